This design comes from an exercise in tuning for small area and a short achievable clock period on the open sky130 flow, not from production work. Where RTL was checked, it was by simulation tests only, not by an equivalence proof against the original. Order is by start time. A run may have started before the one above it ended, and the first run may already hold edits. The series may have gaps, and a smaller design here may also do less where the tests do not look. For runs 1 to 3, only the layout was checked, not whether the RTL still works. No activity file was given, so power comes from the tool's default toggle rates.

--- design/flow/design.v ---
module ALU( op_i, funct_i, shamt_i, imm_i, rs_i, rt_i, result_o, cond_o );
input  [5:0]  op_i;
input  [5:0]  funct_i;
input  [4:0]  shamt_i;
input  [15:0] imm_i;
input  [31:0] rs_i;
input  [31:0] rt_i;
output [31:0] result_o;
output        cond_o;
wire r    = op_i == 6'b000000;
wire addi = op_i == 6'b001000;
wire lw   = op_i == 6'b100011;
wire sw   = op_i == 6'b101011;
wire beq  = op_i == 6'b000100;
wire bne  = op_i == 6'b000101;
wire blt  = op_i == 6'b000110;
wire bgez = op_i == 6'b000001;
wire jr   = r & (funct_i == 6'b001000);
wire rr   = r & ~jr;
reg [3:0] aop;
always @(*) begin
  if (addi | lw | sw) aop = 4'b0010;
  else if (beq)       aop = 4'b0110;
  else if (bne)       aop = 4'b0111;
  else if (rr) begin
    case (funct_i)
      6'b100000: aop = 4'b0010;
      6'b100010: aop = 4'b0110;
      6'b100100: aop = 4'b0000;
      6'b100101: aop = 4'b0001;
      6'b100111: aop = 4'b1100;
      6'b101010: aop = 4'b0111;
      6'b000000: aop = 4'b0001;
      6'b000010: aop = 4'b0000;
      6'b000100: aop = 4'b0011;
      6'b000110: aop = 4'b0010;
      default:   aop = 4'b0000;
    endcase
  end
  else aop = 4'b0000;
end
wire [31:0] se = {{16{imm_i[15]}}, imm_i};
wire [31:0] b  = (addi | lw | sw) ? se : bgez ? 32'd0 : rt_i;
wire [31:0] x = rs_i ^ {32{aop[3]}};
wire [31:0] y = b ^ {32{aop[2]}};
wire [31:0] sum = x + y + {31'd0, aop[2]};
reg  [31:0] alu;
always @(*) begin
  case (aop[1:0])
    2'b00: alu = x & y;
    2'b01: alu = x | y;
    2'b10: alu = sum;
    default: alu = {31'd0, sum[31]};
  endcase
end
wire zero = alu == 32'd0;
wire shift = rr & (funct_i == 6'b000000 || funct_i == 6'b000010);
wire [31:0] shl = rt_i << shamt_i;
wire [31:0] shr = rt_i >> shamt_i;
wire lui = ~(rr | addi | lw | sw | beq | bne | blt | bgez);    
assign result_o = lui ? {imm_i, 16'd0} : shift ? (funct_i[1] ? shr : shl) : alu;
assign cond_o = bne ? ~zero : blt ? alu[0] : bgez ? ~alu[0] : zero;
endmodule
module Reg_File( clk_i, rst_n, RSaddr_i, RTaddr_i, Wrtaddr_i, Wrtdata_i, RegWrite_i, RSdata_o, RTdata_o );
input           clk_i;
input           rst_n;
input           RegWrite_i;
input  [5-1:0]  RSaddr_i;
input  [5-1:0]  RTaddr_i;
input  [5-1:0]  Wrtaddr_i;
input  [32-1:0] Wrtdata_i;
output reg [32-1:0] RSdata_o;
output reg [32-1:0] RTdata_o;
reg [31:0] r [0:31];
wire [31:0] wd = rst_n ? Wrtdata_i : 32'd0;
genvar g;
generate
  for (g = 0; g < 32; g = g + 1) begin : regs
    wire we = ~rst_n | (RegWrite_i & (Wrtaddr_i == g));
    wire [31:0] d = (g == 29) ? {wd[31:8], wd[7] | ~rst_n, wd[6:0]} : wd;
    always @(posedge clk_i)
      if (we) r[g] <= d;
  end
endgenerate
integer i;
always @(*) begin
  RSdata_o = 32'd0;
  RTdata_o = 32'd0;
  for (i = 0; i < 32; i = i + 1) begin
    RSdata_o = RSdata_o | (r[i] & {32{RSaddr_i == i}});
    RTdata_o = RTdata_o | (r[i] & {32{RTaddr_i == i}});
  end
end
endmodule
module Pipeline_CPU( clk_i, rst_n, imem_addr_o, imem_data_i,
                     dmem_addr_o, dmem_wdata_o, dmem_we_o, dmem_re_o, dmem_rdata_i );
input         clk_i;
input         rst_n;
output [31:0] imem_addr_o;
input  [31:0] imem_data_i;
output [31:0] dmem_addr_o;
output [31:0] dmem_wdata_o;
output        dmem_we_o;
output        dmem_re_o;
input  [31:0] dmem_rdata_i;
reg  [31:2] pc;
reg  [31:2] mem_target;
wire        pcsrc;
wire [31:2] pc4 = pc + 30'd1;
always @(posedge clk_i or negedge rst_n)
  if (!rst_n) pc <= 30'd0;
  else        pc <= pcsrc ? mem_target : pc4;
assign imem_addr_o = {pc, 2'b00};
reg [31:0] id_intr;
reg [31:2] id_pc4;
always @(posedge clk_i)
  if (!rst_n) begin
    id_intr <= 32'd0;
    id_pc4  <= 30'd0;
  end else begin
    id_intr <= imem_data_i;
    id_pc4  <= pc4;
  end
reg [31:26] ex_op;
reg [25:0]  ex_f;
reg [31:2]  ex_pc4;
always @(posedge clk_i) begin
  if (!rst_n) ex_op <= 6'b000010;
  else        ex_op <= id_intr[31:26];
  ex_f   <= id_intr[25:0];
  ex_pc4 <= id_pc4;
end
wire [4:0] ex_rs_a = ex_f[25:21];
wire [4:0] ex_rt_a = ex_f[20:16];
wire [4:0] ex_rd_a = ex_f[15:11];
wire [15:0] ex_imm = ex_f[15:0];
wire e_r    = ex_op == 6'b000000;
wire e_lw   = ex_op == 6'b100011;
wire e_sw   = ex_op == 6'b101011;
wire e_beq  = ex_op == 6'b000100;
wire e_bne  = ex_op == 6'b000101;
wire e_j    = ex_op == 6'b000010;
wire e_jal  = ex_op == 6'b000011;
wire e_blt  = ex_op == 6'b000110;
wire e_bgez = ex_op == 6'b000001;
wire e_jr   = e_r & (ex_f[5:0] == 6'b001000);
wire e_branch = e_beq | e_bne | e_blt | e_bgez;
wire e_regwrite = ~(e_sw | e_beq | e_bne | e_j | e_jr | e_blt | e_bgez);
wire [4:0] e_wr = e_r ? ex_rd_a : e_jal ? 5'd31 : ex_rt_a;
wire [31:0] rs_val, rt_val;
reg         wb_regwrite;
reg  [4:0]  wb_wr;
reg  [31:0] wb_data;
Reg_File RF(
  .clk_i(clk_i), .rst_n(rst_n),
  .RSaddr_i(ex_rs_a), .RTaddr_i(ex_rt_a),
  .Wrtaddr_i(wb_wr), .Wrtdata_i(wb_data), .RegWrite_i(wb_regwrite),
  .RSdata_o(rs_val), .RTdata_o(rt_val)
);
wire [31:0] e_result;
wire        e_cond;
ALU ALU1(
  .op_i(ex_op), .funct_i(ex_f[5:0]), .shamt_i(ex_f[10:6]), .imm_i(ex_imm),
  .rs_i(rs_val), .rt_i(rt_val), .result_o(e_result), .cond_o(e_cond)
);
wire [31:2] e_target = ex_pc4 + {{14{ex_imm[15]}}, ex_imm};
reg        mem_re, mem_we, mem_regwrite, mem_cond;
reg [4:0]  mem_wr;
reg [31:0] mem_result, mem_rt;
always @(posedge clk_i) begin
  if (!rst_n) begin
    mem_re <= 1'b0;
    mem_we <= 1'b0;
    mem_regwrite <= 1'b0;
  end else begin
    mem_re <= e_lw;
    mem_we <= e_sw;
    mem_regwrite <= e_regwrite;
  end
  mem_cond   <= e_cond;
  mem_wr     <= e_wr;
  mem_result <= e_result;
  mem_rt     <= rt_val;
  mem_target <= e_target;
end
assign pcsrc = e_branch & mem_cond;
assign dmem_addr_o  = mem_result;
assign dmem_wdata_o = mem_rt;
assign dmem_re_o    = mem_re;
assign dmem_we_o    = mem_we;
always @(posedge clk_i) begin
  if (!rst_n) wb_regwrite <= 1'b0;
  else        wb_regwrite <= mem_regwrite;
  wb_wr   <= mem_wr;
  wb_data <= mem_re ? dmem_rdata_i : mem_result;
end
endmodule
--- design/flow/config.mk ---
export PLATFORM = sky130hd
export DESIGN_NAME = Pipeline_CPU
export DESIGN_NICKNAME = Pipeline_CPU
export VERILOG_FILES = /design/flow/design.v
export SDC_FILE = /design/flow/constraint.sdc
export NUM_CORES = 8
export LEC_CHECK = 0
export CAP_MARGIN = 20
export CORE_MARGIN = 2
export CORE_UTILIZATION = 30
export SLEW_MARGIN = 20
--- design/flow/run.sh ---
#!/bin/bash
# synth_recipe.tcl (not shown) runs the flow's synth.tcl, then flattens the netlist and writes it again
# the make line also repeats each setting of config.mk as NAME=value (left out here)
make -C /OpenROAD-flow-scripts/flow DESIGN_CONFIG=/design/flow/config.mk WORK_HOME=/design/flow/orfs CLKGATE_MAP_FILE= SYNTH_SCRIPT=/design/flow/synth_recipe.tcl finish
--- design/flow/constraint.sdc ---
create_clock -name core_clock -period 20.0 [get_ports {clk_i}]
set_input_delay 4.0000 -clock core_clock [delete_from_list [all_inputs] [get_ports {clk_i}]]
set_output_delay 4.0000 -clock core_clock [all_outputs]
set_load 0.01 [all_outputs]
==> results of run 1 <==
[layout make-up]
cell class,count,area share
Antenna cell,10,0.000357
Clock buffer,170,0.0529
Clock inverter,75,0.0114
Inverter,104,0.00557
Multi-Input combinational cell,3153,0.318
Sequential cell,1319,0.525
Tap cell,2640,0.0471
Timing Repair Buffer,312,0.0395
[cells by family after synthesis]
group	synth area share
other	0.0000627
AOI/OAI and AO/OA	0.181
xor gates and xnor gates	0.0180
muxes	0.0315
adders and majority gates	0.0203
buffers and inverters	0.0283
and+or+nand+nor	0.105
DFF	0.615
[per-layer routing]
| metal | up-vias | GRT usage |
|---|---|---|
| li1 | 19600 | - |
| met1 | 24700 | 0.342 |
| met2 | 5095 | 0.393 |
| met3 | 1555 | 0.140 |
| met4 | 20 | 0.161 |
| met5 | - | 0.0185 |
[metrics by stage]
stage           util  instances  area [µm²]
2_1_floorplan      -       4909       59800
3_3_place_gp   0.331       7525       65500
3_5_place_dp   0.331       7525       65500
4_1_cts        0.354       7770       70000
5_1_grt        0.354       7774       70100
6_report       0.354       7783       70100
[placed cells by master (no fill, tap or decap), types with 135 or more instances in the layout]
cell type	netlist	routed
nand3_1	216	215
nand2_1	311	311
nor2_1	210	153
edfxtp_1	1024	1024
a21oi_1	137	135
a22oi_1	815	815
clkbuf_16	0	139
buf_4	8	149
clkdlybuf4s50_1	0	160
dfxtp_1	265	259
[where the power goes]
group	total, W	switching (W)	internal, W
registers	0.00349	0.000215	0.00327
clock network	0.00262	0.00116	0.00146
logic	0.00123	0.000817	0.000415
[sequential cells by signal, summed over array words and instances, names as in the netlist, 5 cells and up]
signal,count
ex_op,6
mem_target,30
ex_pc4,30
pc,30
mem_result,32
mem_rt,32
id_intr,32
wb_wr,5
wb_data,32
RF.r,1024
ex_f,26
mem_wr,5
id_pc4,30
[how the worst min path moves through the flow]
stage,cells past startpoint,start,to
after floorplan,0,id_intr[0],ex_f[0]
after global placement,0,id_pc4[24],ex_pc4[24]
after detailed placement,0,id_intr[24],ex_f[24]
after CTS,0,id_intr[14],ex_f[14]
after global routing,0,id_pc4[16],ex_pc4[16]
final,0,id_pc4[16],ex_pc4[16]
==> summary.txt, run 1 <==
worst slew pin tran=~1300 ps; DR vias=~51,000; post-detail-place hpwl=171 mm; synth unique cells=roughly 90; max incr delay on CP=1000 ps; IO Pins=approximately 160; Setup Fix Bufs, Post-CTS=0; WL met1=roughly 100 mm; WS Path Type=register to register; Req. time, crit path=roughly 21,000 ps; Die Width=~450 µm; initial core utilization=0.302; Lkg Pwr=around 25 nW; R2R cell count=26; Yosys top cell area share=0.514; Async SR Flop Fraction=0.0227; Primary FF master, synth=edfxtp_1; Worst setup SP type=register; largest area contributor in the netlist=edfxtp_1; vias per cell=6.55; crit path buf inv count=1; final hold violations=0; first-pass GRT wire length=around 400 mm; Avg Synthesized Cell Area=approximately 12 µm²; fillcell total=~19,000; Design Power=0.00734 W; post-CTS sizing=0; CP top delay family=simple AND/OR/NAND/NOR gates; most frequent CP cell=nor4_1; post-route ant nets=0; fraction of the yosys area taken by sequential cells=0.615; drt first-iter violations=~9,900; Final GP Congestion=around 1.0; critical path's slowest cell=nor4_1; clk slew on worst S/H paths=~70 ps; TNS Setup=0 ps; met2 WL=between 100 and 150 mm; Cells after Synth=approximately 4,900; Pre-Repair DR Iteration Count=10; most frequent cell after synthesis=edfxtp_1; VDD IR max=approximately 92 µV; DR WL/cell=37.8 µm; Post-synth top cells=edfxtp_1 (1,024), a22oi_1 (815), nand2_1 (311); Hold/Removal Path Class=register to register; DRC violations left=0; WP depth=26; largest net degree at the start of global routing=about 70; synthesized cell area=59,800 µm²; Core Box Area=just under 200,000 µm²; share of cells above drive strength 1=0.110; Max-cap violations=0; vias in the first global route=between 40,000 and 50,000; multi-input logic area=approximately 22,000 µm²; met3 wire len=between 50 and 60 mm; Max Fclk=~0.11 GHz; DIE AREA=between 200,000 and 250,000 µm²; row cnt=163; worst setup path start=ex_f[16]; Slew headroom=0.106; Tot GR Track Use=0.280; Longest Clk Path Bufs=3; cts hold-fix bufs=0; Synth Register Bits=1,319; Final period util=0.476; Hold WS=319 ps; Slew Viols, Final=0; Clk Latency, worst-skew pair=830 ps; number of flops mapped to enable cells by yosys=1,024; CTS Root Cell=clkbuf_16; Min Clock Period, post-route=around 9500 ps; Storage cell area=roughly 37,000 µm²; P&R area growth vs syn=17.1%; crit path max fanout=18; port buffer count=between 150 and 200; critical path data arrival time=approximately 10,000 ps; Reg2Reg Launch Point=ex_f[16]; YS warnings=4; highest metal used=met5; Worst Clk Skew=between 60 and 70 ps; pre-CTS setup slack=11,010 ps; Worst R2R End=mem_cond; Final setup viols=0; CP Capture Type=register; initial antenna violation count=19; clock sink count=about 1,300; PD cells=between 100 and 150 nW/µm²; worst setup margin=between 10,000 and 15,000 ps; TritonCTS Buffers=between 100 and 150; chip height=between 400 and 500 µm; Max H-tree Level=4; gr ovfl total=0; reg-to-reg slack, setup=~10,000 ps; nets@finish=about 5,200; top post-synthesis cells by area=edfxtp_1 (51%), a22oi_1 (10%), dfxtp_1 (8.9%); Critical Path Sink=mem_cond; unrepaired setup endpoints after global routing=false; TritonCTS clock tree=done; status=timing/DRC/antenna clean; DRT Wirelength=294 mm
==> inputs of run 2 (changes only) <==
--- a/design/flow/design.v
+++ b/design/flow/design.v
@@ -39,58 +39,75 @@
   end
   else aop = 4'b0000;
 end
-wire [31:0] se = {{16{imm_i[15]}}, imm_i};
-wire [31:0] b  = (addi | lw | sw) ? se : bgez ? 32'd0 : rt_i;
-wire [31:0] x = rs_i ^ {32{aop[3]}};
-wire [31:0] y = b ^ {32{aop[2]}};
-wire [31:0] sum = x + y + {31'd0, aop[2]};
+wire imm_src = addi | lw | sw;
+wire [31:0] b = imm_src ? {{16{imm_i[15]}}, imm_i} : bgez ? 32'd0 : rt_i;
+wire [31:0] y   = b ^ {32{aop[2]}};
+wire [31:0] sum = rs_i + y + {31'd0, aop[2]};
+wire [31:0] orv = rs_i | b;
 reg  [31:0] alu;
 always @(*) begin
   case (aop[1:0])
-    2'b00: alu = x & y;
-    2'b01: alu = x | y;
+    2'b00: alu = aop[3] ? ~orv : (rs_i & b);
+    2'b01: alu = orv;
     2'b10: alu = sum;
     default: alu = {31'd0, sum[31]};
   endcase
 end
-wire zero = alu == 32'd0;
+wire zero = ~|alu;
 wire shift = rr & (funct_i == 6'b000000 || funct_i == 6'b000010);
-wire [31:0] shl = rt_i << shamt_i;
-wire [31:0] shr = rt_i >> shamt_i;
+wire left  = ~funct_i[1];
+wire [31:0] rt_rev, sh_rev, sh;
+genvar i;
+generate
+  for (i = 0; i < 32; i = i + 1) begin : rev
+    assign rt_rev[i] = rt_i[31-i];
+    assign sh_rev[i] = sh[31-i];
+  end
+endgenerate
+assign sh = (left ? rt_rev : rt_i) >> shamt_i;
 wire lui = ~(rr | addi | lw | sw | beq | bne | blt | bgez);    
-assign result_o = lui ? {imm_i, 16'd0} : shift ? (funct_i[1] ? shr : shl) : alu;
+assign result_o = lui ? {imm_i, 16'd0} : shift ? (left ? sh_rev : sh) : alu;
 assign cond_o = bne ? ~zero : blt ? alu[0] : bgez ? ~alu[0] : zero;
 endmodule
-module Reg_File( clk_i, rst_n, RSaddr_i, RTaddr_i, Wrtaddr_i, Wrtdata_i, RegWrite_i, RSdata_o, RTdata_o );
-input           clk_i;
-input           rst_n;
-input           RegWrite_i;
-input  [5-1:0]  RSaddr_i;
-input  [5-1:0]  RTaddr_i;
-input  [5-1:0]  Wrtaddr_i;
-input  [32-1:0] Wrtdata_i;
-output reg [32-1:0] RSdata_o;
-output reg [32-1:0] RTdata_o;
-reg [31:0] r [0:31];
-wire [31:0] wd = rst_n ? Wrtdata_i : 32'd0;
-genvar g;
-generate
-  for (g = 0; g < 32; g = g + 1) begin : regs
-    wire we = ~rst_n | (RegWrite_i & (Wrtaddr_i == g));
-    wire [31:0] d = (g == 29) ? {wd[31:8], wd[7] | ~rst_n, wd[6:0]} : wd;
-    always @(posedge clk_i)
-      if (we) r[g] <= d;
-  end
-endgenerate
-integer i;
-always @(*) begin
-  RSdata_o = 32'd0;
-  RTdata_o = 32'd0;
-  for (i = 0; i < 32; i = i + 1) begin
-    RSdata_o = RSdata_o | (r[i] & {32{RSaddr_i == i}});
-    RTdata_o = RTdata_o | (r[i] & {32{RTaddr_i == i}});
-  end
-end
+module aoi222( a, b, c, d, e, f, y );
+input  a, b, c, d, e, f;
+output y;
+assign y = ~((a & b) | (c & d) | (e & f));
+endmodule
+module aoi22( a, b, c, d, y );
+input  a, b, c, d;
+output y;
+assign y = ~((a & b) | (c & d));
+endmodule
+module rfmux32( d, s, y );
+input  [31:0] d;
+input  [31:0] s;
+output        y;
+wire   [10:0] n;
+genvar i;
+generate
+  for (i = 0; i < 10; i = i + 1) begin : g
+    aoi222 u( .a(d[3*i]), .b(s[3*i]), .c(d[3*i+1]), .d(s[3*i+1]), .e(d[3*i+2]), .f(s[3*i+2]), .y(n[i]) );
+  end
+endgenerate
+aoi22 u10( .a(d[30]), .b(s[30]), .c(d[31]), .d(s[31]), .y(n[10]) );
+assign y = ~(&n);
+endmodule
+module Reg_File( q, addr, data );
+input  [1023:0] q;
+input  [4:0]    addr;
+output [31:0]   data;
+wire   [31:0]   sel = 32'd1 << addr;
+genvar b, i;
+generate
+  for (b = 0; b < 32; b = b + 1) begin : bits
+    wire [31:0] d;
+    for (i = 0; i < 32; i = i + 1) begin : regs
+      assign d[i] = q[32*i+b];
+    end
+    rfmux32 m( .d(d), .s(sel), .y(data[b]) );
+  end
+endgenerate
 endmodule
 module Pipeline_CPU( clk_i, rst_n, imem_addr_o, imem_data_i,
                      dmem_addr_o, dmem_wdata_o, dmem_we_o, dmem_re_o, dmem_rdata_i );
@@ -130,10 +147,27 @@
   ex_f   <= id_intr[25:0];
   ex_pc4 <= id_pc4;
 end
-wire [4:0] ex_rs_a = ex_f[25:21];
-wire [4:0] ex_rt_a = ex_f[20:16];
-wire [4:0] ex_rd_a = ex_f[15:11];
-wire [15:0] ex_imm = ex_f[15:0];
+reg         wb_regwrite;
+reg  [4:0]  wb_wr;
+reg  [31:0] wb_data;
+reg         rf_rst;
+always @(posedge clk_i) rf_rst <= ~rst_n;
+wire [31:0]   rf_wd = rf_rst ? 32'd0 : wb_data;
+wire [1023:0] rf_q;
+genvar g;
+generate
+  for (g = 0; g < 32; g = g + 1) begin : rf
+    reg [31:0] r;
+    wire we = rf_rst | (wb_regwrite & (wb_wr == g));
+    always @(posedge clk_i)
+      if (we) r <= (g == 29) ? {rf_wd[31:8], rf_wd[7] | rf_rst, rf_wd[6:0]} : rf_wd;
+    assign rf_q[32*g+31:32*g] = r;
+  end
+endgenerate
+wire [4:0]  ex_rs_a = ex_f[25:21];
+wire [4:0]  ex_rt_a = ex_f[20:16];
+wire [4:0]  ex_rd_a = ex_f[15:11];
+wire [15:0] ex_imm  = ex_f[15:0];
 wire e_r    = ex_op == 6'b000000;
 wire e_lw   = ex_op == 6'b100011;
 wire e_sw   = ex_op == 6'b101011;
@@ -148,15 +182,8 @@
 wire e_regwrite = ~(e_sw | e_beq | e_bne | e_j | e_jr | e_blt | e_bgez);
 wire [4:0] e_wr = e_r ? ex_rd_a : e_jal ? 5'd31 : ex_rt_a;
 wire [31:0] rs_val, rt_val;
-reg         wb_regwrite;
-reg  [4:0]  wb_wr;
-reg  [31:0] wb_data;
-Reg_File RF(
-  .clk_i(clk_i), .rst_n(rst_n),
-  .RSaddr_i(ex_rs_a), .RTaddr_i(ex_rt_a),
-  .Wrtaddr_i(wb_wr), .Wrtdata_i(wb_data), .RegWrite_i(wb_regwrite),
-  .RSdata_o(rs_val), .RTdata_o(rt_val)
-);
+Reg_File RS( .q(rf_q), .addr(ex_rs_a), .data(rs_val) );
+Reg_File RT( .q(rf_q), .addr(ex_rt_a), .data(rt_val) );
 wire [31:0] e_result;
 wire        e_cond;
 ALU ALU1(
==> design/flow/flow/run.sh (new file) <==
#!/bin/bash
# Layout flow: the standard flow (standard.sh, ORFS) with two changes:
#  - ports are buffered with buf_2 instead of the delay cell buffer_ports picks
#  - repair_timing aims for a larger setup margin, so the resizer works on the
#    paths that set the achieved clock period
# ORFS writes each step's full log under orfs/logs/; make's own output goes to
# flow_make.log.
set -euo pipefail
bash standard.sh \
  "BUFFER_PORTS_ARGS=-buffer_cell sky130_fd_sc_hd__buf_2" \
  SETUP_SLACK_MARGIN=14.5 \
  finish > flow_make.log 2>&1
==> design/flow/standard.sh (new file) <==
#!/bin/bash
# synth_recipe.tcl (not shown) runs the flow's synth.tcl, then flattens the netlist and writes it again
# the make line also repeats each setting of config.mk as NAME=value (left out here)
make -C /OpenROAD-flow-scripts/flow DESIGN_CONFIG=/design/flow/config.mk WORK_HOME=/design/flow/orfs CLKGATE_MAP_FILE= SYNTH_SCRIPT=/design/flow/synth_recipe.tcl "${@:-finish}"
--- a/design/flow/config.mk
+++ b/design/flow/config.mk
@@ -7,5 +7,9 @@
 export LEC_CHECK = 0
 export CAP_MARGIN = 20
 export CORE_MARGIN = 2
-export CORE_UTILIZATION = 30
+export CORE_UTILIZATION = 55
+export CTS_BUF_LIST = sky130_fd_sc_hd__clkbuf_16
+export CTS_CLUSTER_DIAMETER = 80
+export CTS_CLUSTER_SIZE = 20
 export SLEW_MARGIN = 20
+export SYNTH_HIERARCHICAL = 1
removed: design/flow/run.sh
==> summary.txt, run 2 <==
status=timing/DRC/antenna clean; VDD IR max=78.7 µV (-14%); chip height=326 µm (-28%); port buffer count=161 (unchanged); Worst Clk Skew=46.1 ps (-18.3 ps); DR vias=44,900 (-12%); share of cells above drive strength 1=0.205 (+0.0944); Pint=0.00447 W (-13%); top post-synthesis cells by area=edfxtp_1 (54%), a222oi_1 (11%), dfxtp_1 (9.3%); number of flops mapped to enable cells by yosys=1,024 (unchanged); Async SR Flop Fraction=0.0227 (about the same); synth unique cells=93 (+1.1%); Clk pwr share=0.260 (-0.097); DRC violations left=0 (unchanged); DIE AREA=106,000 µm² (-48%); Slew Viols, Final=0 (unchanged); Synth Area in Compound Gates=0.186 (+0.00494); synthesized cell area=57,100 µm² (-4.6%); largest family of logic cells by synthesized area=compound AO/OA/AOI/OAI gates; worst setup margin=14,070 ps (+3580 ps); Sw Pwr=0.00195 W (-11%); final hold violations=0 (unchanged); crit-path cells=or2_4 -> nor2_4 -> buf_12 -> a222oi_1 -> nand4_1 -> or3_4 -> and3_1 -> a21oi_2 -> xnor2_1 -> ha_1 -> a21oi_1 -> o21ai_0 -> a21oi_2 -> o21ai_2 -> xor2_1 -> a221o_1 -> or4_1 -> nor4_2 -> nand3_1 -> a21oi_1; crit path max fanout=32 (+14); Tot GR Track Use=0.408 (+0.128); most frequent cell after synthesis=edfxtp_1; WS Path Type=register to register; Final GP Congestion=0.995 (-0.11%); Final period util=0.297 (-0.179); CP Capture Type=register; Post-Synth XOR/XNOR Area=0.0146 (-0.00343); Cells after Synth=4,113 (-16%); placed instance area=61,000 µm² (-6.8%); max incr delay on CP=640 ps (-360 ps); Pre-Repair DR Iteration Count=14 (+4); max reg flops=1,024 (unchanged); Yosys top cell area share=0.539 (+0.0249); initial core utilization=0.553 (+0.251); clk slew on worst S/H paths=90 ps (+20 ps); Storage cell area=36,900 µm² (about the same); TNS Setup=0 ps (unchanged); post-synthesis mux area share=0.0286 (-0.00293); Lkg Pwr=23.2 nW (-7.3%); fraction of the yosys area taken by sequential cells=0.645 (+0.0301); Max-cap violations=0 (unchanged); TritonCTS clock tree=done; Final setup viols=0 (unchanged); unrepaired setup endpoints after global routing=true; Clk Latency, worst-skew pair=700 ps (-130 ps); largest net degree at the start of global routing=60 (-15%); sw frac=0.303 (+0.00490); first-pass GRT wire length=309 mm (-22%); CTS Root Cell=clkbuf_16; YS warnings=8 (+4); Design Power=0.00642 W (-13%); initial antenna violation count=7 (-12); multi-input logic area=21,100 µm² (-5.4%); pre-CTS setup slack=13,190 ps (+2170 ps); crit path buf inv count=1 (unchanged); clock sink count=1,320 (+0.076%); combinational group share of total power=0.197 (+0.029); Max Fclk=0.169 GHz (+60%); PD cells=98.8 nW/µm² (-5.7%); DRT Wirelength=224 mm (-24%); Core Box Area=103,000 µm² (-48%); row cnt=118 (-28%); critical path's slowest cell=a222oi_1; most common cell after layout, fill and taps aside=edfxtp_1; Synth Area in Simple Gates=0.0980 (-0.00715); Hold WS=324 ps (+5.00 ps); nets@finish=4,580 (-12%); DR WL/cell=38.1 µm (+0.71%); worst slew pin tran=1120 ps (-208 ps); Max H-tree Level=3 (-1); Min Clock Period, post-route=5930 ps (-3580 ps); Largest Register=rf.r; gr ovfl total=0 (unchanged); sequential fraction of design power=0.543 (+0.068); most frequent cells in the layout=edfxtp_1 (1,024), a222oi_1 (640), dfxtp_1 (258), nor2_1 (248), buf_4 (189); Req. time, crit path=20,620 ps (-90 ps); cts hold-fix bufs=0 (unchanged); vias per cell=7.64 (+17%); TritonCTS Buffers=78 (-43%); IO Pins=164 (unchanged); fin area=65,000 µm² (-7.3%); critical path data arrival time=6550 ps (-3670 ps); drt first-iter violations=9,998 (+0.58%); Slew headroom=0.250 (+0.144); Die Width=326 µm (-28%); fillcell total=7,861 (-59%); P&R area growth vs syn=13.9%; Primary FF master, synth=edfxtp_1; largest area contributor in the netlist=edfxtp_1; Avg Synthesized Cell Area=13.9 µm² (+14%); post-detail-place hpwl=137 mm (-20%); Worst setup SP type=register; vias in the first global route=41,900 (-13%); post-route ant nets=0 (unchanged); Hold/Removal Path Class=register to register; adder-cell area share of the yosys netlist=0.0154 (-0.00494); Synth Register Bits=1,320 (+0.076%); Longest Clk Path Bufs=3 (unchanged); Post-synth top cells=edfxtp_1 (1,024), a222oi_1 (640), nor2_1 (314); CP top delay family=simple AND/OR/NAND/NOR gates
[run 2: final cells by class]
cell class	instances	share of cell area
well taps	1380	0.0266
repair buffers	392	0.0446
diodes	1	0.0000385
clock inverters	54	0.00460
inverters	26	0.00150
flip-flops and latches	1320	0.567
clock buffers	81	0.0312
multi-input cells	2627	0.324
[run 2: worst register-to-register path: stages, from the launching register on]
cell	delay, ps
dfxtp_4	400
or2_4	230
nor2_4	70
buf_12	200
a222oi_1	650
nand4_1	470
or3_4	550
and3_1	180
a21oi_2	180
xnor2_1	180
ha_1	290
a21oi_1	270
o21ai_0	140
a21oi_2	270
o21ai_2	160
xor2_1	160
a221o_1	340
or4_1	590
nor4_2	270
nand3_1	110
a21oi_1	140
[run 2: metrics by stage]
stage	std cells	util
after global placement	5665	0.591
after CTS	5835	0.622
final	5881	0.630
after floorplan	4114	-
after global routing	5880	0.630
after detailed placement	5666	0.591
[run 2: cells by family (layout without fill, tap and decap cells)]
| kind of cell | after synthesis | in the layout |
|---|---|---|
| compound gates | 1244 | 1244 |
| xor+xnor | 95 | 95 |
| flops | 1320 | 1320 |
| buf+inv | 167 | 553 |
| mux | 118 | 118 |
| simple gates | 1099 | 1099 |
| other cells | 1 | 3 |
| fa+ha+maj | 69 | 69 |
[run 2: repair_timing]
action | in CTS | in global routing
gates cloned | 3 | 2
endpoints found under the setup margin | 30 | 19
gates resized for setup | 120 | 91
pin swaps | 43 | 65
setup buffers | 31 | 42
[run 2: worst paths after layout]
kind | startpoint | endpoint | slack (ps) | depth (start not counted)
hold reg to reg | id_pc4[29] | ex_pc4[29] | 320 | 0
setup / recovery | ex_f[20] | mem_cond | 14070 | 20
setup reg to reg | ex_f[20] | mem_cond | 14070 | 20
max in group asynchronous | rst_n | pc[3] | 15840 | 3
min in group asynchronous | rst_n | pc[11] | 3310 | 2
hold / removal | id_pc4[29] | ex_pc4[29] | 320 | 0
[run 2: layer usage]
metal / routed length, µm / up-vias / track usage
li1: - / 18400 / -
met2: 94500 / 3834 / 0.584
met4: 15000 / 8 / 0.237
met5: 144 / - / 0.00665
met1: 81800 / 22100 / 0.565
met3: 32700 / 601 / 0.105
[run 2: per-module statistics from Yosys (local to each module, per instance)]
module,area [µm²],flip-flops and latches
Pipeline_CPU,40700,1320
aoi222,10.0,0
Reg_File,214,0
ALU,7250,0
rfmux32,23.8,0
aoi22,12.5,0
[run 2: power by group through the flow]
stage | registers [W] | clock network [W] | logic (W)
finish | 0.00349 | 0.00167 | 0.00127
detailed placement | 0.00354 | 0 | 0.00114
CTS | 0.00348 | 0.00168 | 0.00117
global route | 0.00352 | 0.00177 | 0.00132
floorplan | 0.00350 | 0 | 0.000648
global placement | 0.00353 | 0 | 0.00114
==> inputs of run 3 (changes only) <==
--- a/design/flow/design.v
+++ b/design/flow/design.v
@@ -1,4 +1,4 @@
-module ALU( op_i, funct_i, shamt_i, imm_i, rs_i, rt_i, result_o, cond_o );
+module ALU( op_i, funct_i, shamt_i, imm_i, rs_i, rt_i, result_o, rt_o, use_rt_o );
 input  [5:0]  op_i;
 input  [5:0]  funct_i;
 input  [4:0]  shamt_i;
@@ -6,7 +6,8 @@
 input  [31:0] rs_i;
 input  [31:0] rt_i;
 output [31:0] result_o;
-output        cond_o;
+output [31:0] rt_o;
+output        use_rt_o;
 wire r    = op_i == 6'b000000;
 wire addi = op_i == 6'b001000;
 wire lw   = op_i == 6'b100011;
@@ -43,17 +44,14 @@
 wire [31:0] b = imm_src ? {{16{imm_i[15]}}, imm_i} : bgez ? 32'd0 : rt_i;
 wire [31:0] y   = b ^ {32{aop[2]}};
 wire [31:0] sum = rs_i + y + {31'd0, aop[2]};
+wire sel_and = aop[1:0] == 2'b00 & ~aop[3];
+wire sel_nor = aop[1:0] == 2'b00 &  aop[3];
+wire sel_or  = aop[1:0] == 2'b01;
+wire sel_sum = aop[1:0] == 2'b10;
+wire sel_lt  = aop[1:0] == 2'b11;
 wire [31:0] orv = rs_i | b;
-reg  [31:0] alu;
-always @(*) begin
-  case (aop[1:0])
-    2'b00: alu = aop[3] ? ~orv : (rs_i & b);
-    2'b01: alu = orv;
-    2'b10: alu = sum;
-    default: alu = {31'd0, sum[31]};
-  endcase
-end
-wire zero = ~|alu;
+wire [31:0] logic_v = ({32{sel_and}} & rs_i & b) | ({32{sel_or}} & orv) | ({32{sel_nor}} & ~orv);
+assign result_o = logic_v | ({32{sel_sum}} & sum) | {31'd0, sel_lt & sum[31]};
 wire shift = rr & (funct_i == 6'b000000 || funct_i == 6'b000010);
 wire left  = ~funct_i[1];
 wire [31:0] rt_rev, sh_rev, sh;
@@ -66,8 +64,48 @@
 endgenerate
 assign sh = (left ? rt_rev : rt_i) >> shamt_i;
 wire lui = ~(rr | addi | lw | sw | beq | bne | blt | bgez);    
-assign result_o = lui ? {imm_i, 16'd0} : shift ? (left ? sh_rev : sh) : alu;
-assign cond_o = bne ? ~zero : blt ? alu[0] : bgez ? ~alu[0] : zero;
+assign rt_o = lui ? {imm_i, 16'd0} : shift ? (left ? sh_rev : sh) : rt_i;
+assign use_rt_o = lui | shift;
+endmodule
+module Adder( a, b, c, s );
+parameter W = 32;
+input  [W-1:0] a;
+input  [W-1:0] b;
+input          c;
+output [W-1:0] s;
+localparam L = $clog2(W);
+wire [W-1:0] g0 = a & b;
+wire [W-1:0] p0 = a ^ b;
+wire [W-1:0] G [0:2*L-1];
+wire [W-1:0] P [0:2*L-1];
+assign G[0] = {g0[W-1:1], g0[0] | (p0[0] & c)};
+assign P[0] = p0;
+genvar l, i;
+generate
+  for (l = 0; l < L; l = l + 1) begin : up
+    for (i = 0; i < W; i = i + 1) begin : bt
+      if ((i % (1 << (l+1))) == (1 << (l+1)) - 1) begin : op
+        assign G[l+1][i] = G[l][i] | (P[l][i] & G[l][i - (1<<l)]);
+        assign P[l+1][i] = P[l][i] & P[l][i - (1<<l)];
+      end else begin : pass
+        assign G[l+1][i] = G[l][i];
+        assign P[l+1][i] = P[l][i];
+      end
+    end
+  end
+  for (l = L-1; l > 0; l = l - 1) begin : dn
+    for (i = 0; i < W; i = i + 1) begin : bt
+      if ((i % (1 << l)) == (1 << (l-1)) - 1 && i >= (1 << l)) begin : op
+        assign G[2*L-l][i] = G[2*L-1-l][i] | (P[2*L-1-l][i] & G[2*L-1-l][i - (1<<(l-1))]);
+        assign P[2*L-l][i] = P[2*L-1-l][i] & P[2*L-1-l][i - (1<<(l-1))];
+      end else begin : pass
+        assign G[2*L-l][i] = G[2*L-1-l][i];
+        assign P[2*L-l][i] = P[2*L-1-l][i];
+      end
+    end
+  end
+endgenerate
+assign s = p0 ^ {G[2*L-1][W-2:0], c};
 endmodule
 module aoi222( a, b, c, d, e, f, y );
 input  a, b, c, d, e, f;
@@ -184,14 +222,17 @@
 wire [31:0] rs_val, rt_val;
 Reg_File RS( .q(rf_q), .addr(ex_rs_a), .data(rs_val) );
 Reg_File RT( .q(rf_q), .addr(ex_rt_a), .data(rt_val) );
-wire [31:0] e_result;
-wire        e_cond;
+wire [31:0] e_result, e_rt;
+wire        e_use_rt;
 ALU ALU1(
   .op_i(ex_op), .funct_i(ex_f[5:0]), .shamt_i(ex_f[10:6]), .imm_i(ex_imm),
-  .rs_i(rs_val), .rt_i(rt_val), .result_o(e_result), .cond_o(e_cond)
+  .rs_i(rs_val), .rt_i(rt_val), .result_o(e_result), .rt_o(e_rt), .use_rt_o(e_use_rt)
 );
-wire [31:2] e_target = ex_pc4 + {{14{ex_imm[15]}}, ex_imm};
-reg        mem_re, mem_we, mem_regwrite, mem_cond;
+wire [1:0] e_bt = e_bne ? 2'd1 : e_blt ? 2'd2 : e_bgez ? 2'd3 : 2'd0;
+wire [31:2] e_target;
+Adder #(.W(30)) BA( .a(ex_pc4), .b({{14{ex_imm[15]}}, ex_imm}), .c(1'b0), .s(e_target) );
+reg        mem_re, mem_we, mem_regwrite, mem_ld, mem_use_rt;
+reg [1:0]  mem_bt;
 reg [4:0]  mem_wr;
 reg [31:0] mem_result, mem_rt;
 always @(posedge clk_i) begin
@@ -204,11 +245,23 @@
     mem_we <= e_sw;
     mem_regwrite <= e_regwrite;
   end
-  mem_cond   <= e_cond;
+  mem_ld     <= e_lw;
+  mem_use_rt <= e_use_rt;
+  mem_bt     <= e_bt;
   mem_wr     <= e_wr;
   mem_result <= e_result;
-  mem_rt     <= rt_val;
+  mem_rt     <= e_rt;
   mem_target <= e_target;
+end
+wire mem_zero = ~|mem_result;
+reg  mem_cond;
+always @(*) begin
+  case (mem_bt)
+    2'd0: mem_cond = mem_zero;
+    2'd1: mem_cond = ~mem_zero;
+    2'd2: mem_cond = mem_result[0];
+    default: mem_cond = ~mem_result[0];
+  endcase
 end
 assign pcsrc = e_branch & mem_cond;
 assign dmem_addr_o  = mem_result;
@@ -219,6 +272,6 @@
   if (!rst_n) wb_regwrite <= 1'b0;
   else        wb_regwrite <= mem_regwrite;
   wb_wr   <= mem_wr;
-  wb_data <= mem_re ? dmem_rdata_i : mem_result;
-end
-endmodule
+  wb_data <= mem_ld ? dmem_rdata_i : mem_use_rt ? mem_rt : mem_result;
+end
+endmodule
==> summary.txt, run 3 <==
most common cell after layout, fill and taps aside=edfxtp_1; Core Box Area=102,000 µm² (-1.3%); status=timing/DRC/antenna clean; PD cells=100 nW/µm² (+1.4%); Min Clock Period, post-route=5460 ps (-477 ps); VDD IR max=93.0 µV (+18%); top post-synthesis cells by area=edfxtp_1 (54%), a222oi_1 (11%), dfxtp_1 (9.5%); number of flops mapped to enable cells by yosys=1,024 (unchanged); IO Pins=164 (unchanged); Die Width=325 µm (-0.43%); Slew headroom=0.226 (-0.0239); clk slew on worst S/H paths=90 ps (about the same); vias in the first global route=41,000 (-2.2%); synth unique cells=93 (unchanged); Final period util=0.273 (-0.0238); Yosys top cell area share=0.543 (+0.00468); post-detail-place hpwl=136 mm (-0.91%); TritonCTS clock tree=done; CP Capture Type=register; largest net degree at the start of global routing=65 (+8.3%); Max-cap violations=0 (unchanged); Slew Viols, Final=0 (unchanged); R2R cell count=17 (-15%); initial antenna violation count=21 (+14); Final setup viols=0 (unchanged); YS warnings=9 (+1); Post-synth top cells=edfxtp_1 (1,024), a222oi_1 (640), dfxtp_1 (269); port buffer count=161 (unchanged); Max H-tree Level=3 (unchanged); nets@finish=4,339 (-5.3%); TritonCTS Buffers=77 (-1.3%); Avg Synthesized Cell Area=14.5 µm² (+4.2%); Longest Clk Path Bufs=3 (unchanged); drt first-iter violations=10,700 (+7.2%); Tot GR Track Use=0.396 (-0.0120); Cells after Synth=3,914 (-4.8%); TNS Setup=0 ps (unchanged); synthesized cell area=56,600 µm² (-0.86%); DRC violations left=0 (unchanged); initial core utilization=0.555 (+0.00230); crit path max fanout=32 (unchanged); Clk Latency, worst-skew pair=700 ps (about the same); Reg2Reg Launch Point=ex_f[16]; vias per cell=7.72 (+0.95%); clock sink count=1,323 (+0.23%); worst hold stages=0 (unchanged); Lkg Pwr=22.8 nW (-1.5%); Primary FF master, synth=edfxtp_1; most frequent cell after synthesis=edfxtp_1; Hold Path End=ex_f[1]; Worst R2R End=mem_result[29]; Final GP Congestion=1.06 (+6.8%); DR vias=43,400 (-3.4%); max reg flops=1,024 (unchanged); Hold Crit Start=id_intr[1]; share of cells above drive strength 1=0.183 (-0.0215); Pre-Repair DR Iteration Count=19 (+5); Synth Register Bits=1,323 (+0.23%); most frequent cells in the layout=edfxtp_1 (1,024), a222oi_1 (640), dfxtp_1 (254), buf_2 (160), o21ai_0 (152); critical path data arrival time=5980 ps (-570 ps); WS Path Type=register to register; P&R area growth vs syn=11.6%; worst slew pin tran=1160 ps (+39.8 ps); largest area contributor in the netlist=edfxtp_1; post-route ant nets=0 (unchanged); row cnt=117 (-0.85%); placed instance area=60,300 µm² (-1.2%); Async SR Flop Fraction=0.0227 (-0.0000515); DIE AREA=105,000 µm² (-0.85%); chip height=325 µm (-0.43%); gr ovfl total=0 (unchanged); DRT Wirelength=215 mm (-4.2%); first-pass GRT wire length=301 mm (-2.6%); Worst setup SP type=register; Largest Register=rf.r; fin area=63,200 µm² (-2.8%); fraction of the yosys area taken by sequential cells=0.652 (+0.00667); Worst Clk Skew=33.6 ps (-12.5 ps); CTS Root Cell=clkbuf_16; Hold/Removal Path Class=register to register; Max Fclk=0.183 GHz (+8.7%); reg-to-reg slack, setup=14,540 ps (+480 ps); unrepaired setup endpoints after global routing=false; final hold violations=0 (unchanged); DR WL/cell=38.2 µm (+0.12%); Req. time, crit path=20,530 ps (-90 ps)
run 3: cell count changes after synthesis, sizes merged, moves of 20 or more:
| cell | change |
|---|---|
| and2 | +30 |
| o21ai | +51 |
| nand2 | -50 |
| mux2i | +28 |
| inv | +25 |
| a22oi | +26 |
| xnor2 | +22 |
| a21oi | -55 |
| nor2 | -114 |
| a211oi | -20 |
run 3: worst max path at each step:
| stage | start | to | cells past startpoint |
|---|---|---|---|
| final | ex_f[16] | mem_result[29] | 17 |
| after CTS | ex_f[18] | mem_result[31] | 18 |
| after detailed placement | ex_f[20] | mem_result[28] | 18 |
| after floorplan | ex_f[21] | mem_result[31] | 15 |
| after global placement | ex_f[18] | mem_result[28] | 18 |
| after global routing | ex_f[17] | mem_result[31] | 18 |
run 3: final cells by class:
| type | instances | area, µm² |
|---|---|---|
| Clock buffer | 78 | 1950 |
| Timing Repair Buffer | 314 | 2120 |
| Fill cell | 7705 | 38700 |
| Tap cell | 1368 | 1710 |
| Inverter | 53 | 199 |
| Sequential cell | 1323 | 36900 |
| Clock inverter | 62 | 398 |
| Antenna cell | 6 | 15.0 |
| Multi-Input combinational cell | 2423 | 19900 |
run 3: metrics by stage:
stage / instances / power, W / setup slack (ps) / hold slack [ps] / util
3_3_place_gp: 5463 / 0.00462 / 14230 / 311 / 0.591
6_report: 5627 / 0.00633 / 14540 / 320 / 0.620
4_1_cts: 5609 / 0.00628 / 14520 / 329 / 0.616
5_1_grt: 5621 / 0.00652 / 14480 / 330 / 0.620
2_1_floorplan: 3916 / 0.00413 / 14580 / 310 / -
3_5_place_dp: 5467 / 0.00465 / 14090 / 313 / 0.591
run 3: what timing repair did:
item / CTS / global route
hold buffers: 0 / 0
endpoints found under the setup margin: 16 / 11
setup buffers: 2 / 11
gates resized for setup: 33 / 71
pin swaps: 6 / 38
run 3: modules after synthesis, one instance, submodules excluded, excerpt:
module	flops+latches	cells inside	area [µm²]	times used
Pipeline_CPU	1323	1776	39900	1
aoi22	0	1	12.5	64
ALU	0	940	6290	1
rfmux32	0	4	23.8	64
Reg_File	0	47	214	2
aoi222	0	1	10.0	640
run 3: logic make-up after synthesis:
logic type	share of synthesized area
AOI/OAI and AO/OA	0.180
xor gates and xnor gates	0.0159
adders and majority gates	0.0202
buffers and inverters	0.0120
DFF	0.652
muxes	0.0360
other	0.0000663
and+or+nand+nor	0.0836
run 3: worst max-delay path, stage by stage, from the launching register on:
cell      delay [ps]
dfxtp_2          380
or3b_4           290
nor2_2            60
buf_12           180
a222oi_1         660
nand4_1          460
or3_1            730
a21oi_1          400
xnor2_1          170
ha_1             200
a21o_1           170
a21oi_1           80
nor2b_1          160
nor4_1            70
o41ai_1          590
a31oi_1          110
xor2_1           160
o21ai_0          370
run 3: power by group:
group	switching [W]	leakage [nW]	total (W)	internal, W
sequential	0.000211	13.2	0.00354	0.00333
combinational	0.000748	8.30	0.00112	0.000370
clock	0.000901	1.34	0.00167	0.000770
total	0.00186	22.8	0.00633	0.00447
run 3: routing by layer:
metal	wire length, µm	global-route usage	up-vias
met5	104	0	-
met2	94900	0.601	3884
met1	74400	0.531	21300
met4	14800	0.222	16
li1	-	-	17500
met3	30600	0.0873	667
==> inputs of run 4 (changes only) <==
--- a/design/flow/design.v
+++ b/design/flow/design.v
@@ -1,13 +1,16 @@
-module ALU( op_i, funct_i, shamt_i, imm_i, rs_i, rt_i, result_o, rt_o, use_rt_o );
+module ALU( op_i, funct_i, shamt_i, imm_i, rs_n_i, rt_n_i, result_o, slt_o, rt_o, use_rt_o );
 input  [5:0]  op_i;
 input  [5:0]  funct_i;
 input  [4:0]  shamt_i;
 input  [15:0] imm_i;
-input  [31:0] rs_i;
-input  [31:0] rt_i;
+input  [31:0] rs_n_i;      
+input  [31:0] rt_n_i;      
 output [31:0] result_o;
+output        slt_o;
 output [31:0] rt_o;
 output        use_rt_o;
+wire [31:0] rs_i = ~rs_n_i;
+wire [31:0] rt_i = ~rt_n_i;
 wire r    = op_i == 6'b000000;
 wire addi = op_i == 6'b001000;
 wire lw   = op_i == 6'b100011;
@@ -51,7 +54,8 @@
 wire sel_lt  = aop[1:0] == 2'b11;
 wire [31:0] orv = rs_i | b;
 wire [31:0] logic_v = ({32{sel_and}} & rs_i & b) | ({32{sel_or}} & orv) | ({32{sel_nor}} & ~orv);
-assign result_o = logic_v | ({32{sel_sum}} & sum) | {31'd0, sel_lt & sum[31]};
+assign result_o = logic_v | ({32{sel_sum | sel_lt}} & sum);
+assign slt_o = sel_lt;
 wire shift = rr & (funct_i == 6'b000000 || funct_i == 6'b000010);
 wire left  = ~funct_i[1];
 wire [31:0] rt_rev, sh_rev, sh;
@@ -68,12 +72,12 @@
 assign use_rt_o = lui | shift;
 endmodule
 module Adder( a, b, c, s );
-parameter W = 32;
+parameter W = 16;
+parameter L = 4;        
 input  [W-1:0] a;
 input  [W-1:0] b;
 input          c;
 output [W-1:0] s;
-localparam L = $clog2(W);
 wire [W-1:0] g0 = a & b;
 wire [W-1:0] p0 = a ^ b;
 wire [W-1:0] G [0:2*L-1];
@@ -117,10 +121,10 @@
 output y;
 assign y = ~((a & b) | (c & d));
 endmodule
-module rfmux32( d, s, y );
+module rfmux32( d, s, yn );
 input  [31:0] d;
 input  [31:0] s;
-output        y;
+output        yn;
 wire   [10:0] n;
 genvar i;
 generate
@@ -129,13 +133,12 @@
   end
 endgenerate
 aoi22 u10( .a(d[30]), .b(s[30]), .c(d[31]), .d(s[31]), .y(n[10]) );
-assign y = ~(&n);
-endmodule
-module Reg_File( q, addr, data );
+assign yn = &n;
+endmodule
+module Reg_File( q, sel, data_n );
 input  [1023:0] q;
-input  [4:0]    addr;
-output [31:0]   data;
-wire   [31:0]   sel = 32'd1 << addr;
+input  [31:0]   sel;
+output [31:0]   data_n;
 genvar b, i;
 generate
   for (b = 0; b < 32; b = b + 1) begin : bits
@@ -143,7 +146,7 @@
     for (i = 0; i < 32; i = i + 1) begin : regs
       assign d[i] = q[32*i+b];
     end
-    rfmux32 m( .d(d), .s(sel), .y(data[b]) );
+    rfmux32 m( .d(d), .s(sel), .yn(data_n[b]) );
   end
 endgenerate
 endmodule
@@ -162,7 +165,7 @@
 reg  [31:2] mem_target;
 wire        pcsrc;
 wire [31:2] pc4 = pc + 30'd1;
-always @(posedge clk_i or negedge rst_n)
+always @(posedge clk_i)
   if (!rst_n) pc <= 30'd0;
   else        pc <= pcsrc ? mem_target : pc4;
 assign imem_addr_o = {pc, 2'b00};
@@ -176,14 +179,22 @@
     id_intr <= imem_data_i;
     id_pc4  <= pc4;
   end
+wire d_r   = id_intr[31:26] == 6'b000000;
+wire d_jal = id_intr[31:26] == 6'b000011;
+wire [4:0] d_wr = d_r ? id_intr[15:11] : d_jal ? 5'd31 : id_intr[20:16];
 reg [31:26] ex_op;
-reg [25:0]  ex_f;
+reg [15:0]  ex_f;
+reg [31:0]  ex_rs_sel, ex_rt_sel;
+reg [4:0]   ex_wr;
 reg [31:2]  ex_pc4;
 always @(posedge clk_i) begin
   if (!rst_n) ex_op <= 6'b000010;
   else        ex_op <= id_intr[31:26];
-  ex_f   <= id_intr[25:0];
-  ex_pc4 <= id_pc4;
+  ex_f      <= id_intr[15:0];
+  ex_rs_sel <= 32'd1 << id_intr[25:21];
+  ex_rt_sel <= 32'd1 << id_intr[20:16];
+  ex_wr     <= d_wr;
+  ex_pc4    <= id_pc4;
 end
 reg         wb_regwrite;
 reg  [4:0]  wb_wr;
@@ -202,9 +213,6 @@
     assign rf_q[32*g+31:32*g] = r;
   end
 endgenerate
-wire [4:0]  ex_rs_a = ex_f[25:21];
-wire [4:0]  ex_rt_a = ex_f[20:16];
-wire [4:0]  ex_rd_a = ex_f[15:11];
 wire [15:0] ex_imm  = ex_f[15:0];
 wire e_r    = ex_op == 6'b000000;
 wire e_lw   = ex_op == 6'b100011;
@@ -212,26 +220,37 @@
 wire e_beq  = ex_op == 6'b000100;
 wire e_bne  = ex_op == 6'b000101;
 wire e_j    = ex_op == 6'b000010;
-wire e_jal  = ex_op == 6'b000011;
 wire e_blt  = ex_op == 6'b000110;
 wire e_bgez = ex_op == 6'b000001;
 wire e_jr   = e_r & (ex_f[5:0] == 6'b001000);
 wire e_branch = e_beq | e_bne | e_blt | e_bgez;
 wire e_regwrite = ~(e_sw | e_beq | e_bne | e_j | e_jr | e_blt | e_bgez);
-wire [4:0] e_wr = e_r ? ex_rd_a : e_jal ? 5'd31 : ex_rt_a;
-wire [31:0] rs_val, rt_val;
-Reg_File RS( .q(rf_q), .addr(ex_rs_a), .data(rs_val) );
-Reg_File RT( .q(rf_q), .addr(ex_rt_a), .data(rt_val) );
+wire [31:0] rs_n, rt_n;
+Reg_File RS( .q(rf_q), .sel(ex_rs_sel), .data_n(rs_n) );
+Reg_File RT( .q(rf_q), .sel(ex_rt_sel), .data_n(rt_n) );
 wire [31:0] e_result, e_rt;
-wire        e_use_rt;
+wire        e_use_rt, e_slt;
 ALU ALU1(
   .op_i(ex_op), .funct_i(ex_f[5:0]), .shamt_i(ex_f[10:6]), .imm_i(ex_imm),
-  .rs_i(rs_val), .rt_i(rt_val), .result_o(e_result), .rt_o(e_rt), .use_rt_o(e_use_rt)
+  .rs_n_i(rs_n), .rt_n_i(rt_n), .result_o(e_result), .slt_o(e_slt), .rt_o(e_rt), .use_rt_o(e_use_rt)
 );
 wire [1:0] e_bt = e_bne ? 2'd1 : e_blt ? 2'd2 : e_bgez ? 2'd3 : 2'd0;
-wire [31:2] e_target;
-Adder #(.W(30)) BA( .a(ex_pc4), .b({{14{ex_imm[15]}}, ex_imm}), .c(1'b0), .s(e_target) );
-reg        mem_re, mem_we, mem_regwrite, mem_ld, mem_use_rt;
+wire [17:2] t_lo;
+wire        t_c;
+Adder #(.W(16), .L(4)) BA( .a(ex_pc4[17:2]), .b(ex_imm), .c(1'b0), .s(t_lo) );
+assign t_c = (ex_pc4[17] & ex_imm[15]) | ((ex_pc4[17] | ex_imm[15]) & ~t_lo[17]);
+wire        t_en = t_c ^ ex_imm[15];
+wire [31:18] t_q = ex_pc4[31:18] ^ {14{ex_imm[15]}};
+wire [31:18] t_run;                        
+assign t_run[18] = 1'b1;
+genvar ti;
+generate
+  for (ti = 19; ti < 32; ti = ti + 1) begin : tr
+    assign t_run[ti] = t_run[ti-1] & t_q[ti-1];
+  end
+endgenerate
+wire [31:2] e_target = {ex_pc4[31:18] ^ ({14{t_en}} & t_run), t_lo};
+reg        mem_re, mem_we, mem_regwrite, mem_ld, mem_use_rt, mem_slt;
 reg [1:0]  mem_bt;
 reg [4:0]  mem_wr;
 reg [31:0] mem_result, mem_rt;
@@ -247,20 +266,22 @@
   end
   mem_ld     <= e_lw;
   mem_use_rt <= e_use_rt;
+  mem_slt    <= e_slt;
   mem_bt     <= e_bt;
-  mem_wr     <= e_wr;
+  mem_wr     <= ex_wr;
   mem_result <= e_result;
   mem_rt     <= e_rt;
   mem_target <= e_target;
 end
-wire mem_zero = ~|mem_result;
+wire [31:0] mem_alu  = mem_slt ? {31'd0, mem_result[31]} : mem_result;
+wire        mem_zero = ~|mem_alu;
 reg  mem_cond;
 always @(*) begin
   case (mem_bt)
     2'd0: mem_cond = mem_zero;
     2'd1: mem_cond = ~mem_zero;
-    2'd2: mem_cond = mem_result[0];
-    default: mem_cond = ~mem_result[0];
+    2'd2: mem_cond = mem_alu[0];
+    default: mem_cond = ~mem_alu[0];
   endcase
 end
 assign pcsrc = e_branch & mem_cond;
@@ -272,6 +293,6 @@
   if (!rst_n) wb_regwrite <= 1'b0;
   else        wb_regwrite <= mem_regwrite;
   wb_wr   <= mem_wr;
-  wb_data <= mem_ld ? dmem_rdata_i : mem_use_rt ? mem_rt : mem_result;
-end
-endmodule
+  wb_data <= mem_ld ? dmem_rdata_i : mem_use_rt ? mem_rt : mem_alu;
+end
+endmodule
--- a/design/flow/flow/run.sh
+++ b/design/flow/flow/run.sh
@@ -8,5 +8,5 @@
 set -euo pipefail
 bash standard.sh \
   "BUFFER_PORTS_ARGS=-buffer_cell sky130_fd_sc_hd__buf_2" \
-  SETUP_SLACK_MARGIN=14.5 \
+  SETUP_SLACK_MARGIN=14.8 \
   finish > flow_make.log 2>&1
==> summary.txt, run 4 <==
status=timing/DRC/antenna clean; number of flops mapped to enable cells by yosys=1,024 (unchanged); critical path data arrival time=1200 ps (-4780 ps); Hold/Removal Path Class=register to register; max incr delay on CP=400 ps (-330 ps); Primary FF master, synth=edfxtp_1; Max Fclk=0.192 GHz (+4.9%); gr ovfl total=0 (unchanged); adder-cell area share of the yosys netlist=0.0128 (-0.00740); Cells after Synth=4,084 (+4.3%); TritonCTS clock tree=done; largest net degree at the start of global routing=71 (+9.2%); Longest Clk Path Bufs=3 (unchanged); vias in the first global route=41,900 (+2.2%); Worst Clk Skew=31.4 ps (-2.17 ps); chip height=328 µm (+1.1%); TNS Setup=0 ps (unchanged); VDD IR max=91.6 µV (-1.4%); unrepaired setup endpoints after global routing=true; DRT Wirelength=216 mm (+0.59%); Final GP Congestion=0.969 (-8.8%); cts hold-fix bufs=0 (unchanged); reg-to-reg slack, setup=14,930 ps (+390 ps); port buffer count=161 (unchanged); Synth Register Bits=1,383 (+4.5%); Avg Synthesized Cell Area=14.2 µm² (-2.1%); CP top delay family=flip-flops; DR WL/cell=36.9 µm (-3.4%); Storage cell area=38,200 µm² (+3.5%); fraction of the yosys area taken by sequential cells=0.656 (+0.00432); final hold violations=0 (unchanged); largest area contributor in the netlist=edfxtp_1; DRC violations left=0 (unchanged); Synth Area in Simple Gates=0.0950 (+0.0114); Die Width=328 µm (+1.1%); top post-synthesis cells by area=edfxtp_1 (53%), dfxtp_1 (12%), a222oi_1 (11%); initial core utilization=0.556 (+0.000858); Yosys top cell area share=0.532 (-0.0116); YS warnings=9 (unchanged); most frequent cells in the layout=edfxtp_1 (1,024), a222oi_1 (640), dfxtp_1 (250), buf_4 (225), nor2_1 (196); Min Clock Period, post-route=5200 ps (-254 ps); DR vias=44,100 (+1.6%); crit-path cells=buf_6; fillcell total=8,016 (+4.0%); PD cells=96.6 nW/µm² (-3.6%); Final period util=0.260 (-0.0127); most common cell after layout, fill and taps aside=edfxtp_1; post-detail-place hpwl=129 mm (-5.0%); worst setup path start=mem_result[31]; Tot GR Track Use=0.391 (-0.00494); fin util=0.625 (+0.00544); Final setup viols=0 (unchanged); critical path's slowest cell=dfxtp_4; post-route ant nets=0 (unchanged); clock sink count=1,383 (+4.5%); post-synthesis mux area share=0.0218 (-0.0142); initial antenna violation count=8 (-62%); largest family of logic cells by synthesized area=compound AO/OA/AOI/OAI gates; IO Pins=164 (unchanged); Core Box Area=104,000 µm² (+2.0%); Clk Latency, worst-skew pair=700 ps (about the same); Largest Register=rf.r; first-pass GRT wire length=298 mm (-0.79%); worst slew pin tran=1180 ps (+21.7 ps); Lkg Pwr=23.0 nW (+0.83%); WS Path Type=register to output pin; Reg2Reg Launch Point=ex_rt_sel[3]; max reg flops=1,024 (unchanged); synth unique cells=89 (-4.3%); Pre-Repair DR Iteration Count=13 (-6); TritonCTS Buffers=80 (+3.9%); clk slew on worst S/H paths=90 ps (about the same); row cnt=118 (+0.85%); Max H-tree Level=3 (unchanged); vias per cell=7.53 (-2.4%); synthesized cell area=57,800 µm² (+2.2%); Async SR Flop Fraction=0 (-0.0227); Post-Synth XOR/XNOR Area=0.0161 (+0.000116); CTS Root Cell=clkbuf_16; multi-input logic area=19,500 µm² (-1.7%); crit path buf inv count=1 (unchanged); CP Capture Type=output pin; share of cells above drive strength 1=0.199 (+0.0151); Slew headroom=0.212 (-0.0145); most frequent cell after synthesis=edfxtp_1; Worst setup SP type=register; Synth Area in Compound Gates=0.184 (+0.00366); drt first-iter violations=9,830 (-8.3%); P&R area growth vs syn=12.4%; Post-synth top cells=edfxtp_1 (1,024), a222oi_1 (640), dfxtp_1 (359); Max-cap violations=0 (unchanged); Req. time, crit path=16,000 ps (-4530 ps); Hold Crit Start=id_intr[1]; nets@finish=4,540 (+4.6%); Hold WS=327 ps (+7.85 ps); DIE AREA=108,000 µm² (+2.1%); Slew Viols, Final=0 (unchanged); crit path max fanout=2 (-94%)
run 4: cell count changes after synthesis, moves of 29 or more:
| cell | before | now |
|---|---|---|
| o21ai_0 | 153 | 203 |
| or3_1 | 70 | 26 |
| nor3_2 | 0 | 80 |
| mux2_2 | 59 | 11 |
| nand2_1 | 129 | 179 |
| dfxtp_1 | 269 | 359 |
| dfrtp_1 | 30 | 0 |
| nor3_1 | 27 | 56 |
run 4: routing by layer:
layer  vias to the layer above  share of wire  global-route usage
met5                         -        0.00012                   0
met4                         4          0.065               0.219
met3                       609           0.14               0.108
met2                      3507           0.43               0.572
met1                     21700           0.36               0.530
li1                      18200              -                   -
run 4: per-module statistics from Yosys, one instance, submodules excluded, excerpt:
module        cells  area [µm²]  flip-flops and latches  copies in the design
Pipeline_CPU   2062       41800                    1383                     1
aoi222            1        10.0                       0                   640
ALU             997        6420                       0                     1
rfmux32           4        27.5                       0                    64
aoi22             1        12.5                       0                    64
run 4: what timing repair did:
action / 4_1_cts / 5_1_grt
gates resized for setup: 184 / 52
buffers inserted: 57 / 13
pin swaps: 0 / 11
setup endpoints to repair: 105 / 75
run 4: final timing paths:
check                                  endpoint  depth (start not counted)
worst max-delay path            dmem_addr_o[31]                          1
worst min-delay path                    ex_f[1]                          0
worst max register to register   mem_result[29]                         15
worst min register to register          ex_f[1]                          0
run 4: logic make-up after synthesis:
group | count (synthesis)
adder cells (fa/ha/maj) | 53
AND/OR/NAND/NOR | 995
AO/OA/AOI/OAI | 1254
XOR/XNOR | 106
buffers and inverters | 206
other | 1
multiplexers | 86
flip-flops | 1383
run 4: layout make-up:
type / instances / share of cell area
Antenna cell: 5 / 0.000192
Clock buffer: 80 / 0.0308
Clock inverter: 54 / 0.00483
Inverter: 70 / 0.00404
Multi-Input combinational cell: 2497 / 0.300
Sequential cell: 1383 / 0.588
Tap cell: 1380 / 0.0266
Timing Repair Buffer: 389 / 0.0457
run 4: stage by stage:
step	cells	total power, W	instance area [µm²]	worst slack (ps)
CTS	5840	0.00623	64600	14770
global route	5853	0.00645	65000	14710
floorplan	4086	0.00408	57800	15080
detailed placement	5649	0.00454	61400	13980
finish	5858	0.00628	65000	14800
global placement	5648	0.00452	61300	13990
run 4: power breakdown:
part           internal [W]  switching, W
clock              0.000760      0.000939
sequential          0.00339      0.000164
combinational      0.000332      0.000696
total               0.00448       0.00180
run 4: worst register-to-register path, stage by stage (launching register included):
cell,delay (ps)
dfxtp_1,470
buf_6,310
a222oi_1,380
nand4_1,380
nor3_2,500
o21ai_0,150
o21ai_0,230
xor2_1,140
ha_1,420
nand4_1,140
a211oi_2,570
o211ai_2,310
nor4_2,270
a31oi_1,90
or4b_1,470
nand3_1,150
==> inputs of run 5 (changes only) <==
--- a/design/flow/design.v
+++ b/design/flow/design.v
@@ -116,11 +116,6 @@
 output y;
 assign y = ~((a & b) | (c & d) | (e & f));
 endmodule
-module aoi22( a, b, c, d, y );
-input  a, b, c, d;
-output y;
-assign y = ~((a & b) | (c & d));
-endmodule
 module rfmux32( d, s, yn );
 input  [31:0] d;
 input  [31:0] s;
@@ -132,7 +127,7 @@
     aoi222 u( .a(d[3*i]), .b(s[3*i]), .c(d[3*i+1]), .d(s[3*i+1]), .e(d[3*i+2]), .f(s[3*i+2]), .y(n[i]) );
   end
 endgenerate
-aoi22 u10( .a(d[30]), .b(s[30]), .c(d[31]), .d(s[31]), .y(n[10]) );
+assign n[10] = ~((d[30] & s[30]) | (d[31] & s[31]));
 assign yn = &n;
 endmodule
 module Reg_File( q, sel, data_n );
@@ -201,7 +196,7 @@
 reg  [31:0] wb_data;
 reg         rf_rst;
 always @(posedge clk_i) rf_rst <= ~rst_n;
-wire [31:0]   rf_wd = rf_rst ? 32'd0 : wb_data;
+wire [31:0]   rf_wd = wb_data;
 wire [1023:0] rf_q;
 genvar g;
 generate
@@ -293,6 +288,7 @@
   if (!rst_n) wb_regwrite <= 1'b0;
   else        wb_regwrite <= mem_regwrite;
   wb_wr   <= mem_wr;
-  wb_data <= mem_ld ? dmem_rdata_i : mem_use_rt ? mem_rt : mem_alu;
-end
-endmodule
+  if (!rst_n) wb_data <= 32'd0;
+  else        wb_data <= mem_ld ? dmem_rdata_i : mem_use_rt ? mem_rt : mem_alu;
+end
+endmodule
--- a/design/flow/config.mk
+++ b/design/flow/config.mk
@@ -7,7 +7,7 @@
 export LEC_CHECK = 0
 export CAP_MARGIN = 20
 export CORE_MARGIN = 2
-export CORE_UTILIZATION = 55
+export CORE_UTILIZATION = 72
 export CTS_BUF_LIST = sky130_fd_sc_hd__clkbuf_16
 export CTS_CLUSTER_DIAMETER = 80
 export CTS_CLUSTER_SIZE = 20
==> summary.txt, run 5 <==
number of flops mapped to enable cells by yosys=1,024 (unchanged); Lkg Pwr=23.2 nW (+0.70%); post-detail-place hpwl=120 mm (-7.0%); Pre-Repair DR Iteration Count=22 (+9); DR vias=45,700 (+3.6%); synthesized cell area=57,500 µm² (-0.52%); chip height=287 µm (-13%); Final period util=0.260 (about the same); unrepaired setup endpoints after global routing=true; Final GP Congestion=1.06 (+9.5%); combinational group share of total power=0.159 (-0.005); drt first-iter violations=12,000 (+22%); CP top delay family=flip-flops; synth unique cells=91 (+2.2%); Pint=0.00445 W (-0.62%); Hold/Removal Path Class=register to register; row cnt=103 (-13%); adder-cell area share of the yosys netlist=0.0128 (+0.0000670); Die Width=287 µm (-13%); final hold violations=0 (unchanged); post-synthesis mux area share=0.0213 (-0.000495); Sw Pwr=0.00177 W (-1.6%); Min Clock Period, post-route=5200 ps (+2.40 ps); Tot GR Track Use=0.484 (+0.0924); largest net degree at the start of global routing=72 (+1.4%); Synth Area in Compound Gates=0.182 (-0.00217); clock sink count=1,383 (unchanged); worst slew pin tran=1290 ps (+112 ps); Largest Register=rf.r; Core Box Area=79,000 µm² (-24%); Clk Latency, worst-skew pair=710 ps (about the same); fillcell total=4,406 (-45%); most frequent cells in the layout=edfxtp_1 (1,024), a222oi_1 (640), dfxtp_1 (276), nor2_1 (266), buf_4 (225); Max Fclk=0.192 GHz (about the same); TritonCTS clock tree=done; VDD IR max=94.7 µV (+3.3%); fraction of the yosys area taken by sequential cells=0.660 (+0.00344); initial antenna violation count=6 (-2); nets@finish=4,546 (+0.13%); DRT Wirelength=204 mm (-5.5%); Max-cap violations=0 (unchanged); Slew Viols, Final=0 (unchanged); DIE AREA=82,100 µm² (-24%); gr ovfl total=0 (unchanged); Cells after Synth=4,091 (+0.17%); Post-Synth XOR/XNOR Area=0.0161 (+0.0000842); crit path max fanout=2 (unchanged); Avg Synthesized Cell Area=14.1 µm² (-0.69%); CP Capture Type=output pin; critical path's slowest cell=dfxtp_1; port buffer count=161 (unchanged); cts hold-fix bufs=0 (unchanged); WS Path Type=register to output pin; initial core utilization=0.728 (+0.172); sequential fraction of design power=0.570 (+0.004); crit-path cells=buf_2; vias per cell=8.30 (+10%); YS warnings=9 (unchanged); Slew headroom=0.130 (-0.0820); Yosys top cell area share=0.535 (+0.00279); Worst Clk Skew=44.6 ps (+13.2 ps); crit path buf inv count=1 (unchanged); TNS Setup=0 ps (unchanged); top post-synthesis cells by area=edfxtp_1 (53%), dfxtp_1 (12%), a222oi_1 (11%); TritonCTS Buffers=81 (+1.3%); largest family of logic cells by synthesized area=compound AO/OA/AOI/OAI gates; Clk pwr share=0.271 (about the same); Primary FF master, synth=edfxtp_1; Worst setup SP type=register; Final setup viols=0 (unchanged); max incr delay on CP=370 ps (-30 ps); IO Pins=164 (unchanged); Longest Clk Path Bufs=3 (unchanged); Max H-tree Level=3 (unchanged); vias in the first global route=43,100 (+2.7%); largest area contributor in the netlist=edfxtp_1; max reg flops=1,024 (unchanged); DRC violations left=0 (unchanged); share of cells above drive strength 1=0.168 (-0.0308); PD cells=97.4 nW/µm² (+0.80%); DR WL/cell=37.1 µm (+0.56%); status=timing/DRC/antenna clean; clk slew on worst S/H paths=80 ps (about the same); Synth Register Bits=1,383 (unchanged); P&R area growth vs syn=11.1%; first-pass GRT wire length=284 mm (-4.8%); sw frac=0.284 (-0.00208); Req. time, crit path=16,000 ps (about the same); most common cell after layout, fill and taps aside=edfxtp_1; reg-to-reg slack, setup=14,810 ps (-120 ps); post-route ant nets=0 (unchanged); Post-synth top cells=edfxtp_1 (1,024), a222oi_1 (640), dfxtp_1 (359); CTS Root Cell=clkbuf_16; most frequent cell after synthesis=edfxtp_1; critical path data arrival time=1200 ps (about the same); Design Power=0.00622 W (-0.91%); Synth Area in Simple Gates=0.0937 (-0.00133); Async SR Flop Fraction=0 (unchanged)
## run 5: path summary, 6_finish.rpt
path	from	end	depth (start not counted)
setup reg to reg	ex_rs_sel[27]	mem_result[24]	14
setup / recovery	mem_rt[3]	dmem_wdata_o[3]	1
hold / removal	id_intr[3]	ex_f[3]	0
hold reg to reg	id_intr[3]	ex_f[3]	0
## run 5: final cells by class
| class | count | area [µm²] | area share |
|---|---|---|---|
| Clock inverter | 27 | 246 | 0.00386 |
| Antenna cell | 2 | 5.00 | 0.0000783 |
| Tap cell | 1050 | 1310 | 0.0206 |
| Sequential cell | 1383 | 38100 | 0.597 |
| Clock buffer | 82 | 2050 | 0.0321 |
| Inverter | 71 | 267 | 0.00417 |
| Timing Repair Buffer | 389 | 2730 | 0.0428 |
| Multi-Input combinational cell | 2501 | 19200 | 0.300 |
## run 5: modules after synthesis, one instance, submodules excluded, excerpt
module	cell area [µm²]	copies in the design	flip-flops and latches
ALU	6420	1	0
Pipeline_CPU	41700	1	1383
rfmux32	37.5	64	0
aoi222	10.0	640	0
## run 5: per-layer routing
metal,global-route usage,part of all wire
met1,0.613,0.31
met2,0.679,0.41
met3,0.221,0.20
met4,0.300,0.083
met5,0.00872,0.00079
## run 5: what timing repair did
item	in CTS	in global routing
endpoints found under the setup margin	73	67
setup buffers	29	35
pin swaps	0	20
resized for setup	109	59
## run 5: through the flow
step / instances / cell area [µm²] / util / hold slack, ps / setup slack, ps
floorplan: 4093 / 57500 / - / 310 / 14990
global placement: 5327 / 60500 / 0.766 / 310 / 14320
detailed placement: 5327 / 60500 / 0.766 / 312 / 14290
CTS: 5465 / 63300 / 0.801 / 329 / 14780
global route: 5503 / 63900 / 0.809 / 334 / 14740
finish: 5505 / 63900 / 0.809 / 328 / 14800
## run 5: power by group through the flow
stage | Clock [W] | Combinational, W | Sequential, W
finish | 0.00168 | 0.000991 | 0.00355
global route | 0.00177 | 0.00102 | 0.00357
CTS | 0.00167 | 0.000902 | 0.00353
detailed placement | 0 | 0.000881 | 0.00360
global placement | 0 | 0.000870 | 0.00358
floorplan | 0 | 0.000485 | 0.00359
## run 5: cell families (layout without fill, tap and decap cells)
family                     count (synthesis)  in the layout
AOI/OAI and AO/OA                       1263           1263
xor gates and xnor gates                 106            106
adders and majority gates                 53             53
buffers and inverters                    209            569
DFF                                     1383           1383
muxes                                     83             83
other                                      1              5
and+or+nand+nor                          993            993
==> inputs of run 6 (changes only) <==
--- a/design/flow/design.v
+++ b/design/flow/design.v
@@ -46,7 +46,28 @@
 wire imm_src = addi | lw | sw;
 wire [31:0] b = imm_src ? {{16{imm_i[15]}}, imm_i} : bgez ? 32'd0 : rt_i;
 wire [31:0] y   = b ^ {32{aop[2]}};
-wire [31:0] sum = rs_i + y + {31'd0, aop[2]};
+wire [31:0] sum;
+wire [31:0] pg_g0 = rs_i & y;
+wire [31:0] pg_p0 = rs_i ^ y;
+wire [31:0] pg_G [0:5];
+wire [31:0] pg_P [0:5];
+assign pg_G[0] = {pg_g0[31:1], pg_g0[0] | (pg_p0[0] & aop[2])};
+assign pg_P[0] = pg_p0;
+genvar pl, pi;
+generate
+  for (pl = 0; pl < 5; pl = pl + 1) begin : skl
+    for (pi = 0; pi < 32; pi = pi + 1) begin : bt
+      if (((pi >> pl) & 1) == 1) begin : op
+        assign pg_G[pl+1][pi] = pg_G[pl][pi] | (pg_P[pl][pi] & pg_G[pl][((pi >> pl) << pl) - 1]);
+        assign pg_P[pl+1][pi] = pg_P[pl][pi] & pg_P[pl][((pi >> pl) << pl) - 1];
+      end else begin : pass
+        assign pg_G[pl+1][pi] = pg_G[pl][pi];
+        assign pg_P[pl+1][pi] = pg_P[pl][pi];
+      end
+    end
+  end
+endgenerate
+assign sum = pg_p0 ^ {pg_G[5][30:0], aop[2]};
 wire sel_and = aop[1:0] == 2'b00 & ~aop[3];
 wire sel_nor = aop[1:0] == 2'b00 &  aop[3];
 wire sel_or  = aop[1:0] == 2'b01;
@@ -116,6 +137,11 @@
 output y;
 assign y = ~((a & b) | (c & d) | (e & f));
 endmodule
+module rfbit( we, we_n, wd, q, d );
+input  we, we_n, wd, q;
+output d;
+assign d = (we & wd) | (we_n & q);
+endmodule
 module rfmux32( d, s, yn );
 input  [31:0] d;
 input  [31:0] s;
@@ -179,15 +205,15 @@
 wire [4:0] d_wr = d_r ? id_intr[15:11] : d_jal ? 5'd31 : id_intr[20:16];
 reg [31:26] ex_op;
 reg [15:0]  ex_f;
-reg [31:0]  ex_rs_sel, ex_rt_sel;
+reg [4:0]   ex_rs_a, ex_rt_a;
 reg [4:0]   ex_wr;
 reg [31:2]  ex_pc4;
 always @(posedge clk_i) begin
   if (!rst_n) ex_op <= 6'b000010;
   else        ex_op <= id_intr[31:26];
   ex_f      <= id_intr[15:0];
-  ex_rs_sel <= 32'd1 << id_intr[25:21];
-  ex_rt_sel <= 32'd1 << id_intr[20:16];
+  ex_rs_a   <= id_intr[25:21];
+  ex_rt_a   <= id_intr[20:16];
   ex_wr     <= d_wr;
   ex_pc4    <= id_pc4;
 end
@@ -198,13 +224,18 @@
 always @(posedge clk_i) rf_rst <= ~rst_n;
 wire [31:0]   rf_wd = wb_data;
 wire [1023:0] rf_q;
-genvar g;
+genvar g, gb;
 generate
   for (g = 0; g < 32; g = g + 1) begin : rf
-    reg [31:0] r;
-    wire we = rf_rst | (wb_regwrite & (wb_wr == g));
-    always @(posedge clk_i)
-      if (we) r <= (g == 29) ? {rf_wd[31:8], rf_wd[7] | rf_rst, rf_wd[6:0]} : rf_wd;
+    reg  [31:0] r;
+    wire [31:0] d;
+    wire we   = rf_rst | (wb_regwrite & (wb_wr == g));
+    wire we_n = ~we;
+    wire [31:0] wd = (g == 29) ? {rf_wd[31:8], rf_wd[7] | rf_rst, rf_wd[6:0]} : rf_wd;
+    for (gb = 0; gb < 32; gb = gb + 1) begin : bits
+      rfbit u( .we(we), .we_n(we_n), .wd(wd[gb]), .q(r[gb]), .d(d[gb]) );
+    end
+    always @(posedge clk_i) r <= d;
     assign rf_q[32*g+31:32*g] = r;
   end
 endgenerate
@@ -221,6 +252,8 @@
 wire e_branch = e_beq | e_bne | e_blt | e_bgez;
 wire e_regwrite = ~(e_sw | e_beq | e_bne | e_j | e_jr | e_blt | e_bgez);
 wire [31:0] rs_n, rt_n;
+wire [31:0] ex_rs_sel = 32'd1 << ex_rs_a;
+wire [31:0] ex_rt_sel = 32'd1 << ex_rt_a;
 Reg_File RS( .q(rf_q), .sel(ex_rs_sel), .data_n(rs_n) );
 Reg_File RT( .q(rf_q), .sel(ex_rt_sel), .data_n(rt_n) );
 wire [31:0] e_result, e_rt;
--- a/design/flow/config.mk
+++ b/design/flow/config.mk
@@ -7,7 +7,7 @@
 export LEC_CHECK = 0
 export CAP_MARGIN = 20
 export CORE_MARGIN = 2
-export CORE_UTILIZATION = 72
+export CORE_UTILIZATION = 65
 export CTS_BUF_LIST = sky130_fd_sc_hd__clkbuf_16
 export CTS_CLUSTER_DIAMETER = 80
 export CTS_CLUSTER_SIZE = 20
==> summary.txt, run 6 <==
crit path max fanout=32 (+30); P&R area growth vs syn=11.9%; Final period util=0.263 (+0.00316); reg-to-reg slack, setup=14,730 ps (-80 ps); YS warnings=9 (unchanged); DR WL/cell=36.2 µm (-2.3%); TritonCTS clock tree=done; port buffer count=161 (unchanged); post-detail-place hpwl=140 mm (+16%); Hold/Removal Path Class=register to register; critical path data arrival time=5830 ps (+4630 ps); Worst R2R End=mem_result[29]; Primary FF master, synth=dfxtp_1; IO Pins=164 (unchanged); Die Width=295 µm (+2.8%); Req. time, crit path=20,560 ps (+4560 ps); TNS Setup=0 ps (unchanged); Slew Viols, Final=0 (unchanged); PD cells=83.2 nW/µm² (-15%); Clk Latency, worst-skew pair=690 ps (-20 ps); gr ovfl total=0 (unchanged); Pre-Repair DR Iteration Count=23 (+4.5%); nets@finish=5,365 (+18%); Slew headroom=0.215 (+0.0856); Worst Clk Skew=43.6 ps (-1.02 ps); Lkg Pwr=23.9 nW (+3.2%); most frequent cell after synthesis=dfxtp_1; R2R cell count=20 (+6); drt first-iter violations=12,900 (+7.2%); worst slew pin tran=1180 ps (-118 ps); top post-synthesis cells by area=dfxtp_1 (48%), a22o_1 (17%), a222oi_1 (12%); max reg flops=1,024 (unchanged); synthesized cell area=54,900 µm² (-4.5%); Avg Synthesized Cell Area=11.3 µm² (-20%); largest area contributor in the netlist=dfxtp_1; Max-cap violations=0 (unchanged); largest net degree at the start of global routing=76 (+5.6%); unrepaired setup endpoints after global routing=true; Final GP Congestion=1.04 (-1.9%); CP Capture Type=register; initial core utilization=0.656 (-0.0718); DRC violations left=0 (unchanged); Reg2Reg Launch Point=ex_rt_a[1]; initial antenna violation count=9 (+3); Core Box Area=83,700 µm² (+5.9%); Design Power=0.00511 W (-18%); Async SR Flop Fraction=0 (unchanged); DIE AREA=86,800 µm² (+5.7%); DR vias=53,300 (+17%); Final setup viols=0 (unchanged); DRT Wirelength=232 mm (+13%); most frequent cells in the layout=dfxtp_1 (1,251), a22o_1 (1,088), a222oi_1 (640), buf_4 (232), nand2_1 (170); number of flops mapped to enable cells by yosys=0 (-100%); most common cell after layout, fill and taps aside=dfxtp_1; CTS Root Cell=clkbuf_16; status=timing/DRC/antenna clean; fraction of the yosys area taken by sequential cells=0.485 (-0.175); clock sink count=1,329 (-3.9%); post-route ant nets=0 (unchanged); Worst setup SP type=register; vias per cell=8.34 (+0.46%); Yosys top cell area share=0.485 (-0.0502); Max Fclk=0.190 GHz (-1.2%); first-pass GRT wire length=329 mm (+16%); clk slew on worst S/H paths=80 ps (about the same); Tot GR Track Use=0.507 (+0.0232); Min Clock Period, post-route=5270 ps (+63.2 ps); VDD IR max=83.3 µV (-12%); Cells after Synth=4,876 (+19%); synth unique cells=83 (-8.8%); WS Path Type=register to register; Hold Crit Start=id_intr[7]; row cnt=106 (+2.9%); Longest Clk Path Bufs=3 (unchanged); Max H-tree Level=3 (unchanged); chip height=295 µm (+2.8%); worst hold stages=0 (unchanged); Hold Path End=ex_f[7]; Largest Register=rf.r; TritonCTS Buffers=76 (-6.2%); Synth Register Bits=1,329 (-3.9%); share of cells above drive strength 1=0.161 (-0.00654); final hold violations=0 (unchanged); Post-synth top cells=dfxtp_1 (1,329), a22o_1 (1,088), a222oi_1 (640); vias in the first global route=49,400 (+15%)
-- run 6: changes by cell type in the layout (fill, tap and decap cells not counted), moves of 27 or more --
| cell | previous run | this run |
|---|---|---|
| o21ai_0 | 151 | 85 |
| nand2_1 | 217 | 170 |
| nor3_1 | 63 | 28 |
| nor2_1 | 266 | 160 |
| a21oi_1 | 158 | 88 |
| nor2_2 | 2 | 61 |
| mux2_4 | 1 | 28 |
| a21o_1 | 17 | 44 |
| dfxtp_1 | 276 | 1251 |
| edfxtp_1 | 1024 | 0 |
| a22o_1 | 64 | 1088 |
-- run 6: Yosys stat by module, one instance, submodules excluded, a selection --
module	flip-flops and latches	cells	copies in the design	cell area, µm²
rfmux32	0	5	64	37.5
ALU	0	825	1	5960
Pipeline_CPU	1329	2002	1	30600
rfbit	0	1	1024	8.76
aoi222	0	1	640	10.0
-- run 6: layout make-up --
type,instances,area [µm²]
clock inverter,11,124
antenna,5,12.5
tap,1134,1420
timing repair buffer,405,2760
sequential,1329,26800
fill,5942,22300
clock buffer,78,1950
multi-input combinational,3339,28000
inverter,92,345
-- run 6: cell families after synthesis --
family          share of synthesized area
xor+xnor                           0.0162
fa+ha+maj                          0.0147
buf+inv                            0.0160
mux                                0.0353
other cells                     0.0000683
simple gates                       0.0885
compound gates                      0.345
flops                               0.485
-- run 6: metal layers --
layer	global-route usage	wire (µm)
met4	0.400	23200
met2	0.688	89400
met3	0.219	40500
met5	0.0278	354
met1	0.622	78000
-- run 6: worst max path at each step --
stage / startpoint / to / slack (ps) / depth (start not counted)
floorplan: ex_rt_a[2] / mem_result[30] / 14970 / 17
global placement: ex_rt_a[1] / mem_result[31] / 14040 / 18
CTS: mem_result[14] / dmem_addr_o[14] / 14790 / 1
global route: ex_rt_a[0] / mem_result[29] / 14710 / 21
finish: ex_rt_a[1] / mem_result[29] / 14730 / 20
detailed placement: ex_rt_a[1] / mem_result[30] / 13860 / 18
-- run 6: what timing repair did --
| action | in CTS | in global routing |
|---|---|---|
| endpoints found under the setup margin | 78 | 61 |
| cloned | 0 | 0 |
| setup buffers | 27 | 38 |
| hold buffers | 0 | 0 |
| pin swaps | 22 | 60 |
| resized for setup | 129 | 82 |
-- run 6: critical path, cell delays in order, from the launching register on --
cell and delay (ps):
dfxtp_2 410, nand2b_4 230, buf_4 140, nor2_2 30, buf_4 320, a222oi_1 510
nand4_1 460, nor4_4 740, o21a_1 300, xnor2_1 80, ha_1 230, a21o_1 220
o21bai_1 180, a21bo_2 200, a21oi_1 170, o21ai_2 80, buf_4 170, buf_4 130
a31o_2 240, a211oi_2 200, o21ai_1 90
-- run 6: power by group --
group	total, W	switching [W]	internal, W
logic	0.000604	0.000398	0.000206
registers	0.00290	0.000125	0.00278
clock network	0.00160	0.000897	0.000705
total	0.00511	0.00142	0.00369
-- run 6: through the flow --
step           cell area, µm²  hold WS, ps  setup slack, ps   util  std cells
2_1_floorplan           54900          310            14970      -       4878
3_3_place_gp            58200          310            14040  0.695       6234
3_5_place_dp            58200          312            13860  0.695       6234
4_1_cts                 60900          325            14790  0.727       6350
5_1_grt                 61400          332            14710  0.734       6389
6_report                61400          323            14730  0.734       6393
==> inputs of run 7 (changes only) <==
--- a/design/flow/design.v
+++ b/design/flow/design.v
@@ -1,16 +1,14 @@
-module ALU( op_i, funct_i, shamt_i, imm_i, rs_n_i, rt_n_i, result_o, slt_o, rt_o, use_rt_o );
+module ALU( op_i, funct_i, shamt_i, imm_i, rs_i, rt_i, result_o, slt_o, rt_o, use_rt_o );
 input  [5:0]  op_i;
 input  [5:0]  funct_i;
 input  [4:0]  shamt_i;
 input  [15:0] imm_i;
-input  [31:0] rs_n_i;      
-input  [31:0] rt_n_i;      
+input  [31:0] rs_i;
+input  [31:0] rt_i;
 output [31:0] result_o;
 output        slt_o;
 output [31:0] rt_o;
 output        use_rt_o;
-wire [31:0] rs_i = ~rs_n_i;
-wire [31:0] rt_i = ~rt_n_i;
 wire r    = op_i == 6'b000000;
 wire addi = op_i == 6'b001000;
 wire lw   = op_i == 6'b100011;
@@ -87,7 +85,18 @@
     assign sh_rev[i] = sh[31-i];
   end
 endgenerate
-assign sh = (left ? rt_rev : rt_i) >> shamt_i;
+wire [31:0] sh_a = left ? rt_rev : rt_i;
+wire [34:0] sh_ax = {3'b0, sh_a};
+wire [31:0] sh_b, sh_c;
+wire [43:0] sh_bx = {12'b0, sh_b};
+wire [47:0] sh_cx = {16'b0, sh_c};
+generate
+  for (i = 0; i < 32; i = i + 1) begin : shs
+    assign sh_b[i] = shamt_i[1:0] == 2'd0 ? sh_ax[i] : shamt_i[1:0] == 2'd1 ? sh_ax[i+1] : shamt_i[1:0] == 2'd2 ? sh_ax[i+2] : sh_ax[i+3];
+    assign sh_c[i] = shamt_i[3:2] == 2'd0 ? sh_bx[i] : shamt_i[3:2] == 2'd1 ? sh_bx[i+4] : shamt_i[3:2] == 2'd2 ? sh_bx[i+8] : sh_bx[i+12];
+    assign sh[i]   = shamt_i[4] ? sh_cx[i+16] : sh_cx[i];
+  end
+endgenerate
 wire lui = ~(rr | addi | lw | sw | beq | bne | blt | bgez);    
 assign rt_o = lui ? {imm_i, 16'd0} : shift ? (left ? sh_rev : sh) : rt_i;
 assign use_rt_o = lui | shift;
@@ -137,16 +146,37 @@
 output y;
 assign y = ~((a & b) | (c & d) | (e & f));
 endmodule
+module nand4m( a, b, c, d, y );
+input  a, b, c, d;
+output y;
+assign y = ~(a & b & c & d);
+endmodule
+module nand2m( a, b, y );
+input  a, b;
+output y;
+assign y = ~(a & b);
+endmodule
+module nor2m( a, b, y );
+input  a, b;
+output y;
+assign y = ~(a | b);
+endmodule
+module and3m( a, b, c, y );
+input  a, b, c;
+output y;
+assign y = a & b & c;
+endmodule
 module rfbit( we, we_n, wd, q, d );
 input  we, we_n, wd, q;
 output d;
 assign d = (we & wd) | (we_n & q);
 endmodule
-module rfmux32( d, s, yn );
+module rfmux32( d, s, y );
 input  [31:0] d;
 input  [31:0] s;
-output        yn;
-wire   [10:0] n;
+output        y;
+wire   [10:0] n;       
+wire          p0, p1, a2, q0;
 genvar i;
 generate
   for (i = 0; i < 10; i = i + 1) begin : g
@@ -154,12 +184,16 @@
   end
 endgenerate
 assign n[10] = ~((d[30] & s[30]) | (d[31] & s[31]));
-assign yn = &n;
+nand4m r0( .a(n[0]), .b(n[1]), .c(n[2]), .d(n[3]), .y(p0) );
+nand4m r1( .a(n[4]), .b(n[5]), .c(n[6]), .d(n[7]), .y(p1) );
+and3m  r2( .a(n[8]), .b(n[9]), .c(n[10]), .y(a2) );
+nor2m  r3( .a(p0), .b(p1), .y(q0) );
+nand2m r4( .a(q0), .b(a2), .y(y) );
 endmodule
-module Reg_File( q, sel, data_n );
+module Reg_File( q, sel, data );
 input  [1023:0] q;
 input  [31:0]   sel;
-output [31:0]   data_n;
+output [31:0]   data;
 genvar b, i;
 generate
   for (b = 0; b < 32; b = b + 1) begin : bits
@@ -167,7 +201,7 @@
     for (i = 0; i < 32; i = i + 1) begin : regs
       assign d[i] = q[32*i+b];
     end
-    rfmux32 m( .d(d), .s(sel), .yn(data_n[b]) );
+    rfmux32 m( .d(d), .s(sel), .y(data[b]) );
   end
 endgenerate
 endmodule
@@ -251,16 +285,16 @@
 wire e_jr   = e_r & (ex_f[5:0] == 6'b001000);
 wire e_branch = e_beq | e_bne | e_blt | e_bgez;
 wire e_regwrite = ~(e_sw | e_beq | e_bne | e_j | e_jr | e_blt | e_bgez);
-wire [31:0] rs_n, rt_n;
+wire [31:0] rs_val, rt_val;
 wire [31:0] ex_rs_sel = 32'd1 << ex_rs_a;
 wire [31:0] ex_rt_sel = 32'd1 << ex_rt_a;
-Reg_File RS( .q(rf_q), .sel(ex_rs_sel), .data_n(rs_n) );
-Reg_File RT( .q(rf_q), .sel(ex_rt_sel), .data_n(rt_n) );
+Reg_File RS( .q(rf_q), .sel(ex_rs_sel), .data(rs_val) );
+Reg_File RT( .q(rf_q), .sel(ex_rt_sel), .data(rt_val) );
 wire [31:0] e_result, e_rt;
 wire        e_use_rt, e_slt;
 ALU ALU1(
   .op_i(ex_op), .funct_i(ex_f[5:0]), .shamt_i(ex_f[10:6]), .imm_i(ex_imm),
-  .rs_n_i(rs_n), .rt_n_i(rt_n), .result_o(e_result), .slt_o(e_slt), .rt_o(e_rt), .use_rt_o(e_use_rt)
+  .rs_i(rs_val), .rt_i(rt_val), .result_o(e_result), .slt_o(e_slt), .rt_o(e_rt), .use_rt_o(e_use_rt)
 );
 wire [1:0] e_bt = e_bne ? 2'd1 : e_blt ? 2'd2 : e_bgez ? 2'd3 : 2'd0;
 wire [17:2] t_lo;
==> summary.txt, run 7 <==
Core Box Area=83,400 µm² (-0.32%); dpl cells=6,192 (-0.67%); Hold Crit Start=id_intr[7]; synthesized cell area=54,600 µm² (-0.49%); fraction of the yosys area taken by sequential cells=0.487 (+0.00240); share of cells above drive strength 1=0.167 (+0.00542); CP Capture Type=register; WP depth=14 (-30%); PD cells=83.9 nW/µm² (+0.92%); CTS Root Cell=clkbuf_16; R2R cell count=14 (-30%); most frequent cell after synthesis=dfxtp_1; Non-Filler Instances=6,330 (-0.99%); unrepaired setup endpoints after global routing=true; critical path's slowest cell=nor2_1; worst slew pin tran=1260 ps (+80.3 ps); WS Path Type=register to register; DRT Wirelength=236 mm (+2.1%); Cells after Synth=4,881 (+0.10%); initial core utilization=0.655 (-0.00115); Worst setup SP type=register; Lkg Pwr=23.3 nW (-2.6%); number of flops mapped to enable cells by yosys=0 (unchanged); drt first-iter violations=13,100 (+2.1%); Longest Clk Path Bufs=3 (unchanged); Req. time, crit path=20,460 ps (-100 ps); Max H-tree Level=3 (unchanged); YS warnings=9 (unchanged); crit-path cells=or2_4 -> nor2_2 -> buf_6 -> a222oi_1 -> nand4_1 -> nor2_1 -> nand2_1 -> mux4_2 -> mux2i_1 -> nor2_1 -> a21oi_1 -> mux2i_1 -> a21oi_1 -> o21ai_0; crit path buf inv count=1 (-3); Pre-Repair DR Iteration Count=17 (-26%); Worst Clk Skew=37.5 ps (-6.11 ps); Hold/Removal Path Class=register to register; row cnt=106 (unchanged); Reg2Reg Launch Point=ex_rt_a[1]; clock sink count=1,329 (unchanged); fin area=61,200 µm² (-0.45%); met2 WL=90.4 mm (+1.2%); TNS Setup=0 ps (unchanged); final hold violations=0 (unchanged); TritonCTS clock tree=done; Largest Register=rf.r; max reg flops=1,024 (unchanged); Final GP Congestion=1.04 (+0.26%); Final setup viols=0 (unchanged); Synth Register Bits=1,329 (unchanged); Max Fclk=0.180 GHz (-5.0%); gr ovfl total=0 (unchanged); most frequent cells in the layout=dfxtp_1 (1,233), a22o_1 (1,038), a222oi_1 (642), buf_4 (216), nor2_1 (213); Die Width=294 µm (-0.24%); crit path max fanout=32 (unchanged); Design Power=0.00513 W (+0.46%); DR WL/cell=37.3 µm (+3.1%); DR vias=53,500 (+0.37%); CP top delay family=simple AND/OR/NAND/NOR gates; VDD IR max=84.9 µV (+1.9%); Max-cap violations=0 (unchanged); first-pass GRT wire length=335 mm (+1.8%); DIE AREA=86,400 µm² (-0.48%); chip height=294 µm (-0.24%); Tot GR Track Use=0.520 (+0.0138); worst hold stages=0 (unchanged); max incr delay on CP=650 ps (-90 ps); critical path data arrival time=6000 ps (+170 ps); Final period util=0.277 (+0.0138); post-route ant nets=0 (unchanged); vias in the first global route=48,700 (-1.4%); Yosys top cell area share=0.487 (+0.00240); initial antenna violation count=15 (+6); clk slew on worst S/H paths=90 ps (about the same); largest net degree at the start of global routing=75 (-1.3%); highest metal used=met5; Primary FF master, synth=dfxtp_1; P&R area growth vs syn=11.9% (about the same); Clk Latency, worst-skew pair=690 ps (about the same); placed instance area=58,000 µm² (-0.34%); Post-synth top cells=dfxtp_1 (1,329), a22o_1 (1,038), a222oi_1 (642); Avg Synthesized Cell Area=11.2 µm² (-0.59%); nets@finish=5,358 (-0.13%); synth unique cells=90 (+8.4%); status=timing/DRC/antenna clean; fillcell total=5,976 (+0.57%); largest area contributor in the netlist=dfxtp_1; Min Clock Period, post-route=5540 ps (+275 ps); post-detail-place hpwl=137 mm (-1.9%); WL met1=81.9 mm (+5.0%); port buffer count=161 (unchanged); Slew headroom=0.160 (-0.0555); IO Pins=164 (unchanged); most common cell after layout, fill and taps aside=dfxtp_1; top post-synthesis cells by area=dfxtp_1 (49%), a22o_1 (17%), a222oi_1 (12%); vias per cell=8.45 (+1.4%); DRC violations left=0 (unchanged); Async SR Flop Fraction=0 (unchanged); worst setup path start=ex_rt_a[1]; Slew Viols, Final=0 (unchanged); fin util=0.733 (-0.000996); TritonCTS Buffers=77 (+1.3%); met3 wire len=44.4 mm (+9.6%)
-- run 7: worst reg2reg max path, delay by kind of cell (launching register included) --
family / cells / cell delay, ps
AND/OR/NAND/NOR: 6 / 2010
multiplexers: 3 / 1170
flip-flops: 1 / 450
buffers and inverters: 1 / 220
AO/OA/AOI/OAI: 4 / 1470
-- run 7: layout make-up --
type	count	area, µm²	share of cell area
Antenna cell	5	12.5	0.000205
Clock buffer	79	1980	0.0323
Clock inverter	9	91.3	0.00149
Inverter	68	258	0.00421
Multi-Input combinational cell	3373	27800	0.455
Sequential cell	1329	26900	0.439
Tap cell	1080	1350	0.0221
Timing Repair Buffer	387	2750	0.0450
-- run 7: timing repair --
item	CTS	global route
setup buffers	33	11
endpoints found under the setup margin	117	77
gates cloned	1	0
hold buffers	0	0
pin swaps	4	32
endpoints found under the hold margin	0	0
resized for setup	199	84
-- run 7: logic make-up (layout without fill, tap and decap cells) --
kind of cell / count (synthesis) / in the layout / share of synthesized area
flip-flops: 1329 / 1329 / 0.487
AND/OR/NAND/NOR: 902 / 903 / 0.0825
buffers and inverters: 182 / 543 / 0.0140
adder cells (fa/ha/maj): 56 / 56 / 0.0147
AO/OA/AOI/OAI: 2190 / 2190 / 0.353
XOR/XNOR: 104 / 104 / 0.0169
multiplexers: 117 / 117 / 0.0316
other: 1 / 8 / 0.0000686
-- run 7: worst paths after layout --
check                           slack, ps    endpoint
worst max-delay path                14460  mem_rt[29]
worst min-delay path                  330     ex_f[7]
worst max register to register      14460  mem_rt[29]
worst min register to register        330     ex_f[7]
-- run 7: where the power goes --
group | switching (W) | total, W | internal, W
Clock | 0.000898 | 0.00161 | 0.000713
Sequential | 0.000123 | 0.00290 | 0.00278
Combinational | 0.000424 | 0.000622 | 0.000198
Total | 0.00145 | 0.00513 | 0.00369
-- run 7: stage by stage --
step,worst slack (ps),hold slack [ps]
floorplan,14860,310
global placement,14110,311
detailed placement,14080,312
CTS,14750,329
global route,14760,336
finish,14460,330
-- run 7: per-layer routing --
layer / track usage / vias to the layer above
met5: 0 / -
met4: 0.325 / 24
met3: 0.261 / 1117
met2: 0.693 / 5124
met1: 0.663 / 25700
li1: - / 21500
-- run 7: per-module statistics from Yosys, one instance, submodules excluded, excerpt --
module | flops+latches | cell area (µm²) | times used | cells
nand2m | 0 | 3.75 | 64 | 1
nor2m | 0 | 3.75 | 64 | 1
Pipeline_CPU | 1329 | 30600 | 1 | 1999
rfmux32 | 0 | 12.5 | 64 | 1
rfbit | 0 | 8.76 | 1024 | 1
nand4m | 0 | 6.26 | 128 | 1
and3m | 0 | 6.26 | 64 | 1
aoi222 | 0 | 10.0 | 640 | 1
ALU | 0 | 5630 | 1 | 769
==> inputs of run 8 (changes only) <==
--- a/design/flow/design.v
+++ b/design/flow/design.v
@@ -1,14 +1,16 @@
-module ALU( op_i, funct_i, shamt_i, imm_i, rs_i, rt_i, result_o, slt_o, rt_o, use_rt_o );
+module ALU( op_i, funct_i, shamt_i, imm_i, rs_n_i, rt_n_i, result_o, slt_o, rt_o, use_rt_o );
 input  [5:0]  op_i;
 input  [5:0]  funct_i;
 input  [4:0]  shamt_i;
 input  [15:0] imm_i;
-input  [31:0] rs_i;
-input  [31:0] rt_i;
+input  [31:0] rs_n_i;      
+input  [31:0] rt_n_i;      
 output [31:0] result_o;
 output        slt_o;
 output [31:0] rt_o;
 output        use_rt_o;
+wire [31:0] rs_i = ~rs_n_i;
+wire [31:0] rt_i = ~rt_n_i;
 wire r    = op_i == 6'b000000;
 wire addi = op_i == 6'b001000;
 wire lw   = op_i == 6'b100011;
@@ -85,18 +87,7 @@
     assign sh_rev[i] = sh[31-i];
   end
 endgenerate
-wire [31:0] sh_a = left ? rt_rev : rt_i;
-wire [34:0] sh_ax = {3'b0, sh_a};
-wire [31:0] sh_b, sh_c;
-wire [43:0] sh_bx = {12'b0, sh_b};
-wire [47:0] sh_cx = {16'b0, sh_c};
-generate
-  for (i = 0; i < 32; i = i + 1) begin : shs
-    assign sh_b[i] = shamt_i[1:0] == 2'd0 ? sh_ax[i] : shamt_i[1:0] == 2'd1 ? sh_ax[i+1] : shamt_i[1:0] == 2'd2 ? sh_ax[i+2] : sh_ax[i+3];
-    assign sh_c[i] = shamt_i[3:2] == 2'd0 ? sh_bx[i] : shamt_i[3:2] == 2'd1 ? sh_bx[i+4] : shamt_i[3:2] == 2'd2 ? sh_bx[i+8] : sh_bx[i+12];
-    assign sh[i]   = shamt_i[4] ? sh_cx[i+16] : sh_cx[i];
-  end
-endgenerate
+assign sh = (left ? rt_rev : rt_i) >> shamt_i;
 wire lui = ~(rr | addi | lw | sw | beq | bne | blt | bgez);    
 assign rt_o = lui ? {imm_i, 16'd0} : shift ? (left ? sh_rev : sh) : rt_i;
 assign use_rt_o = lui | shift;
@@ -146,37 +137,16 @@
 output y;
 assign y = ~((a & b) | (c & d) | (e & f));
 endmodule
-module nand4m( a, b, c, d, y );
-input  a, b, c, d;
-output y;
-assign y = ~(a & b & c & d);
-endmodule
-module nand2m( a, b, y );
-input  a, b;
-output y;
-assign y = ~(a & b);
-endmodule
-module nor2m( a, b, y );
-input  a, b;
-output y;
-assign y = ~(a | b);
-endmodule
-module and3m( a, b, c, y );
-input  a, b, c;
-output y;
-assign y = a & b & c;
-endmodule
 module rfbit( we, we_n, wd, q, d );
 input  we, we_n, wd, q;
 output d;
 assign d = (we & wd) | (we_n & q);
 endmodule
-module rfmux32( d, s, y );
+module rfmux32( d, s, yn );
 input  [31:0] d;
 input  [31:0] s;
-output        y;
-wire   [10:0] n;       
-wire          p0, p1, a2, q0;
+output        yn;
+wire   [10:0] n;
 genvar i;
 generate
   for (i = 0; i < 10; i = i + 1) begin : g
@@ -184,16 +154,12 @@
   end
 endgenerate
 assign n[10] = ~((d[30] & s[30]) | (d[31] & s[31]));
-nand4m r0( .a(n[0]), .b(n[1]), .c(n[2]), .d(n[3]), .y(p0) );
-nand4m r1( .a(n[4]), .b(n[5]), .c(n[6]), .d(n[7]), .y(p1) );
-and3m  r2( .a(n[8]), .b(n[9]), .c(n[10]), .y(a2) );
-nor2m  r3( .a(p0), .b(p1), .y(q0) );
-nand2m r4( .a(q0), .b(a2), .y(y) );
+assign yn = &n;
 endmodule
-module Reg_File( q, sel, data );
+module Reg_File( q, sel, data_n );
 input  [1023:0] q;
 input  [31:0]   sel;
-output [31:0]   data;
+output [31:0]   data_n;
 genvar b, i;
 generate
   for (b = 0; b < 32; b = b + 1) begin : bits
@@ -201,7 +167,7 @@
     for (i = 0; i < 32; i = i + 1) begin : regs
       assign d[i] = q[32*i+b];
     end
-    rfmux32 m( .d(d), .s(sel), .y(data[b]) );
+    rfmux32 m( .d(d), .s(sel), .yn(data_n[b]) );
   end
 endgenerate
 endmodule
@@ -239,15 +205,15 @@
 wire [4:0] d_wr = d_r ? id_intr[15:11] : d_jal ? 5'd31 : id_intr[20:16];
 reg [31:26] ex_op;
 reg [15:0]  ex_f;
-reg [4:0]   ex_rs_a, ex_rt_a;
+reg [31:0]  ex_rs_sel, ex_rt_sel;    
 reg [4:0]   ex_wr;
 reg [31:2]  ex_pc4;
 always @(posedge clk_i) begin
   if (!rst_n) ex_op <= 6'b000010;
   else        ex_op <= id_intr[31:26];
   ex_f      <= id_intr[15:0];
-  ex_rs_a   <= id_intr[25:21];
-  ex_rt_a   <= id_intr[20:16];
+  ex_rs_sel <= 32'd1 << id_intr[25:21];
+  ex_rt_sel <= 32'd1 << id_intr[20:16];
   ex_wr     <= d_wr;
   ex_pc4    <= id_pc4;
 end
@@ -285,16 +251,14 @@
 wire e_jr   = e_r & (ex_f[5:0] == 6'b001000);
 wire e_branch = e_beq | e_bne | e_blt | e_bgez;
 wire e_regwrite = ~(e_sw | e_beq | e_bne | e_j | e_jr | e_blt | e_bgez);
-wire [31:0] rs_val, rt_val;
-wire [31:0] ex_rs_sel = 32'd1 << ex_rs_a;
-wire [31:0] ex_rt_sel = 32'd1 << ex_rt_a;
-Reg_File RS( .q(rf_q), .sel(ex_rs_sel), .data(rs_val) );
-Reg_File RT( .q(rf_q), .sel(ex_rt_sel), .data(rt_val) );
+wire [31:0] rs_n, rt_n;
+Reg_File RS( .q(rf_q), .sel(ex_rs_sel), .data_n(rs_n) );
+Reg_File RT( .q(rf_q), .sel(ex_rt_sel), .data_n(rt_n) );
 wire [31:0] e_result, e_rt;
 wire        e_use_rt, e_slt;
 ALU ALU1(
   .op_i(ex_op), .funct_i(ex_f[5:0]), .shamt_i(ex_f[10:6]), .imm_i(ex_imm),
-  .rs_i(rs_val), .rt_i(rt_val), .result_o(e_result), .slt_o(e_slt), .rt_o(e_rt), .use_rt_o(e_use_rt)
+  .rs_n_i(rs_n), .rt_n_i(rt_n), .result_o(e_result), .slt_o(e_slt), .rt_o(e_rt), .use_rt_o(e_use_rt)
 );
 wire [1:0] e_bt = e_bne ? 2'd1 : e_blt ? 2'd2 : e_bgez ? 2'd3 : 2'd0;
 wire [17:2] t_lo;
==> summary.txt, run 8 <==
status=timing/DRC/antenna clean; Final GP Congestion=1.04 (-0.53%); Worst setup SP type=register; row cnt=107 (+0.94%); Hold/Removal Path Class=register to register; YS warnings=9 (unchanged); TNS Setup=0 ps (unchanged); Lkg Pwr=24.1 nW (+3.4%); Clk pwr share=0.314 (about the same); Req. time, crit path=20,440 ps (-20 ps); clk slew on worst S/H paths=80 ps (about the same); max incr delay on CP=1050 ps (+400 ps); Hold Crit Start=id_intr[1]; fin area=62,300 µm² (+1.9%); Cells after Synth=4,967 (+1.8%); number of flops mapped to enable cells by yosys=0 (unchanged); top post-synthesis cells by area=dfxtp_1 (50%), a22o_1 (17%), a222oi_1 (11%); Core Box Area=85,100 µm² (+2.1%); initial antenna violation count=1 (-14); final hold violations=0 (unchanged); reg-to-reg slack, setup=14,780 ps (+320 ps); most frequent CP cell=mux4_2; largest area contributor in the netlist=dfxtp_1; clock sink count=1,383 (+4.1%); synthesized cell area=55,900 µm² (+2.3%); DRT Wirelength=234 mm (-0.95%); Hold WS=326 ps (-4.10 ps); post-detail-place hpwl=143 mm (+4.6%); Hold Path End=ex_f[1]; fillcell total=6,133 (+2.6%); DRC violations left=0 (unchanged); drt first-iter violations=12,700 (-3.0%); DIE AREA=88,300 µm² (+2.2%); crit-path cells=buf_4 -> a222oi_1 -> nand4_1 -> nor4_2 -> mux4_2 -> or2_2 -> mux4_2 -> nor2_1 -> a21oi_1 -> o22ai_1 -> nand2_1 -> o311ai_1; most common cell after layout, fill and taps aside=dfxtp_1; critical path's slowest cell=nor4_2; most frequent cells in the layout=dfxtp_1 (1,283), a22o_1 (1,088), a222oi_1 (640), buf_4 (247), nor2_1 (209); Sw Pwr=0.00145 W (+0.51%); DR WL/cell=36.1 µm (-3.3%); Worst R2R End=mem_rt[29]; Worst Clk Skew=35.9 ps (-1.58 ps); combinational group share of total power=0.115 (-0.006); sw frac=0.274 (-0.00721); crit path max fanout=32 (unchanged); DR vias=54,000 (+0.90%); placed instance area=59,000 µm² (+1.8%); gr ovfl total=0 (unchanged); fraction of the yosys area taken by sequential cells=0.496 (+0.00861); Max-cap violations=0 (unchanged); Synth Register Bits=1,383 (+4.1%); worst slew pin tran=1230 ps (-28.4 ps); Clk Latency, worst-skew pair=700 ps (about the same); critical path data arrival time=5660 ps (-340 ps); Slew Viols, Final=0 (unchanged); Slew headroom=0.174 (+0.0141); vias in the first global route=50,400 (+3.4%); Min Clock Period, post-route=5220 ps (-324 ps); CTS Root Cell=clkbuf_16; initial core utilization=0.656 (+0.00121); TritonCTS Buffers=79 (+2.6%); post-route ant nets=0 (unchanged); Largest Register=rf.r; pre-CTS setup slack=14,060 ps (-21.4 ps); Non-Filler Instances=6,486 (+2.5%); Max H-tree Level=3 (unchanged); Final period util=0.261 (-0.0162); sequential fraction of design power=0.571 (+0.006); nets@finish=5,455 (+1.8%); first-pass GRT wire length=337 mm (+0.56%); Yosys top cell area share=0.496 (+0.00861); PD cells=85.0 nW/µm² (+1.3%); worst hold stages=0 (unchanged); Tot GR Track Use=0.504 (-0.0167); max reg flops=1,024 (unchanged); Primary FF master, synth=dfxtp_1; Pint=0.00384 W (+4.2%); Pre-Repair DR Iteration Count=15 (-2); WS Path Type=register to register; CP Capture Type=register; largest net degree at the start of global routing=71 (-5.3%); P&R area growth vs syn=11.5%; share of cells above drive strength 1=0.143 (-0.0232); chip height=297 µm (+1.1%); Storage cell area=27,900 µm² (+3.9%); vias per cell=8.32 (-1.5%); R2R cell count=12 (-2); dpl cells=6,336 (+2.3%); Longest Clk Path Bufs=3 (unchanged); Reg2Reg Launch Point=ex_rt_sel[21]; synth unique cells=84 (-6.7%); multi-input logic area=27,500 µm² (-1.2%); worst setup margin=14,780 ps (+324 ps); TritonCTS clock tree=done; Async SR Flop Fraction=0 (unchanged); most frequent cell after synthesis=dfxtp_1; Final setup viols=0 (unchanged); IO Pins=164 (unchanged); Max Fclk=0.192 GHz (+6.2%); VDD IR max=88.3 µV (+4.0%); port buffer count=161 (unchanged); unrepaired setup endpoints after global routing=true; Avg Synthesized Cell Area=11.2 µm² (+0.49%); Die Width=297 µm (+1.1%); Post-synth top cells=dfxtp_1 (1,383), a22o_1 (1,088), a222oi_1 (640)
[run 8: cell types whose count changed after synthesis, sizes merged, moves of 50 or more]
cell / delta
nor2: -101
dfxtp: +54
and3: -67
a22oi: -95
a22o: +50
nor4: +66
[run 8: logic make-up after synthesis]
| logic type | Yosys count | share of synthesized area |
|---|---|---|
| adders and majority gates | 56 | 0.0144 |
| AOI/OAI and AO/OA | 2213 | 0.342 |
| other | 1 | 0.0000671 |
| buffers and inverters | 218 | 0.0161 |
| xor gates and xnor gates | 104 | 0.0163 |
| muxes | 107 | 0.0272 |
| DFF | 1383 | 0.496 |
| and+or+nand+nor | 885 | 0.0884 |
[run 8: Yosys stat by module (local to each module, per instance), excerpt]
| module | area, µm² | times used | cells | flops+latches |
|---|---|---|---|---|
| aoi222 | 10.0 | 640 | 1 | 0 |
| rfbit | 8.76 | 1024 | 1 | 0 |
| ALU | 5940 | 1 | 826 | 0 |
| Pipeline_CPU | 31600 | 1 | 2092 | 1383 |
| rfmux32 | 37.5 | 64 | 5 | 0 |
[run 8: layer usage]
metal	vias to the layer above	track usage	part of all wire
met5	-	0.0119	0.00061
met4	2	0.371	0.096
met3	1327	0.199	0.17
met2	5214	0.704	0.40
met1	25600	0.626	0.34
li1	21900	-	-
[run 8: how the worst max path moves through the flow]
stage	from	slack (ps)	cells past startpoint	endpoint
3_3_place_gp	rst_n	14110	7	pc[8]
3_5_place_dp	rst_n	14060	7	pc[6]
6_report	ex_rt_sel[21]	14780	12	mem_rt[29]
4_1_cts	pc[23]	14780	1	imem_addr_o[23]
5_1_grt	pc[23]	14780	1	imem_addr_o[23]
2_1_floorplan	rst_n	15150	4	pc[29]
[run 8: cell type report]
class                      count  share of cell area
clock buffer                  81              0.0325
tap                         1144              0.0230
inverter                      91             0.00548
sequential                  1383               0.448
clock inverter                 8             0.00161
antenna                        1           0.0000402
timing repair buffer         410              0.0474
multi-input combinational   3368               0.442
[run 8: power by group through the flow]
stage	sequential, W	combinational, W	clock, W
global route	0.00304	0.000622	0.00174
floorplan	0.00306	0.000317	0
detailed placement	0.00308	0.000550	0
finish	0.00302	0.000608	0.00166
global placement	0.00308	0.000538	0
CTS	0.00301	0.000568	0.00165
[run 8: worst max-delay path: cells and delay by family, from the launching register on]
family                 cells  cell delay (ps)
AOI/OAI and AO/OA          4             1390
buffers and inverters      1              270
DFF                        1              310
muxes                      2              830
and+or+nand+nor            5             2100
[run 8: stage by stage]
| stage | util | power (W) |
|---|---|---|
| after floorplan | - | 0.00338 |
| after global placement | 0.693 | 0.00361 |
| after detailed placement | 0.693 | 0.00363 |
| after CTS | 0.729 | 0.00523 |
| after global routing | 0.732 | 0.00540 |
| final | 0.732 | 0.00529 |
[run 8: repair_timing]
action	CTS	global route
endpoints found under the setup margin	97	61
setup buffers	45	15
pin swaps	2	21
hold buffers	0	0
hold endpoints to repair	0	0
gates resized for setup	177	38
==> inputs of run 9 (changes only) <==
--- a/design/flow/design.v
+++ b/design/flow/design.v
@@ -205,15 +205,15 @@
 wire [4:0] d_wr = d_r ? id_intr[15:11] : d_jal ? 5'd31 : id_intr[20:16];
 reg [31:26] ex_op;
 reg [15:0]  ex_f;
-reg [31:0]  ex_rs_sel, ex_rt_sel;    
+reg [4:0]   ex_rs_a, ex_rt_a;
 reg [4:0]   ex_wr;
 reg [31:2]  ex_pc4;
 always @(posedge clk_i) begin
   if (!rst_n) ex_op <= 6'b000010;
   else        ex_op <= id_intr[31:26];
   ex_f      <= id_intr[15:0];
-  ex_rs_sel <= 32'd1 << id_intr[25:21];
-  ex_rt_sel <= 32'd1 << id_intr[20:16];
+  ex_rs_a   <= id_intr[25:21];
+  ex_rt_a   <= id_intr[20:16];
   ex_wr     <= d_wr;
   ex_pc4    <= id_pc4;
 end
@@ -252,6 +252,8 @@
 wire e_branch = e_beq | e_bne | e_blt | e_bgez;
 wire e_regwrite = ~(e_sw | e_beq | e_bne | e_j | e_jr | e_blt | e_bgez);
 wire [31:0] rs_n, rt_n;
+wire [31:0] ex_rs_sel = 32'd1 << ex_rs_a;
+wire [31:0] ex_rt_sel = 32'd1 << ex_rt_a;
 Reg_File RS( .q(rf_q), .sel(ex_rs_sel), .data_n(rs_n) );
 Reg_File RT( .q(rf_q), .sel(ex_rt_sel), .data_n(rt_n) );
 wire [31:0] e_result, e_rt;
--- a/design/flow/flow/run.sh
+++ b/design/flow/flow/run.sh
@@ -8,5 +8,5 @@
 set -euo pipefail
 bash standard.sh \
   "BUFFER_PORTS_ARGS=-buffer_cell sky130_fd_sc_hd__buf_2" \
-  SETUP_SLACK_MARGIN=14.8 \
+  SETUP_SLACK_MARGIN=14.9 \
   finish > flow_make.log 2>&1
==> summary.txt, run 9 <==
post-route ant nets=0 (unchanged); crit-path cells=buf_6; Max H-tree Level=3 (unchanged); nets@finish=5,437 (-0.33%); port buffer count=161 (unchanged); vias per cell=8.35 (+0.35%); WS Path Type=register to output pin; YS warnings=9 (unchanged); Tot GR Track Use=0.516 (+0.0120); critical path data arrival time=1220 ps (-4440 ps); max incr delay on CP=420 ps (-630 ps); Post-synth top cells=dfxtp_1 (1,329), a22o_1 (1,088), a222oi_1 (640); fillcell total=5,726 (-6.6%); Async SR Flop Fraction=0 (unchanged); initial antenna violation count=11 (+10); Max Fclk=0.191 GHz (about the same); gr ovfl total=0 (unchanged); number of flops mapped to enable cells by yosys=0 (unchanged); synth unique cells=83 (-1.2%); TritonCTS Buffers=76 (-3.8%); Slew headroom=0.0627 (-0.111); Core Box Area=83,700 µm² (-1.7%); DRT Wirelength=236 mm (+0.73%); P&R area growth vs syn=14.1%; worst slew pin tran=1390 ps (+165 ps); Primary FF master, synth=dfxtp_1; DR vias=54,000 (+0.043%); largest net degree at the start of global routing=76 (+7.0%); crit path max fanout=2 (-94%); Clk Latency, worst-skew pair=690 ps (about the same); PD cells=82.1 nW/µm² (-3.4%); final hold violations=0 (unchanged); Die Width=295 µm (-0.85%); VDD IR max=84.5 µV (-4.2%); CP Capture Type=output pin; TritonCTS clock tree=done; largest area contributor in the netlist=dfxtp_1; Lkg Pwr=24.4 nW (+1.3%); Longest Clk Path Bufs=3 (unchanged); dpl cells=6,234 (-1.6%); Largest Register=rf.r; Final GP Congestion=1.04 (+0.27%); status=timing/DRC/antenna clean; Max-cap violations=0 (unchanged); CTS Root Cell=clkbuf_16; top post-synthesis cells by area=dfxtp_1 (48%), a22o_1 (17%), a222oi_1 (12%); Slew Viols, Final=0 (unchanged); Cells after Synth=4,876 (-1.8%); DR WL/cell=36.5 µm (+1.0%); vias in the first global route=50,400 (+0.11%); Final period util=0.261 (about the same); Hold/Removal Path Class=register to register; Final setup viols=0 (unchanged); post-detail-place hpwl=140 mm (-2.5%); share of cells above drive strength 1=0.180 (+0.0370); Design Power=0.00514 W (-2.9%); clk slew on worst S/H paths=90 ps (about the same); initial core utilization=0.656 (about the same); CP top delay family=flip-flops; most common cell after layout, fill and taps aside=dfxtp_1; TNS Setup=0 ps (unchanged); first-pass GRT wire length=335 mm (-0.61%); drt first-iter violations=12,900 (+1.5%); chip height=295 µm (-0.85%); fin area=62,700 µm² (+0.57%); Req. time, crit path=16,000 ps (-4440 ps); Worst Clk Skew=42.4 ps (+6.47 ps); DRC violations left=0 (unchanged); cts hold-fix bufs=0 (unchanged); Non-Filler Instances=6,466 (-0.31%); Min Clock Period, post-route=5220 ps (+3.70 ps); crit path buf inv count=1 (unchanged); critical path's slowest cell=dfxtp_4; Avg Synthesized Cell Area=11.3 µm² (+0.11%); Synth Register Bits=1,329 (-3.9%); Yosys top cell area share=0.485 (-0.0110); most frequent cell after synthesis=dfxtp_1; fin util=0.749 (+0.0170); synthesized cell area=54,900 µm² (-1.7%); max reg flops=1,024 (unchanged); DIE AREA=86,800 µm² (-1.7%); Pre-Repair DR Iteration Count=23 (+8); unrepaired setup endpoints after global routing=true; IO Pins=164 (unchanged); placed instance area=58,200 µm² (-1.5%); most frequent cells in the layout=dfxtp_1 (1,212), a22o_1 (1,088), a222oi_1 (640), buf_4 (293), nand2_1 (169); fraction of the yosys area taken by sequential cells=0.485 (-0.0110); clock sink count=1,329 (-3.9%); Worst setup SP type=register; row cnt=106 (-0.93%)
## run 9: cell types whose count changed in the layout (fill, tap and decap cells not counted), moves of 19 or more
cell,delta
buf_6,+69
a21oi_1,-25
dfxtp_1,-71
nor2_1,-50
xnor2_1,-20
nor3_1,-31
buf_2,-53
mux2_4,+28
buf_4,+46
nor2_2,+61
o21ai_0,-19
dfxtp_2,+27
## run 9: per-module statistics from Yosys, one instance, submodules excluded, excerpt
module,copies in the design,area [µm²],flops+latches,cells
Pipeline_CPU,1,30600,1329,2002
aoi222,640,10.0,0,1
rfbit,1024,8.76,0,1
ALU,1,5960,0,825
rfmux32,64,37.5,0,5
## run 9: path summary, 6_finish.rpt
kind | from | to | slack [ps] | depth (start not counted)
worst max register to register | ex_rt_a[0] | mem_result[29] | 14820 | 20
worst min register to register | id_intr[21] | ex_rs_a[0] | 320 | 0
worst min-delay path | id_intr[21] | ex_rs_a[0] | 320 | 0
worst max-delay path | mem_result[14] | dmem_addr_o[14] | 14780 | 1
## run 9: area by class of cell
cell class	count	area (µm²)	area share
multi-input combinational	3339	28100	0.448
clock buffer	78	1950	0.0312
clock inverter	11	124	0.00198
inverter	92	345	0.00551
timing repair buffer	477	3890	0.0621
sequential	1329	26800	0.428
tap	1134	1420	0.0226
antenna	6	15.0	0.000240
## run 9: kinds of logic after synthesis
group | synth area share
adder cells (fa/ha/maj) | 0.0147
XOR/XNOR | 0.0162
AO/OA/AOI/OAI | 0.345
flip-flops | 0.485
other | 0.0000683
multiplexers | 0.0353
buffers and inverters | 0.0160
AND/OR/NAND/NOR | 0.0885
## run 9: through the flow
step	setup slack [ps]	hold WS [ps]
after floorplan	14970	310
after global placement	14040	310
final	14780	320
after CTS	14790	325
after global routing	14780	332
after detailed placement	13860	312
## run 9: timing repair
| item | CTS | global route |
|---|---|---|
| pin swaps | 33 | 70 |
| resized for setup | 289 | 82 |
| endpoints found under the hold margin | 0 | 0 |
| endpoints found under the setup margin | 123 | 143 |
| setup buffers | 94 | 43 |
## run 9: power breakdown
part	leakage (nW)	internal, W	total, W	switching [W]
sequential	10.9	0.00278	0.00290	0.000127
combinational	12.5	0.000222	0.000627	0.000405
clock	1.03	0.000706	0.00161	0.000906
total	24.4	0.00371	0.00514	0.00144
## run 9: metal layers
metal,routed length [µm],vias up,global-route usage
met1,79200,25600,0.626
li1,-,21700,-
met5,418,-,0.0369
met3,41000,1404,0.227
met2,92300,5249,0.707
met4,22900,10,0.401
==> inputs of run 10 (changes only) <==
--- a/design/flow/flow/run.sh
+++ b/design/flow/flow/run.sh
@@ -8,5 +8,5 @@
 set -euo pipefail
 bash standard.sh \
   "BUFFER_PORTS_ARGS=-buffer_cell sky130_fd_sc_hd__buf_2" \
-  SETUP_SLACK_MARGIN=14.9 \
+  SETUP_SLACK_MARGIN=14.8 \
   finish > flow_make.log 2>&1
--- a/design/flow/config.mk
+++ b/design/flow/config.mk
@@ -7,7 +7,7 @@
 export LEC_CHECK = 0
 export CAP_MARGIN = 20
 export CORE_MARGIN = 2
-export CORE_UTILIZATION = 65
+export CORE_UTILIZATION = 55
 export CTS_BUF_LIST = sky130_fd_sc_hd__clkbuf_16
 export CTS_CLUSTER_DIAMETER = 80
 export CTS_CLUSTER_SIZE = 20
==> summary.txt, run 10 <==
CP Capture Type=register; dpl cells=6,400 (+2.7%); Lkg Pwr=24.3 nW (-0.25%); top post-synthesis cells by area=dfxtp_1 (48%), a22o_1 (17%), a222oi_1 (12%); worst slew pin tran=1230 ps (-168 ps); R2R cell count=18 (-10%); vias in the first global route=48,200 (-4.4%); worst setup path start=ex_rs_a[3]; CP top delay family=compound AO/OA/AOI/OAI gates; Die Width=320 µm (+8.6%); Worst R2R End=mem_result[30]; crit path max fanout=32 (+30); Async SR Flop Fraction=0 (unchanged); reg-to-reg slack, setup=14,640 ps (-180 ps); Longest Clk Path Bufs=3 (unchanged); DR vias=52,500 (-2.7%); synth unique cells=83 (unchanged); Clk Latency, worst-skew pair=720 ps (+30 ps); max incr delay on CP=630 ps (+210 ps); clock sink count=1,329 (unchanged); Slew headroom=0.175 (+0.113); Avg Synthesized Cell Area=11.3 µm² (unchanged); Final period util=0.268 (+0.00690); WS Path Type=register to register; placed instance area=58,500 µm² (+0.66%); most frequent cells in the layout=dfxtp_1 (1,231), a22o_1 (1,088), a222oi_1 (640), buf_4 (283), nand2_1 (169); TritonCTS Buffers=77 (+1.3%); critical path data arrival time=5890 ps (+4670 ps); DIE AREA=102,000 µm² (+18%); Max-cap violations=0 (unchanged); fillcell total=7,935 (+39%); crit-path cells=or3_1 -> nor2_2 -> buf_4 -> a222oi_1 -> nand4_1 -> nor4_4 -> inv_1 -> ha_1 -> o21a_1 -> o211ai_1 -> a311oi_4 -> o211ai_1 -> buf_4 -> o21ai_2 -> buf_6 -> a311oi_4 -> xor2_1 -> o221ai_1; Slew Viols, Final=0 (unchanged); gr ovfl total=0 (unchanged); worst hold stages=0 (unchanged); PD cells=82.0 nW/µm² (about the same); Worst setup SP type=register; drt first-iter violations=12,300 (-5.0%); critical path's slowest cell=nand4_1; synthesized cell area=54,900 µm² (unchanged); Design Power=0.00514 W (about the same); first-pass GRT wire length=341 mm (+1.8%); Hold/Removal Path Class=register to register; YS warnings=9 (unchanged); DRC violations left=0 (unchanged); Core Box Area=98,700 µm² (+18%); CTS Root Cell=clkbuf_16; max reg flops=1,024 (unchanged); largest area contributor in the netlist=dfxtp_1; Non-Filler Instances=6,610 (+2.2%); clk slew on worst S/H paths=80 ps (about the same); status=timing/DRC/antenna clean; Hold Path End=ex_f[9]; Final GP Congestion=1.02 (-2.2%); initial antenna violation count=9 (-2); post-detail-place hpwl=147 mm (+5.4%); Worst Clk Skew=49.3 ps (+6.90 ps); share of cells above drive strength 1=0.177 (-0.00346); Max H-tree Level=3 (unchanged); Final setup viols=0 (unchanged); DRT Wirelength=240 mm (+1.8%); fraction of the yosys area taken by sequential cells=0.485 (unchanged); Tot GR Track Use=0.446 (-0.0698); final hold violations=0 (unchanged); DR WL/cell=36.3 µm (-0.40%); P&R area growth vs syn=14.2% (about the same); number of flops mapped to enable cells by yosys=0 (unchanged); TNS Setup=0 ps (unchanged); Synth Register Bits=1,329 (unchanged); crit path buf inv count=4 (+3); Cells after Synth=4,876 (unchanged); fin area=62,700 µm² (about the same); Yosys top cell area share=0.485 (unchanged); row cnt=115 (+8.5%); Reg2Reg Launch Point=ex_rs_a[3]; Largest Register=rf.r; TritonCTS clock tree=done; Primary FF master, synth=dfxtp_1; port buffer count=161 (unchanged); post-route ant nets=0 (unchanged); largest net degree at the start of global routing=76 (unchanged); most common cell after layout, fill and taps aside=dfxtp_1; Pre-Repair DR Iteration Count=20 (-13%); vias per cell=7.95 (-4.9%); unrepaired setup endpoints after global routing=true; Hold Crit Start=id_intr[9]; Req. time, crit path=20,530 ps (+4530 ps); Max Fclk=0.187 GHz (-2.6%); Min Clock Period, post-route=5360 ps (+138 ps); IO Pins=164 (unchanged); chip height=320 µm (+8.6%); initial core utilization=0.556 (-0.0998); Post-synth top cells=dfxtp_1 (1,329), a22o_1 (1,088), a222oi_1 (640); most frequent cell after synthesis=dfxtp_1; VDD IR max=64.5 µV (-24%); nets@finish=5,426 (-0.20%)
-- run 10: timing repair --
| action | CTS | global route |
|---|---|---|
| pin swaps | 24 | 62 |
| resized for setup | 207 | 105 |
| endpoints found under the setup margin | 108 | 65 |
| gates cloned | 0 | 3 |
| setup buffers | 75 | 34 |
| hold buffers | 0 | 0 |
-- run 10: worst reg2reg max path, stage by stage (launching register included) --
cell	delay, ps
dfxtp_1	520
or3_1	360
nor2_2	70
buf_4	290
a222oi_1	490
nand4_1	640
nor4_4	550
inv_1	90
ha_1	330
o21a_1	180
o211ai_1	330
a311oi_4	100
o211ai_1	220
buf_4	170
o21ai_2	60
buf_6	130
a311oi_4	330
xor2_1	190
o221ai_1	130
-- run 10: per-stage QoR --
stage | hold slack (ps) | util | setup WS (ps)
floorplan | 310 | - | 14970
global placement | 310 | 0.593 | 14020
detailed placement | 312 | 0.593 | 13850
CTS | 328 | 0.627 | 14760
global route | 333 | 0.635 | 14600
finish | 327 | 0.635 | 14640
-- run 10: cells by family after synthesis --
| family | after synthesis | synth area share |
|---|---|---|
| multiplexers | 135 | 0.0353 |
| AND/OR/NAND/NOR | 866 | 0.0885 |
| flip-flops | 1329 | 0.485 |
| XOR/XNOR | 101 | 0.0162 |
| adder cells (fa/ha/maj) | 56 | 0.0147 |
| AO/OA/AOI/OAI | 2178 | 0.345 |
| buffers and inverters | 210 | 0.0160 |
| other | 1 | 0.0000683 |
-- run 10: cell type report --
class                      instances  area [µm²]  area share
sequential                      1329       26800       0.428
multi-input combinational       3339       28200       0.450
antenna                            6        15.0    0.000239
tap                             1287        1610      0.0257
timing repair buffer             465        3580      0.0571
clock inverter                    14         151     0.00241
inverter                          92         345     0.00551
clock buffer                      78        1950      0.0311
-- run 10: metal layers --
layer  vias to the layer above  wire length, µm  GRT usage
met4                         8            19600      0.300
met2                      4497            98000      0.635
li1                      21700                -          -
met1                     25300            88000      0.575
met3                       995            34500      0.145
met5                         -               92    0.00378
-- run 10: per-module statistics from Yosys, one instance, submodules excluded, a selection --
module,times used,cells inside,flip-flops and latches
aoi222,640,1,0
Pipeline_CPU,1,2002,1329
rfmux32,64,5,0
ALU,1,825,0
rfbit,1024,1,0
-- run 10: report_power, final --
group	internal (W)	leakage, nW	switching [W]	total, W
clock network	0.000709	1.04	0.000914	0.00162
logic	0.000216	12.4	0.000410	0.000625
registers	0.00278	10.9	0.000118	0.00290
total	0.00370	24.3	0.00144	0.00514
-- run 10: worst max-delay path by stage --
stage	end	slack [ps]	cells after the start
3_5_place_dp	mem_result[30]	13850	18
3_3_place_gp	mem_result[31]	14020	18
2_1_floorplan	mem_result[30]	14970	17
5_1_grt	mem_result[30]	14600	21
6_report	mem_result[30]	14640	18
4_1_cts	mem_result[30]	14760	21
==> inputs of run 11 (changes only) <==
==> design/flow/flow/run.sh (replaced) <==
#!/bin/bash
# Layout flow: the standard flow (standard.sh, ORFS) with these changes:
#  - ports are buffered with buf_2 instead of the delay cell buffer_ports picks
#  - repair_timing aims for a larger setup margin, so the resizer works on the
#    paths that set the achieved clock period
#  - the timing repair after global routing estimates wire parasitics 20%
#    higher (flow/pessimistic_rc.tcl), closer to the extracted ones
# ORFS writes each step's full log under orfs/logs/; make's own output goes to
# flow_make.log.
set -euo pipefail
here=$(cd "$(dirname "$0")" && pwd)
bash standard.sh \
  "BUFFER_PORTS_ARGS=-buffer_cell sky130_fd_sc_hd__buf_2" \
  SETUP_SLACK_MARGIN=14.8 \
  "PRE_GLOBAL_ROUTE_TCL=$here/pessimistic_rc.tcl" \
  finish > flow_make.log 2>&1
==> design/flow/flow/pessimistic_rc.tcl (new file) <==
# Sourced before global routing (PRE_GLOBAL_ROUTE_TCL). The parasitics that
# the post-global-route repair estimates from the global routes come out
# lower than the ones extracted from the finished layout; raising the wire
# capacitance and resistance estimates by 20% makes that repair aim at the
# extracted values instead.
set rc_scale 1.2
foreach {layer c r} {
  li1  1.499e-04   7.176e-02
  met1 1.72375E-04 8.929e-04
  met2 1.36233E-04 8.929e-04
  met3 2.14962E-04 1.567e-04
  met4 1.48128E-04 1.567e-04
  met5 1.54087E-04 1.781e-05
} {
  set_layer_rc -layer $layer -capacitance [expr {$c * $rc_scale}] -resistance [expr {$r * $rc_scale}]
}
set_wire_rc -signal -layer met1
set_wire_rc -clock -layer met3
puts "pessimistic_rc: layer RC scaled by $rc_scale for the global-route repair"
--- a/design/flow/config.mk
+++ b/design/flow/config.mk
@@ -7,7 +7,7 @@
 export LEC_CHECK = 0
 export CAP_MARGIN = 20
 export CORE_MARGIN = 2
-export CORE_UTILIZATION = 55
+export CORE_UTILIZATION = 65
 export CTS_BUF_LIST = sky130_fd_sc_hd__clkbuf_16
 export CTS_CLUSTER_DIAMETER = 80
 export CTS_CLUSTER_SIZE = 20
==> summary.txt, run 11 <==
WS Path Type=register to register; Largest Register=rf.r; PD cells=81.8 nW/µm² (-0.34%); Final period util=0.264 (-0.00445); Max Fclk=0.190 GHz (+1.7%); nets@finish=5,451 (+0.46%); R2R cell count=19 (+1); crit path max fanout=6 (-81%); number of flops mapped to enable cells by yosys=0 (unchanged); top post-synthesis cells by area=dfxtp_1 (48%), a22o_1 (17%), a222oi_1 (12%); post-detail-place hpwl=140 mm (-5.1%); share of cells above drive strength 1=0.184 (+0.00710); first-pass GRT wire length=329 mm (-3.5%); Primary FF master, synth=dfxtp_1; synth unique cells=83 (unchanged); Final GP Congestion=1.04 (+2.2%); max reg flops=1,024 (unchanged); vias per cell=8.33 (+4.9%); Worst setup SP type=register; Longest Clk Path Bufs=3 (unchanged); Final setup viols=0 (unchanged); chip height=295 µm (-7.9%); TritonCTS Buffers=76 (-1.3%); critical path data arrival time=5760 ps (-130 ps); vias in the first global route=49,400 (+2.5%); Pre-Repair DR Iteration Count=22 (+10%); Core Box Area=83,700 µm² (-15%); most common cell after layout, fill and taps aside=dfxtp_1; port buffer count=161 (unchanged); Worst Clk Skew=52.6 ps (+3.36 ps); worst slew pin tran=1070 ps (-155 ps); final hold violations=0 (unchanged); CP Capture Type=register; Synth Register Bits=1,329 (unchanged); largest area contributor in the netlist=dfxtp_1; Clk Latency, worst-skew pair=700 ps (-20 ps); Req. time, crit path=20,490 ps (-40 ps); Max-cap violations=0 (unchanged); crit-path cells=nand3b_1 -> buf_4 -> nor2_4 -> buf_12 -> buf_6 -> a222oi_1 -> nand4_1 -> nor4_4 -> o21ai_1 -> o21ai_2 -> xnor2_2 -> ha_4 -> a21o_1 -> a21oi_2 -> nand2_1 -> a21o_1 -> a21oi_1 -> fa_1 -> o211ai_1; Post-synth top cells=dfxtp_1 (1,329), a22o_1 (1,088), a222oi_1 (640); DR vias=54,000 (+2.8%); Slew headroom=0.285 (+0.110); Avg Synthesized Cell Area=11.3 µm² (unchanged); post-route ant nets=0 (unchanged); VDD IR max=82.6 µV (+28%); Max H-tree Level=3 (unchanged); Async SR Flop Fraction=0 (unchanged); Min Clock Period, post-route=5270 ps (-89.0 ps); clock sink count=1,329 (unchanged); unrepaired setup endpoints after global routing=true; Hold/Removal Path Class=register to register; row cnt=106 (-7.8%); drt first-iter violations=13,100 (+6.4%); YS warnings=9 (unchanged); largest net degree at the start of global routing=76 (unchanged); initial antenna violation count=7 (-2); P&R area growth vs syn=14.4%; DIE AREA=86,800 µm² (-15%); crit path buf inv count=3 (-1); Tot GR Track Use=0.507 (+0.0608); TNS Setup=0 ps (unchanged); max incr delay on CP=580 ps (-50 ps); TritonCTS clock tree=done; Design Power=0.00514 W (-0.14%); most frequent cell after synthesis=dfxtp_1; DR WL/cell=36.5 µm (+0.37%); Die Width=295 µm (-7.9%); worst hold stages=0 (unchanged); initial core utilization=0.656 (+0.0998); fraction of the yosys area taken by sequential cells=0.485 (unchanged); status=timing/DRC/antenna clean; gr ovfl total=0 (unchanged); DRC violations left=0 (unchanged); IO Pins=164 (unchanged); synthesized cell area=54,900 µm² (unchanged); WP depth=19 (+1); clk slew on worst S/H paths=90 ps (about the same); Cells after Synth=4,876 (unchanged); most frequent CP cell=a21o_1; CTS Root Cell=clkbuf_16; CP top delay family=compound AO/OA/AOI/OAI gates; Lkg Pwr=24.5 nW (+0.82%); Slew Viols, Final=0 (unchanged); Yosys top cell area share=0.485 (unchanged); DRT Wirelength=236 mm (-1.6%); critical path's slowest cell=nand4_1; most frequent cells in the layout=dfxtp_1 (1,221), a22o_1 (1,088), a222oi_1 (640), buf_4 (305), nand2_1 (169)
run 11: cell counts after synthesis:
Identical to the previous run, type by type.
run 11: report_power, final:
| part | switching, W | leakage [nW] | total, W | internal [W] |
|---|---|---|---|---|
| Sequential | 0.000127 | 10.9 | 0.00290 | 0.00278 |
| Combinational | 0.000406 | 12.6 | 0.000629 | 0.000222 |
| Clock | 0.000899 | 1.03 | 0.00160 | 0.000705 |
| Total | 0.00143 | 24.5 | 0.00514 | 0.00370 |
run 11: cell families after synthesis:
| group | share of synthesized area |
|---|---|
| flops | 0.485 |
| fa+ha+maj | 0.0147 |
| xor+xnor | 0.0162 |
| simple gates | 0.0885 |
| compound gates | 0.345 |
| other cells | 0.0000683 |
| buf+inv | 0.0160 |
| mux | 0.0353 |
run 11: path summary, 6_finish.rpt:
kind | from | to | slack [ps]
setup / recovery | ex_rt_a[3] | mem_result[8] | 14730
hold / removal | id_intr[7] | ex_f[7] | 320
setup reg to reg | ex_rt_a[3] | mem_result[8] | 14730
hold reg to reg | id_intr[7] | ex_f[7] | 320
run 11: routing by layer:
metal	track usage	up-vias	part of all wire	wire length (µm)
met1	0.622	25500	0.33	78600
met5	0.0278	-	0.0017	399
met4	0.400	10	0.10	23600
li1	-	21800	-	-
met2	0.688	5289	0.39	91900
met3	0.219	1471	0.18	41800
run 11: repair_timing:
action | CTS | global route
hold buffers | 0 | 0
gates cloned | 0 | 2
buffers inserted | 27 | 122
pin swaps | 22 | 98
resized for setup | 129 | 265
setup endpoints to repair | 78 | 137
run 11: per-stage QoR:
stage | setup WS, ps | hold WS (ps) | utilization | std cells | area, µm²
finish | 14730 | 316 | 0.751 | 6479 | 62800
global route | 14530 | 328 | 0.750 | 6475 | 62800
CTS | 14790 | 325 | 0.727 | 6350 | 60900
detailed placement | 13860 | 312 | 0.695 | 6234 | 58200
global placement | 14040 | 310 | 0.695 | 6234 | 58200
floorplan | 14970 | 310 | - | 4878 | 54900
run 11: cell type report:
type	instances	area (µm²)
Multi-Input combinational cell	3339	28300
Clock inverter	11	124
Inverter	92	345
Fill cell	5720	20900
Tap cell	1134	1420
Antenna cell	5	12.5
Clock buffer	78	1950
Sequential cell	1329	26900
Timing Repair Buffer	491	3790
run 11: modules after synthesis, one instance, submodules excluded, a selection:
module,area [µm²],times used
Pipeline_CPU,30600,1
ALU,5960,1
rfmux32,37.5,64
aoi222,10.0,640
rfbit,8.76,1024
==> inputs of run 12 (changes only) <==
--- a/design/flow/design.v
+++ b/design/flow/design.v
@@ -142,9 +142,11 @@
 output d;
 assign d = (we & wd) | (we_n & q);
 endmodule
-module rfmux32( d, s, yn );
+module rfmux32( d, s, dw, bw, yn );
 input  [31:0] d;
 input  [31:0] s;
+input         dw;
+input         bw;
 output        yn;
 wire   [10:0] n;
 genvar i;
@@ -153,12 +155,14 @@
     aoi222 u( .a(d[3*i]), .b(s[3*i]), .c(d[3*i+1]), .d(s[3*i+1]), .e(d[3*i+2]), .f(s[3*i+2]), .y(n[i]) );
   end
 endgenerate
-assign n[10] = ~((d[30] & s[30]) | (d[31] & s[31]));
+aoi222 u10( .a(d[30]), .b(s[30]), .c(d[31]), .d(s[31]), .e(dw), .f(bw), .y(n[10]) );
 assign yn = &n;
 endmodule
-module Reg_File( q, sel, data_n );
+module Reg_File( q, sel, wd, byp, data_n );
 input  [1023:0] q;
 input  [31:0]   sel;
+input  [31:0]   wd;
+input           byp;
 output [31:0]   data_n;
 genvar b, i;
 generate
@@ -167,7 +171,7 @@
     for (i = 0; i < 32; i = i + 1) begin : regs
       assign d[i] = q[32*i+b];
     end
-    rfmux32 m( .d(d), .s(sel), .yn(data_n[b]) );
+    rfmux32 m( .d(d), .s(sel), .dw(wd[b]), .bw(byp), .yn(data_n[b]) );
   end
 endgenerate
 endmodule
@@ -203,27 +207,36 @@
 wire d_r   = id_intr[31:26] == 6'b000000;
 wire d_jal = id_intr[31:26] == 6'b000011;
 wire [4:0] d_wr = d_r ? id_intr[15:11] : d_jal ? 5'd31 : id_intr[20:16];
+reg         wb_regwrite;
+reg  [4:0]  wb_wr;
+reg  [31:0] wb_data;
+wire [1023:0] rf_q;
+wire [4:0]  d_rs_a = id_intr[25:21];
+wire [4:0]  d_rt_a = id_intr[20:16];
+wire        d_rs_byp = wb_regwrite & (wb_wr == d_rs_a);
+wire        d_rt_byp = wb_regwrite & (wb_wr == d_rt_a);
+wire [31:0] d_rs_sel = d_rs_byp ? 32'd0 : 32'd1 << d_rs_a;
+wire [31:0] d_rt_sel = d_rt_byp ? 32'd0 : 32'd1 << d_rt_a;
+wire [31:0] d_rs_n, d_rt_n;
+Reg_File RS( .q(rf_q), .sel(d_rs_sel), .wd(wb_data), .byp(d_rs_byp), .data_n(d_rs_n) );
+Reg_File RT( .q(rf_q), .sel(d_rt_sel), .wd(wb_data), .byp(d_rt_byp), .data_n(d_rt_n) );
 reg [31:26] ex_op;
 reg [15:0]  ex_f;
-reg [4:0]   ex_rs_a, ex_rt_a;
+reg [31:0]  ex_rs_n, ex_rt_n;       
 reg [4:0]   ex_wr;
 reg [31:2]  ex_pc4;
 always @(posedge clk_i) begin
   if (!rst_n) ex_op <= 6'b000010;
   else        ex_op <= id_intr[31:26];
   ex_f      <= id_intr[15:0];
-  ex_rs_a   <= id_intr[25:21];
-  ex_rt_a   <= id_intr[20:16];
+  ex_rs_n   <= d_rs_n;
+  ex_rt_n   <= d_rt_n;
   ex_wr     <= d_wr;
   ex_pc4    <= id_pc4;
 end
-reg         wb_regwrite;
-reg  [4:0]  wb_wr;
-reg  [31:0] wb_data;
 reg         rf_rst;
 always @(posedge clk_i) rf_rst <= ~rst_n;
 wire [31:0]   rf_wd = wb_data;
-wire [1023:0] rf_q;
 genvar g, gb;
 generate
   for (g = 0; g < 32; g = g + 1) begin : rf
@@ -251,16 +264,11 @@
 wire e_jr   = e_r & (ex_f[5:0] == 6'b001000);
 wire e_branch = e_beq | e_bne | e_blt | e_bgez;
 wire e_regwrite = ~(e_sw | e_beq | e_bne | e_j | e_jr | e_blt | e_bgez);
-wire [31:0] rs_n, rt_n;
-wire [31:0] ex_rs_sel = 32'd1 << ex_rs_a;
-wire [31:0] ex_rt_sel = 32'd1 << ex_rt_a;
-Reg_File RS( .q(rf_q), .sel(ex_rs_sel), .data_n(rs_n) );
-Reg_File RT( .q(rf_q), .sel(ex_rt_sel), .data_n(rt_n) );
 wire [31:0] e_result, e_rt;
 wire        e_use_rt, e_slt;
 ALU ALU1(
   .op_i(ex_op), .funct_i(ex_f[5:0]), .shamt_i(ex_f[10:6]), .imm_i(ex_imm),
-  .rs_n_i(rs_n), .rt_n_i(rt_n), .result_o(e_result), .slt_o(e_slt), .rt_o(e_rt), .use_rt_o(e_use_rt)
+  .rs_n_i(ex_rs_n), .rt_n_i(ex_rt_n), .result_o(e_result), .slt_o(e_slt), .rt_o(e_rt), .use_rt_o(e_use_rt)
 );
 wire [1:0] e_bt = e_bne ? 2'd1 : e_blt ? 2'd2 : e_bgez ? 2'd3 : 2'd0;
 wire [17:2] t_lo;
==> design/flow/flow/run.sh (replaced) <==
#!/bin/bash
# Layout flow: the standard flow (standard.sh, ORFS) with two changes:
#  - ports are buffered with buf_2 instead of the delay cell buffer_ports picks
#  - repair_timing aims for a larger setup margin, so the resizer works on the
#    paths that set the achieved clock period
# ORFS writes each step's full log under orfs/logs/; make's own output goes to
# flow_make.log.
set -euo pipefail
bash standard.sh \
  "BUFFER_PORTS_ARGS=-buffer_cell sky130_fd_sc_hd__buf_2" \
  SETUP_SLACK_MARGIN=14.8 \
  finish > flow_make.log 2>&1
removed: design/flow/flow/pessimistic_rc.tcl
==> summary.txt, run 12 <==
status=timing/DRC/antenna clean; nets@finish=5,438 (-0.24%); post-route ant nets=0 (unchanged); most frequent cells in the layout=dfxtp_1 (1,293), a22o_1 (1,024), a222oi_1 (704), buf_4 (231), nor2_1 (159); DR WL/cell=36.2 µm (-0.74%); max reg flops=1,024 (unchanged); P&R area growth vs syn=11.2%; Post-synth top cells=dfxtp_1 (1,383), a22o_1 (1,024), a222oi_1 (704); Non-Filler Instances=6,470 (-0.14%); Avg Synthesized Cell Area=11.3 µm² (+0.50%); PD cells=85.1 nW/µm² (+4.1%); Hold/Removal Path Class=register to register; Yosys top cell area share=0.493 (+0.00870); CP Capture Type=output pin; Primary FF master, synth=dfxtp_1; Max Fclk=0.192 GHz (+0.96%); WS Path Type=register to output pin; fillcell total=6,221 (+8.8%); IO Pins=164 (unchanged); Pre-Repair DR Iteration Count=17 (-23%); Slew Viols, Final=0 (unchanged); DRC violations left=0 (unchanged); YS warnings=9 (unchanged); chip height=298 µm (+1.1%); largest area contributor in the netlist=dfxtp_1; fin util=0.731 (-0.0196); Final GP Congestion=1.06 (+1.6%); Lkg Pwr=24.0 nW (-2.3%); Slew headroom=0.120 (-0.166); max incr delay on CP=410 ps (-170 ps); DR vias=53,900 (-0.18%); Longest Clk Path Bufs=3 (unchanged); TNS Setup=0 ps (unchanged); gr ovfl total=0 (unchanged); final hold violations=0 (unchanged); fraction of the yosys area taken by sequential cells=0.493 (+0.00870); initial antenna violation count=3 (-4); synthesized cell area=56,100 µm² (+2.2%); Largest Register=rf.r; worst hold stages=0 (unchanged); DIE AREA=88,700 µm² (+2.2%); Hold Crit Start=id_intr[5]; Final period util=0.261 (-0.00251); share of cells above drive strength 1=0.153 (-0.0306); critical path's slowest cell=dfxtp_4; Async SR Flop Fraction=0 (unchanged); Die Width=298 µm (+1.1%); CP top delay family=flip-flops; post-detail-place hpwl=138 mm (-0.90%); port buffer count=161 (unchanged); clk slew on worst S/H paths=90 ps (about the same); Req. time, crit path=16,000 ps (-4490 ps); row cnt=107 (+0.94%); clock sink count=1,383 (+4.1%); Worst R2R End=mem_result[30]; Core Box Area=85,400 µm² (+2.1%); number of flops mapped to enable cells by yosys=0 (unchanged); most common cell after layout, fill and taps aside=dfxtp_1; Clk Latency, worst-skew pair=700 ps (about the same); TritonCTS Buffers=79 (+3.9%); Synth Register Bits=1,383 (+4.1%); top post-synthesis cells by area=dfxtp_1 (49%), a22o_1 (16%), a222oi_1 (13%); crit path buf inv count=1 (-2); drt first-iter violations=13,500 (+3.4%); synth unique cells=82 (-1.2%); Min Clock Period, post-route=5220 ps (-50.3 ps); Final setup viols=0 (unchanged); Worst setup SP type=register; worst slew pin tran=1320 ps (+245 ps); VDD IR max=74.4 µV (-10%); crit-path cells=buf_6; Tot GR Track Use=0.498 (-0.00846); vias in the first global route=49,800 (+0.80%); critical path data arrival time=1220 ps (-4540 ps); most frequent cell after synthesis=dfxtp_1; initial core utilization=0.657 (+0.00106); first-pass GRT wire length=333 mm (+1.2%); vias per cell=8.33 (about the same); dpl cells=6,323 (+1.4%); crit path max fanout=2 (-4); R2R cell count=16 (-3); Hold Path End=ex_f[5]; largest net degree at the start of global routing=76 (unchanged); unrepaired setup endpoints after global routing=true; CTS Root Cell=clkbuf_16; Cells after Synth=4,960 (+1.7%); Worst Clk Skew=44.7 ps (-7.92 ps); TritonCTS clock tree=done; Max-cap violations=0 (unchanged); DRT Wirelength=234 mm (-0.88%); Max H-tree Level=3 (unchanged); Reg2Reg Launch Point=ex_op[28]; reg-to-reg slack, setup=14,990 ps (+260 ps)
==> run 12: cell types whose count changed after synthesis, sizes merged, moves of 8 or more <==
cell | before | now
a222oi | 640 | 704
a22o | 1088 | 1024
dfxtp | 1329 | 1383
nand2 | 171 | 117
nand3 | 39 | 104
nor3 | 30 | 96
nor4 | 80 | 21
xnor2 | 50 | 58
==> run 12: per-layer routing <==
metal  GRT usage  vias up  wire length [µm]
li1            -    21900                 -
met1       0.623    25600             79700
met2       0.705     5181             93700
met3       0.201     1211             40000
met4       0.334        4             20700
met5           0        -                22
==> run 12: worst max-delay path by stage <==
stage,from,to,slack [ps],cells after the start
finish,mem_result[2],dmem_addr_o[2],14780,1
global route,ex_op[28],mem_result[30],14760,16
CTS,mem_result[5],dmem_addr_o[5],14740,1
detailed placement,rst_n,pc[20],14210,6
global placement,rst_n,pc[6],14260,6
floorplan,rst_n,id_intr[10],15130,4
==> run 12: cell type report <==
type / count / area [µm²] / area share
antenna: 2 / 5.00 / 0.0000802
clock buffer: 80 / 2000 / 0.0321
sequential: 1383 / 27900 / 0.447
inverter: 95 / 357 / 0.00571
timing repair buffer: 393 / 2740 / 0.0439
multi-input combinational: 3364 / 27800 / 0.446
clock inverter: 9 / 183 / 0.00293
tap: 1144 / 1430 / 0.0229
==> run 12: cell families after synthesis <==
kind of cell / count (synthesis) / synth area share
AO/OA/AOI/OAI: 2181 / 0.339
flip-flops: 1383 / 0.493
AND/OR/NAND/NOR: 877 / 0.0857
buffers and inverters: 215 / 0.0160
multiplexers: 135 / 0.0344
XOR/XNOR: 112 / 0.0176
adder cells (fa/ha/maj): 56 / 0.0144
other: 1 / 0.0000668
==> run 12: where the power goes <==
group	switching, W	leakage, nW	internal, W
Sequential	0.000132	11.3	0.00289
Clock	0.000941	1.06	0.000741
Combinational	0.000406	11.6	0.000201
==> run 12: Yosys stat by module (local to each module, per instance), excerpt <==
module / flip-flops and latches / cells / area (µm²) / copies in the design
rfmux32: 0 / 4 / 27.5 / 64
Pipeline_CPU: 1383 / 2082 / 31800 / 1
aoi222: 0 / 1 / 10.0 / 704
rfbit: 0 / 1 / 8.76 / 1024
ALU: 0 / 825 / 5960 / 1
==> run 12: what timing repair did <==
| action | CTS | global route |
|---|---|---|
| gates cloned | 0 | 0 |
| endpoints found under the setup margin | 84 | 52 |
| hold buffers | 0 | 0 |
| pin swaps | 0 | 1 |
| buffers inserted | 35 | 18 |
| gates resized for setup | 124 | 31 |
==> run 12: stage by stage <==
stage	instance area [µm²]	power [W]	setup WS (ps)	hold slack, ps
detailed placement	59400	0.00363	14210	312
finish	62400	0.00531	14780	327
CTS	62100	0.00524	14740	321
floorplan	56100	0.00338	15130	310
global placement	59400	0.00362	14260	310
global route	62400	0.00541	14760	335
==> inputs of run 13 (changes only) <==
--- a/design/flow/flow/run.sh
+++ b/design/flow/flow/run.sh
@@ -8,5 +8,5 @@
 set -euo pipefail
 bash standard.sh \
   "BUFFER_PORTS_ARGS=-buffer_cell sky130_fd_sc_hd__buf_2" \
-  SETUP_SLACK_MARGIN=14.8 \
+  SETUP_SLACK_MARGIN=14.75 \
   finish > flow_make.log 2>&1
==> summary.txt, run 13 <==
status=timing/DRC/antenna clean; most frequent cell after synthesis=dfxtp_1; CTS Root Cell=clkbuf_16; Final setup viols=0 (unchanged); Post-Synth XOR/XNOR Area=0.0176 (unchanged); pre-CTS setup slack=14,210 ps (unchanged); Tot GR Track Use=0.495 (-0.00282); Longest Clk Path Bufs=3 (unchanged); IO Pins=164 (unchanged); largest family of logic cells by synthesized area=compound AO/OA/AOI/OAI gates; drt first-iter violations=13,700 (+1.2%); Largest Register=rf.r; synthesized cell area=56,100 µm² (unchanged); TritonCTS Buffers=79 (unchanged); worst setup margin=14,750 ps (-30.4 ps); Req. time, crit path=16,000 ps (about the same); clk slew on worst S/H paths=90 ps (about the same); Yosys top cell area share=0.493 (unchanged); Async SR Flop Fraction=0 (unchanged); WS Path Type=register to output pin; crit path max fanout=3 (+1); Avg Synthesized Cell Area=11.3 µm² (unchanged); Pre-Repair DR Iteration Count=17 (unchanged); Reg2Reg Launch Point=ex_op[28]; CP top delay family=flip-flops; largest area contributor in the netlist=dfxtp_1; DRT Wirelength=232 mm (-0.80%); DR vias=53,400 (-0.82%); most common cell after layout, fill and taps aside=dfxtp_1; largest net degree at the start of global routing=76 (unchanged); fillcell total=6,318 (+1.6%); gr ovfl total=0 (unchanged); post-detail-place hpwl=138 mm (unchanged); Slew Viols, Final=0 (unchanged); final hold violations=0 (unchanged); chip height=298 µm (unchanged); Primary FF master, synth=dfxtp_1; Worst setup SP type=register; CP Capture Type=output pin; Lkg Pwr=23.7 nW (-1.3%); DR WL/cell=36.2 µm (about the same); adder-cell area share of the yosys netlist=0.0144 (unchanged); PD cells=85.8 nW/µm² (+0.81%); most frequent cells in the layout=dfxtp_1 (1,316), a22o_1 (1,024), a222oi_1 (704), buf_4 (177), buf_2 (161); max incr delay on CP=410 ps (about the same); Min Clock Period, post-route=5250 ps (+30.4 ps); initial core utilization=0.657 (unchanged); Synth Area in Compound Gates=0.339 (unchanged); row cnt=107 (unchanged); WP depth=1 (unchanged); top post-synthesis cells by area=dfxtp_1 (49%), a22o_1 (16%), a222oi_1 (13%); Hold/Removal Path Class=register to register; reg-to-reg slack, setup=15,030 ps (+40 ps); vias in the first global route=49,500 (-0.61%); Hold Crit Start=id_intr[7]; Hold WS=330 ps (+3.00 ps); Slew headroom=0.0944 (-0.0254); DRC violations left=0 (unchanged); crit path buf inv count=1 (unchanged); max reg flops=1,024 (unchanged); TNS Setup=0 ps (unchanged); number of flops mapped to enable cells by yosys=0 (unchanged); Clk Latency, worst-skew pair=700 ps (about the same); Final period util=0.263 (+0.00152); cts hold-fix bufs=0 (unchanged); Worst R2R End=mem_result[30]; Cells after Synth=4,960 (unchanged); Final GP Congestion=1.06 (unchanged); Max-cap violations=0 (unchanged); YS warnings=9 (unchanged); nets@finish=5,388 (-0.92%); post-route ant nets=0 (unchanged); Synth Area in Simple Gates=0.0857 (unchanged); Hold Path End=ex_f[7]; worst slew pin tran=1360 ps (+38.0 ps); vias per cell=8.33 (about the same); Worst Clk Skew=48.4 ps (+3.71 ps); TritonCTS clock tree=done; Die Width=298 µm (unchanged); synth unique cells=82 (unchanged); crit-path cells=buf_2; share of cells above drive strength 1=0.141 (-0.0124); Post-synth top cells=dfxtp_1 (1,383), a22o_1 (1,024), a222oi_1 (704); critical path's slowest cell=dfxtp_4; Synth Register Bits=1,383 (unchanged); worst hold stages=0 (unchanged); Core Box Area=85,400 µm² (unchanged); DIE AREA=88,700 µm² (unchanged); unrepaired setup endpoints after global routing=true; clock sink count=1,383 (unchanged); VDD IR max=74.8 µV (+0.56%); Max Fclk=0.190 GHz (-0.58%); P&R area growth vs syn=10.1%; Max H-tree Level=3 (unchanged); port buffer count=161 (unchanged); critical path data arrival time=1250 ps (+30 ps); first-pass GRT wire length=331 mm (-0.54%); fraction of the yosys area taken by sequential cells=0.493 (unchanged); post-synthesis mux area share=0.0344 (unchanged); initial antenna violation count=4 (+1); R2R cell count=15 (-1)
## run 13: cell counts after synthesis
No cell type changed its count.
## run 13: routing by layer
metal / GRT usage / wire length, µm / vias up
met1: 0.622 / 78900 / 25500
met4: 0.321 / 20200 / 6
li1: - / - / 21800
met2: 0.704 / 93100 / 5039
met3: 0.199 / 40000 / 1130
met5: 0 / 32 / -
## run 13: final cells by class
cell class	count	area (µm²)	share of cell area
timing repair buffer	343	2230	0.0360
inverter	95	357	0.00577
sequential	1383	27800	0.450
tap	1144	1430	0.0232
antenna	1	2.50	0.0000405
clock inverter	9	183	0.00295
multi-input combinational	3364	27800	0.450
clock buffer	80	2000	0.0324
## run 13: logic make-up after synthesis
group                      after synthesis
buffers and inverters                  215
and+or+nand+nor                        877
AOI/OAI and AO/OA                     2181
muxes                                  135
other                                    1
xor gates and xnor gates               112
DFF                                   1383
adders and majority gates               56
## run 13: worst register-to-register path, delay by kind of cell, from the launching register on
kind / cells / cell delay (ps)
buffers and inverters: 1 / 370
and+or+nand+nor: 4 / 1460
adders and majority gates: 1 / 450
AOI/OAI and AO/OA: 7 / 1810
xor gates and xnor gates: 2 / 370
DFF: 1 / 430
## run 13: power breakdown
group / total [W] / internal, W / switching (W)
Sequential: 0.00303 / 0.00289 / 0.000135
Clock: 0.00168 / 0.000741 / 0.000941
Combinational: 0.000593 / 0.000194 / 0.000398
## run 13: through the flow
| stage | total power (W) | cell area, µm² | utilization | std cells |
|---|---|---|---|---|
| floorplan | 0.00338 | 56100 | - | 4962 |
| global placement | 0.00362 | 59400 | 0.695 | 6323 |
| detailed placement | 0.00363 | 59400 | 0.695 | 6323 |
| CTS | 0.00524 | 61700 | 0.722 | 6413 |
| global route | 0.00541 | 61800 | 0.724 | 6418 |
| finish | 0.00530 | 61800 | 0.724 | 6419 |
## run 13: worst max-delay path by stage
| stage | startpoint | end | slack (ps) |
|---|---|---|---|
| 3_5_place_dp | rst_n | pc[20] | 14210 |
| 4_1_cts | mem_result[5] | dmem_addr_o[5] | 14680 |
| 2_1_floorplan | rst_n | id_intr[10] | 15130 |
| 5_1_grt | ex_op[28] | mem_result[30] | 14730 |
| 6_report | mem_result[2] | dmem_addr_o[2] | 14750 |
| 3_3_place_gp | rst_n | pc[6] | 14260 |
## run 13: timing repair
action,in CTS,in global routing
endpoints found under the setup margin,50,28
resized for setup,56,24
buffers inserted,1,1
## run 13: modules after synthesis (local to each module, per instance), excerpt
| module | times used | cells |
|---|---|---|
| ALU | 1 | 825 |
| rfbit | 1024 | 1 |
| aoi222 | 704 | 1 |
| Pipeline_CPU | 1 | 2082 |
| rfmux32 | 64 | 4 |
==> inputs of run 14 (changes only) <==
--- a/design/flow/flow/run.sh
+++ b/design/flow/flow/run.sh
@@ -8,5 +8,5 @@
 set -euo pipefail
 bash standard.sh \
   "BUFFER_PORTS_ARGS=-buffer_cell sky130_fd_sc_hd__buf_2" \
-  SETUP_SLACK_MARGIN=14.75 \
+  SETUP_SLACK_MARGIN=14.7 \
   finish > flow_make.log 2>&1
==> summary.txt, run 14 <==
VDD IR max=75.4 µV (+0.87%); DR vias=53,400 (-0.082%); IO Pins=164 (unchanged); largest net degree at the start of global routing=76 (unchanged); critical path's slowest cell=dfxtp_1; Largest Register=rf.r; Worst R2R End=mem_result[30]; gr ovfl total=0 (unchanged); crit-path cells=buf_2; Min Clock Period, post-route=5290 ps (+39.3 ps); Primary FF master, synth=dfxtp_1; clk slew on worst S/H paths=80 ps (about the same); Tot GR Track Use=0.496 (about the same); post-route ant nets=0 (unchanged); crit path buf inv count=1 (unchanged); status=timing/DRC/antenna clean; Die Width=298 µm (unchanged); max incr delay on CP=430 ps (+20 ps); Slew headroom=0.0911 (-0.00328); DRC violations left=0 (unchanged); largest area contributor in the netlist=dfxtp_1; synthesized cell area=56,100 µm² (unchanged); Max H-tree Level=3 (unchanged); PD cells=85.9 nW/µm² (+0.12%); Pre-Repair DR Iteration Count=17 (unchanged); most common cell after layout, fill and taps aside=dfxtp_1; Max Fclk=0.189 GHz (-0.74%); row cnt=107 (unchanged); DR WL/cell=36.2 µm (about the same); Cells after Synth=4,960 (unchanged); Worst setup SP type=register; final hold violations=0 (unchanged); vias per cell=8.32 (about the same); TritonCTS clock tree=done; max reg flops=1,024 (unchanged); fraction of the yosys area taken by sequential cells=0.493 (unchanged); combinational group share of total power=0.112 (about the same); most frequent cell after synthesis=dfxtp_1; CP top delay family=flip-flops; unrepaired setup endpoints after global routing=true; Clk Latency, worst-skew pair=700 ps (about the same); Max-cap violations=0 (unchanged); Critical Path Sink=dmem_addr_o[14]; Core Box Area=85,400 µm² (unchanged); Synth Register Bits=1,383 (unchanged); DIE AREA=88,700 µm² (unchanged); Sw Pwr=0.00147 W (about the same); TNS Setup=0 ps (unchanged); CTS Root Cell=clkbuf_16; reg-to-reg slack, setup=14,920 ps (-110 ps); vias in the first global route=49,500 (-0.010%); share of cells above drive strength 1=0.134 (-0.00702); Async SR Flop Fraction=0 (unchanged); nets@finish=5,388 (unchanged); Slew Viols, Final=0 (unchanged); chip height=298 µm (unchanged); R2R cell count=16 (+1); Avg Synthesized Cell Area=11.3 µm² (unchanged); WP depth=1 (unchanged); Reg2Reg Launch Point=ex_op[28]; TritonCTS Buffers=79 (unchanged); Post-synth top cells=dfxtp_1 (1,383), a22o_1 (1,024), a222oi_1 (704); critical path data arrival time=1290 ps (+40 ps); most frequent cells in the layout=dfxtp_1 (1,351), a22o_1 (1,024), a222oi_1 (704), buf_4 (177), buf_2 (161); P&R area growth vs syn=10.0%; Yosys top cell area share=0.493 (unchanged); CP Capture Type=output pin; synth unique cells=82 (unchanged); post-detail-place hpwl=138 mm (unchanged); Final GP Congestion=1.06 (unchanged); Hold WS=330 ps (-0.0680 ps); initial antenna violation count=5 (+1); first-pass GRT wire length=331 mm (about the same); Final period util=0.265 (+0.00196); drt first-iter violations=13,000 (-4.7%); sw frac=0.278 (about the same); worst slew pin tran=1360 ps (+4.90 ps); Non-Filler Instances=6,419 (unchanged); dpl cells=6,323 (unchanged); clock sink count=1,383 (unchanged); Worst Clk Skew=49.4 ps (+0.987 ps); YS warnings=9 (unchanged); WS Path Type=register to output pin; worst setup path start=mem_result[14]; port buffer count=161 (unchanged); Req. time, crit path=16,000 ps (about the same); Longest Clk Path Bufs=3 (unchanged); number of flops mapped to enable cells by yosys=0 (unchanged); Hold/Removal Path Class=register to register; top post-synthesis cells by area=dfxtp_1 (49%), a22o_1 (16%), a222oi_1 (13%); Clk pwr share=0.317 (about the same); Lkg Pwr=23.6 nW (about the same); Final setup viols=0 (unchanged); crit path max fanout=3 (unchanged); DRT Wirelength=232 mm (about the same); sequential fraction of design power=0.571 (about the same); initial core utilization=0.657 (unchanged); Pint=0.00383 W (about the same)
run 14: cell counts after synthesis:
Identical to the previous run, type by type.
run 14: repair_timing:
item / CTS / global route
buffers inserted: 0 / 2
hold buffers: 0 / 0
pin swaps: 0 / 1
setup endpoints to repair: 20 / 21
cloned: 0 / 0
gates resized for setup: 19 / 15
run 14: layout make-up:
class                           count  area (µm²)
Tap cell                         1144        1430
Antenna cell                        1        2.50
Inverter                           95         357
Multi-Input combinational cell   3364       27800
Clock buffer                       80        2000
Fill cell                        6346       23700
Timing Repair Buffer              343        2230
Clock inverter                      9         183
Sequential cell                  1383       27700
run 14: per-stage QoR:
stage,area [µm²],total power [W],utilization,setup WS (ps)
after global routing,61700,0.00541,0.723,14630
after global placement,59400,0.00362,0.695,14260
after detailed placement,59400,0.00363,0.695,14210
after floorplan,56100,0.00338,-,15130
after CTS,61600,0.00524,0.721,14680
final,61700,0.00530,0.723,14710
run 14: per-layer routing:
metal	wire [µm]	global-route usage	share of wire	up-vias
met1	79200	0.623	0.34	25300
met3	40000	0.200	0.17	1129
met4	20000	0.324	0.086	8
met2	93100	0.701	0.40	5147
li1	-	-	-	21800
met5	40	0	0.00017	-
run 14: power groups by stage:
stage / combinational (W) / clock, W / sequential [W]
after floorplan: 0.000323 / 0 / 0.00306
after global placement: 0.000541 / 0 / 0.00308
after detailed placement: 0.000552 / 0 / 0.00308
after CTS: 0.000555 / 0.00167 / 0.00302
after global routing: 0.000604 / 0.00176 / 0.00304
final: 0.000595 / 0.00168 / 0.00303
run 14: cell families after synthesis:
logic type,Yosys count,synth area share
simple gates,877,0.0857
compound gates,2181,0.339
other cells,1,0.0000668
fa+ha+maj,56,0.0144
xor+xnor,112,0.0176
flops,1383,0.493
buf+inv,215,0.0160
mux,135,0.0344
run 14: worst min-delay path by stage:
| stage | startpoint | endpoint | cells after the start |
|---|---|---|---|
| finish | id_intr[7] | ex_f[7] | 0 |
| global route | mem_wr[1] | wb_wr[1] | 0 |
| CTS | id_pc4[21] | ex_pc4[21] | 0 |
| floorplan | id_intr[0] | ex_f[0] | 0 |
| detailed placement | id_pc4[7] | ex_pc4[7] | 0 |
| global placement | id_pc4[21] | ex_pc4[21] | 0 |
run 14: Yosys stat by module, one instance, submodules excluded, excerpt:
module,flops+latches,times used,cell area (µm²)
ALU,0,1,5960
Pipeline_CPU,1383,1,31800
aoi222,0,704,10.0
rfbit,0,1024,8.76
rfmux32,0,64,27.5
==> inputs of run 15 (changes only) <==
--- a/design/flow/flow/run.sh
+++ b/design/flow/flow/run.sh
@@ -8,5 +8,5 @@
 set -euo pipefail
 bash standard.sh \
   "BUFFER_PORTS_ARGS=-buffer_cell sky130_fd_sc_hd__buf_2" \
-  SETUP_SLACK_MARGIN=14.7 \
+  SETUP_SLACK_MARGIN=14.6 \
   finish > flow_make.log 2>&1
==> summary.txt, run 15 <==
Synth Register Bits=1,383 (unchanged); Tot GR Track Use=0.495 (about the same); crit-path cells=buf_2; first-pass GRT wire length=331 mm (-0.11%); most frequent cell after synthesis=dfxtp_1; most common cell after layout, fill and taps aside=dfxtp_1; nets@finish=5,388 (unchanged); Clk Latency, worst-skew pair=700 ps (about the same); share of cells above drive strength 1=0.129 (-0.00493); YS warnings=9 (unchanged); Final period util=0.271 (+0.00634); synth unique cells=82 (unchanged); largest net degree at the start of global routing=76 (unchanged); unrepaired setup endpoints after global routing=false; Avg Synthesized Cell Area=11.3 µm² (unchanged); VDD IR max=75.3 µV (-0.16%); Slew headroom=0.114 (+0.0227); reg-to-reg slack, setup=14,870 ps (-50 ps); CP top delay family=flip-flops; post-route ant nets=0 (unchanged); Post-synth top cells=dfxtp_1 (1,383), a22o_1 (1,024), a222oi_1 (704); Async SR Flop Fraction=0 (unchanged); DIE AREA=88,700 µm² (unchanged); Req. time, crit path=16,000 ps (about the same); Pre-Repair DR Iteration Count=17 (unchanged); Lkg Pwr=23.6 nW (about the same); Core Box Area=85,400 µm² (unchanged); Max Fclk=0.185 GHz (-2.3%); port buffer count=161 (unchanged); Worst setup SP type=register; CP Capture Type=output pin; gr ovfl total=0 (unchanged); synthesized cell area=56,100 µm² (unchanged); max reg flops=1,024 (unchanged); Hold Path End=ex_f[5]; Min Clock Period, post-route=5420 ps (+127 ps); Longest Clk Path Bufs=3 (unchanged); Storage cell area=27,700 µm² (-0.14%); Worst R2R End=mem_result[30]; Reg2Reg Launch Point=ex_op[28]; max incr delay on CP=520 ps (+90 ps); DR vias=53,400 (+0.094%); Hold/Removal Path Class=register to register; R2R cell count=16 (unchanged); crit path max fanout=3 (unchanged); worst slew pin tran=1330 ps (-34.0 ps); initial antenna violation count=5 (unchanged); vias per cell=8.33 (about the same); Slew Viols, Final=0 (unchanged); multi-input logic area=27,800 µm² (unchanged); worst hold stages=0 (unchanged); clock sink count=1,383 (unchanged); final hold violations=0 (unchanged); top post-synthesis cells by area=dfxtp_1 (49%), a22o_1 (16%), a222oi_1 (13%); DRT Wirelength=232 mm (about the same); Worst Clk Skew=46.6 ps (-2.80 ps); initial core utilization=0.657 (unchanged); P&R area growth vs syn=9.93% (about the same); Max-cap violations=0 (unchanged); TritonCTS Buffers=79 (unchanged); most frequent cells in the layout=dfxtp_1 (1,377), a22o_1 (1,024), a222oi_1 (704), buf_4 (177), buf_2 (161); Primary FF master, synth=dfxtp_1; clk slew on worst S/H paths=90 ps (about the same); Cells after Synth=4,960 (unchanged); PD cells=85.9 nW/µm² (about the same); IO Pins=164 (unchanged); fraction of the yosys area taken by sequential cells=0.493 (unchanged); CTS Root Cell=clkbuf_16; Die Width=298 µm (unchanged); Largest Register=rf.r; Hold Crit Start=id_intr[5]; Yosys top cell area share=0.493 (unchanged); worst setup path start=mem_result[2]; Design Power=0.00530 W (about the same); critical path data arrival time=1420 ps (+130 ps); status=timing/DRC/antenna clean; Max H-tree Level=3 (unchanged); fillcell total=6,349 (+0.047%); drt first-iter violations=13,100 (+0.59%); cts hold-fix bufs=0 (unchanged); crit path buf inv count=1 (unchanged); WS Path Type=register to output pin; number of flops mapped to enable cells by yosys=0 (unchanged); Final setup viols=0 (unchanged); post-detail-place hpwl=138 mm (unchanged); critical path's slowest cell=dfxtp_1; row cnt=107 (unchanged); TNS Setup=0 ps (unchanged); DR WL/cell=36.2 µm (about the same); DRC violations left=0 (unchanged); Final GP Congestion=1.06 (unchanged); chip height=298 µm (unchanged); vias in the first global route=49,500 (+0.028%); largest area contributor in the netlist=dfxtp_1; TritonCTS clock tree=done
run 15: cells by family after synthesis:
family	share of synthesized area
fa+ha+maj	0.0144
flops	0.493
xor+xnor	0.0176
other cells	0.0000668
simple gates	0.0857
compound gates	0.339
buf+inv	0.0160
mux	0.0344
run 15: area by class of cell:
cell class | instances | share of cell area
Inverter | 95 | 0.00578
Antenna cell | 1 | 0.0000406
Timing Repair Buffer | 343 | 0.0361
Sequential cell | 1383 | 0.449
Tap cell | 1144 | 0.0232
Multi-Input combinational cell | 3364 | 0.451
Clock buffer | 80 | 0.0324
Clock inverter | 9 | 0.00296
run 15: where the power goes:
part           internal, W  switching, W
registers          0.00289      0.000135
clock network     0.000741      0.000940
logic             0.000194      0.000399
total              0.00383       0.00147
run 15: metal layers:
metal  up-vias  track usage  wire (µm)
met5         -            0         40
met4         8        0.324      19900
met3      1123        0.199      39900
met2      5108        0.700      92900
met1     25400        0.623      79500
li1      21800            -          -
run 15: timing repair:
action | in CTS | in global routing
buffers inserted | 0 | 2
hold endpoints to repair | 0 | 0
pin swaps | 0 | 1
endpoints found under the setup margin | 2 | 8
resized for setup | 2 | 3
run 15: per-module statistics from Yosys (local to each module, per instance), excerpt:
module | cells | flops+latches
rfbit | 1 | 0
Pipeline_CPU | 2082 | 1383
ALU | 825 | 0
rfmux32 | 4 | 0
aoi222 | 1 | 0
run 15: through the flow:
step	instances	utilization	cell area, µm²	setup slack [ps]	hold slack (ps)
finish	6419	0.722	61700	14580	330
global route	6418	0.722	61700	14600	335
CTS	6412	0.721	61600	14600	321
detailed placement	6323	0.695	59400	14210	312
global placement	6323	0.695	59400	14260	310
floorplan	4962	-	56100	15130	310
run 15: worst max-delay path by stage:
stage                                end  slack (ps)  depth (start not counted)
final                     dmem_addr_o[2]       14580                          1
after global routing      dmem_addr_o[2]       14600                          1
after CTS                 mem_result[30]       14600                         15
after detailed placement          pc[20]       14210                          6
after global placement             pc[6]       14260                          6
after floorplan              id_intr[10]       15130                          4

static timing again, ports no longer ideal:
How much do the figures lean on ideal ports? The routed layouts below were timed once more, with nothing changed but the port constraints.
Step 1 sets driving cells, clkbuf_16 on the clock port and buf_2 on the other inputs (assumed; they add their load-dependent delay and slew).
Step 2, shift: input delay + t, output delay - t, t = (earliest + latest rising clock arrival at the registers) / 2. This alone moves slack from input paths to output paths.
Slacks: ideal / step 1 / step 2; pairs: ideal / step 1.
| run | t (ns) | slack for setup (ns) | worst setup path at the end | slew at the worst register clock pin (ns) |
|---|---|---|---|---|
| run 1 | 0.891 | 10.488 / 10.488 / 10.488 | register to register | 0.08 / 0.08 |
| run 2 | 0.760 | 14.067 / 14.067 / 14.067 | register to register | 0.10 / 0.10 |
| run 3 | 0.758 | 14.544 / 14.514 / 14.470 | input to register | 0.09 / 0.09 |
| run 4 | 0.760 | 14.797 / 14.723 / 14.225 | input to register | 0.10 / 0.10 |
| run 5 | 0.756 | 14.795 / 14.722 / 14.195 | input to register | 0.09 / 0.09 |
| run 6 | 0.740 | 14.732 / 14.718 / 14.198 | input to register | 0.09 / 0.09 |
| run 7 | 0.743 | 14.456 / 14.456 / 14.170 | input to register | 0.09 / 0.09 |
| run 8 | 0.763 | 14.781 / 14.709 / 14.239 | input to register | 0.09 / 0.09 |
| run 9 | 0.744 | 14.777 / 14.704 / 14.367 | input to register | 0.09 / 0.09 |
| run 10 | 0.776 | 14.639 / 14.639 / 14.215 | input to register | 0.09 / 0.09 |
| run 11 | 0.742 | 14.728 / 14.709 / 14.266 | input to register | 0.09 / 0.09 |
| run 12 | 0.750 | 14.778 / 14.701 / 14.364 | input to register | 0.09 / 0.09 |
| run 13 | 0.750 | 14.748 / 14.673 / 14.191 | input to register | 0.09 / 0.09 |
| run 14 | 0.753 | 14.708 / 14.632 / 14.216 | input to register | 0.09 / 0.09 |
| run 15 | 0.750 | 14.582 / 14.507 / 14.205 | input to register | 0.09 / 0.09 |
After both steps every run listed still meets setup and hold. The setup slack of run 5, which loses most, moves by -0.073 ns with the drivers and by -0.600 ns with both steps.
